This is an optimization exercise on Yosys and OpenROAD, whose aim is small area, a short achievable clock period and few clock cycles, not a production implementation. RTL that was checked went through simulation tests only; none was proved equivalent to the original. Runs are listed by start time; runs that overlapped did not see each other's results, and the first one shown may already differ from the original design. Some runs may be left out. An edit can pass the tests and still lose a function that they never use. For run 13, only the layout was checked, not whether the RTL still works.

==> flow/design.v <==
typedef enum logic[1:0]{
    ACCU_FSM_IDLE = 2'b00,
    ACCU_FSM_CAL,
    ACCU_FSM_VLD
}cmac_accu_fsm_e;
module ytydla_cmac_mul(
    clk,
    rst_n,
    data,
    weight,
    result);
    input               clk;
    input               rst_n;
    input   signed           [32 - 1:0]   data;
    input   signed           [32 - 1:0]   weight;
    output  signed           [32 - 1:0]   result;
    logic   signed           [2 * 32 - 1:0] temp;
    logic   [32 - 1:0] pre_output;
    assign  temp = (data * weight) >> 12;
    assign  result = pre_output;
    always_ff @(posedge clk or negedge rst_n)begin
        if (~rst_n) begin
            pre_output <= 32'b0;
        end
        else begin
            pre_output <= temp;
        end
    end
endmodule
module ytydla_cmac_accu(ytydla_core_clk,
                             ytydla_core_rst_n,
                             cmac2accu_valid,
                             cmac2accu_adder_0,
                             cmac2accu_adder_1,
                             cmac2accu_adder_2,
                             cmac2accu_adder_3,
                             cmac2accu_adder_4,
                             cmac2accu_adder_5,
                             cmac2accu_adder_6,
                             cmac2accu_adder_7,
                             accu2cmac_aggregation,
                             accu2cmac_valid);
    input                               ytydla_core_clk;
    input                               ytydla_core_rst_n;
    input                               cmac2accu_valid;
    input    [32 - 1:0] cmac2accu_adder_0;
    input    [32 - 1:0] cmac2accu_adder_1;
    input    [32 - 1:0] cmac2accu_adder_2;
    input    [32 - 1:0] cmac2accu_adder_3;
    input    [32 - 1:0] cmac2accu_adder_4;
    input    [32 - 1:0] cmac2accu_adder_5;
    input    [32 - 1:0] cmac2accu_adder_6;
    input    [32 - 1:0] cmac2accu_adder_7;
    output   logic  [32 - 1:0] accu2cmac_aggregation;
    output   logic                       accu2cmac_valid;
    cmac_accu_fsm_e                     cmac_accu_fsm;
    logic      [2:0]                    cal_time;
    logic   [32 - 1:0] accu_level1_0;
    logic   [32 - 1:0] accu_level1_1;
    logic   [32 - 1:0] accu_level2_0;
    assign accu2cmac_valid = (cmac_accu_fsm == ACCU_FSM_VLD);
    always_ff @(posedge ytydla_core_clk or negedge ytydla_core_rst_n) begin
        if (~ytydla_core_rst_n) begin
            cmac_accu_fsm <= ACCU_FSM_IDLE;
        end else begin
            case (cmac_accu_fsm)
                ACCU_FSM_IDLE: 
                cmac_accu_fsm <= cmac2accu_valid ? ACCU_FSM_CAL : ACCU_FSM_IDLE;
                ACCU_FSM_CAL :
                if (cal_time >= 2) begin
                    cmac_accu_fsm <= ACCU_FSM_VLD;
                end
                else begin
                    cmac_accu_fsm <= ACCU_FSM_CAL;
                end
                ACCU_FSM_VLD:
                cmac_accu_fsm <= ACCU_FSM_IDLE;
            endcase
        end
    end
    always_ff @(posedge ytydla_core_clk or negedge ytydla_core_rst_n) begin
        if (~ytydla_core_rst_n) begin
            cal_time <= 'b0;
        end
        else begin
            if (cmac_accu_fsm == ACCU_FSM_CAL)
                cal_time <= cal_time + 1;
            else
                cal_time <= 'b0; 
        end
    end
    always_ff   @(posedge ytydla_core_clk) begin
        accu_level1_0 <= cmac2accu_adder_3 + cmac2accu_adder_2 + cmac2accu_adder_1 + cmac2accu_adder_0;
    end
    always_ff   @(posedge ytydla_core_clk) begin
        accu_level1_1 <= cmac2accu_adder_7 + cmac2accu_adder_6 + cmac2accu_adder_5 + cmac2accu_adder_4;
    end
    always_ff   @(posedge ytydla_core_clk) begin
        accu_level2_0 <= accu_level1_1 + accu_level1_0;
    end
    always_ff   @(posedge ytydla_core_clk) begin
        accu2cmac_aggregation <= accu_level2_0;
    end
endmodule
module ytydla_cmac(ytydla_core_clk,
                        ytydla_core_rst_n,
                        mem2cmac_valid,
                        mem2cmac_dat_0,
                        mem2cmac_dat_1,
                        mem2cmac_dat_2,
                        mem2cmac_dat_3,
                        mem2cmac_dat_4,
                        mem2cmac_dat_5,
                        mem2cmac_dat_6,
                        mem2cmac_dat_7,
                        mem2cmac_dat_size,
                        mem2cmac_wt_0,
                        mem2cmac_wt_1,
                        mem2cmac_wt_2,
                        mem2cmac_wt_3,
                        mem2cmac_wt_4,
                        mem2cmac_wt_5,
                        mem2cmac_wt_6,
                        mem2cmac_wt_7,
                        cmac2mem_result,
                        cmac2mem_valid);
    input                                    ytydla_core_clk;
    input                                    ytydla_core_rst_n;
    input                                    mem2cmac_valid;
    input       [32 - 1:0]  mem2cmac_dat_0;
    input       [32 - 1:0]  mem2cmac_dat_1;
    input       [32 - 1:0]  mem2cmac_dat_2;
    input       [32 - 1:0]  mem2cmac_dat_3;
    input       [32 - 1:0]  mem2cmac_dat_4;
    input       [32 - 1:0]  mem2cmac_dat_5;
    input       [32 - 1:0]  mem2cmac_dat_6;
    input       [32 - 1:0]  mem2cmac_dat_7;
    input       [31:0]                       mem2cmac_dat_size;
    input       [32 - 1:0]  mem2cmac_wt_0;
    input       [32 - 1:0]  mem2cmac_wt_1;
    input       [32 - 1:0]  mem2cmac_wt_2;
    input       [32 - 1:0]  mem2cmac_wt_3;
    input       [32 - 1:0]  mem2cmac_wt_4;
    input       [32 - 1:0]  mem2cmac_wt_5;
    input       [32 - 1:0]  mem2cmac_wt_6;
    input       [32 - 1:0]  mem2cmac_wt_7;
    output  logic  [32 - 1:0]  cmac2mem_result;
    output  logic                               cmac2mem_valid;
    logic         [32 - 1:0]  cmac_dat_0;
    logic         [32 - 1:0]  cmac_dat_1;
    logic         [32 - 1:0]  cmac_dat_2;
    logic         [32 - 1:0]  cmac_dat_3;
    logic         [32 - 1:0]  cmac_dat_4;
    logic         [32 - 1:0]  cmac_dat_5;
    logic         [32 - 1:0]  cmac_dat_6;
    logic         [32 - 1:0]  cmac_dat_7;
    logic         [32 - 1:0]  cmac_wt_0;
    logic         [32 - 1:0]  cmac_wt_1;
    logic         [32 - 1:0]  cmac_wt_2;
    logic         [32 - 1:0]  cmac_wt_3;
    logic         [32 - 1:0]  cmac_wt_4;
    logic         [32 - 1:0]  cmac_wt_5;
    logic         [32 - 1:0]  cmac_wt_6;
    logic         [32 - 1:0]  cmac_wt_7;
    logic         [32 - 1:0]  mul_result_0;
    logic         [32 - 1:0]  mul_result_1;
    logic         [32 - 1:0]  mul_result_2;
    logic         [32 - 1:0]  mul_result_3;
    logic         [32 - 1:0]  mul_result_4;
    logic         [32 - 1:0]  mul_result_5;
    logic         [32 - 1:0]  mul_result_6;
    logic         [32 - 1:0]  mul_result_7;
    logic                                      input_valid_d1;       
    logic                                      cmac2accu_valid;
    logic                                      accu2cmac_valid;
    assign cmac2mem_valid = accu2cmac_valid;
    always_ff @(posedge ytydla_core_clk or negedge ytydla_core_rst_n) begin
        if (~ytydla_core_rst_n) begin
            input_valid_d1 <= 0;
        end
        else begin
            input_valid_d1 <= mem2cmac_valid;
        end
    end
    always_ff @(posedge ytydla_core_clk or negedge ytydla_core_rst_n) begin
        if (~ytydla_core_rst_n) begin
            cmac2accu_valid <= 0;
        end
        else begin
            cmac2accu_valid <= input_valid_d1;
        end
    end
    always_ff @(posedge ytydla_core_clk or negedge ytydla_core_rst_n) begin
        if (~ytydla_core_rst_n)begin
            cmac_dat_0 <= 0;
        end
        else begin
            if(mem2cmac_dat_size > 0) begin
                cmac_dat_0 <= mem2cmac_dat_0;
            end
            else begin
                cmac_dat_0 <= 0;
            end
        end
    end
    always_ff @(posedge ytydla_core_clk or negedge ytydla_core_rst_n) begin
        if (~ytydla_core_rst_n)begin
            cmac_dat_1 <= 0;
        end
        else begin
            if(mem2cmac_dat_size > 1) begin
                cmac_dat_1 <= mem2cmac_dat_1;
            end
            else begin
                cmac_dat_1 <= 0;
            end
        end
    end
    always_ff @(posedge ytydla_core_clk or negedge ytydla_core_rst_n) begin
        if (~ytydla_core_rst_n)begin
            cmac_dat_2 <= 0;
        end
        else begin
            if(mem2cmac_dat_size > 2) begin
                cmac_dat_2 <= mem2cmac_dat_2;
            end
            else begin
                cmac_dat_2 <= 0;
            end
        end
    end
    always_ff @(posedge ytydla_core_clk or negedge ytydla_core_rst_n) begin
        if (~ytydla_core_rst_n)begin
            cmac_dat_3 <= 0;
        end
        else begin
            if(mem2cmac_dat_size > 3) begin
                cmac_dat_3 <= mem2cmac_dat_3;
            end
            else begin
                cmac_dat_3 <= 0;
            end
        end
    end
    always_ff @(posedge ytydla_core_clk or negedge ytydla_core_rst_n) begin
        if (~ytydla_core_rst_n)begin
            cmac_dat_4 <= 0;
        end
        else begin
            if(mem2cmac_dat_size > 4) begin
                cmac_dat_4 <= mem2cmac_dat_4;
            end
            else begin
                cmac_dat_4 <= 0;
            end
        end
    end
    always_ff @(posedge ytydla_core_clk or negedge ytydla_core_rst_n) begin
        if (~ytydla_core_rst_n)begin
            cmac_dat_5 <= 0;
        end
        else begin
            if(mem2cmac_dat_size > 5) begin
                cmac_dat_5 <= mem2cmac_dat_5;
            end
            else begin
                cmac_dat_5 <= 0;
            end
        end
    end
    always_ff @(posedge ytydla_core_clk or negedge ytydla_core_rst_n) begin
        if (~ytydla_core_rst_n)begin
            cmac_dat_6 <= 0;
        end
        else begin
            if(mem2cmac_dat_size > 6) begin
                cmac_dat_6 <= mem2cmac_dat_6;
            end
            else begin
                cmac_dat_6 <= 0;
            end
        end
    end
    always_ff @(posedge ytydla_core_clk or negedge ytydla_core_rst_n) begin
        if (~ytydla_core_rst_n)begin
            cmac_dat_7 <= 0;
        end
        else begin
            if(mem2cmac_dat_size > 7) begin
                cmac_dat_7 <= mem2cmac_dat_7;
            end
            else begin
                cmac_dat_7 <= 0;
            end
        end
    end
    always_ff @(posedge ytydla_core_clk or negedge ytydla_core_rst_n) begin
        if (~ytydla_core_rst_n)begin
            cmac_wt_0 <= 0;
        end
        else begin
            if(mem2cmac_dat_size > 0) begin
                cmac_wt_0 <= mem2cmac_wt_0;
            end
            else begin
                cmac_wt_0 <= 0;
            end
        end
    end
    always_ff @(posedge ytydla_core_clk or negedge ytydla_core_rst_n) begin
        if (~ytydla_core_rst_n)begin
            cmac_wt_1 <= 0;
        end
        else begin
            if(mem2cmac_dat_size > 1) begin
                cmac_wt_1 <= mem2cmac_wt_1;
            end
            else begin
                cmac_wt_1 <= 0;
            end
        end
    end
    always_ff @(posedge ytydla_core_clk or negedge ytydla_core_rst_n) begin
        if (~ytydla_core_rst_n)begin
            cmac_wt_2 <= 0;
        end
        else begin
            if(mem2cmac_dat_size > 2) begin
                cmac_wt_2 <= mem2cmac_wt_2;
            end
            else begin
                cmac_wt_2 <= 0;
            end
        end
    end
    always_ff @(posedge ytydla_core_clk or negedge ytydla_core_rst_n) begin
        if (~ytydla_core_rst_n)begin
            cmac_wt_3 <= 0;
        end
        else begin
            if(mem2cmac_dat_size > 3) begin
                cmac_wt_3 <= mem2cmac_wt_3;
            end
            else begin
                cmac_wt_3 <= 0;
            end
        end
    end
    always_ff @(posedge ytydla_core_clk or negedge ytydla_core_rst_n) begin
        if (~ytydla_core_rst_n)begin
            cmac_wt_4 <= 0;
        end
        else begin
            if(mem2cmac_dat_size > 4) begin
                cmac_wt_4 <= mem2cmac_wt_4;
            end
            else begin
                cmac_wt_4 <= 0;
            end
        end
    end
    always_ff @(posedge ytydla_core_clk or negedge ytydla_core_rst_n) begin
        if (~ytydla_core_rst_n)begin
            cmac_wt_5 <= 0;
        end
        else begin
            if(mem2cmac_dat_size > 5) begin
                cmac_wt_5 <= mem2cmac_wt_5;
            end
            else begin
                cmac_wt_5 <= 0;
            end
        end
    end
    always_ff @(posedge ytydla_core_clk or negedge ytydla_core_rst_n) begin
        if (~ytydla_core_rst_n)begin
            cmac_wt_6 <= 0;
        end
        else begin
            if(mem2cmac_dat_size > 6) begin
                cmac_wt_6 <= mem2cmac_wt_6;
            end
            else begin
                cmac_wt_6 <= 0;
            end
        end
    end
    always_ff @(posedge ytydla_core_clk or negedge ytydla_core_rst_n) begin
        if (~ytydla_core_rst_n)begin
            cmac_wt_7 <= 0;
        end
        else begin
            if(mem2cmac_dat_size > 7) begin
                cmac_wt_7 <= mem2cmac_wt_7;
            end
            else begin
                cmac_wt_7 <= 0;
            end
        end
    end
    ytydla_cmac_mul mul_0(.clk      (ytydla_core_clk),
                          .rst_n    (ytydla_core_rst_n),
                          .data     (cmac_dat_0),
                          .weight   (cmac_wt_0),
                          .result   (mul_result_0));
    ytydla_cmac_mul mul_1(.clk      (ytydla_core_clk),
                          .rst_n    (ytydla_core_rst_n),
                          .data     (cmac_dat_1),
                          .weight   (cmac_wt_1),
                          .result   (mul_result_1));
    ytydla_cmac_mul mul_2(.clk      (ytydla_core_clk),
                          .rst_n    (ytydla_core_rst_n),
                          .data     (cmac_dat_2),
                          .weight   (cmac_wt_2),
                          .result   (mul_result_2));
    ytydla_cmac_mul mul_3(.clk      (ytydla_core_clk),
                          .rst_n    (ytydla_core_rst_n),
                          .data     (cmac_dat_3),
                          .weight   (cmac_wt_3),
                          .result   (mul_result_3));
    ytydla_cmac_mul mul_4(.clk      (ytydla_core_clk),
                          .rst_n    (ytydla_core_rst_n),
                          .data     (cmac_dat_4),
                          .weight   (cmac_wt_4),
                          .result   (mul_result_4));
    ytydla_cmac_mul mul_5(.clk      (ytydla_core_clk),
                          .rst_n    (ytydla_core_rst_n),
                          .data     (cmac_dat_5),
                          .weight   (cmac_wt_5),
                          .result   (mul_result_5));
    ytydla_cmac_mul mul_6(.clk      (ytydla_core_clk),
                          .rst_n    (ytydla_core_rst_n),
                          .data     (cmac_dat_6),
                          .weight   (cmac_wt_6),
                          .result   (mul_result_6));
    ytydla_cmac_mul mul_7(.clk      (ytydla_core_clk),
                          .rst_n    (ytydla_core_rst_n),
                          .data     (cmac_dat_7),
                          .weight   (cmac_wt_7),
                          .result   (mul_result_7));
    ytydla_cmac_accu   cmac_accu(
                                .ytydla_core_clk    (ytydla_core_clk),
                                .ytydla_core_rst_n  (ytydla_core_rst_n),
                                .cmac2accu_valid    (cmac2accu_valid),
                                .cmac2accu_adder_0  (mul_result_0),
                                .cmac2accu_adder_1  (mul_result_1),
                                .cmac2accu_adder_2  (mul_result_2),
                                .cmac2accu_adder_3  (mul_result_3),
                                .cmac2accu_adder_4  (mul_result_4),
                                .cmac2accu_adder_5  (mul_result_5),
                                .cmac2accu_adder_6  (mul_result_6),
                                .cmac2accu_adder_7  (mul_result_7),
                                .accu2cmac_aggregation (cmac2mem_result),
                                .accu2cmac_valid     (accu2cmac_valid));
endmodule
==> flow/run.sh <==
#!/bin/bash
# synth_recipe.tcl (not shown) runs the flow's synth.tcl, then flattens the netlist and writes it again
# the make line also repeats each setting of config.mk as NAME=value (left out here)
make -C /OpenROAD-flow-scripts/flow DESIGN_CONFIG=/design/flow/config.mk WORK_HOME=/design/flow/orfs CLKGATE_MAP_FILE= SYNTH_SCRIPT=/design/flow/synth_recipe.tcl finish
==> flow/config.mk <==
export PLATFORM = sky130hd
export DESIGN_NAME = ytydla_cmac
export DESIGN_NICKNAME = ytydla_cmac
export VERILOG_FILES = /design/flow/design.v
export SDC_FILE = /design/flow/constraint.sdc
export NUM_CORES = 4
export LEC_CHECK = 0
export CAP_MARGIN = 20
export CORE_MARGIN = 2
export CORE_UTILIZATION = 45
export PLACE_DENSITY = 0.6
export SLEW_MARGIN = 20
==> flow/constraint.sdc <==
create_clock -name core_clock -period 9.0 [get_ports {ytydla_core_clk}]
set_input_delay 1.8000 -clock core_clock [delete_from_list [all_inputs] [get_ports {ytydla_core_clk}]]
set_output_delay 1.8000 -clock core_clock [all_outputs]
set_load 0.01 [all_outputs]
==> results of run 1 <==
-- critical path: stages (launching register included) --
cell      delay (ps)
dfrtp_1          950
and2_1           260
fa_1             430
fa_1             490
inv_1             50
fa_1             460
fa_1             560
inv_1             60
fa_1             510
inv_1             60
fa_1             530
inv_1             50
fa_1             490
fa_1             410
ha_1             340
a21o_1           170
a21o_1           170
a21oi_1          150
o21ai_0          200
a22oi_1          380
a311oi_2         250
a41o_2           360
a31o_4           280
a2111o_1         420
o211ai_2          80
xnor2_1          130
-- cell usage after synthesis (109+ instances only) --
cell,n
clkbuf_1,1250
a21o_1,109
nor2b_1,558
inv_1,5954
nand2_1,3145
dfrtp_1,775
a21oi_1,188
dfxtp_1,128
xnor2_1,531
xor2_1,157
nor2_1,202
ha_1,1369
fa_1,6085
and2_1,3572
-- per-layer routing --
| metal | track usage | wire (um) | vias to the layer above |
|---|---|---|---|
| li1 | - | - | 69913 |
| met3 | 0.0380 | 39100 | 996 |
| met1 | 0.344 | 275000 | 85244 |
| met2 | 0.439 | 328000 | 4330 |
| met5 | 0 | 96 | - |
| met4 | 0.115 | 36300 | 16 |
-- kinds of logic after synthesis --
family	Yosys count	share of synthesized area
xor gates and xnor gates	688	0.0252
muxes	2	0.0000838
DFF	903	0.0919
adders and majority gates	7454	0.581
buffers and inverters	7217	0.113
and+or+nand+nor	7789	0.169
AOI/OAI and AO/OA	666	0.0193
-- through the flow --
stage          hold WS [ps]  utilization
4_1_cts                 325        0.487
2_1_floorplan           310            -
5_1_grt                 329        0.488
6_report                324        0.488
3_3_place_gp            312        0.478
3_5_place_dp            313        0.478
-- final timing paths --
path | start | to | cells after the start
setup / recovery | cmac_wt_0[4] | mul_0.pre_output[26] | 25
hold / removal | cmac_accu.accu_level2_0[31] | cmac_accu.accu2cmac_aggregation[31] | 0
setup reg to reg | cmac_wt_0[4] | mul_0.pre_output[26] | 25
hold reg to reg | cmac_accu.accu_level2_0[31] | cmac_accu.accu2cmac_aggregation[31] | 0
max in group asynchronous | ytydla_core_rst_n | cmac_wt_1[12] | 3
min in group asynchronous | ytydla_core_rst_n | cmac_dat_7[8] | 1
-- area by class of cell --
class                           instances  share of cell area
Inverter                             5954              0.0866
Multi-Input combinational cell      16599               0.736
Tap cell                             6994              0.0339
Timing Repair Buffer                 1108              0.0385
Sequential cell                       903              0.0852
Clock buffer                          177              0.0152
Antenna cell                           91            0.000883
Clock inverter                         69             0.00328
==> impl_metrics.ini, run 1 <==
[run_status]
status = complete, no violations

[clocking]
root_buffer = clkbuf_16
cts_num_sinks = 903
path_clk_slew_ps = 50
cts_hold_buf = 0
clock_path_buffers = 4
worstSkewPairLatency_ps = 930
htree_levels = 4
cts_buffers = 137
post_cts_buffers = 0
post_cts_resized = 0
cts_tree = built

[die]
start_util = 0.452
num_rows = 267
design.core.area_mm2 = 0.529
die_y_um = 733
die_area_mm2 = 0.537
ios = 580
die_w_um = 733

[final_layout]
layoutNonFillerInstCount = 31895
final_cell_mix = fa_1, inv_1, and2_1
final_common_cell = fa_1
multi_input_area_mm2 = 0.190
regArea_mm2 = 0.0220
num-fill-cells = 49396
drive_gt1_frac = 0.0340
final_area_mm2 = 0.258
area_delta_synth_final_pct = 7.96
final_nets = 32704

[yosys]
synth_cells = 24719
netlist_area_mm2 = 0.239
seq_area_frac_synth = 0.0919
syn-num-nets = 32720
synth.top_cell.area_share = 0.510
synthDistinctLibCells = 94
post_synth.cell_area_avg_um2 = 9.67
async_flop_share = 0.858
synth_area_leaders = fa_1, inv_1, and2_1
synth_seq_cells = 903
synth_edf_count = 0
synth_ff_type = dfrtp_1
yosys.area.top_type = fa_1
yosys_warnings = 3

[timing]
finalSetupTns_ps = 0
rsz0062_at_grt = false
final-max-slew-violation-count = 0
fin_crit_ps = 8360
fin_worst_skew_ps = 77.0
worst_slew_pin_slew_ps = 1150
finalSetupViolations = 0
max_freq_mhz = 120
fin_crit_sh = 0.929
maxSlewHeadroom = 0.233
hold_viol = 0
timing.final.ws_setup_ps = 638

[global_route]
grt_pass1_vias = 180720
grtUsageTotal = 0.263
grt_pass1_wl_mm = 1080
grt_max_degree = 136
antenna_found_initial = 71
grt-ovfl-total = 0

[critical_path]
cp.required_ps = 9770
path_max_fanout = 24
startpoint_type = flip-flop
ff2ff_setup_slack_ps = 640
cp-end-kind = flip-flop
worstSetupPathType = reg2reg
critical_path_arrival_ps = 9130

[detailed_routing]
avgViaCountPerCell = 5.03
vias = 160499
firstDrtPassIters = 6
dr.first_iter.drc_count = 8920
wirelength_mm = 679
drc = 0
antenna_left = 0
wl_per_cell_um = 21.3

[hold_path]
hp-class = reg2reg

[placed_design]
dpl.cell_count = 31558
hpwl_mm = 576
dpl_cell_area_mm2 = 0.253
place_congestion = 0.898
place_ws_ps = 655
numPortBuffers = 579

[run]
maxCapViolations = 0
Testbench counts, summed over its fixed seeds: cycles 16,800.
Power of run 1 is not shown: default switching activity piles up to over one toggle a cycle in this logic, so the estimate is an artifact.
==> run 2: too many edits to list; what changed since run 1 <==
flow/design.v: 455 -> 2364 lines; modules unchanged: 0
  ytydla_cmac: edited, 351 -> 2364 lines, shown in part
  removed: ytydla_cmac_mul, ytydla_cmac_accu
  code outside the modules changed too, not shown
==> module ytydla_cmac, changes in run 2, first 46 of 2654 lines <==
@@ -1,23 +1,23 @@
 module ytydla_cmac(ytydla_core_clk,
-                        ytydla_core_rst_n,
-                        mem2cmac_valid,
-                        mem2cmac_dat_0,
-                        mem2cmac_dat_1,
-                        mem2cmac_dat_2,
-                        mem2cmac_dat_3,
-                        mem2cmac_dat_4,
-                        mem2cmac_dat_5,
-                        mem2cmac_dat_6,
-                        mem2cmac_dat_7,
-                        mem2cmac_dat_size,
-                        mem2cmac_wt_0,
-                        mem2cmac_wt_1,
-                        mem2cmac_wt_2,
-                        mem2cmac_wt_3,
-                        mem2cmac_wt_4,
-                        mem2cmac_wt_5,
-                        mem2cmac_wt_6,
-                        mem2cmac_wt_7,
-                        cmac2mem_result,
-                        cmac2mem_valid);
+                   ytydla_core_rst_n,
+                   mem2cmac_valid,
+                   mem2cmac_dat_0,
+                   mem2cmac_dat_1,
+                   mem2cmac_dat_2,
+                   mem2cmac_dat_3,
+                   mem2cmac_dat_4,
+                   mem2cmac_dat_5,
+                   mem2cmac_dat_6,
+                   mem2cmac_dat_7,
+                   mem2cmac_dat_size,
+                   mem2cmac_wt_0,
+                   mem2cmac_wt_1,
+                   mem2cmac_wt_2,
+                   mem2cmac_wt_3,
+                   mem2cmac_wt_4,
+                   mem2cmac_wt_5,
+                   mem2cmac_wt_6,
+                   mem2cmac_wt_7,
+                   cmac2mem_result,
+                   cmac2mem_valid);
     input                                    ytydla_core_clk;
@@ -44,308 +44,2321 @@
--- a/flow/config.mk
+++ b/flow/config.mk
@@ -11,2 +11,3 @@
 export PLACE_DENSITY = 0.6
+export SETUP_SLACK_MARGIN = 4.0
 export SLEW_MARGIN = 20
==> impl_metrics.ini, run 2 <==
[run_status]
status = complete, no violations

[placed_design]
hpwl_mm = 112
place_congestion = 1.18
numPortBuffers = 579

[die]
die_w_um = 249
design.core.area_mm2 = 0.0591
ios = 580
num_rows = 89
start_util = 0.456
die_area_mm2 = 0.0619
die_y_um = 249

[yosys]
post_synth.cell_area_avg_um2 = 9.00
netlist_area_mm2 = 0.0270
seq_area_frac_synth = 0.133
async_flop_share = 0.0112
yosys_warnings = 3
yosys.area.top_type = fa_1
synthDistinctLibCells = 74
syn-num-nets = 3932
synth_common_cells = inv_1, fa_1, xnor2_1
synth.top_cell.area_share = 0.209
synth_cells = 2998
synth_ff_type = dfxtp_1
synth_area_leaders = fa_1, dfxtp_1, xnor2_1
synth.most_common_cell = inv_1
synth_seq_cells = 179
synth_edf_count = 0

[clocking]
cts_buffers = 17
htree_levels = 4
clock_path_buffers = 2
worstSkewPairLatency_ps = 470
root_buffer = clkbuf_16
path_clk_slew_ps = 70
cts_num_sinks = 179
cts_hold_buf = 0
cts_tree = built

[timing]
fin_worst_skew_ps = 14.9
finalSetupViolations = 0
fin_crit_ps = 5100
fin_crit_sh = 0.566
maxSlewHeadroom = 0.157
hold_viol = 0
rsz0062_at_grt = true
worst_slew_pin_slew_ps = 1260
max_freq_mhz = 196
finalSetupTns_ps = 0
final-max-slew-violation-count = 0

[final_layout]
final_cell_mix = clkdlybuf4s50_1, inv_1, fa_1
num-fill-cells = 5150
regArea_mm2 = 0.00368
area_delta_synth_final_pct = 28.7
largestRegisters = accC: 44 flops, accS: 44 flops
drive_gt1_frac = 0.109
final_nets = 4382
multi_input_area_mm2 = 0.0215
final_common_cell = clkdlybuf4s50_1

[detailed_routing]
firstDrtPassIters = 28
wirelength_mm = 139
wl_per_cell_um = 32.6
antenna_left = 0
vias = 28681
dr.first_iter.drc_count = 4802
drc = 0
avgViaCountPerCell = 6.73

[critical_path]
worstSetupPathType = reg2out
cp-end-kind = output port
startpoint_type = flip-flop
cp.required_ps = 7200
critical_path_arrival_ps = 3300
path_max_fanout = 5

[global_route]
grt_max_degree = 75
grt_pass1_wl_mm = 199
grt_pass1_vias = 28089
grtUsageTotal = 0.439
antenna_found_initial = 32
grt-ovfl-total = 0

[run]
maxCapViolations = 0

[hold_path]
hp-class = reg2reg
## run 2: cell types whose count changed in the layout (fill, tap and decap cells not counted), sizes merged, moves of 532 or more
| cell | previous run | this run |
|---|---|---|
| fa | 6085 | 281 |
| inv | 5977 | 377 |
| and2 | 3572 | 10 |
| nand2 | 3145 | 202 |
| ha | 1369 | 106 |
| dfrtp | 775 | 2 |
| nor2b | 558 | 26 |
## run 2: cell type report
class	instances	share of cell area
timing repair buffer	662	0.184
antenna	27	0.00195
sequential	179	0.106
clock buffer	21	0.0139
inverter	385	0.0427
tap	773	0.0279
multi-input combinational	2203	0.621
clock inverter	10	0.00281
## run 2: stage by stage
| stage | setup slack (ps) | instance area, um2 | hold WS, ps | cells | utilization |
|---|---|---|---|---|---|
| after global placement | 3260 | 33200 | 609 | 4163 | 0.562 |
| after global routing | 3810 | 34700 | 670 | 4253 | 0.587 |
| after floorplan | 4180 | 27000 | 510 | 2998 | - |
| after CTS | 3790 | 34300 | 639 | 4213 | 0.580 |
| final | 3900 | 34700 | 635 | 4260 | 0.587 |
| after detailed placement | 3320 | 33200 | 623 | 4163 | 0.562 |
## run 2: logic make-up after synthesis
kind of cell | after synthesis | share of synthesized area
AOI/OAI and AO/OA | 679 | 0.187
adders and majority gates | 394 | 0.260
and+or+nand+nor | 636 | 0.122
DFF | 179 | 0.133
buffers and inverters | 617 | 0.0872
xor gates and xnor gates | 301 | 0.0977
muxes | 192 | 0.112
## run 2: worst max-delay path, stage by stage (launching register included)
cell and delay (ps):
dfxtp_2 440, ha_2 340, a21o_1 160, a21o_1 170
a21o_1 210, a21o_1 180, a21oi_1 200, nor3b_4 310
a211oi_4 120, or4_1 500, nand3_2 90, buf_6 110
## run 2: routing by layer
| layer | vias up | global-route usage | wire length [um] |
|---|---|---|---|
| li1 | 11698 | - | - |
| met1 | 13971 | 0.553 | 50800 |
| met2 | 2502 | 0.671 | 60200 |
| met3 | 498 | 0.164 | 19700 |
| met4 | 12 | 0.192 | 8270 |
| met5 | - | 0 | 93 |
## run 2: worst paths after layout
| kind | from | endpoint | slack, ps | cells past startpoint |
|---|---|---|---|---|
| worst min register to register | cls_r[1] | dr1[17] | 630 | 2 |
| max in group asynchronous | ytydla_core_rst_n | phase[1] | 7020 | 1 |
| min in group asynchronous | ytydla_core_rst_n | phase[0] | 1660 | 1 |
| worst max-delay path | accS[29] | cmac2mem_result[28] | 3900 | 11 |
| worst min-delay path | cls_r[1] | dr1[17] | 630 | 2 |
| worst max register to register | dr0[15] | accC[19] | 4090 | 13 |
## run 2: repair_timing
action	CTS	global route
gates resized for setup	134	83
pin swaps	21	21
setup endpoints to repair	66	66
setup buffers	18	18
gates cloned	1	0
Testbench counts for the RTL of run 2, summed over its fixed seeds: cycles 18,946.
Power of run 2 is left out for the same reason.
## Run 3: large edit since run 2, in outline
flow/design.v: 2364 -> 2738 lines; modules unchanged: 0
  ytydla_cmac: edited, 2364 -> 2738 lines, shown in part
==> module ytydla_cmac as of run 3, first 43 of 2738 lines <==
module ytydla_cmac(ytydla_core_clk,
                   ytydla_core_rst_n,
                   mem2cmac_valid,
                   mem2cmac_dat_0,
                   mem2cmac_dat_1,
                   mem2cmac_dat_2,
                   mem2cmac_dat_3,
                   mem2cmac_dat_4,
                   mem2cmac_dat_5,
                   mem2cmac_dat_6,
                   mem2cmac_dat_7,
                   mem2cmac_dat_size,
                   mem2cmac_wt_0,
                   mem2cmac_wt_1,
                   mem2cmac_wt_2,
                   mem2cmac_wt_3,
                   mem2cmac_wt_4,
                   mem2cmac_wt_5,
                   mem2cmac_wt_6,
                   mem2cmac_wt_7,
                   cmac2mem_result,
                   cmac2mem_valid);
    input                                    ytydla_core_clk;
    input                                    ytydla_core_rst_n;
    input                                    mem2cmac_valid;
    input       [32 - 1:0]  mem2cmac_dat_0;
    input       [32 - 1:0]  mem2cmac_dat_1;
    input       [32 - 1:0]  mem2cmac_dat_2;
    input       [32 - 1:0]  mem2cmac_dat_3;
    input       [32 - 1:0]  mem2cmac_dat_4;
    input       [32 - 1:0]  mem2cmac_dat_5;
    input       [32 - 1:0]  mem2cmac_dat_6;
    input       [32 - 1:0]  mem2cmac_dat_7;
    input       [31:0]                       mem2cmac_dat_size;
    input       [32 - 1:0]  mem2cmac_wt_0;
    input       [32 - 1:0]  mem2cmac_wt_1;
    input       [32 - 1:0]  mem2cmac_wt_2;
    input       [32 - 1:0]  mem2cmac_wt_3;
    input       [32 - 1:0]  mem2cmac_wt_4;
    input       [32 - 1:0]  mem2cmac_wt_5;
    input       [32 - 1:0]  mem2cmac_wt_6;
    input       [32 - 1:0]  mem2cmac_wt_7;
    output  logic  [32 - 1:0]  cmac2mem_result;
removed: flow/run.sh
==> flow/flow/run.sh (new file) <==
#!/bin/bash
# The standard layout (standard.sh, all ORFS steps unchanged), except that the port
# buffers that global placement inserts use the plain sky130 buffer cell named below instead
# of the cell buffer_ports picks by default (a clock delay buffer).
set -euo pipefail
export BUFFER_PORTS_ARGS="-buffer_cell sky130_fd_sc_hd__buf_1"
bash standard.sh > standard_flow.log 2>&1
==> flow/standard.sh (new file) <==
#!/bin/bash
# synth_recipe.tcl (not shown) runs the flow's synth.tcl, then flattens the netlist and writes it again
# the make line also repeats each setting of config.mk as NAME=value (left out here)
make -C /OpenROAD-flow-scripts/flow DESIGN_CONFIG=/design/flow/config.mk WORK_HOME=/design/flow/orfs CLKGATE_MAP_FILE= SYNTH_SCRIPT=/design/flow/synth_recipe.tcl "${@:-finish}"
--- a/flow/config.mk
+++ b/flow/config.mk
@@ -11,3 +11,3 @@
 export PLACE_DENSITY = 0.6
-export SETUP_SLACK_MARGIN = 4.0
+export SETUP_SLACK_MARGIN = 4.5
 export SLEW_MARGIN = 20
==> impl_metrics.ini, run 3 <==
[detailed_routing]
avgViaCountPerCell = 6.47
drc = 0
vias = 29325
wirelength_mm = 149
firstDrtPassIters = 7
dr.first_iter.drc_count = 4121
wl_per_cell_um = 33.0
antenna_left = 0

[critical_path]
cp-end-kind = output port
crit_top_cell = a21oi_2
slowest_delay_ps = 380
critPathTopFamily = compound AO/OA/AOI/OAI gates
slowest_stage = dfxtp_4
worstSetupPathType = reg2out
worst-path-buf-inv = 1
critical_path_arrival_ps = 3150
cp.required_ps = 7200
startpoint_type = flip-flop
path_max_fanout = 4
path_cells = ha_4 -> a21o_1 -> a21oi_2 -> o21bai_2 -> o211ai_1 -> a21oi_2 -> o41ai_4 -> o22ai_2 -> or3_1 -> o211a_1 -> buf_2

[die]
design.core.area_mm2 = 0.0645
num_rows = 93
die_area_mm2 = 0.0672
ios = 580
die_y_um = 259
start_util = 0.455
die_w_um = 259

[global_route]
grt_max_degree = 99
grtUsageTotal = 0.433
grt_pass1_vias = 27627
antenna_found_initial = 38
grt_pass1_wl_mm = 205
grt-ovfl-total = 0

[yosys]
synth_seq_cells = 196
synth.top_cell.area_share = 0.247
post_synth.cell_area_avg_um2 = 9.64
synth_edf_count = 0
netlist_area_mm2 = 0.0293
synth.most_common_cell = inv_1
yosys_warnings = 3
yosys.area.top_type = fa_1
seq_area_frac_synth = 0.134
async_flop_share = 0.0102
synthDistinctLibCells = 71
synth_ff_type = dfxtp_1
synth_common_cells = inv_1, a22oi_1, fa_1
synth_cells = 3040
syn-num-nets = 4049
synth_area_leaders = fa_1, dfxtp_1, a22oi_1

[run]
maxCapViolations = 0

[placed_design]
place_congestion = 1.15
numPortBuffers = 579
hpwl_mm = 117

[final_layout]
final_common_cell = buf_1
final_cell_mix = buf_1, inv_1, a22oi_1
drive_gt1_frac = 0.207
final_nets = 4642
num-fill-cells = 5941
largestRegisters = accC: 44 flops, accS: 44 flops
area_delta_synth_final_pct = 22.3

[timing]
fin_crit_sh = 0.550
rsz0062_at_grt = true
maxSlewHeadroom = 0.376
max_freq_mhz = 202
finalSetupViolations = 0
worst_slew_pin_slew_ps = 936
fin_worst_skew_ps = 17.5
hold_viol = 0
final-max-slew-violation-count = 0
fin_crit_ps = 4950
finalSetupTns_ps = 0

[clocking]
cts_tree = built
path_clk_slew_ps = 80
cts_num_sinks = 196
root_buffer = clkbuf_16
htree_levels = 4
cts_buffers = 17
worstSkewPairLatency_ps = 510
clock_path_buffers = 2

[hold_path]
hp-class = reg2reg

[run_status]
status = complete, no violations
==> run 3: cell types whose count changed after synthesis, sizes merged, moves of 38 or more <==
cell | previous run | this run
a22oi | 246 | 393
xnor2 | 249 | 327
a221oi | 64 | 26
nand2 | 202 | 92
a222oi | 64 | 0
fa | 281 | 361
==> run 3: final cells by class <==
class / count / area, um2 / area share
antenna: 29 / 72.6 / 0.00203
inverter: 409 / 1620 / 0.0452
timing repair buffer: 842 / 4560 / 0.127
clock inverter: 13 / 133 / 0.00370
clock buffer: 19 / 453 / 0.0126
multi-input combinational: 2167 / 23600 / 0.660
tap: 855 / 1070 / 0.0299
sequential: 196 / 4280 / 0.119
==> run 3: repair_timing <==
action,4_1_cts,5_1_grt
hold buffers,0,0
setup endpoints to repair,72,59
hold endpoints to repair,0,0
resized for setup,281,181
buffers inserted,102,133
pin swaps,40,92
==> run 3: kinds of logic (layout without fill, tap and decap cells) <==
kind of cell / after synthesis / after routing / synth area share
buffers and inverters: 677 / 1283 / 0.0895
adders and majority gates: 466 / 466 / 0.291
xor gates and xnor gates: 391 / 391 / 0.117
and+or+nand+nor: 453 / 453 / 0.0843
AOI/OAI and AO/OA: 662 / 662 / 0.164
DFF: 196 / 196 / 0.134
muxes: 195 / 195 / 0.120
other: 0 / 29 / 0
==> run 3: per-layer routing <==
metal / share of wire / vias up / global-route usage
li1: - / 11911 / -
met1: 0.36 / 14493 / 0.536
met2: 0.41 / 2354 / 0.613
met3: 0.15 / 547 / 0.212
met4: 0.072 / 20 / 0.243
met5: 0.00086 / - / 0
==> run 3: per-stage QoR <==
| step | setup slack [ps] | utilization | hold slack (ps) | instances | cell area (um2) |
|---|---|---|---|---|---|
| 3_5_place_dp | 3590 | 0.492 | 526 | 4234 | 31700 |
| 6_report | 4050 | 0.556 | 551 | 4530 | 35800 |
| 4_1_cts | 3990 | 0.526 | 542 | 4368 | 33900 |
| 2_1_floorplan | 4480 | - | 466 | 3040 | 29300 |
| 5_1_grt | 3930 | 0.555 | 596 | 4511 | 35800 |
| 3_3_place_gp | 3620 | 0.492 | 532 | 4233 | 31700 |
==> run 3: worst paths after layout <==
check                                       start                   to  slack [ps]  cells past startpoint
min in group asynchronous       ytydla_core_rst_n             phase[0]        1070                      1
worst min register to register             k_r[2]                s2_fl         550                      1
max in group asynchronous       ytydla_core_rst_n             phase[1]        7800                      1
worst max register to register             dr1[6]             accC[12]        4530                     15
worst max-delay path                     accS[13]  cmac2mem_result[31]        4050                     11
worst min-delay path                       k_r[2]                s2_fl         550                      1
==> run 3: worst register-to-register path, cell delays in order, from the launching register on <==
cell and delay (ps):
dfxtp_4 390, buf_4 150, a22oi_2 180, xor2_1 210, fa_1 500, fa_1 470, inv_1 100, ha_2 230
ha_2 260, ha_4 230, nor2b_1 130, maj3_1 350, nand2_1 90, o31ai_2 80, fa_1 570, fa_1 420
Testbench counts for the RTL of run 3, summed over its fixed seeds: cycles 16,597.
Power of run 3 is left out for the same reason.
==> run 4: changes to the inputs <==
--- a/flow/design.v
+++ b/flow/design.v
@@ -2736,3 +2736,331 @@
     end
-    assign cmac2mem_result = accS[43:12] + accC[43:12];
+    wire [31:0] op = accS[43:12] ^ accC[43:12];
+    wire [31:0] og0 = accS[43:12] & accC[43:12];
+    wire [31:0] opp0 = op;
+    wire [31:0] og1, opp1;
+    assign og1[0] = og0[0];
+    assign opp1[0] = opp0[0];
+    assign og1[1] = og0[1] | (opp0[1] & og0[0]);
+    assign opp1[1] = opp0[1] & opp0[0];
+    assign og1[2] = og0[2] | (opp0[2] & og0[1]);
+    assign opp1[2] = opp0[2] & opp0[1];
+    assign og1[3] = og0[3] | (opp0[3] & og0[2]);
+    assign opp1[3] = opp0[3] & opp0[2];
+    assign og1[4] = og0[4] | (opp0[4] & og0[3]);
+    assign opp1[4] = opp0[4] & opp0[3];
+    assign og1[5] = og0[5] | (opp0[5] & og0[4]);
+    assign opp1[5] = opp0[5] & opp0[4];
+    assign og1[6] = og0[6] | (opp0[6] & og0[5]);
+    assign opp1[6] = opp0[6] & opp0[5];
+    assign og1[7] = og0[7] | (opp0[7] & og0[6]);
+    assign opp1[7] = opp0[7] & opp0[6];
+    assign og1[8] = og0[8] | (opp0[8] & og0[7]);
+    assign opp1[8] = opp0[8] & opp0[7];
+    assign og1[9] = og0[9] | (opp0[9] & og0[8]);
+    assign opp1[9] = opp0[9] & opp0[8];
+    assign og1[10] = og0[10] | (opp0[10] & og0[9]);
+    assign opp1[10] = opp0[10] & opp0[9];
+    assign og1[11] = og0[11] | (opp0[11] & og0[10]);
+    assign opp1[11] = opp0[11] & opp0[10];
+    assign og1[12] = og0[12] | (opp0[12] & og0[11]);
+    assign opp1[12] = opp0[12] & opp0[11];
+    assign og1[13] = og0[13] | (opp0[13] & og0[12]);
+    assign opp1[13] = opp0[13] & opp0[12];
+    assign og1[14] = og0[14] | (opp0[14] & og0[13]);
+    assign opp1[14] = opp0[14] & opp0[13];
+    assign og1[15] = og0[15] | (opp0[15] & og0[14]);
+    assign opp1[15] = opp0[15] & opp0[14];
+    assign og1[16] = og0[16] | (opp0[16] & og0[15]);
+    assign opp1[16] = opp0[16] & opp0[15];
+    assign og1[17] = og0[17] | (opp0[17] & og0[16]);
+    assign opp1[17] = opp0[17] & opp0[16];
+    assign og1[18] = og0[18] | (opp0[18] & og0[17]);
+    assign opp1[18] = opp0[18] & opp0[17];
+    assign og1[19] = og0[19] | (opp0[19] & og0[18]);
+    assign opp1[19] = opp0[19] & opp0[18];
+    assign og1[20] = og0[20] | (opp0[20] & og0[19]);
+    assign opp1[20] = opp0[20] & opp0[19];
+    assign og1[21] = og0[21] | (opp0[21] & og0[20]);
+    assign opp1[21] = opp0[21] & opp0[20];
+    assign og1[22] = og0[22] | (opp0[22] & og0[21]);
+    assign opp1[22] = opp0[22] & opp0[21];
+    assign og1[23] = og0[23] | (opp0[23] & og0[22]);
+    assign opp1[23] = opp0[23] & opp0[22];
+    assign og1[24] = og0[24] | (opp0[24] & og0[23]);
+    assign opp1[24] = opp0[24] & opp0[23];
+    assign og1[25] = og0[25] | (opp0[25] & og0[24]);
+    assign opp1[25] = opp0[25] & opp0[24];
+    assign og1[26] = og0[26] | (opp0[26] & og0[25]);
+    assign opp1[26] = opp0[26] & opp0[25];
+    assign og1[27] = og0[27] | (opp0[27] & og0[26]);
+    assign opp1[27] = opp0[27] & opp0[26];
+    assign og1[28] = og0[28] | (opp0[28] & og0[27]);
+    assign opp1[28] = opp0[28] & opp0[27];
+    assign og1[29] = og0[29] | (opp0[29] & og0[28]);
+    assign opp1[29] = opp0[29] & opp0[28];
+    assign og1[30] = og0[30] | (opp0[30] & og0[29]);
+    assign opp1[30] = opp0[30] & opp0[29];
+    assign og1[31] = og0[31] | (opp0[31] & og0[30]);
+    assign opp1[31] = opp0[31] & opp0[30];
+    wire [31:0] og2, opp2;
+    assign og2[0] = og1[0];
+    assign opp2[0] = opp1[0];
+    assign og2[1] = og1[1];
+    assign opp2[1] = opp1[1];
+    assign og2[2] = og1[2] | (opp1[2] & og1[0]);
+    assign opp2[2] = opp1[2] & opp1[0];
+    assign og2[3] = og1[3] | (opp1[3] & og1[1]);
+    assign opp2[3] = opp1[3] & opp1[1];
+    assign og2[4] = og1[4] | (opp1[4] & og1[2]);
+    assign opp2[4] = opp1[4] & opp1[2];
+    assign og2[5] = og1[5] | (opp1[5] & og1[3]);
+    assign opp2[5] = opp1[5] & opp1[3];
+    assign og2[6] = og1[6] | (opp1[6] & og1[4]);
+    assign opp2[6] = opp1[6] & opp1[4];
+    assign og2[7] = og1[7] | (opp1[7] & og1[5]);
+    assign opp2[7] = opp1[7] & opp1[5];
+    assign og2[8] = og1[8] | (opp1[8] & og1[6]);
+    assign opp2[8] = opp1[8] & opp1[6];
+    assign og2[9] = og1[9] | (opp1[9] & og1[7]);
+    assign opp2[9] = opp1[9] & opp1[7];
+    assign og2[10] = og1[10] | (opp1[10] & og1[8]);
+    assign opp2[10] = opp1[10] & opp1[8];
+    assign og2[11] = og1[11] | (opp1[11] & og1[9]);
+    assign opp2[11] = opp1[11] & opp1[9];
+    assign og2[12] = og1[12] | (opp1[12] & og1[10]);
+    assign opp2[12] = opp1[12] & opp1[10];
+    assign og2[13] = og1[13] | (opp1[13] & og1[11]);
+    assign opp2[13] = opp1[13] & opp1[11];
+    assign og2[14] = og1[14] | (opp1[14] & og1[12]);
+    assign opp2[14] = opp1[14] & opp1[12];
+    assign og2[15] = og1[15] | (opp1[15] & og1[13]);
+    assign opp2[15] = opp1[15] & opp1[13];
+    assign og2[16] = og1[16] | (opp1[16] & og1[14]);
+    assign opp2[16] = opp1[16] & opp1[14];
+    assign og2[17] = og1[17] | (opp1[17] & og1[15]);
+    assign opp2[17] = opp1[17] & opp1[15];
+    assign og2[18] = og1[18] | (opp1[18] & og1[16]);
+    assign opp2[18] = opp1[18] & opp1[16];
+    assign og2[19] = og1[19] | (opp1[19] & og1[17]);
+    assign opp2[19] = opp1[19] & opp1[17];
+    assign og2[20] = og1[20] | (opp1[20] & og1[18]);
+    assign opp2[20] = opp1[20] & opp1[18];
+    assign og2[21] = og1[21] | (opp1[21] & og1[19]);
+    assign opp2[21] = opp1[21] & opp1[19];
+    assign og2[22] = og1[22] | (opp1[22] & og1[20]);
+    assign opp2[22] = opp1[22] & opp1[20];
+    assign og2[23] = og1[23] | (opp1[23] & og1[21]);
+    assign opp2[23] = opp1[23] & opp1[21];
+    assign og2[24] = og1[24] | (opp1[24] & og1[22]);
+    assign opp2[24] = opp1[24] & opp1[22];
+    assign og2[25] = og1[25] | (opp1[25] & og1[23]);
+    assign opp2[25] = opp1[25] & opp1[23];
+    assign og2[26] = og1[26] | (opp1[26] & og1[24]);
+    assign opp2[26] = opp1[26] & opp1[24];
+    assign og2[27] = og1[27] | (opp1[27] & og1[25]);
+    assign opp2[27] = opp1[27] & opp1[25];
+    assign og2[28] = og1[28] | (opp1[28] & og1[26]);
+    assign opp2[28] = opp1[28] & opp1[26];
+    assign og2[29] = og1[29] | (opp1[29] & og1[27]);
+    assign opp2[29] = opp1[29] & opp1[27];
+    assign og2[30] = og1[30] | (opp1[30] & og1[28]);
+    assign opp2[30] = opp1[30] & opp1[28];
+    assign og2[31] = og1[31] | (opp1[31] & og1[29]);
+    assign opp2[31] = opp1[31] & opp1[29];
+    wire [31:0] og3, opp3;
+    assign og3[0] = og2[0];
+    assign opp3[0] = opp2[0];
+    assign og3[1] = og2[1];
+    assign opp3[1] = opp2[1];
+    assign og3[2] = og2[2];
+    assign opp3[2] = opp2[2];
+    assign og3[3] = og2[3];
+    assign opp3[3] = opp2[3];
+    assign og3[4] = og2[4] | (opp2[4] & og2[0]);
+    assign opp3[4] = opp2[4] & opp2[0];
+    assign og3[5] = og2[5] | (opp2[5] & og2[1]);
+    assign opp3[5] = opp2[5] & opp2[1];
+    assign og3[6] = og2[6] | (opp2[6] & og2[2]);
+    assign opp3[6] = opp2[6] & opp2[2];
+    assign og3[7] = og2[7] | (opp2[7] & og2[3]);
+    assign opp3[7] = opp2[7] & opp2[3];
+    assign og3[8] = og2[8] | (opp2[8] & og2[4]);
+    assign opp3[8] = opp2[8] & opp2[4];
+    assign og3[9] = og2[9] | (opp2[9] & og2[5]);
+    assign opp3[9] = opp2[9] & opp2[5];
+    assign og3[10] = og2[10] | (opp2[10] & og2[6]);
+    assign opp3[10] = opp2[10] & opp2[6];
+    assign og3[11] = og2[11] | (opp2[11] & og2[7]);
+    assign opp3[11] = opp2[11] & opp2[7];
+    assign og3[12] = og2[12] | (opp2[12] & og2[8]);
+    assign opp3[12] = opp2[12] & opp2[8];
+    assign og3[13] = og2[13] | (opp2[13] & og2[9]);
+    assign opp3[13] = opp2[13] & opp2[9];
+    assign og3[14] = og2[14] | (opp2[14] & og2[10]);
+    assign opp3[14] = opp2[14] & opp2[10];
+    assign og3[15] = og2[15] | (opp2[15] & og2[11]);
+    assign opp3[15] = opp2[15] & opp2[11];
+    assign og3[16] = og2[16] | (opp2[16] & og2[12]);
+    assign opp3[16] = opp2[16] & opp2[12];
+    assign og3[17] = og2[17] | (opp2[17] & og2[13]);
+    assign opp3[17] = opp2[17] & opp2[13];
+    assign og3[18] = og2[18] | (opp2[18] & og2[14]);
+    assign opp3[18] = opp2[18] & opp2[14];
+    assign og3[19] = og2[19] | (opp2[19] & og2[15]);
+    assign opp3[19] = opp2[19] & opp2[15];
+    assign og3[20] = og2[20] | (opp2[20] & og2[16]);
+    assign opp3[20] = opp2[20] & opp2[16];
+    assign og3[21] = og2[21] | (opp2[21] & og2[17]);
+    assign opp3[21] = opp2[21] & opp2[17];
+    assign og3[22] = og2[22] | (opp2[22] & og2[18]);
+    assign opp3[22] = opp2[22] & opp2[18];
+    assign og3[23] = og2[23] | (opp2[23] & og2[19]);
+    assign opp3[23] = opp2[23] & opp2[19];
+    assign og3[24] = og2[24] | (opp2[24] & og2[20]);
+    assign opp3[24] = opp2[24] & opp2[20];
+    assign og3[25] = og2[25] | (opp2[25] & og2[21]);
+    assign opp3[25] = opp2[25] & opp2[21];
+    assign og3[26] = og2[26] | (opp2[26] & og2[22]);
+    assign opp3[26] = opp2[26] & opp2[22];
+    assign og3[27] = og2[27] | (opp2[27] & og2[23]);
+    assign opp3[27] = opp2[27] & opp2[23];
+    assign og3[28] = og2[28] | (opp2[28] & og2[24]);
+    assign opp3[28] = opp2[28] & opp2[24];
+    assign og3[29] = og2[29] | (opp2[29] & og2[25]);
+    assign opp3[29] = opp2[29] & opp2[25];
+    assign og3[30] = og2[30] | (opp2[30] & og2[26]);
+    assign opp3[30] = opp2[30] & opp2[26];
+    assign og3[31] = og2[31] | (opp2[31] & og2[27]);
+    assign opp3[31] = opp2[31] & opp2[27];
+    wire [31:0] og4, opp4;
+    assign og4[0] = og3[0];
+    assign opp4[0] = opp3[0];
+    assign og4[1] = og3[1];
+    assign opp4[1] = opp3[1];
+    assign og4[2] = og3[2];
+    assign opp4[2] = opp3[2];
+    assign og4[3] = og3[3];
+    assign opp4[3] = opp3[3];
+    assign og4[4] = og3[4];
+    assign opp4[4] = opp3[4];
+    assign og4[5] = og3[5];
+    assign opp4[5] = opp3[5];
+    assign og4[6] = og3[6];
+    assign opp4[6] = opp3[6];
+    assign og4[7] = og3[7];
+    assign opp4[7] = opp3[7];
+    assign og4[8] = og3[8] | (opp3[8] & og3[0]);
+    assign opp4[8] = opp3[8] & opp3[0];
+    assign og4[9] = og3[9] | (opp3[9] & og3[1]);
+    assign opp4[9] = opp3[9] & opp3[1];
+    assign og4[10] = og3[10] | (opp3[10] & og3[2]);
+    assign opp4[10] = opp3[10] & opp3[2];
+    assign og4[11] = og3[11] | (opp3[11] & og3[3]);
+    assign opp4[11] = opp3[11] & opp3[3];
+    assign og4[12] = og3[12] | (opp3[12] & og3[4]);
+    assign opp4[12] = opp3[12] & opp3[4];
+    assign og4[13] = og3[13] | (opp3[13] & og3[5]);
+    assign opp4[13] = opp3[13] & opp3[5];
+    assign og4[14] = og3[14] | (opp3[14] & og3[6]);
+    assign opp4[14] = opp3[14] & opp3[6];
+    assign og4[15] = og3[15] | (opp3[15] & og3[7]);
+    assign opp4[15] = opp3[15] & opp3[7];
+    assign og4[16] = og3[16] | (opp3[16] & og3[8]);
+    assign opp4[16] = opp3[16] & opp3[8];
+    assign og4[17] = og3[17] | (opp3[17] & og3[9]);
+    assign opp4[17] = opp3[17] & opp3[9];
+    assign og4[18] = og3[18] | (opp3[18] & og3[10]);
+    assign opp4[18] = opp3[18] & opp3[10];
+    assign og4[19] = og3[19] | (opp3[19] & og3[11]);
+    assign opp4[19] = opp3[19] & opp3[11];
+    assign og4[20] = og3[20] | (opp3[20] & og3[12]);
+    assign opp4[20] = opp3[20] & opp3[12];
+    assign og4[21] = og3[21] | (opp3[21] & og3[13]);
+    assign opp4[21] = opp3[21] & opp3[13];
+    assign og4[22] = og3[22] | (opp3[22] & og3[14]);
+    assign opp4[22] = opp3[22] & opp3[14];
+    assign og4[23] = og3[23] | (opp3[23] & og3[15]);
+    assign opp4[23] = opp3[23] & opp3[15];
+    assign og4[24] = og3[24] | (opp3[24] & og3[16]);
+    assign opp4[24] = opp3[24] & opp3[16];
+    assign og4[25] = og3[25] | (opp3[25] & og3[17]);
+    assign opp4[25] = opp3[25] & opp3[17];
+    assign og4[26] = og3[26] | (opp3[26] & og3[18]);
+    assign opp4[26] = opp3[26] & opp3[18];
+    assign og4[27] = og3[27] | (opp3[27] & og3[19]);
+    assign opp4[27] = opp3[27] & opp3[19];
+    assign og4[28] = og3[28] | (opp3[28] & og3[20]);
+    assign opp4[28] = opp3[28] & opp3[20];
+    assign og4[29] = og3[29] | (opp3[29] & og3[21]);
+    assign opp4[29] = opp3[29] & opp3[21];
+    assign og4[30] = og3[30] | (opp3[30] & og3[22]);
+    assign opp4[30] = opp3[30] & opp3[22];
+    assign og4[31] = og3[31] | (opp3[31] & og3[23]);
+    assign opp4[31] = opp3[31] & opp3[23];
+    wire [31:0] og5, opp5;
+    assign og5[0] = og4[0];
+    assign opp5[0] = opp4[0];
+    assign og5[1] = og4[1];
+    assign opp5[1] = opp4[1];
+    assign og5[2] = og4[2];
+    assign opp5[2] = opp4[2];
+    assign og5[3] = og4[3];
+    assign opp5[3] = opp4[3];
+    assign og5[4] = og4[4];
+    assign opp5[4] = opp4[4];
+    assign og5[5] = og4[5];
+    assign opp5[5] = opp4[5];
+    assign og5[6] = og4[6];
+    assign opp5[6] = opp4[6];
+    assign og5[7] = og4[7];
+    assign opp5[7] = opp4[7];
+    assign og5[8] = og4[8];
+    assign opp5[8] = opp4[8];
+    assign og5[9] = og4[9];
+    assign opp5[9] = opp4[9];
+    assign og5[10] = og4[10];
+    assign opp5[10] = opp4[10];
+    assign og5[11] = og4[11];
+    assign opp5[11] = opp4[11];
+    assign og5[12] = og4[12];
+    assign opp5[12] = opp4[12];
+    assign og5[13] = og4[13];
+    assign opp5[13] = opp4[13];
+    assign og5[14] = og4[14];
+    assign opp5[14] = opp4[14];
+    assign og5[15] = og4[15];
+    assign opp5[15] = opp4[15];
+    assign og5[16] = og4[16] | (opp4[16] & og4[0]);
+    assign opp5[16] = opp4[16] & opp4[0];
+    assign og5[17] = og4[17] | (opp4[17] & og4[1]);
+    assign opp5[17] = opp4[17] & opp4[1];
+    assign og5[18] = og4[18] | (opp4[18] & og4[2]);
+    assign opp5[18] = opp4[18] & opp4[2];
+    assign og5[19] = og4[19] | (opp4[19] & og4[3]);
+    assign opp5[19] = opp4[19] & opp4[3];
+    assign og5[20] = og4[20] | (opp4[20] & og4[4]);
+    assign opp5[20] = opp4[20] & opp4[4];
+    assign og5[21] = og4[21] | (opp4[21] & og4[5]);
+    assign opp5[21] = opp4[21] & opp4[5];
+    assign og5[22] = og4[22] | (opp4[22] & og4[6]);
+    assign opp5[22] = opp4[22] & opp4[6];
+    assign og5[23] = og4[23] | (opp4[23] & og4[7]);
+    assign opp5[23] = opp4[23] & opp4[7];
+    assign og5[24] = og4[24] | (opp4[24] & og4[8]);
+    assign opp5[24] = opp4[24] & opp4[8];
+    assign og5[25] = og4[25] | (opp4[25] & og4[9]);
+    assign opp5[25] = opp4[25] & opp4[9];
+    assign og5[26] = og4[26] | (opp4[26] & og4[10]);
+    assign opp5[26] = opp4[26] & opp4[10];
+    assign og5[27] = og4[27] | (opp4[27] & og4[11]);
+    assign opp5[27] = opp4[27] & opp4[11];
+    assign og5[28] = og4[28] | (opp4[28] & og4[12]);
+    assign opp5[28] = opp4[28] & opp4[12];
+    assign og5[29] = og4[29] | (opp4[29] & og4[13]);
+    assign opp5[29] = opp4[29] & opp4[13];
+    assign og5[30] = og4[30] | (opp4[30] & og4[14]);
+    assign opp5[30] = opp4[30] & opp4[14];
+    assign og5[31] = og4[31] | (opp4[31] & og4[15]);
+    assign opp5[31] = opp4[31] & opp4[15];
+    assign cmac2mem_result = op ^ {og5[30:0], 1'b0};
 endmodule
--- a/flow/config.mk
+++ b/flow/config.mk
@@ -11,3 +11,3 @@
 export PLACE_DENSITY = 0.6
-export SETUP_SLACK_MARGIN = 4.5
+export SETUP_SLACK_MARGIN = 5.0
 export SLEW_MARGIN = 20
==> impl_metrics.ini, run 4 <==
[run]
maxCapViolations = 0

[yosys]
post_synth.cell_area_avg_um2 = 9.22
yosys_warnings = 3
netlist_area_mm2 = 0.0295
syn-num-nets = 4210
synth.top_cell.area_share = 0.245
synth_ff_type = dfxtp_1
async_flop_share = 0.0102
synth_cells = 3202
synth_common_cells = inv_1, fa_1, a22oi_1
synth_seq_cells = 196
synthDistinctLibCells = 75
seq_area_frac_synth = 0.133
yosys.area.top_type = fa_1
synth.most_common_cell = inv_1
synth_edf_count = 0
synth_area_leaders = fa_1, dfxtp_1, xnor2_1

[detailed_routing]
wirelength_mm = 152
wl_per_cell_um = 31.9
avgViaCountPerCell = 6.45
drc = 0
vias = 30805
dr.first_iter.drc_count = 4598
firstDrtPassIters = 9
antenna_left = 0

[final_layout]
final_cell_mix = buf_1, inv_1, buf_4
final_nets = 4886
area_delta_synth_final_pct = 31.0
final_common_cell = buf_1
drive_gt1_frac = 0.309
final_area_mm2 = 0.0387
largestRegisters = accC: 44 flops, accS: 44 flops
layoutNonFillerInstCount = 4774

[placed_design]
hpwl_mm = 116
dpl_cell_area_mm2 = 0.0323
numPortBuffers = 579
place_congestion = 1.29
dpl.cell_count = 4376

[critical_path]
critPathTopFamily = compound AO/OA/AOI/OAI gates
worstSetupPathType = reg2out
cp.required_ps = 7200
startpoint_type = flip-flop
cp-end-kind = output port
worst-path-buf-inv = 1
path_cells = ha_4 -> or3_4 -> a311oi_4 -> o311ai_4 -> a2111oi_4 -> o21ai_2 -> a41oi_2 -> o21ai_2 -> xor2_1 -> buf_2
path_max_fanout = 3
crit_top_cell = o21ai_2
slowest_delay_ps = 420
slowest_stage = a2111oi_4
critical_path_arrival_ps = 3120

[global_route]
grtUsageTotal = 0.441
antenna_found_initial = 37
grt_pass1_vias = 29839
grt-ovfl-total = 0
grt_max_degree = 80
grt_pass1_wl_mm = 212

[die]
die_w_um = 260
design.core.area_mm2 = 0.0647
die_area_mm2 = 0.0676
num_rows = 93
start_util = 0.456
die_y_um = 260
ios = 580

[clocking]
worstSkewPairLatency_ps = 520
htree_levels = 4
cts_hold_buf = 0
clock_path_buffers = 2
cts_tree = built
path_clk_slew_ps = 90
cts_buffers = 17
root_buffer = clkbuf_16
cts_num_sinks = 196

[timing]
fin_worst_skew_ps = 22.1
finalSetupViolations = 0
whs_ps = 512
finalSetupTns_ps = 0
worst_slew_pin_slew_ps = 1110
fin_crit_sh = 0.547
rsz0062_at_grt = true
hold_viol = 0
final-max-slew-violation-count = 0
fin_crit_ps = 4920
max_freq_mhz = 203
maxSlewHeadroom = 0.258

[run_status]
status = complete, no violations

[hold_path]
hp-class = reg2reg
## run 4: cell types whose count changed in the layout (fill, tap and decap cells not counted), moves of 56 or more
cell / delta
a22oi_1: -136
a22oi_2: +100
buf_1: -63
fa_1: -89
fa_2: +89
inv_1: -59
inv_2: +61
mux4_2: -56
## run 4: path summary, 6_finish.rpt
check	startpoint	to	slack, ps	cells past startpoint
max	accS[16]	cmac2mem_result[29]	4080	10
min	rw_N	bn1[8]	510	2
max reg2reg	b20[0]	accC[19]	4460	13
min reg2reg	rw_N	bn1[8]	510	2
max in group asynchronous	ytydla_core_rst_n	phase[0]	7820	1
min in group asynchronous	ytydla_core_rst_n	phase[1]	1060	1
## run 4: kinds of logic (layout without fill, tap and decap cells)
group | Yosys count | count (layout) | synth area share
and+or+nand+nor | 519 | 520 | 0.0931
AOI/OAI and AO/OA | 777 | 777 | 0.197
adders and majority gates | 470 | 470 | 0.290
other | 0 | 28 | 0
buffers and inverters | 706 | 1394 | 0.0926
muxes | 144 | 144 | 0.0779
DFF | 196 | 196 | 0.133
xor gates and xnor gates | 390 | 390 | 0.116
## run 4: cell type report
type | count | area [um2]
flip-flops and latches | 196 | 4280
diodes | 28 | 70.1
clock buffers | 17 | 425
multi-input cells | 2301 | 25200
repair buffers | 950 | 5800
fillers | 5652 | 26000
clock inverters | 15 | 210
inverters | 412 | 1660
well taps | 855 | 1070
## run 4: per-stage QoR
| stage | worst slack, ps | utilization |
|---|---|---|
| after floorplan | 4640 | - |
| after global placement | 3800 | 0.499 |
| after detailed placement | 3780 | 0.499 |
| after CTS | 3980 | 0.574 |
| after global routing | 3970 | 0.597 |
| final | 4080 | 0.598 |
## run 4: timing repair
action                     in CTS  in global routing
gates cloned                    2                  0
gates resized for setup       610                243
setup endpoints to repair     149                103
pin swaps                     193                154
setup buffers                 267                 69
## run 4: worst min-delay path, cell delays in order, from the launching register on
cell     delay [ps]
dfxtp_1         340
nand2_1          60
a21oi_1          60
## run 4: routing by layer
layer  vias to the layer above  part of all wire  global-route usage
met1                     15212              0.38               0.562
li1                      12705                 -                   -
met3                       531              0.13               0.171
met5                         -           0.00037                   0
met2                      2347              0.42               0.644
met4                        10             0.069               0.233
Testbench counts for the RTL of run 4, summed over its fixed seeds: cycles 16,597.
Power of run 4 is left out for the same reason.
==> run 5: changes to the inputs <==
--- a/flow/config.mk
+++ b/flow/config.mk
@@ -11,3 +11,3 @@
 export PLACE_DENSITY = 0.6
-export SETUP_SLACK_MARGIN = 5.0
+export SETUP_SLACK_MARGIN = 4.0
 export SLEW_MARGIN = 20
==> impl_metrics.ini, run 5 <==
[critical_path]
critical_path_arrival_ps = 3170
r2r-end = accC[12]
cp-end-kind = output port
path_cells = ha_4 -> inv_2 -> fa_2 -> nor2b_4 -> o31ai_2 -> a211o_1 -> a21o_1 -> a31oi_4 -> a211oi_2 -> o31ai_1 -> a21oi_1 -> xnor2_1 -> buf_2
cp.required_ps = 7200
r2r-start = dr0[6]
slowest_stage = fa_2
startpoint_type = flip-flop
worstSetupPathType = reg2out
critPathTopFamily = compound AO/OA/AOI/OAI gates
slowest_delay_ps = 410
path_max_fanout = 3
r2r_cells = 13
worst-path-buf-inv = 2
ff2ff_setup_slack_ps = 4080

[global_route]
grt_max_degree = 80
grt_pass1_wl_mm = 205
antenna_found_initial = 31
grtUsageTotal = 0.428
grt-ovfl-total = 0
grt_pass1_vias = 27727

[yosys]
synth.most_common_cell = inv_1
synth_ff_type = dfxtp_1
synth_area_leaders = fa_1, dfxtp_1, xnor2_1
syn-num-nets = 4210
synth_common_cells = inv_1, fa_1, a22oi_1
synthDistinctLibCells = 75
seq_area_frac_synth = 0.133
yosys_warnings = 3
synth_seq_cells = 196
async_flop_share = 0.0102
netlist_area_mm2 = 0.0295
yosys.area.top_type = fa_1
synth.top_cell.area_share = 0.245
post_synth.cell_area_avg_um2 = 9.22
synth_cells = 3202
synth_edf_count = 0

[detailed_routing]
avgViaCountPerCell = 6.49
dr.first_iter.drc_count = 4392
antenna_left = 0
drc = 0
wl_met3_mm = 19.1
firstDrtPassIters = 7
vias = 29147
wl_met2_mm = 61.7
wirelength_mm = 146
met1_length_mm = 58.5
wl_per_cell_um = 32.6
routed.top_layer = met5

[hold_path]
hp-class = reg2reg
min_from = phase[1]
min_path_cells = 1
hold_end = phase[1]

[timing]
fin_worst_skew_ps = 14.5
fin_crit_ps = 4970
finalSetupViolations = 0
timing.final.ws_setup_ps = 4030
rsz0062_at_grt = true
hold_viol = 0
final-max-slew-violation-count = 0
worst_slew_pin_slew_ps = 1070
maxSlewHeadroom = 0.284
finalSetupTns_ps = 0
fin_crit_sh = 0.552
max_freq_mhz = 201
whs_ps = 554

[die]
start_util = 0.456
num_rows = 93
ios = 580
design.core.area_mm2 = 0.0647
die_w_um = 260
die_y_um = 260
die_area_mm2 = 0.0676

[placed_design]
place_congestion = 1.10
numPortBuffers = 579
place_ws_ps = 3520
hpwl_mm = 118

[final_layout]
drive_gt1_frac = 0.0909
final_cell_mix = buf_1, inv_1, fa_1
final_common_cell = buf_1
area_delta_synth_final_pct = 12.9
fin_util = 0.515
largestRegisters = accC: 44 flops, accS: 44 flops
final_nets = 4605

[clocking]
root_buffer = clkbuf_16
path_clk_slew_ps = 80
clock_path_buffers = 2
worstSkewPairLatency_ps = 520
cts_buffers = 17
cts_num_sinks = 196
cts_hold_buf = 0
cts_tree = built
htree_levels = 4

[run]
maxCapViolations = 0

[run_status]
status = complete, no violations
run 5: cell counts after synthesis:
Identical to the previous run, type by type.
run 5: cell families after synthesis:
family                     Yosys count  synth area share
buffers and inverters              706            0.0926
adders and majority gates          470             0.290
muxes                              144            0.0779
AOI/OAI and AO/OA                  777             0.197
and+or+nand+nor                    519            0.0931
DFF                                196             0.133
xor gates and xnor gates           390             0.116
run 5: repair_timing:
item	4_1_cts	5_1_grt
pin swaps	11	15
gates resized for setup	60	65
buffers inserted	18	19
endpoints found under the setup margin	42	26
run 5: metal layers:
layer,vias to the layer above,GRT usage
li1,12119,-
met1,14386,0.591
met2,2307,0.615
met3,331,0.130
met4,4,0.187
met5,-,0
run 5: worst max-delay path by stage:
stage / cells past startpoint / from / to
after floorplan: 14 / bn0[1] / accC[12]
after global placement: 11 / accS[13] / cmac2mem_result[29]
after detailed placement: 11 / accS[13] / cmac2mem_result[29]
after CTS: 13 / accS[12] / cmac2mem_result[30]
after global routing: 13 / accS[12] / cmac2mem_result[30]
final: 13 / accS[12] / cmac2mem_result[30]
run 5: metrics by stage:
stage	std cells	cell area, um2
floorplan	3202	29500
global placement	4396	32000
detailed placement	4396	32000
CTS	4446	32900
global route	4482	33300
finish	4489	33300
run 5: worst register-to-register path: stages, from the launching register on:
cell and delay (ps):
dfxtp_2 680, a22oi_1 200, xor2_1 220, fa_1 470
fa_1 520, inv_1 40, ha_1 260, ha_1 220
ha_1 320, maj3_1 380, maj3_1 370, and3_1 210
fa_1 530, fa_1 400
run 5: cell type report:
type | count | area [um2]
antenna | 24 | 60.1
clock buffer | 17 | 425
clock inverter | 15 | 180
fill | 6332 | 31400
inverter | 412 | 1580
multi-input combinational | 2300 | 23100
sequential | 196 | 4030
tap | 855 | 1070
timing repair buffer | 670 | 2870
Power of run 5 is left out for the same reason.
==> run 6: changes to the inputs <==
--- a/flow/config.mk
+++ b/flow/config.mk
@@ -11,3 +11,3 @@
 export PLACE_DENSITY = 0.6
-export SETUP_SLACK_MARGIN = 4.0
+export SETUP_SLACK_MARGIN = 3.5
 export SLEW_MARGIN = 20
==> impl_metrics.ini, run 6 <==
[detailed_routing]
firstDrtPassIters = 8
antenna_left = 0
wirelength_mm = 145
wl_per_cell_um = 32.6
vias = 28893
dr.first_iter.drc_count = 4386
drc = 0
avgViaCountPerCell = 6.49

[global_route]
grt-ovfl-total = 0
grt_pass1_vias = 27582
grt_max_degree = 80
grtUsageTotal = 0.425
antenna_found_initial = 31
grt_pass1_wl_mm = 204

[clocking]
cts_buffers = 17
clock_path_buffers = 2
path_clk_slew_ps = 80
worstSkewPairLatency_ps = 520
htree_levels = 4
root_buffer = clkbuf_16
cts_tree = built
cts_hold_buf = 0
cts_num_sinks = 196

[critical_path]
worst-path-buf-inv = 2
cp.required_ps = 7200
cp-end-kind = output port
critical_path_arrival_ps = 3570
slowest_stage = fa_1
path_cells = ha_1 -> inv_1 -> fa_1 -> nor2b_1 -> o31ai_1 -> a211o_1 -> a21o_1 -> a31oi_2 -> a211oi_1 -> o31ai_1 -> a21oi_1 -> xnor2_1 -> buf_1
slowest_delay_ps = 440
crit_top_cell = o31ai_1
critPathTopFamily = compound AO/OA/AOI/OAI gates
startpoint_type = flip-flop
path_max_fanout = 3
worstSetupPathType = reg2out

[yosys]
yosys_warnings = 3
synthDistinctLibCells = 75
synth_compound_area_frac = 0.197
yosys.area.top_type = fa_1
synth_common_cells = inv_1, fa_1, a22oi_1
synth.top_cell.area_share = 0.245
synth_fa_ha_area_frac = 0.290
synth.most_common_cell = inv_1
syn-num-nets = 4210
synthXorXnorAreaFrac = 0.116
synth_seq_cells = 196
synth_area_leaders = fa_1, dfxtp_1, xnor2_1
synth_top_family_by_area = adder cells
async_flop_share = 0.0102
synthSimpleGateAreaFrac = 0.0931
synth_edf_count = 0
post_synth.cell_area_avg_um2 = 9.22
seq_area_frac_synth = 0.133
muxShareOfSynthArea = 0.0779
synth_cells = 3202
netlist_area_mm2 = 0.0295
synth_ff_type = dfxtp_1

[final_layout]
num-fill-cells = 6382
layoutNonFillerInstCount = 4453
fin_util = 0.506
final_nets = 4569
final_area_mm2 = 0.0327
final_common_cell = buf_1
drive_gt1_frac = 0.0562
area_delta_synth_final_pct = 10.9
largestRegisters = accC: 44 flops, accS: 44 flops
final_cell_mix = buf_1, inv_1, fa_1

[placed_design]
numPortBuffers = 579
hpwl_mm = 118
dpl_cell_area_mm2 = 0.0320
place_congestion = 1.10
dpl.cell_count = 4396

[timing]
fin_crit_ps = 5370
finalSetupViolations = 0
hold_viol = 0
finalSetupTns_ps = 0
worst_slew_pin_slew_ps = 1190
maxSlewHeadroom = 0.208
fin_crit_sh = 0.597
rsz0062_at_grt = true
max_freq_mhz = 186
final-max-slew-violation-count = 0
fin_worst_skew_ps = 15.2

[hold_path]
hp-class = reg2reg

[run]
maxCapViolations = 0

[die]
start_util = 0.456
num_rows = 93
die_w_um = 260
die_area_mm2 = 0.0676
die_y_um = 260
ios = 580
design.core.area_mm2 = 0.0647

[run_status]
status = complete, no violations
-- run 6: cell type report --
| class | count | area [um2] | area share |
|---|---|---|---|
| diodes | 24 | 60.1 | 0.00183 |
| clock buffers | 17 | 425 | 0.0130 |
| clock inverters | 15 | 180 | 0.00550 |
| inverters | 412 | 1550 | 0.0475 |
| multi-input cells | 2300 | 22900 | 0.700 |
| flip-flops and latches | 196 | 3950 | 0.121 |
| well taps | 855 | 1070 | 0.0327 |
| repair buffers | 634 | 2590 | 0.0790 |
-- run 6: repair_timing --
action	4_1_cts	5_1_grt
endpoints found under the setup margin	6	8
cloned	0	0
pin swaps	1	1
endpoints found under the hold margin	0	0
buffers inserted	1	0
resized for setup	4	5
-- run 6: final timing paths --
path                       cells past startpoint  slack [ps]              start                   to
max reg2reg                                   12        3650             bn1[7]             accC[19]
min reg2reg                                    1         560           phase[1]             phase[1]
min                                            1         560           phase[1]             phase[1]
max in group asynchronous                      1        7530  ytydla_core_rst_n             phase[1]
max                                           13        3630           accS[12]  cmac2mem_result[30]
min in group asynchronous                      1        1180  ytydla_core_rst_n             phase[0]
-- run 6: logic make-up after synthesis --
family,after synthesis
adders and majority gates,470
AOI/OAI and AO/OA,777
muxes,144
and+or+nand+nor,519
DFF,196
buffers and inverters,706
xor gates and xnor gates,390
-- run 6: worst reg2reg max path, delay by kind of cell, from the launching register on --
family | cells | cell delay, ps
XOR/XNOR | 1 | 480
adder cells (fa/ha/maj) | 7 | 3010
buffers and inverters | 4 | 1010
flip-flops | 1 | 710
-- run 6: metrics by stage --
step	worst slack, ps	hold WS (ps)
after floorplan	4200	458
after global placement	3600	536
after detailed placement	3520	534
after CTS	3560	553
after global routing	3420	599
final	3630	555
-- run 6: metal layers --
metal  track usage  routed length (um)  share of wire  vias to the layer above
li1              -                   -              -                    12050
met1         0.584               58300           0.40                    14310
met4         0.175                6550          0.045                        4
met3         0.133               18800           0.13                      321
met5             0                  26        0.00018                        -
met2         0.618               61600           0.42                     2208
Power of run 6 is left out for the same reason.
==> run 7: changes to the inputs <==
--- a/flow/config.mk
+++ b/flow/config.mk
@@ -7,3 +7,3 @@
 export LEC_CHECK = 0
-export CAP_MARGIN = 20
+export CAP_MARGIN = 5
 export CORE_MARGIN = 2
@@ -11,3 +11,3 @@
 export PLACE_DENSITY = 0.6
-export SETUP_SLACK_MARGIN = 3.5
-export SLEW_MARGIN = 20
+export SETUP_SLACK_MARGIN = 4.0
+export SLEW_MARGIN = 5
==> impl_metrics.ini, run 7 <==
[yosys]
synth_edf_count = 0
synth_area_leaders = fa_1, dfxtp_1, xnor2_1
synth.most_common_cell = inv_1
syn-num-nets = 4210
synthDistinctLibCells = 75
netlist_area_mm2 = 0.0295
yosys.area.top_type = fa_1
synth_ff_type = dfxtp_1
synth.top_cell.area_share = 0.245
seq_area_frac_synth = 0.133
synth_common_cells = inv_1, fa_1, a22oi_1
synth_cells = 3202
synth_seq_cells = 196
async_flop_share = 0.0102
yosys_warnings = 3
post_synth.cell_area_avg_um2 = 9.22

[clocking]
root_buffer = clkbuf_16
clock_path_buffers = 2
cts_tree = built
cts_num_sinks = 196
worstSkewPairLatency_ps = 520
cts_hold_buf = 0
htree_levels = 4
cts_buffers = 17
path_clk_slew_ps = 80

[detailed_routing]
dr.first_iter.drc_count = 4571
avgViaCountPerCell = 6.52
wirelength_mm = 146
vias = 29258
antenna_left = 0
wl_per_cell_um = 32.6
drc = 0
firstDrtPassIters = 7

[critical_path]
cp-end-kind = output port
cp-startpoint = accS[12]
critical_path_arrival_ps = 3180
r2r_cells = 13
startpoint_type = flip-flop
cp.required_ps = 7200
path_max_fanout = 3
worstSetupPathType = reg2out
r2r-start = dr0[6]

[final_layout]
final_area_mm2 = 0.0333
regArea_mm2 = 0.00403
largestRegisters = accC: 44 flops, accS: 44 flops
fin_util = 0.515
num-fill-cells = 6330
final_cell_mix = buf_1, inv_1, fa_1
drive_gt1_frac = 0.0909
final_nets = 4605
area_delta_synth_final_pct = 12.8
multi_input_area_mm2 = 0.0231
final_common_cell = buf_1

[global_route]
grt-ovfl-total = 0
grt_max_degree = 80
grtUsageTotal = 0.428
antenna_found_initial = 31
grt_pass1_vias = 27727
grt_pass1_wl_mm = 205

[timing]
finalSetupViolations = 0
hold_viol = 0
final-max-slew-violation-count = 0
finalSetupTns_ps = 0
max_freq_mhz = 201
fin_worst_skew_ps = 13.5
worst_slew_pin_slew_ps = 1230
timing.final.ws_setup_ps = 4020
maxSlewHeadroom = 0.178
fin_crit_ps = 4980
fin_crit_sh = 0.553
rsz0062_at_grt = true

[die]
design.core.area_mm2 = 0.0647
ios = 580
die_w_um = 260
num_rows = 93
die_area_mm2 = 0.0676
die_y_um = 260
start_util = 0.456

[placed_design]
place_congestion = 1.10
numPortBuffers = 579
hpwl_mm = 118
place_ws_ps = 3520
dpl_cell_area_mm2 = 0.0320

[hold_path]
hp-class = reg2reg
min_from = phase[1]
min_path_cells = 1

[run]
maxCapViolations = 0

[run_status]
status = complete, no violations
[run 7: changes by cell type in the layout (fill, tap and decap cells not counted), moves of 3 or more]
| cell | before | now |
|---|---|---|
| dfxtp_1 | 187 | 132 |
| dfxtp_2 | 5 | 55 |
| buf_4 | 55 | 90 |
| ha_1 | 100 | 92 |
| ha_4 | 0 | 7 |
| inv_1 | 402 | 395 |
| buf_1 | 579 | 574 |
| clkinv_1 | 5 | 0 |
| dfxtp_4 | 2 | 7 |
| inv_4 | 1 | 6 |
| buf_2 | 0 | 4 |
| clkinvlp_4 | 3 | 7 |
| o21ai_0 | 47 | 44 |
[run 7: kinds of logic after synthesis]
group / count (synthesis) / synth area share
xor gates and xnor gates: 390 / 0.116
adders and majority gates: 470 / 0.290
and+or+nand+nor: 519 / 0.0931
AOI/OAI and AO/OA: 777 / 0.197
DFF: 196 / 0.133
buffers and inverters: 706 / 0.0926
muxes: 144 / 0.0779
[run 7: timing repair]
action                     in CTS  in global routing
setup buffers                  18                 19
resized for setup              60                 65
pin swaps                      11                 15
setup endpoints to repair      42                 26
[run 7: path summary, 6_finish.rpt]
kind	end	slack, ps
max	cmac2mem_result[30]	4020
min	phase[1]	550
max reg2reg	accC[12]	4060
min reg2reg	phase[1]	550
max in group asynchronous	phase[1]	7510
min in group asynchronous	phase[0]	1190
[run 7: critical path: stages, from the launching register on]
cell and delay, ps:
dfxtp_4 370, ha_4 150, inv_2 40, fa_2 410
nor2b_4 140, o31ai_2 70, a211o_1 300, a21o_1 240
a31oi_4 170, a211oi_2 110, o31ai_1 270, a21oi_1 120
xnor2_1 130, buf_2 140
[run 7: per-stage QoR]
step / std cells / hold slack [ps]
6_report: 4488 / 554
4_1_cts: 4446 / 553
3_5_place_dp: 4396 / 534
2_1_floorplan: 3202 / 458
5_1_grt: 4482 / 600
3_3_place_gp: 4396 / 536
[run 7: routing by layer]
| metal | global-route usage | up-vias | wire length, um |
|---|---|---|---|
| li1 | - | 12120 | - |
| met1 | 0.591 | 14440 | 58100 |
| met2 | 0.615 | 2343 | 61500 |
| met3 | 0.130 | 349 | 19600 |
| met4 | 0.187 | 6 | 7120 |
| met5 | 0 | - | 36 |
[run 7: cell type report]
type / count / area share
multi-input combinational: 2300 / 0.693
timing repair buffer: 670 / 0.0861
inverter: 412 / 0.0476
sequential: 196 / 0.121
antenna: 23 / 0.00173
clock inverter: 15 / 0.00541
tap: 855 / 0.0321
clock buffer: 17 / 0.0128
Power of run 7 is left out for the same reason.
==> run 8: changes to the inputs <==
--- a/flow/config.mk
+++ b/flow/config.mk
@@ -7,7 +7,7 @@
 export LEC_CHECK = 0
-export CAP_MARGIN = 5
+export CAP_MARGIN = 20
 export CORE_MARGIN = 2
-export CORE_UTILIZATION = 45
-export PLACE_DENSITY = 0.6
+export CORE_UTILIZATION = 55
+export PLACE_DENSITY = 0.7
 export SETUP_SLACK_MARGIN = 4.0
-export SLEW_MARGIN = 5
+export SLEW_MARGIN = 20
==> impl_metrics.ini, run 8 <==
[yosys]
synth_area_leaders = fa_1, dfxtp_1, xnor2_1
synthSimpleGateAreaFrac = 0.0931
yosys_warnings = 3
netlist_area_mm2 = 0.0295
synth_common_cells = inv_1, fa_1, a22oi_1
post_synth.cell_area_avg_um2 = 9.22
muxShareOfSynthArea = 0.0779
syn-num-nets = 4210
synthDistinctLibCells = 75
synth_ff_type = dfxtp_1
seq_area_frac_synth = 0.133
yosys.area.top_type = fa_1
synth.most_common_cell = inv_1
synth_cells = 3202
synth_compound_area_frac = 0.197
synthXorXnorAreaFrac = 0.116
synth.top_cell.area_share = 0.245
async_flop_share = 0.0102
synth_seq_cells = 196
synth_edf_count = 0
synth_fa_ha_area_frac = 0.290
synth_top_family_by_area = adder cells

[timing]
maxSlewHeadroom = 0.273
hold_viol = 0
worst_slew_pin_slew_ps = 1090
fin_crit_sh = 0.566
fin_crit_ps = 5100
finalSetupViolations = 0
final-max-slew-violation-count = 0
fin_worst_skew_ps = 21.7
finalSetupTns_ps = 0
max_freq_mhz = 196
rsz0062_at_grt = true

[final_layout]
largestRegisters = accC: 44 flops, accS: 44 flops
final_cell_mix = buf_1, inv_1, fa_1
area_delta_synth_final_pct = 11.8
drive_gt1_frac = 0.0892
final_nets = 4593
final_common_cell = buf_1

[detailed_routing]
wl_per_cell_um = 34.6
firstDrtPassIters = 13
vias = 31408
wl_met2_mm = 59.7
wl_met3_mm = 25.8
drc = 0
wirelength_mm = 149
antenna_left = 0
met1_length_mm = 50.9
dr.first_iter.drc_count = 6110
avgViaCountPerCell = 7.30
routed.top_layer = met5

[global_route]
grt_pass1_vias = 30625
grt_max_degree = 80
grt_pass1_wl_mm = 209
grtUsageTotal = 0.520
grt-ovfl-total = 0
antenna_found_initial = 30

[clocking]
clock_path_buffers = 2
htree_levels = 4
path_clk_slew_ps = 80
cts_num_sinks = 196
cts_hold_buf = 0
root_buffer = clkbuf_16
worstSkewPairLatency_ps = 500
cts_tree = built
cts_buffers = 17

[die]
ios = 580
die_area_mm2 = 0.0555
start_util = 0.559
die_y_um = 236
die_w_um = 236
design.core.area_mm2 = 0.0528
num_rows = 84

[critical_path]
cp-end-kind = output port
r2r-start = bn1[5]
startpoint_type = flip-flop
path_max_fanout = 3
cp-startpoint = accS[12]
worstSetupPathType = reg2out
critical_path_arrival_ps = 3300
cp.required_ps = 7200

[run]
maxCapViolations = 0

[run_status]
status = complete, no violations

[placed_design]
hpwl_mm = 117
numPortBuffers = 579
place_congestion = 1.19

[hold_path]
min_from = accC[43]
hp-class = reg2reg
==> run 8: cell counts after synthesis <==
No cell type changed its count.
==> run 8: worst paths after layout <==
path / end / slack, ps / depth (start not counted)
worst max-delay path: cmac2mem_result[30] / 3900 / 13
worst min register to register: accC[43] / 600 / 2
min in group asynchronous: phase[0] / 1230 / 1
max in group asynchronous: phase[1] / 7440 / 1
worst min-delay path: accC[43] / 600 / 2
worst max register to register: accC[16] / 4000 / 13
==> run 8: cell families (layout without fill, tap and decap cells) <==
| group | after synthesis | in the layout |
|---|---|---|
| AND/OR/NAND/NOR | 519 | 519 |
| flip-flops | 196 | 196 |
| XOR/XNOR | 390 | 390 |
| AO/OA/AOI/OAI | 777 | 777 |
| adder cells (fa/ha/maj) | 470 | 470 |
| other | 0 | 19 |
| buffers and inverters | 706 | 1101 |
| multiplexers | 144 | 144 |
==> run 8: layout make-up <==
cell class	count	area, um2
sequential	196	4040
multi-input combinational	2300	23100
tap	688	861
inverter	412	1590
antenna	19	47.5
timing repair buffer	658	2780
clock buffer	20	437
fill	4284	19800
clock inverter	11	153
==> run 8: through the flow <==
step | hold slack (ps) | cells | cell area, um2 | setup slack [ps] | utilization
finish | 605 | 4304 | 33000 | 3900 | 0.625
global route | 616 | 4296 | 33000 | 3830 | 0.625
CTS | 583 | 4262 | 32600 | 3920 | 0.619
detailed placement | 567 | 4222 | 31800 | 3610 | 0.602
global placement | 530 | 4222 | 31800 | 3630 | 0.602
floorplan | 458 | 3202 | 29500 | 4200 | -
==> run 8: repair_timing <==
action	in CTS	in global routing
gates resized for setup	80	56
endpoints found under the setup margin	46	29
buffers inserted	9	22
pin swaps	13	12
==> run 8: metal layers <==
layer | GRT usage | vias up
met2 | 0.738 | 3431
li1 | - | 12101
met3 | 0.242 | 857
met1 | 0.642 | 15001
met4 | 0.310 | 18
met5 | 0.0260 | -
==> run 8: critical path, stage by stage, from the launching register on <==
cell and delay, ps:
dfxtp_4 390, ha_4 160, inv_4 40, fa_2 370, nor2b_4 190, o31ai_4 90, a211o_1 310, a21o_1 240
a31oi_4 210, a211oi_2 110, o31ai_1 250, a21oi_1 120, xnor2_1 150, buf_2 150
Power of run 8 is left out for the same reason.
==> run 9: changes to the inputs <==
--- a/flow/config.mk
+++ b/flow/config.mk
@@ -9,4 +9,6 @@
 export CORE_MARGIN = 2
-export CORE_UTILIZATION = 55
-export PLACE_DENSITY = 0.7
+export CORE_UTILIZATION = 45
+export CTS_CLUSTER_DIAMETER = 150
+export CTS_CLUSTER_SIZE = 40
+export PLACE_DENSITY = 0.6
 export SETUP_SLACK_MARGIN = 4.0
==> impl_metrics.ini, run 9 <==
[yosys]
synth_common_cells = inv_1, fa_1, a22oi_1
synth.top_cell.area_share = 0.245
yosys.area.top_type = fa_1
synth_edf_count = 0
post_synth.cell_area_avg_um2 = 9.22
syn-num-nets = 4210
synth_area_leaders = fa_1, dfxtp_1, xnor2_1
synth_cells = 3202
yosys_warnings = 3
synthDistinctLibCells = 75
synth_seq_cells = 196
seq_area_frac_synth = 0.133
synth_ff_type = dfxtp_1
async_flop_share = 0.0102
synth.most_common_cell = inv_1
netlist_area_mm2 = 0.0295

[run]
maxCapViolations = 0

[final_layout]
drive_gt1_frac = 0.0909
final_nets = 4605
final_cell_mix = buf_1, inv_1, fa_1
largestRegisters = accC: 44 flops, accS: 44 flops
area_delta_synth_final_pct = 12.9
final_common_cell = buf_1

[detailed_routing]
wl_per_cell_um = 32.6
avgViaCountPerCell = 6.49
antenna_left = 0
wirelength_mm = 146
drc = 0
vias = 29147
firstDrtPassIters = 7
dr.first_iter.drc_count = 4392

[timing]
fin_crit_ps = 4970
fin_worst_skew_ps = 14.5
timing.final.ws_setup_ps = 4030
fin_crit_sh = 0.552
rsz0062_at_grt = true
finalSetupTns_ps = 0
finalSetupViolations = 0
final-max-slew-violation-count = 0
hold_viol = 0
max_freq_mhz = 201
worst_slew_pin_slew_ps = 1070
maxSlewHeadroom = 0.284

[critical_path]
worstSetupPathType = reg2out
cp-end-kind = output port
startpoint_type = flip-flop
critical_path_arrival_ps = 3170
path_max_fanout = 3
cp.required_ps = 7200

[placed_design]
numPortBuffers = 579
place_ws_ps = 3520
place_congestion = 1.10
hpwl_mm = 118

[clocking]
htree_levels = 4
cts_tree = built
cts_num_sinks = 196
root_buffer = clkbuf_16
clock_path_buffers = 2
worstSkewPairLatency_ps = 520
path_clk_slew_ps = 80
cts_buffers = 17

[die]
num_rows = 93
ios = 580
die_y_um = 260
start_util = 0.456
design.core.area_mm2 = 0.0647
die_w_um = 260
die_area_mm2 = 0.0676

[global_route]
antenna_found_initial = 31
grt_pass1_wl_mm = 205
grt_pass1_vias = 27727
grtUsageTotal = 0.428
grt-ovfl-total = 0
grt_max_degree = 80

[hold_path]
hp-class = reg2reg

[run_status]
status = complete, no violations
==> run 9: cell counts after synthesis <==
No cell type changed its count.
==> run 9: final cells by class <==
class                   count  area [um2]
fillers                  6332       31400
multi-input cells        2300       23100
flip-flops and latches    196        4030
repair buffers            670        2870
inverters                 412        1580
well taps                 855        1070
clock buffers              17         425
clock inverters            15         180
diodes                     24        60.1
==> run 9: critical path, stage by stage, from the launching register on <==
cell      delay [ps]
dfxtp_4          370
ha_4             150
inv_2             40
fa_2             410
nor2b_4          140
o31ai_2           70
a211o_1          300
a21o_1           240
a31oi_4          170
a211oi_2         110
o31ai_1          270
a21oi_1          120
xnor2_1          130
buf_2            140
==> run 9: metrics by stage <==
step / cells / util / instance area [um2] / hold WS, ps
detailed placement: 4396 / 0.495 / 32000 / 534
CTS: 4446 / 0.509 / 32900 / 553
global route: 4482 / 0.515 / 33300 / 600
global placement: 4396 / 0.495 / 32000 / 536
floorplan: 3202 / - / 29500 / 458
finish: 4489 / 0.515 / 33300 / 554
==> run 9: path summary, 6_finish.rpt <==
| kind | start | slack, ps | depth (start not counted) | endpoint |
|---|---|---|---|---|
| worst max-delay path | accS[12] | 4030 | 13 | cmac2mem_result[30] |
| max in group asynchronous | ytydla_core_rst_n | 7530 | 1 | phase[1] |
| worst max register to register | dr0[6] | 4080 | 13 | accC[12] |
| min in group asynchronous | ytydla_core_rst_n | 1190 | 1 | phase[0] |
| worst min-delay path | phase[1] | 550 | 1 | phase[1] |
| worst min register to register | phase[1] | 550 | 1 | phase[1] |
==> run 9: kinds of logic after synthesis <==
kind of cell               after synthesis  synth area share
AOI/OAI and AO/OA                      777             0.197
buffers and inverters                  706            0.0926
and+or+nand+nor                        519            0.0931
adders and majority gates              470             0.290
xor gates and xnor gates               390             0.116
DFF                                    196             0.133
muxes                                  144            0.0779
==> run 9: timing repair <==
item,CTS,global route
hold buffers,0,0
setup endpoints to repair,42,26
buffers inserted,18,19
pin swaps,11,15
gates resized for setup,60,65
hold endpoints to repair,0,0
==> run 9: per-layer routing <==
metal | up-vias | GRT usage | wire length (um)
li1 | 12119 | - | -
met1 | 14386 | 0.591 | 58500
met2 | 2307 | 0.615 | 61700
met3 | 331 | 0.130 | 19100
met4 | 4 | 0.187 | 7000
met5 | - | 0 | 23
Power of run 9 is left out for the same reason.
==> run 10: changes to the inputs <==
==> flow/flow/run.sh (replaced) <==
#!/bin/bash
# The standard layout (standard.sh, all ORFS steps), with two changes:
#  - the port buffers that global placement inserts use the plain sky130 buffer cell named
#    below instead of the cell buffer_ports picks by default (a clock delay buffer);
#  - after the standard synthesis, fixinv.py removes the inverters that Yosys's full-adder
#    extraction leaves between full-adder cells (a full adder is self-dual, so a cell may
#    take inverted inputs and give inverted outputs).  Registers are not touched.
set -euo pipefail
export BUFFER_PORTS_ARGS="-buffer_cell sky130_fd_sc_hd__buf_1"
R=orfs/results/sky130hd/ytydla_cmac/base
bash standard.sh synth > standard_synth.log 2>&1
cp $R/1_2_yosys.v $R/1_2_yosys.standard.v
python3 flow/fixinv.py $R/1_2_yosys.v > fixinv.log 2>&1
rm -f $R/1_synth.odb $R/1_synth.sdc
bash standard.sh > standard_flow.log 2>&1
==> flow/flow/fixinv.py (new file) <==
#!/usr/bin/env python3
"""Remove the inverters that Yosys's extract_fa leaves around full-adder cells.

A full adder is self-dual: FA(~a, ~b, ~c) = (~sum, ~cout).  Every full-adder cell may so
be flipped (fed inverted inputs, giving inverted outputs) without changing the logic.
This script reads the synthesized netlist, looks through all inverters, picks a flip for
each full adder that needs few inverters, and writes the netlist back with only the
inverters that are still needed (one per net and polarity).  Registers and all other
cells are left as they are.
usage: fixinv.py NETLIST.v   (rewritten in place)"""
import re, sys

path = sys.argv[1]
src = open(path).read()
inst_re = re.compile(r'\n(\s*)(sky130_fd_sc_hd__\w+)\s+(\S+)\s*\((.*?)\);', re.S)
pin_re = re.compile(r'\.(\w+)\(\s*(.*?)\s*\)\s*(?:,|$)', re.S)
OUTPINS = {'X', 'Y', 'Q', 'Q_N', 'SUM', 'COUT', 'HI', 'LO'}

matches = list(inst_re.finditer(src))
head = src[:matches[0].start()]
tail = src[matches[-1].end():]
for a, b in zip(matches, matches[1:]):
    assert src[a.end():b.start()].strip() == '', 'unexpected text between cells'
assert tail.strip() == 'endmodule', 'unexpected text after cells'

insts = []
for m in matches:
    pins = {}
    for pm in pin_re.finditer(m.group(4)):
        pins[pm.group(1)] = pm.group(2).strip()
    insts.append({'type': m.group(2), 'name': m.group(3), 'pins': pins, 'indent': m.group(1)})

outports = set()
for m in re.finditer(r'^\s*output\s+(\[(\d+):(\d+)\]\s*)?(\S+?)\s*;', head, re.M):
    if m.group(1):
        hi, lo = int(m.group(2)), int(m.group(3))
        for i in range(min(hi, lo), max(hi, lo) + 1):
            outports.add(f'{m.group(4)}[{i}]')
    else:
        outports.add(m.group(4))

def is_inv(t):
    return re.match(r'sky130_fd_sc_hd__(clk)?inv_\d+$', t) is not None
def is_fa(t):
    return re.match(r'sky130_fd_sc_hd__fa_\d+$', t) is not None

driver = {}
for k, c in enumerate(insts):
    for p, n in c['pins'].items():
        if p in OUTPINS:
            driver[n] = (k, p)

removable = set(k for k, c in enumerate(insts) if is_inv(c['type']) and c['pins']['Y'] not in outports)

def resolve(net):
    par = 0
    seen = 0
    while net in driver and driver[net][0] in removable:
        net = insts[driver[net][0]]['pins']['A']
        par ^= 1
        seen += 1
        assert seen < 100
    return net, par

# loads: list of (inst, pin, base, parity)
loads = []
for k, c in enumerate(insts):
    if k in removable:
        continue
    for p, n in c['pins'].items():
        if p in OUTPINS:
            continue
        b, i = resolve(n)
        loads.append((k, p, b, i))
# output ports fed by removable inverters cannot exist (excluded above)

fas = [k for k, c in enumerate(insts) if is_fa(c['type'])]
flip = {k: 0 for k in fas}
fixed = set(k for k in fas if insts[k]['pins'].get('SUM') in outports or insts[k]['pins'].get('COUT') in outports)

loads_of = {}
for li, (k, p, b, i) in enumerate(loads):
    loads_of.setdefault(b, []).append(li)

def pol(b):
    d = driver.get(b)
    if d and d[0] in flip:
        return flip[d[0]]
    return 0

def need(li):
    k, p, b, i = loads[li]
    return i ^ flip.get(k, 0) ^ pol(b)

def netcost(b):
    return 1 if any(need(li) for li in loads_of.get(b, [])) else 0

def touched(k):
    c = insts[k]
    nets = set()
    for p in ('A', 'B', 'CIN'):
        nets.add(resolve(c['pins'][p])[0])
    for p in ('SUM', 'COUT'):
        if p in c['pins']:
            nets.add(c['pins'][p])
    return nets

before = sum(netcost(b) for b in loads_of)

def local_search(order):
    for it in range(50):
        changed = 0
        for k in order:
            if k in fixed:
                continue
            nets = touched(k)
            c0 = sum(netcost(b) for b in nets)
            flip[k] ^= 1
            c1 = sum(netcost(b) for b in nets)
            if c1 < c0 or (c1 == c0 and rnd.random() < 0.3):
                changed += c1 < c0
            else:
                flip[k] ^= 1
        if not changed:
            break

import random
rnd = random.Random(1)
best = None
for trial in range(12):
    for k in fas:
        flip[k] = 0 if trial == 0 else (rnd.random() < 0.5 and k not in fixed)
    order = list(fas)
    rnd.shuffle(order)
    local_search(order)
    cost = sum(netcost(b) for b in loads_of)
    if best is None or cost < best[0]:
        best = (cost, dict(flip))
flip.update(best[1])
after = sum(netcost(b) for b in loads_of)

# rewrite
invnet = {}
newcells = []
def inverted(b):
    if b not in invnet:
        n = f'fixinv_n{len(invnet)}'
        invnet[b] = n
        newcells.append((b, n))
    return invnet[b]

def fmt(n):
    return n + ' ' if n.startswith('\\') else n

for li, (k, p, b, i) in enumerate(loads):
    insts[k]['pins'][p] = inverted(b) if need(li) else b

out = [head.rstrip('\n')]
decl = [f'  wire {n};' for b, n in newcells]
out += decl
for k, c in enumerate(insts):
    if k in removable:
        continue
    pins = ',\n'.join(f'    .{p}({fmt(n)})' for p, n in c['pins'].items())
    out.append(f"{c['indent'].lstrip(chr(10))}{c['type']} {c['name']} (\n{pins}\n  );")
for j, (b, n) in enumerate(newcells):
    out.append(f'  sky130_fd_sc_hd__inv_1 fixinv_{j} (\n    .A({fmt(b)}),\n    .Y({n})\n  );')
out.append('endmodule')
open(path, 'w').write('\n'.join(out) + '\n')
print(f'full adders {len(fas)}, flipped {sum(flip.values())}; inverters: {len(removable)} removed, '
      f'{len(newcells)} written (cost estimate before {before}, after {after})')
if len(sys.argv) > 2:
    from collections import Counter
    cnt = Counter()
    for li, (k, p, b, i) in enumerate(loads):
        if need(li):
            d = driver.get(b)
            dt = insts[d[0]]['type'].replace('sky130_fd_sc_hd__', '') + '.' + d[1] if d else 'port'
            cnt[(dt, insts[k]['type'].replace('sky130_fd_sc_hd__', '') + '.' + p)] += 1
    for x, v in cnt.most_common(25):
        print(v, x)
--- a/flow/config.mk
+++ b/flow/config.mk
@@ -10,4 +10,2 @@
 export CORE_UTILIZATION = 45
-export CTS_CLUSTER_DIAMETER = 150
-export CTS_CLUSTER_SIZE = 40
 export PLACE_DENSITY = 0.6
==> impl_metrics.ini, run 10 <==
[run_status]
status = complete, no violations

[detailed_routing]
avgViaCountPerCell = 6.81
wirelength_mm = 150
wl_per_cell_um = 34.7
antenna_left = 0
drc = 0
firstDrtPassIters = 10
dr.first_iter.drc_count = 4925
vias = 29445

[yosys]
yosys_warnings = 3
syn-num-nets = 4047
post_synth.cell_area_avg_um2 = 9.51
netlist_area_mm2 = 0.0289
synth_cells = 3039

[placed_design]
numPortBuffers = 579
place_congestion = 1.12
hpwl_mm = 119

[final_layout]
num-fill-cells = 5916
area_delta_synth_final_pct = 13.8
largestRegisters = accC: 44 flops, accS: 44 flops
drive_gt1_frac = 0.106
regArea_mm2 = 0.00406
multi_input_area_mm2 = 0.0231
final_common_cell = buf_1
final_cell_mix = buf_1, fa_1, a22oi_1
final_nets = 4460

[critical_path]
path_max_fanout = 4
r2r-start = dr1[0]
ff2ff_setup_slack_ps = 4040
cp.required_ps = 7200
startpoint_type = flip-flop
worstSetupPathType = reg2out
r2r-end = accC[19]
r2r_cells = 10
cp-end-kind = output port
critical_path_arrival_ps = 3230

[global_route]
grt_pass1_vias = 29487
grt_max_degree = 80
antenna_found_initial = 22
grt_pass1_wl_mm = 212
grtUsageTotal = 0.444
grt-ovfl-total = 0

[die]
design.core.area_mm2 = 0.0633
die_area_mm2 = 0.0663
ios = 580
num_rows = 92
start_util = 0.456
die_y_um = 257
die_w_um = 257

[timing]
max_freq_mhz = 199
worst_slew_pin_slew_ps = 1150
fin_worst_skew_ps = 15.7
finalSetupViolations = 0
maxSlewHeadroom = 0.235
final-max-slew-violation-count = 0
rsz0062_at_grt = true
fin_crit_sh = 0.559
finalSetupTns_ps = 0
fin_crit_ps = 5030
hold_viol = 0

[clocking]
cts_num_sinks = 196
worstSkewPairLatency_ps = 520
cts_buffers = 17
path_clk_slew_ps = 80
root_buffer = clkbuf_16
cts_tree = built
clock_path_buffers = 2
htree_levels = 4

[hold_path]
min_from = phase[1]
min_path_cells = 1
hold_end = phase[1]
hp-class = reg2reg

[run]
maxCapViolations = 0
-- run 10: how the worst max path moves through the flow --
stage                        start                   to  slack (ps)
after floorplan             bn0[4]             accC[12]        4200
after global placement      bn0[4]             accC[12]        3700
after detailed placement    bn0[4]             accC[12]        3640
after CTS                 accS[13]  cmac2mem_result[25]        3980
after global routing      accS[17]  cmac2mem_result[25]        3910
final                     accC[17]  cmac2mem_result[25]        3970
-- run 10: area by class of cell --
cell class	instances	area share
Tap cell	846	0.0322
Multi-Input combinational cell	2300	0.704
Inverter	249	0.0298
Clock inverter	15	0.00551
Clock buffer	17	0.0129
Antenna cell	11	0.000837
Timing Repair Buffer	688	0.0920
Sequential cell	196	0.123
-- run 10: stage by stage --
step / setup WS [ps] / cell area (um2) / hold WS [ps] / util / cells
after global routing: 3910 / 32900 / 585 / 0.519 / 4316
after CTS: 3980 / 32400 / 559 / 0.512 / 4280
final: 3970 / 32900 / 556 / 0.520 / 4322
after floorplan: 4200 / 28900 / 458 / - / 3039
after global placement: 3700 / 31300 / 522 / 0.494 / 4206
after detailed placement: 3640 / 31300 / 540 / 0.494 / 4207
-- run 10: what timing repair did --
| item | in CTS | in global routing |
|---|---|---|
| gates cloned | 0 | 0 |
| endpoints found under the setup margin | 29 | 30 |
| pin swaps | 17 | 22 |
| gates resized for setup | 76 | 69 |
| hold buffers | 0 | 0 |
| buffers inserted | 41 | 30 |
-- run 10: critical path: stages, from the launching register on --
cell       delay (ps)
dfxtp_1           340
ha_2              210
or3_1             410
a311oi_4          350
o311ai_4          150
a2111oi_2         360
buf_4             220
o21ai_4            60
a21o_1            180
a21oi_2           160
xnor2_1           130
buf_2             150
-- run 10: layer usage --
| layer | GRT usage | routed length, um | up-vias |
|---|---|---|---|
| met5 | 0 | 40 | - |
| met4 | 0.202 | 8820 | 6 |
| met3 | 0.157 | 21100 | 465 |
| met2 | 0.663 | 63900 | 2574 |
| met1 | 0.578 | 56000 | 14576 |
| li1 | - | - | 11824 |
Power of run 10 is left out for the same reason.
==> run 11: changes to the inputs <==
==> flow/flow/run.sh (replaced) <==
#!/bin/bash
# The standard layout (standard.sh, all ORFS steps unchanged), except that the port
# buffers that global placement inserts use the plain sky130 buffer cell named below instead
# of the cell buffer_ports picks by default (a clock delay buffer).
set -euo pipefail
export BUFFER_PORTS_ARGS="-buffer_cell sky130_fd_sc_hd__buf_1"
bash standard.sh > standard_flow.log 2>&1
--- a/flow/config.mk
+++ b/flow/config.mk
@@ -10,3 +10,3 @@
 export CORE_UTILIZATION = 45
-export PLACE_DENSITY = 0.6
+export PLACE_DENSITY = 0.5
 export SETUP_SLACK_MARGIN = 4.0
removed: flow/flow/fixinv.py
==> impl_metrics.ini, run 11 <==
[die]
die_w_um = 260
start_util = 0.456
design.core.area_mm2 = 0.0647
die_y_um = 260
num_rows = 93
ios = 580
die_area_mm2 = 0.0676

[final_layout]
final_nets = 4584
fin_util = 0.512
final_common_cell = buf_1
regArea_mm2 = 0.00408
final_cell_mix = buf_1, inv_1, fa_1
final_area_mm2 = 0.0331
multi_input_area_mm2 = 0.0231
drive_gt1_frac = 0.0914
area_delta_synth_final_pct = 12.3
num-fill-cells = 6287
largestRegisters = accC: 44 flops, accS: 44 flops

[critical_path]
path_max_fanout = 4
cp-end-kind = output port
startpoint_type = flip-flop
r2r_cells = 12
worstSetupPathType = reg2out
critical_path_arrival_ps = 3220
cp.required_ps = 7200

[yosys]
yosys_warnings = 3
netlist_area_mm2 = 0.0295
synth_ff_type = dfxtp_1
async_flop_share = 0.0102
synth.top_cell.area_share = 0.245
synthDistinctLibCells = 75
seq_area_frac_synth = 0.133
synth_common_cells = inv_1, fa_1, a22oi_1
synth_area_leaders = fa_1, dfxtp_1, xnor2_1
synth_cells = 3202
syn-num-nets = 4210
yosys.area.top_type = fa_1
synth_edf_count = 0
synth_seq_cells = 196
post_synth.cell_area_avg_um2 = 9.22
synth.most_common_cell = inv_1

[run_status]
status = complete, no violations

[timing]
max_freq_mhz = 199
hold_viol = 0
rsz0062_at_grt = true
finalSetupTns_ps = 0
fin_worst_skew_ps = 26.5
fin_crit_ps = 5020
final-max-slew-violation-count = 0
worst_slew_pin_slew_ps = 1110
finalSetupViolations = 0
fin_crit_sh = 0.557
maxSlewHeadroom = 0.261

[clocking]
cts_tree = built
path_clk_slew_ps = 100
root_buffer = clkbuf_16
htree_levels = 4
clock_path_buffers = 2
cts_num_sinks = 196
cts_buffers = 17
worstSkewPairLatency_ps = 530

[placed_design]
place_congestion = 1.02
dpl_cell_area_mm2 = 0.0319
numPortBuffers = 579
hpwl_mm = 112

[detailed_routing]
dr.first_iter.drc_count = 3988
drc = 0
antenna_left = 0
firstDrtPassIters = 9
avgViaCountPerCell = 6.47
wl_per_cell_um = 30.7
wirelength_mm = 137
vias = 28829

[global_route]
met1_usage = 0.537
grt_pass1_vias = 28374
gr-usage-met2 = 0.626
gr-usage-met3 = 0.0958
antenna_found_initial = 15
grt_max_degree = 93
grtUsageTotal = 0.399
grt-busiest-layer = met2
grt-ovfl-total = 0
grt_pass1_wl_mm = 196

[run]
maxCapViolations = 0

[hold_path]
min_path_cells = 2
hp-class = reg2reg
[run 11: cells by family after synthesis]
| kind of cell | synth area share |
|---|---|
| mux | 0.0779 |
| xor+xnor | 0.116 |
| flops | 0.133 |
| compound gates | 0.197 |
| buf+inv | 0.0926 |
| fa+ha+maj | 0.290 |
| simple gates | 0.0931 |
[run 11: final timing paths]
path | from | end | slack (ps)
setup / recovery | accC[16] | cmac2mem_result[29] | 3980
hold / removal | rw_N | bn0[8] | 550
setup reg to reg | dr0[15] | accC[19] | 4080
hold reg to reg | rw_N | bn0[8] | 550
max in group asynchronous | ytydla_core_rst_n | phase[1] | 7780
min in group asynchronous | ytydla_core_rst_n | phase[0] | 1070
[run 11: worst max-delay path, cell delays in order (launching register included)]
cell and delay [ps]:
dfxtp_4 380, ha_4 170, or3_4 380, a311oi_2 200, buf_4 180, o311ai_4 130, a2111oi_4 470, o21ai_2 140
a41oi_1 220, o21ai_0 120, xor2_1 150, buf_2 140
[run 11: area by class of cell]
class / instances / area share
Multi-Input combinational cell: 2300 / 0.697
Sequential cell: 196 / 0.123
Timing Repair Buffer: 649 / 0.0816
Inverter: 412 / 0.0479
Tap cell: 855 / 0.0323
Clock buffer: 17 / 0.0128
Clock inverter: 15 / 0.00487
Antenna cell: 12 / 0.000906
[run 11: metrics by stage]
| stage | setup WS [ps] | hold slack, ps | instances |
|---|---|---|---|
| after floorplan | 4200 | 458 | 3202 |
| after global placement | 3540 | 528 | 4379 |
| after detailed placement | 3510 | 547 | 4379 |
| after CTS | 3940 | 550 | 4440 |
| after global routing | 3830 | 566 | 4453 |
| final | 3980 | 553 | 4456 |
[run 11: repair_timing]
action | CTS | global route
hold buffers | 0 | 0
gates resized for setup | 88 | 66
pin swaps | 12 | 7
setup endpoints to repair | 41 | 31
buffers inserted | 29 | 4
hold endpoints to repair | 0 | 0
[run 11: per-layer routing]
| metal | vias up | wire (um) | part of all wire |
|---|---|---|---|
| li1 | 12058 | - | - |
| met1 | 14385 | 54400 | 0.40 |
| met2 | 2065 | 61600 | 0.45 |
| met3 | 315 | 15200 | 0.11 |
| met4 | 6 | 5700 | 0.042 |
| met5 | - | 38 | 0.00028 |
Power of run 11 is left out for the same reason.
==> run 12: changes to the inputs <==
--- a/flow/config.mk
+++ b/flow/config.mk
@@ -10,4 +10,4 @@
 export CORE_UTILIZATION = 45
-export PLACE_DENSITY = 0.5
-export SETUP_SLACK_MARGIN = 4.0
+export PLACE_DENSITY = 0.6
+export SETUP_SLACK_MARGIN = 4.25
 export SLEW_MARGIN = 20
==> impl_metrics.ini, run 12 <==
[run_status]
status = complete, no violations

[yosys]
synth_seq_cells = 196
synth_ff_type = dfxtp_1
netlist_area_mm2 = 0.0295
seq_area_frac_synth = 0.133
synth_cells = 3202
post_synth.cell_area_avg_um2 = 9.22
yosys.area.top_type = fa_1
yosys_warnings = 3
synth.top_cell.area_share = 0.245
syn-num-nets = 4210
synth_area_leaders = fa_1, dfxtp_1, xnor2_1
synth_common_cells = inv_1, fa_1, a22oi_1
synthDistinctLibCells = 75
synth_edf_count = 0
synth.most_common_cell = inv_1
async_flop_share = 0.0102

[detailed_routing]
wirelength_mm = 142
wl_per_cell_um = 31.6
avgViaCountPerCell = 6.44
vias = 28997
drc = 0
firstDrtPassIters = 7
dr.first_iter.drc_count = 4105
antenna_left = 0

[timing]
worst_slew_pin_slew_ps = 1120
rsz0062_at_grt = true
whs_ps = 573
hold_viol = 0
final-max-slew-violation-count = 0
fin_crit_ps = 4900
maxSlewHeadroom = 0.253
max_freq_mhz = 204
finalSetupTns_ps = 0
finalSetupViolations = 0
timing.final.ws_setup_ps = 4100
fin_worst_skew_ps = 26.9
fin_crit_sh = 0.545

[die]
die_area_mm2 = 0.0676
die_y_um = 260
start_util = 0.456
die_w_um = 260
ios = 580
design.core.area_mm2 = 0.0647
num_rows = 93

[critical_path]
r2r_cells = 13
ff2ff_setup_slack_ps = 4340
worstSetupPathType = reg2out
startpoint_type = flip-flop
path_max_fanout = 3
cp.required_ps = 7200
r2r-end = accC[21]
cp-end-kind = output port
critical_path_arrival_ps = 3100
r2r-start = b20[8]

[placed_design]
place_congestion = 1.20
place_ws_ps = 3440
dpl.cell_count = 4391
numPortBuffers = 579
hpwl_mm = 114

[global_route]
antenna_found_initial = 25
grt_pass1_wl_mm = 201
grt_pass1_vias = 28187
grt_max_degree = 80
grtUsageTotal = 0.416
grt-ovfl-total = 0

[run]
maxCapViolations = 0

[final_layout]
layoutNonFillerInstCount = 4502
final_nets = 4627
largestRegisters = accC: 44 flops, accS: 44 flops
final_cell_mix = buf_1, inv_1, fa_1
drive_gt1_frac = 0.117
final_common_cell = buf_1
area_delta_synth_final_pct = 15.1

[clocking]
htree_levels = 4
cts_buffers = 17
path_clk_slew_ps = 90
clock_path_buffers = 2
cts_hold_buf = 0
cts_num_sinks = 196
cts_tree = built
worstSkewPairLatency_ps = 530
root_buffer = clkbuf_16

[hold_path]
hp-class = reg2reg
min_path_cells = 1
hold_end = phase[1]
min_from = phase[1]
==> run 12: cell counts after synthesis <==
No cell type changed its count.
==> run 12: per-stage QoR <==
step	util	area (um2)
6_report	0.525	34000
5_1_grt	0.525	34000
4_1_cts	0.515	33300
3_5_place_dp	0.494	32000
3_3_place_gp	0.494	32000
2_1_floorplan	-	29500
==> run 12: critical path, cell delays in order, from the launching register on <==
cell and delay (ps):
dfxtp_4 400, ha_4 160, inv_2 40, fa_2 360
nor2b_4 160, o31ai_4 70, a211o_1 310, a21o_1 210
and3_1 160, o21bai_1 160, a21o_1 200, nand4b_1 110
o311ai_1 80, buf_2 170
==> run 12: how the worst max path moves through the flow <==
stage,start,endpoint,slack (ps),cells past startpoint
after global routing,accS[12],cmac2mem_result[30],3930,13
after detailed placement,accS[13],cmac2mem_result[29],3440,11
after floorplan,bn0[4],accC[12],4250,14
after global placement,accS[13],cmac2mem_result[29],3390,11
final,accS[12],cmac2mem_result[24],4100,13
after CTS,accS[12],cmac2mem_result[30],4000,13
==> run 12: kinds of logic (layout without fill, tap and decap cells) <==
group	after synthesis	after routing	share of synthesized area
AO/OA/AOI/OAI	777	777	0.197
adder cells (fa/ha/maj)	470	470	0.290
multiplexers	144	144	0.0779
other	0	15	0
AND/OR/NAND/NOR	519	520	0.0931
XOR/XNOR	390	390	0.116
flip-flops	196	196	0.133
buffers and inverters	706	1135	0.0926
==> run 12: timing repair <==
item	in CTS	in global routing
pin swaps	31	22
cloned	0	1
setup buffers	39	24
gates resized for setup	169	111
setup endpoints to repair	61	37
==> run 12: layout make-up <==
type	instances	area (um2)
sequential	196	4190
timing repair buffer	691	3120
fill	6149	30700
clock buffer	17	425
antenna	15	37.5
tap	855	1070
multi-input combinational	2301	23300
clock inverter	15	190
inverter	412	1600
==> run 12: metal layers <==
metal / GRT usage / wire, um / up-vias
met5: 0 / 85 / -
met4: 0.168 / 6730 / 12
met3: 0.163 / 19800 / 340
met2: 0.606 / 60100 / 2134
met1: 0.552 / 55400 / 14336
li1: - / - / 12175
Power of run 12 is left out for the same reason.
==> run 13: changes to the inputs <==
--- a/flow/design.v
+++ b/flow/design.v
@@ -1 +1,332 @@
+module ytydla_cmac_add(input [31:0] a, input [31:0] b, output [31:0] s);
+    wire [31:0] op = a ^ b;
+    wire [31:0] og0 = a & b;
+    wire [31:0] opp0 = op;
+    wire [31:0] og1, opp1;
+    assign og1[0] = og0[0];
+    assign opp1[0] = opp0[0];
+    assign og1[1] = og0[1] | (opp0[1] & og0[0]);
+    assign opp1[1] = opp0[1] & opp0[0];
+    assign og1[2] = og0[2] | (opp0[2] & og0[1]);
+    assign opp1[2] = opp0[2] & opp0[1];
+    assign og1[3] = og0[3] | (opp0[3] & og0[2]);
+    assign opp1[3] = opp0[3] & opp0[2];
+    assign og1[4] = og0[4] | (opp0[4] & og0[3]);
+    assign opp1[4] = opp0[4] & opp0[3];
+    assign og1[5] = og0[5] | (opp0[5] & og0[4]);
+    assign opp1[5] = opp0[5] & opp0[4];
+    assign og1[6] = og0[6] | (opp0[6] & og0[5]);
+    assign opp1[6] = opp0[6] & opp0[5];
+    assign og1[7] = og0[7] | (opp0[7] & og0[6]);
+    assign opp1[7] = opp0[7] & opp0[6];
+    assign og1[8] = og0[8] | (opp0[8] & og0[7]);
+    assign opp1[8] = opp0[8] & opp0[7];
+    assign og1[9] = og0[9] | (opp0[9] & og0[8]);
+    assign opp1[9] = opp0[9] & opp0[8];
+    assign og1[10] = og0[10] | (opp0[10] & og0[9]);
+    assign opp1[10] = opp0[10] & opp0[9];
+    assign og1[11] = og0[11] | (opp0[11] & og0[10]);
+    assign opp1[11] = opp0[11] & opp0[10];
+    assign og1[12] = og0[12] | (opp0[12] & og0[11]);
+    assign opp1[12] = opp0[12] & opp0[11];
+    assign og1[13] = og0[13] | (opp0[13] & og0[12]);
+    assign opp1[13] = opp0[13] & opp0[12];
+    assign og1[14] = og0[14] | (opp0[14] & og0[13]);
+    assign opp1[14] = opp0[14] & opp0[13];
+    assign og1[15] = og0[15] | (opp0[15] & og0[14]);
+    assign opp1[15] = opp0[15] & opp0[14];
+    assign og1[16] = og0[16] | (opp0[16] & og0[15]);
+    assign opp1[16] = opp0[16] & opp0[15];
+    assign og1[17] = og0[17] | (opp0[17] & og0[16]);
+    assign opp1[17] = opp0[17] & opp0[16];
+    assign og1[18] = og0[18] | (opp0[18] & og0[17]);
+    assign opp1[18] = opp0[18] & opp0[17];
+    assign og1[19] = og0[19] | (opp0[19] & og0[18]);
+    assign opp1[19] = opp0[19] & opp0[18];
+    assign og1[20] = og0[20] | (opp0[20] & og0[19]);
+    assign opp1[20] = opp0[20] & opp0[19];
+    assign og1[21] = og0[21] | (opp0[21] & og0[20]);
+    assign opp1[21] = opp0[21] & opp0[20];
+    assign og1[22] = og0[22] | (opp0[22] & og0[21]);
+    assign opp1[22] = opp0[22] & opp0[21];
+    assign og1[23] = og0[23] | (opp0[23] & og0[22]);
+    assign opp1[23] = opp0[23] & opp0[22];
+    assign og1[24] = og0[24] | (opp0[24] & og0[23]);
+    assign opp1[24] = opp0[24] & opp0[23];
+    assign og1[25] = og0[25] | (opp0[25] & og0[24]);
+    assign opp1[25] = opp0[25] & opp0[24];
+    assign og1[26] = og0[26] | (opp0[26] & og0[25]);
+    assign opp1[26] = opp0[26] & opp0[25];
+    assign og1[27] = og0[27] | (opp0[27] & og0[26]);
+    assign opp1[27] = opp0[27] & opp0[26];
+    assign og1[28] = og0[28] | (opp0[28] & og0[27]);
+    assign opp1[28] = opp0[28] & opp0[27];
+    assign og1[29] = og0[29] | (opp0[29] & og0[28]);
+    assign opp1[29] = opp0[29] & opp0[28];
+    assign og1[30] = og0[30] | (opp0[30] & og0[29]);
+    assign opp1[30] = opp0[30] & opp0[29];
+    assign og1[31] = og0[31] | (opp0[31] & og0[30]);
+    assign opp1[31] = opp0[31] & opp0[30];
+    wire [31:0] og2, opp2;
+    assign og2[0] = og1[0];
+    assign opp2[0] = opp1[0];
+    assign og2[1] = og1[1];
+    assign opp2[1] = opp1[1];
+    assign og2[2] = og1[2] | (opp1[2] & og1[0]);
+    assign opp2[2] = opp1[2] & opp1[0];
+    assign og2[3] = og1[3] | (opp1[3] & og1[1]);
+    assign opp2[3] = opp1[3] & opp1[1];
+    assign og2[4] = og1[4] | (opp1[4] & og1[2]);
+    assign opp2[4] = opp1[4] & opp1[2];
+    assign og2[5] = og1[5] | (opp1[5] & og1[3]);
+    assign opp2[5] = opp1[5] & opp1[3];
+    assign og2[6] = og1[6] | (opp1[6] & og1[4]);
+    assign opp2[6] = opp1[6] & opp1[4];
+    assign og2[7] = og1[7] | (opp1[7] & og1[5]);
+    assign opp2[7] = opp1[7] & opp1[5];
+    assign og2[8] = og1[8] | (opp1[8] & og1[6]);
+    assign opp2[8] = opp1[8] & opp1[6];
+    assign og2[9] = og1[9] | (opp1[9] & og1[7]);
+    assign opp2[9] = opp1[9] & opp1[7];
+    assign og2[10] = og1[10] | (opp1[10] & og1[8]);
+    assign opp2[10] = opp1[10] & opp1[8];
+    assign og2[11] = og1[11] | (opp1[11] & og1[9]);
+    assign opp2[11] = opp1[11] & opp1[9];
+    assign og2[12] = og1[12] | (opp1[12] & og1[10]);
+    assign opp2[12] = opp1[12] & opp1[10];
+    assign og2[13] = og1[13] | (opp1[13] & og1[11]);
+    assign opp2[13] = opp1[13] & opp1[11];
+    assign og2[14] = og1[14] | (opp1[14] & og1[12]);
+    assign opp2[14] = opp1[14] & opp1[12];
+    assign og2[15] = og1[15] | (opp1[15] & og1[13]);
+    assign opp2[15] = opp1[15] & opp1[13];
+    assign og2[16] = og1[16] | (opp1[16] & og1[14]);
+    assign opp2[16] = opp1[16] & opp1[14];
+    assign og2[17] = og1[17] | (opp1[17] & og1[15]);
+    assign opp2[17] = opp1[17] & opp1[15];
+    assign og2[18] = og1[18] | (opp1[18] & og1[16]);
+    assign opp2[18] = opp1[18] & opp1[16];
+    assign og2[19] = og1[19] | (opp1[19] & og1[17]);
+    assign opp2[19] = opp1[19] & opp1[17];
+    assign og2[20] = og1[20] | (opp1[20] & og1[18]);
+    assign opp2[20] = opp1[20] & opp1[18];
+    assign og2[21] = og1[21] | (opp1[21] & og1[19]);
+    assign opp2[21] = opp1[21] & opp1[19];
+    assign og2[22] = og1[22] | (opp1[22] & og1[20]);
+    assign opp2[22] = opp1[22] & opp1[20];
+    assign og2[23] = og1[23] | (opp1[23] & og1[21]);
+    assign opp2[23] = opp1[23] & opp1[21];
+    assign og2[24] = og1[24] | (opp1[24] & og1[22]);
+    assign opp2[24] = opp1[24] & opp1[22];
+    assign og2[25] = og1[25] | (opp1[25] & og1[23]);
+    assign opp2[25] = opp1[25] & opp1[23];
+    assign og2[26] = og1[26] | (opp1[26] & og1[24]);
+    assign opp2[26] = opp1[26] & opp1[24];
+    assign og2[27] = og1[27] | (opp1[27] & og1[25]);
+    assign opp2[27] = opp1[27] & opp1[25];
+    assign og2[28] = og1[28] | (opp1[28] & og1[26]);
+    assign opp2[28] = opp1[28] & opp1[26];
+    assign og2[29] = og1[29] | (opp1[29] & og1[27]);
+    assign opp2[29] = opp1[29] & opp1[27];
+    assign og2[30] = og1[30] | (opp1[30] & og1[28]);
+    assign opp2[30] = opp1[30] & opp1[28];
+    assign og2[31] = og1[31] | (opp1[31] & og1[29]);
+    assign opp2[31] = opp1[31] & opp1[29];
+    wire [31:0] og3, opp3;
+    assign og3[0] = og2[0];
+    assign opp3[0] = opp2[0];
+    assign og3[1] = og2[1];
+    assign opp3[1] = opp2[1];
+    assign og3[2] = og2[2];
+    assign opp3[2] = opp2[2];
+    assign og3[3] = og2[3];
+    assign opp3[3] = opp2[3];
+    assign og3[4] = og2[4] | (opp2[4] & og2[0]);
+    assign opp3[4] = opp2[4] & opp2[0];
+    assign og3[5] = og2[5] | (opp2[5] & og2[1]);
+    assign opp3[5] = opp2[5] & opp2[1];
+    assign og3[6] = og2[6] | (opp2[6] & og2[2]);
+    assign opp3[6] = opp2[6] & opp2[2];
+    assign og3[7] = og2[7] | (opp2[7] & og2[3]);
+    assign opp3[7] = opp2[7] & opp2[3];
+    assign og3[8] = og2[8] | (opp2[8] & og2[4]);
+    assign opp3[8] = opp2[8] & opp2[4];
+    assign og3[9] = og2[9] | (opp2[9] & og2[5]);
+    assign opp3[9] = opp2[9] & opp2[5];
+    assign og3[10] = og2[10] | (opp2[10] & og2[6]);
+    assign opp3[10] = opp2[10] & opp2[6];
+    assign og3[11] = og2[11] | (opp2[11] & og2[7]);
+    assign opp3[11] = opp2[11] & opp2[7];
+    assign og3[12] = og2[12] | (opp2[12] & og2[8]);
+    assign opp3[12] = opp2[12] & opp2[8];
+    assign og3[13] = og2[13] | (opp2[13] & og2[9]);
+    assign opp3[13] = opp2[13] & opp2[9];
+    assign og3[14] = og2[14] | (opp2[14] & og2[10]);
+    assign opp3[14] = opp2[14] & opp2[10];
+    assign og3[15] = og2[15] | (opp2[15] & og2[11]);
+    assign opp3[15] = opp2[15] & opp2[11];
+    assign og3[16] = og2[16] | (opp2[16] & og2[12]);
+    assign opp3[16] = opp2[16] & opp2[12];
+    assign og3[17] = og2[17] | (opp2[17] & og2[13]);
+    assign opp3[17] = opp2[17] & opp2[13];
+    assign og3[18] = og2[18] | (opp2[18] & og2[14]);
+    assign opp3[18] = opp2[18] & opp2[14];
+    assign og3[19] = og2[19] | (opp2[19] & og2[15]);
+    assign opp3[19] = opp2[19] & opp2[15];
+    assign og3[20] = og2[20] | (opp2[20] & og2[16]);
+    assign opp3[20] = opp2[20] & opp2[16];
+    assign og3[21] = og2[21] | (opp2[21] & og2[17]);
+    assign opp3[21] = opp2[21] & opp2[17];
+    assign og3[22] = og2[22] | (opp2[22] & og2[18]);
+    assign opp3[22] = opp2[22] & opp2[18];
+    assign og3[23] = og2[23] | (opp2[23] & og2[19]);
+    assign opp3[23] = opp2[23] & opp2[19];
+    assign og3[24] = og2[24] | (opp2[24] & og2[20]);
+    assign opp3[24] = opp2[24] & opp2[20];
+    assign og3[25] = og2[25] | (opp2[25] & og2[21]);
+    assign opp3[25] = opp2[25] & opp2[21];
+    assign og3[26] = og2[26] | (opp2[26] & og2[22]);
+    assign opp3[26] = opp2[26] & opp2[22];
+    assign og3[27] = og2[27] | (opp2[27] & og2[23]);
+    assign opp3[27] = opp2[27] & opp2[23];
+    assign og3[28] = og2[28] | (opp2[28] & og2[24]);
+    assign opp3[28] = opp2[28] & opp2[24];
+    assign og3[29] = og2[29] | (opp2[29] & og2[25]);
+    assign opp3[29] = opp2[29] & opp2[25];
+    assign og3[30] = og2[30] | (opp2[30] & og2[26]);
+    assign opp3[30] = opp2[30] & opp2[26];
+    assign og3[31] = og2[31] | (opp2[31] & og2[27]);
+    assign opp3[31] = opp2[31] & opp2[27];
+    wire [31:0] og4, opp4;
+    assign og4[0] = og3[0];
+    assign opp4[0] = opp3[0];
+    assign og4[1] = og3[1];
+    assign opp4[1] = opp3[1];
+    assign og4[2] = og3[2];
+    assign opp4[2] = opp3[2];
+    assign og4[3] = og3[3];
+    assign opp4[3] = opp3[3];
+    assign og4[4] = og3[4];
+    assign opp4[4] = opp3[4];
+    assign og4[5] = og3[5];
+    assign opp4[5] = opp3[5];
+    assign og4[6] = og3[6];
+    assign opp4[6] = opp3[6];
+    assign og4[7] = og3[7];
+    assign opp4[7] = opp3[7];
+    assign og4[8] = og3[8] | (opp3[8] & og3[0]);
+    assign opp4[8] = opp3[8] & opp3[0];
+    assign og4[9] = og3[9] | (opp3[9] & og3[1]);
+    assign opp4[9] = opp3[9] & opp3[1];
+    assign og4[10] = og3[10] | (opp3[10] & og3[2]);
+    assign opp4[10] = opp3[10] & opp3[2];
+    assign og4[11] = og3[11] | (opp3[11] & og3[3]);
+    assign opp4[11] = opp3[11] & opp3[3];
+    assign og4[12] = og3[12] | (opp3[12] & og3[4]);
+    assign opp4[12] = opp3[12] & opp3[4];
+    assign og4[13] = og3[13] | (opp3[13] & og3[5]);
+    assign opp4[13] = opp3[13] & opp3[5];
+    assign og4[14] = og3[14] | (opp3[14] & og3[6]);
+    assign opp4[14] = opp3[14] & opp3[6];
+    assign og4[15] = og3[15] | (opp3[15] & og3[7]);
+    assign opp4[15] = opp3[15] & opp3[7];
+    assign og4[16] = og3[16] | (opp3[16] & og3[8]);
+    assign opp4[16] = opp3[16] & opp3[8];
+    assign og4[17] = og3[17] | (opp3[17] & og3[9]);
+    assign opp4[17] = opp3[17] & opp3[9];
+    assign og4[18] = og3[18] | (opp3[18] & og3[10]);
+    assign opp4[18] = opp3[18] & opp3[10];
+    assign og4[19] = og3[19] | (opp3[19] & og3[11]);
+    assign opp4[19] = opp3[19] & opp3[11];
+    assign og4[20] = og3[20] | (opp3[20] & og3[12]);
+    assign opp4[20] = opp3[20] & opp3[12];
+    assign og4[21] = og3[21] | (opp3[21] & og3[13]);
+    assign opp4[21] = opp3[21] & opp3[13];
+    assign og4[22] = og3[22] | (opp3[22] & og3[14]);
+    assign opp4[22] = opp3[22] & opp3[14];
+    assign og4[23] = og3[23] | (opp3[23] & og3[15]);
+    assign opp4[23] = opp3[23] & opp3[15];
+    assign og4[24] = og3[24] | (opp3[24] & og3[16]);
+    assign opp4[24] = opp3[24] & opp3[16];
+    assign og4[25] = og3[25] | (opp3[25] & og3[17]);
+    assign opp4[25] = opp3[25] & opp3[17];
+    assign og4[26] = og3[26] | (opp3[26] & og3[18]);
+    assign opp4[26] = opp3[26] & opp3[18];
+    assign og4[27] = og3[27] | (opp3[27] & og3[19]);
+    assign opp4[27] = opp3[27] & opp3[19];
+    assign og4[28] = og3[28] | (opp3[28] & og3[20]);
+    assign opp4[28] = opp3[28] & opp3[20];
+    assign og4[29] = og3[29] | (opp3[29] & og3[21]);
+    assign opp4[29] = opp3[29] & opp3[21];
+    assign og4[30] = og3[30] | (opp3[30] & og3[22]);
+    assign opp4[30] = opp3[30] & opp3[22];
+    assign og4[31] = og3[31] | (opp3[31] & og3[23]);
+    assign opp4[31] = opp3[31] & opp3[23];
+    wire [31:0] og5, opp5;
+    assign og5[0] = og4[0];
+    assign opp5[0] = opp4[0];
+    assign og5[1] = og4[1];
+    assign opp5[1] = opp4[1];
+    assign og5[2] = og4[2];
+    assign opp5[2] = opp4[2];
+    assign og5[3] = og4[3];
+    assign opp5[3] = opp4[3];
+    assign og5[4] = og4[4];
+    assign opp5[4] = opp4[4];
+    assign og5[5] = og4[5];
+    assign opp5[5] = opp4[5];
+    assign og5[6] = og4[6];
+    assign opp5[6] = opp4[6];
+    assign og5[7] = og4[7];
+    assign opp5[7] = opp4[7];
+    assign og5[8] = og4[8];
+    assign opp5[8] = opp4[8];
+    assign og5[9] = og4[9];
+    assign opp5[9] = opp4[9];
+    assign og5[10] = og4[10];
+    assign opp5[10] = opp4[10];
+    assign og5[11] = og4[11];
+    assign opp5[11] = opp4[11];
+    assign og5[12] = og4[12];
+    assign opp5[12] = opp4[12];
+    assign og5[13] = og4[13];
+    assign opp5[13] = opp4[13];
+    assign og5[14] = og4[14];
+    assign opp5[14] = opp4[14];
+    assign og5[15] = og4[15];
+    assign opp5[15] = opp4[15];
+    assign og5[16] = og4[16] | (opp4[16] & og4[0]);
+    assign opp5[16] = opp4[16] & opp4[0];
+    assign og5[17] = og4[17] | (opp4[17] & og4[1]);
+    assign opp5[17] = opp4[17] & opp4[1];
+    assign og5[18] = og4[18] | (opp4[18] & og4[2]);
+    assign opp5[18] = opp4[18] & opp4[2];
+    assign og5[19] = og4[19] | (opp4[19] & og4[3]);
+    assign opp5[19] = opp4[19] & opp4[3];
+    assign og5[20] = og4[20] | (opp4[20] & og4[4]);
+    assign opp5[20] = opp4[20] & opp4[4];
+    assign og5[21] = og4[21] | (opp4[21] & og4[5]);
+    assign opp5[21] = opp4[21] & opp4[5];
+    assign og5[22] = og4[22] | (opp4[22] & og4[6]);
+    assign opp5[22] = opp4[22] & opp4[6];
+    assign og5[23] = og4[23] | (opp4[23] & og4[7]);
+    assign opp5[23] = opp4[23] & opp4[7];
+    assign og5[24] = og4[24] | (opp4[24] & og4[8]);
+    assign opp5[24] = opp4[24] & opp4[8];
+    assign og5[25] = og4[25] | (opp4[25] & og4[9]);
+    assign opp5[25] = opp4[25] & opp4[9];
+    assign og5[26] = og4[26] | (opp4[26] & og4[10]);
+    assign opp5[26] = opp4[26] & opp4[10];
+    assign og5[27] = og4[27] | (opp4[27] & og4[11]);
+    assign opp5[27] = opp4[27] & opp4[11];
+    assign og5[28] = og4[28] | (opp4[28] & og4[12]);
+    assign opp5[28] = opp4[28] & opp4[12];
+    assign og5[29] = og4[29] | (opp4[29] & og4[13]);
+    assign opp5[29] = opp4[29] & opp4[13];
+    assign og5[30] = og4[30] | (opp4[30] & og4[14]);
+    assign opp5[30] = opp4[30] & opp4[14];
+    assign og5[31] = og4[31] | (opp4[31] & og4[15]);
+    assign opp5[31] = opp4[31] & opp4[15];
+    assign s = op ^ {og5[30:0], 1'b0};
+endmodule
 module ytydla_cmac(ytydla_core_clk,
@@ -2736,331 +3067,3 @@
     end
-    wire [31:0] op = accS[43:12] ^ accC[43:12];
-    wire [31:0] og0 = accS[43:12] & accC[43:12];
-    wire [31:0] opp0 = op;
-    wire [31:0] og1, opp1;
-    assign og1[0] = og0[0];
-    assign opp1[0] = opp0[0];
-    assign og1[1] = og0[1] | (opp0[1] & og0[0]);
-    assign opp1[1] = opp0[1] & opp0[0];
-    assign og1[2] = og0[2] | (opp0[2] & og0[1]);
-    assign opp1[2] = opp0[2] & opp0[1];
-    assign og1[3] = og0[3] | (opp0[3] & og0[2]);
-    assign opp1[3] = opp0[3] & opp0[2];
-    assign og1[4] = og0[4] | (opp0[4] & og0[3]);
-    assign opp1[4] = opp0[4] & opp0[3];
-    assign og1[5] = og0[5] | (opp0[5] & og0[4]);
-    assign opp1[5] = opp0[5] & opp0[4];
-    assign og1[6] = og0[6] | (opp0[6] & og0[5]);
-    assign opp1[6] = opp0[6] & opp0[5];
-    assign og1[7] = og0[7] | (opp0[7] & og0[6]);
-    assign opp1[7] = opp0[7] & opp0[6];
-    assign og1[8] = og0[8] | (opp0[8] & og0[7]);
-    assign opp1[8] = opp0[8] & opp0[7];
-    assign og1[9] = og0[9] | (opp0[9] & og0[8]);
-    assign opp1[9] = opp0[9] & opp0[8];
-    assign og1[10] = og0[10] | (opp0[10] & og0[9]);
-    assign opp1[10] = opp0[10] & opp0[9];
-    assign og1[11] = og0[11] | (opp0[11] & og0[10]);
-    assign opp1[11] = opp0[11] & opp0[10];
-    assign og1[12] = og0[12] | (opp0[12] & og0[11]);
-    assign opp1[12] = opp0[12] & opp0[11];
-    assign og1[13] = og0[13] | (opp0[13] & og0[12]);
-    assign opp1[13] = opp0[13] & opp0[12];
-    assign og1[14] = og0[14] | (opp0[14] & og0[13]);
-    assign opp1[14] = opp0[14] & opp0[13];
-    assign og1[15] = og0[15] | (opp0[15] & og0[14]);
-    assign opp1[15] = opp0[15] & opp0[14];
-    assign og1[16] = og0[16] | (opp0[16] & og0[15]);
-    assign opp1[16] = opp0[16] & opp0[15];
-    assign og1[17] = og0[17] | (opp0[17] & og0[16]);
-    assign opp1[17] = opp0[17] & opp0[16];
-    assign og1[18] = og0[18] | (opp0[18] & og0[17]);
-    assign opp1[18] = opp0[18] & opp0[17];
-    assign og1[19] = og0[19] | (opp0[19] & og0[18]);
-    assign opp1[19] = opp0[19] & opp0[18];
-    assign og1[20] = og0[20] | (opp0[20] & og0[19]);
-    assign opp1[20] = opp0[20] & opp0[19];
-    assign og1[21] = og0[21] | (opp0[21] & og0[20]);
-    assign opp1[21] = opp0[21] & opp0[20];
-    assign og1[22] = og0[22] | (opp0[22] & og0[21]);
-    assign opp1[22] = opp0[22] & opp0[21];
-    assign og1[23] = og0[23] | (opp0[23] & og0[22]);
-    assign opp1[23] = opp0[23] & opp0[22];
-    assign og1[24] = og0[24] | (opp0[24] & og0[23]);
-    assign opp1[24] = opp0[24] & opp0[23];
-    assign og1[25] = og0[25] | (opp0[25] & og0[24]);
-    assign opp1[25] = opp0[25] & opp0[24];
-    assign og1[26] = og0[26] | (opp0[26] & og0[25]);
-    assign opp1[26] = opp0[26] & opp0[25];
-    assign og1[27] = og0[27] | (opp0[27] & og0[26]);
-    assign opp1[27] = opp0[27] & opp0[26];
-    assign og1[28] = og0[28] | (opp0[28] & og0[27]);
-    assign opp1[28] = opp0[28] & opp0[27];
-    assign og1[29] = og0[29] | (opp0[29] & og0[28]);
-    assign opp1[29] = opp0[29] & opp0[28];
-    assign og1[30] = og0[30] | (opp0[30] & og0[29]);
-    assign opp1[30] = opp0[30] & opp0[29];
-    assign og1[31] = og0[31] | (opp0[31] & og0[30]);
-    assign opp1[31] = opp0[31] & opp0[30];
-    wire [31:0] og2, opp2;
-    assign og2[0] = og1[0];
-    assign opp2[0] = opp1[0];
-    assign og2[1] = og1[1];
-    assign opp2[1] = opp1[1];
-    assign og2[2] = og1[2] | (opp1[2] & og1[0]);
-    assign opp2[2] = opp1[2] & opp1[0];
-    assign og2[3] = og1[3] | (opp1[3] & og1[1]);
-    assign opp2[3] = opp1[3] & opp1[1];
-    assign og2[4] = og1[4] | (opp1[4] & og1[2]);
-    assign opp2[4] = opp1[4] & opp1[2];
-    assign og2[5] = og1[5] | (opp1[5] & og1[3]);
-    assign opp2[5] = opp1[5] & opp1[3];
-    assign og2[6] = og1[6] | (opp1[6] & og1[4]);
-    assign opp2[6] = opp1[6] & opp1[4];
-    assign og2[7] = og1[7] | (opp1[7] & og1[5]);
-    assign opp2[7] = opp1[7] & opp1[5];
-    assign og2[8] = og1[8] | (opp1[8] & og1[6]);
-    assign opp2[8] = opp1[8] & opp1[6];
-    assign og2[9] = og1[9] | (opp1[9] & og1[7]);
-    assign opp2[9] = opp1[9] & opp1[7];
-    assign og2[10] = og1[10] | (opp1[10] & og1[8]);
-    assign opp2[10] = opp1[10] & opp1[8];
-    assign og2[11] = og1[11] | (opp1[11] & og1[9]);
-    assign opp2[11] = opp1[11] & opp1[9];
-    assign og2[12] = og1[12] | (opp1[12] & og1[10]);
-    assign opp2[12] = opp1[12] & opp1[10];
-    assign og2[13] = og1[13] | (opp1[13] & og1[11]);
-    assign opp2[13] = opp1[13] & opp1[11];
-    assign og2[14] = og1[14] | (opp1[14] & og1[12]);
-    assign opp2[14] = opp1[14] & opp1[12];
-    assign og2[15] = og1[15] | (opp1[15] & og1[13]);
-    assign opp2[15] = opp1[15] & opp1[13];
-    assign og2[16] = og1[16] | (opp1[16] & og1[14]);
-    assign opp2[16] = opp1[16] & opp1[14];
-    assign og2[17] = og1[17] | (opp1[17] & og1[15]);
-    assign opp2[17] = opp1[17] & opp1[15];
-    assign og2[18] = og1[18] | (opp1[18] & og1[16]);
-    assign opp2[18] = opp1[18] & opp1[16];
-    assign og2[19] = og1[19] | (opp1[19] & og1[17]);
-    assign opp2[19] = opp1[19] & opp1[17];
-    assign og2[20] = og1[20] | (opp1[20] & og1[18]);
-    assign opp2[20] = opp1[20] & opp1[18];
-    assign og2[21] = og1[21] | (opp1[21] & og1[19]);
-    assign opp2[21] = opp1[21] & opp1[19];
-    assign og2[22] = og1[22] | (opp1[22] & og1[20]);
-    assign opp2[22] = opp1[22] & opp1[20];
-    assign og2[23] = og1[23] | (opp1[23] & og1[21]);
-    assign opp2[23] = opp1[23] & opp1[21];
-    assign og2[24] = og1[24] | (opp1[24] & og1[22]);
-    assign opp2[24] = opp1[24] & opp1[22];
-    assign og2[25] = og1[25] | (opp1[25] & og1[23]);
-    assign opp2[25] = opp1[25] & opp1[23];
-    assign og2[26] = og1[26] | (opp1[26] & og1[24]);
-    assign opp2[26] = opp1[26] & opp1[24];
-    assign og2[27] = og1[27] | (opp1[27] & og1[25]);
-    assign opp2[27] = opp1[27] & opp1[25];
-    assign og2[28] = og1[28] | (opp1[28] & og1[26]);
-    assign opp2[28] = opp1[28] & opp1[26];
-    assign og2[29] = og1[29] | (opp1[29] & og1[27]);
-    assign opp2[29] = opp1[29] & opp1[27];
-    assign og2[30] = og1[30] | (opp1[30] & og1[28]);
-    assign opp2[30] = opp1[30] & opp1[28];
-    assign og2[31] = og1[31] | (opp1[31] & og1[29]);
-    assign opp2[31] = opp1[31] & opp1[29];
-    wire [31:0] og3, opp3;
-    assign og3[0] = og2[0];
-    assign opp3[0] = opp2[0];
-    assign og3[1] = og2[1];
-    assign opp3[1] = opp2[1];
-    assign og3[2] = og2[2];
-    assign opp3[2] = opp2[2];
-    assign og3[3] = og2[3];
-    assign opp3[3] = opp2[3];
-    assign og3[4] = og2[4] | (opp2[4] & og2[0]);
-    assign opp3[4] = opp2[4] & opp2[0];
-    assign og3[5] = og2[5] | (opp2[5] & og2[1]);
-    assign opp3[5] = opp2[5] & opp2[1];
-    assign og3[6] = og2[6] | (opp2[6] & og2[2]);
-    assign opp3[6] = opp2[6] & opp2[2];
-    assign og3[7] = og2[7] | (opp2[7] & og2[3]);
-    assign opp3[7] = opp2[7] & opp2[3];
-    assign og3[8] = og2[8] | (opp2[8] & og2[4]);
-    assign opp3[8] = opp2[8] & opp2[4];
-    assign og3[9] = og2[9] | (opp2[9] & og2[5]);
-    assign opp3[9] = opp2[9] & opp2[5];
-    assign og3[10] = og2[10] | (opp2[10] & og2[6]);
-    assign opp3[10] = opp2[10] & opp2[6];
-    assign og3[11] = og2[11] | (opp2[11] & og2[7]);
-    assign opp3[11] = opp2[11] & opp2[7];
-    assign og3[12] = og2[12] | (opp2[12] & og2[8]);
-    assign opp3[12] = opp2[12] & opp2[8];
-    assign og3[13] = og2[13] | (opp2[13] & og2[9]);
-    assign opp3[13] = opp2[13] & opp2[9];
-    assign og3[14] = og2[14] | (opp2[14] & og2[10]);
-    assign opp3[14] = opp2[14] & opp2[10];
-    assign og3[15] = og2[15] | (opp2[15] & og2[11]);
-    assign opp3[15] = opp2[15] & opp2[11];
-    assign og3[16] = og2[16] | (opp2[16] & og2[12]);
-    assign opp3[16] = opp2[16] & opp2[12];
-    assign og3[17] = og2[17] | (opp2[17] & og2[13]);
-    assign opp3[17] = opp2[17] & opp2[13];
-    assign og3[18] = og2[18] | (opp2[18] & og2[14]);
-    assign opp3[18] = opp2[18] & opp2[14];
-    assign og3[19] = og2[19] | (opp2[19] & og2[15]);
-    assign opp3[19] = opp2[19] & opp2[15];
-    assign og3[20] = og2[20] | (opp2[20] & og2[16]);
-    assign opp3[20] = opp2[20] & opp2[16];
-    assign og3[21] = og2[21] | (opp2[21] & og2[17]);
-    assign opp3[21] = opp2[21] & opp2[17];
-    assign og3[22] = og2[22] | (opp2[22] & og2[18]);
-    assign opp3[22] = opp2[22] & opp2[18];
-    assign og3[23] = og2[23] | (opp2[23] & og2[19]);
-    assign opp3[23] = opp2[23] & opp2[19];
-    assign og3[24] = og2[24] | (opp2[24] & og2[20]);
-    assign opp3[24] = opp2[24] & opp2[20];
-    assign og3[25] = og2[25] | (opp2[25] & og2[21]);
-    assign opp3[25] = opp2[25] & opp2[21];
-    assign og3[26] = og2[26] | (opp2[26] & og2[22]);
-    assign opp3[26] = opp2[26] & opp2[22];
-    assign og3[27] = og2[27] | (opp2[27] & og2[23]);
-    assign opp3[27] = opp2[27] & opp2[23];
-    assign og3[28] = og2[28] | (opp2[28] & og2[24]);
-    assign opp3[28] = opp2[28] & opp2[24];
-    assign og3[29] = og2[29] | (opp2[29] & og2[25]);
-    assign opp3[29] = opp2[29] & opp2[25];
-    assign og3[30] = og2[30] | (opp2[30] & og2[26]);
-    assign opp3[30] = opp2[30] & opp2[26];
-    assign og3[31] = og2[31] | (opp2[31] & og2[27]);
-    assign opp3[31] = opp2[31] & opp2[27];
-    wire [31:0] og4, opp4;
-    assign og4[0] = og3[0];
-    assign opp4[0] = opp3[0];
-    assign og4[1] = og3[1];
-    assign opp4[1] = opp3[1];
-    assign og4[2] = og3[2];
-    assign opp4[2] = opp3[2];
-    assign og4[3] = og3[3];
-    assign opp4[3] = opp3[3];
-    assign og4[4] = og3[4];
-    assign opp4[4] = opp3[4];
-    assign og4[5] = og3[5];
-    assign opp4[5] = opp3[5];
-    assign og4[6] = og3[6];
-    assign opp4[6] = opp3[6];
-    assign og4[7] = og3[7];
-    assign opp4[7] = opp3[7];
-    assign og4[8] = og3[8] | (opp3[8] & og3[0]);
-    assign opp4[8] = opp3[8] & opp3[0];
-    assign og4[9] = og3[9] | (opp3[9] & og3[1]);
-    assign opp4[9] = opp3[9] & opp3[1];
-    assign og4[10] = og3[10] | (opp3[10] & og3[2]);
-    assign opp4[10] = opp3[10] & opp3[2];
-    assign og4[11] = og3[11] | (opp3[11] & og3[3]);
-    assign opp4[11] = opp3[11] & opp3[3];
-    assign og4[12] = og3[12] | (opp3[12] & og3[4]);
-    assign opp4[12] = opp3[12] & opp3[4];
-    assign og4[13] = og3[13] | (opp3[13] & og3[5]);
-    assign opp4[13] = opp3[13] & opp3[5];
-    assign og4[14] = og3[14] | (opp3[14] & og3[6]);
-    assign opp4[14] = opp3[14] & opp3[6];
-    assign og4[15] = og3[15] | (opp3[15] & og3[7]);
-    assign opp4[15] = opp3[15] & opp3[7];
-    assign og4[16] = og3[16] | (opp3[16] & og3[8]);
-    assign opp4[16] = opp3[16] & opp3[8];
-    assign og4[17] = og3[17] | (opp3[17] & og3[9]);
-    assign opp4[17] = opp3[17] & opp3[9];
-    assign og4[18] = og3[18] | (opp3[18] & og3[10]);
-    assign opp4[18] = opp3[18] & opp3[10];
-    assign og4[19] = og3[19] | (opp3[19] & og3[11]);
-    assign opp4[19] = opp3[19] & opp3[11];
-    assign og4[20] = og3[20] | (opp3[20] & og3[12]);
-    assign opp4[20] = opp3[20] & opp3[12];
-    assign og4[21] = og3[21] | (opp3[21] & og3[13]);
-    assign opp4[21] = opp3[21] & opp3[13];
-    assign og4[22] = og3[22] | (opp3[22] & og3[14]);
-    assign opp4[22] = opp3[22] & opp3[14];
-    assign og4[23] = og3[23] | (opp3[23] & og3[15]);
-    assign opp4[23] = opp3[23] & opp3[15];
-    assign og4[24] = og3[24] | (opp3[24] & og3[16]);
-    assign opp4[24] = opp3[24] & opp3[16];
-    assign og4[25] = og3[25] | (opp3[25] & og3[17]);
-    assign opp4[25] = opp3[25] & opp3[17];
-    assign og4[26] = og3[26] | (opp3[26] & og3[18]);
-    assign opp4[26] = opp3[26] & opp3[18];
-    assign og4[27] = og3[27] | (opp3[27] & og3[19]);
-    assign opp4[27] = opp3[27] & opp3[19];
-    assign og4[28] = og3[28] | (opp3[28] & og3[20]);
-    assign opp4[28] = opp3[28] & opp3[20];
-    assign og4[29] = og3[29] | (opp3[29] & og3[21]);
-    assign opp4[29] = opp3[29] & opp3[21];
-    assign og4[30] = og3[30] | (opp3[30] & og3[22]);
-    assign opp4[30] = opp3[30] & opp3[22];
-    assign og4[31] = og3[31] | (opp3[31] & og3[23]);
-    assign opp4[31] = opp3[31] & opp3[23];
-    wire [31:0] og5, opp5;
-    assign og5[0] = og4[0];
-    assign opp5[0] = opp4[0];
-    assign og5[1] = og4[1];
-    assign opp5[1] = opp4[1];
-    assign og5[2] = og4[2];
-    assign opp5[2] = opp4[2];
-    assign og5[3] = og4[3];
-    assign opp5[3] = opp4[3];
-    assign og5[4] = og4[4];
-    assign opp5[4] = opp4[4];
-    assign og5[5] = og4[5];
-    assign opp5[5] = opp4[5];
-    assign og5[6] = og4[6];
-    assign opp5[6] = opp4[6];
-    assign og5[7] = og4[7];
-    assign opp5[7] = opp4[7];
-    assign og5[8] = og4[8];
-    assign opp5[8] = opp4[8];
-    assign og5[9] = og4[9];
-    assign opp5[9] = opp4[9];
-    assign og5[10] = og4[10];
-    assign opp5[10] = opp4[10];
-    assign og5[11] = og4[11];
-    assign opp5[11] = opp4[11];
-    assign og5[12] = og4[12];
-    assign opp5[12] = opp4[12];
-    assign og5[13] = og4[13];
-    assign opp5[13] = opp4[13];
-    assign og5[14] = og4[14];
-    assign opp5[14] = opp4[14];
-    assign og5[15] = og4[15];
-    assign opp5[15] = opp4[15];
-    assign og5[16] = og4[16] | (opp4[16] & og4[0]);
-    assign opp5[16] = opp4[16] & opp4[0];
-    assign og5[17] = og4[17] | (opp4[17] & og4[1]);
-    assign opp5[17] = opp4[17] & opp4[1];
-    assign og5[18] = og4[18] | (opp4[18] & og4[2]);
-    assign opp5[18] = opp4[18] & opp4[2];
-    assign og5[19] = og4[19] | (opp4[19] & og4[3]);
-    assign opp5[19] = opp4[19] & opp4[3];
-    assign og5[20] = og4[20] | (opp4[20] & og4[4]);
-    assign opp5[20] = opp4[20] & opp4[4];
-    assign og5[21] = og4[21] | (opp4[21] & og4[5]);
-    assign opp5[21] = opp4[21] & opp4[5];
-    assign og5[22] = og4[22] | (opp4[22] & og4[6]);
-    assign opp5[22] = opp4[22] & opp4[6];
-    assign og5[23] = og4[23] | (opp4[23] & og4[7]);
-    assign opp5[23] = opp4[23] & opp4[7];
-    assign og5[24] = og4[24] | (opp4[24] & og4[8]);
-    assign opp5[24] = opp4[24] & opp4[8];
-    assign og5[25] = og4[25] | (opp4[25] & og4[9]);
-    assign opp5[25] = opp4[25] & opp4[9];
-    assign og5[26] = og4[26] | (opp4[26] & og4[10]);
-    assign opp5[26] = opp4[26] & opp4[10];
-    assign og5[27] = og4[27] | (opp4[27] & og4[11]);
-    assign opp5[27] = opp4[27] & opp4[11];
-    assign og5[28] = og4[28] | (opp4[28] & og4[12]);
-    assign opp5[28] = opp4[28] & opp4[12];
-    assign og5[29] = og4[29] | (opp4[29] & og4[13]);
-    assign opp5[29] = opp4[29] & opp4[13];
-    assign og5[30] = og4[30] | (opp4[30] & og4[14]);
-    assign opp5[30] = opp4[30] & opp4[14];
-    assign og5[31] = og4[31] | (opp4[31] & og4[15]);
-    assign opp5[31] = opp4[31] & opp4[15];
-    assign cmac2mem_result = op ^ {og5[30:0], 1'b0};
+    ytydla_cmac_add result_add (.a(accS[43:12]), .b(accC[43:12]), .s(cmac2mem_result));
 endmodule
--- a/flow/config.mk
+++ b/flow/config.mk
@@ -11,3 +11,5 @@
 export PLACE_DENSITY = 0.6
-export SETUP_SLACK_MARGIN = 4.25
+export SETUP_SLACK_MARGIN = 4.0
 export SLEW_MARGIN = 20
+export SYNTH_HIERARCHICAL = 1
+export SYNTH_MINIMUM_KEEP_SIZE = 0
==> impl_metrics.ini, run 13 <==
[timing]
finalSetupViolations = 0
worst_slew_pin_slew_ps = 1200
maxSlewHeadroom = 0.189
rsz0062_at_grt = true
hold_viol = 0
max_freq_mhz = 194
fin_crit_ps = 5150
final-max-slew-violation-count = 0
fin_worst_skew_ps = 17.0
finalSetupTns_ps = 0
fin_crit_sh = 0.572

[critical_path]
r2r_cells = 12
startpoint_type = flip-flop
worst-path-buf-inv = 1
slowest_delay_ps = 390
cp.required_ps = 7200
critical_path_arrival_ps = 3350
path_max_fanout = 3
cp-end-kind = output port
path_cells = ha_4 -> fa_2 -> a21o_1 -> a221oi_4 -> or3_4 -> nand3_4 -> a221oi_4 -> o21ai_2 -> or4_1 -> and3_1 -> buf_1
r2r-end = accC[21]
r2r-start = dr1[15]
slowest_stage = or4_1
worstSetupPathType = reg2out
ff2ff_setup_slack_ps = 4040
critPathTopFamily = compound AO/OA/AOI/OAI gates
crit_top_cell = a221oi_4

[yosys]
synth.most_common_cell = inv_1
synth.top_cell.area_share = 0.242
seq_area_frac_synth = 0.132
synth_edf_count = 0
yosys.area.top_type = fa_1
synth_area_leaders = fa_1, dfxtp_1, xnor2_1
syn-num-nets = 4225
async_flop_share = 0.0102
post_synth.cell_area_avg_um2 = 9.27
synthDistinctLibCells = 89
synth_ff_type = dfxtp_1
synth_seq_cells = 196
synth_cells = 3217
yosys_warnings = 9
synth_common_cells = inv_1, fa_1, a22oi_1
netlist_area_mm2 = 0.0298

[detailed_routing]
antenna_left = 0
drc = 0
wirelength_mm = 136
vias = 28557
avgViaCountPerCell = 6.35
firstDrtPassIters = 7
wl_per_cell_um = 30.2
dr.first_iter.drc_count = 3500

[final_layout]
largestRegisters = accC: 44 flops, accS: 44 flops
final_cell_mix = buf_1, inv_1, fa_1
area_delta_synth_final_pct = 12.3
layoutNonFillerInstCount = 4494
drive_gt1_frac = 0.0936
final_common_cell = buf_1
final_nets = 4607

[hold_path]
hp-class = reg2reg
min_path_cells = 1
hold_end = s2_fl
min_from = k_r[2]

[global_route]
antenna_found_initial = 21
grtUsageTotal = 0.396
grt_pass1_wl_mm = 194
grt_pass1_vias = 28024
grt_max_degree = 74
grt-ovfl-total = 0

[run]
maxCapViolations = 0

[run_status]
status = complete, no violations

[die]
ios = 580
num_rows = 94
die_area_mm2 = 0.0683
design.core.area_mm2 = 0.0656
start_util = 0.454
die_y_um = 261
die_w_um = 261

[clocking]
cts_num_sinks = 196
path_clk_slew_ps = 90
htree_levels = 4
root_buffer = clkbuf_16
cts_buffers = 17
clock_path_buffers = 2
cts_tree = built
worstSkewPairLatency_ps = 520
cts_hold_buf = 0

[placed_design]
hpwl_mm = 110
numPortBuffers = 579
place_congestion = 1.17
dpl.cell_count = 4409
==> run 13: cells by family (layout without fill, tap and decap cells) <==
group	count (synthesis)	count (layout)	share of synthesized area
adder cells (fa/ha/maj)	470	470	0.287
multiplexers	144	144	0.0772
other	0	18	0
AND/OR/NAND/NOR	509	509	0.0948
buffers and inverters	702	1097	0.0911
flip-flops	196	196	0.132
XOR/XNOR	388	388	0.114
AO/OA/AOI/OAI	808	808	0.203
==> run 13: routing by layer <==
metal | up-vias | wire, um | global-route usage
met4 | 6 | 7940 | 0.208
met3 | 329 | 15700 | 0.110
li1 | 12208 | - | -
met2 | 1848 | 58600 | 0.598
met1 | 14166 | 53300 | 0.519
met5 | - | 41 | 0
==> run 13: worst max path at each step <==
stage                       startpoint                   to  slack, ps  cells after the start
floorplan                       bn1[2]             accC[12]       4180                     18
global placement    mem2cmac_dat_7[17]             phase[1]       3040                     10
detailed placement  mem2cmac_dat_7[17]             phase[1]       3610                     10
CTS                           accC[12]  cmac2mem_result[28]       3780                     11
global route                  accC[12]  cmac2mem_result[28]       3760                     11
finish                        accC[12]  cmac2mem_result[28]       3850                     11
==> run 13: timing repair <==
action | CTS | global route
setup buffers | 18 | 17
setup endpoints to repair | 33 | 31
hold endpoints to repair | 0 | 0
pin swaps | 12 | 11
gates resized for setup | 42 | 68
==> run 13: per-stage QoR <==
| stage | utilization | hold WS, ps | cell area, um2 | setup slack (ps) |
|---|---|---|---|---|
| 2_1_floorplan | - | 436 | 29800 | 4180 |
| 3_3_place_gp | 0.491 | 472 | 32200 | 3040 |
| 3_5_place_dp | 0.492 | 473 | 32300 | 3610 |
| 6_report | 0.510 | 490 | 33500 | 3850 |
| 5_1_grt | 0.510 | 502 | 33400 | 3760 |
| 4_1_cts | 0.505 | 487 | 33100 | 3780 |
==> run 13: cell type report <==
type	instances	area (um2)
Fill cell	6401	32200
Multi-Input combinational cell	2319	23300
Sequential cell	196	4020
Timing Repair Buffer	660	2820
Inverter	405	1550
Tap cell	864	1080
Clock buffer	17	425
Clock inverter	15	198
Antenna cell	18	45.0
==> run 13: modules after synthesis (local to each module, per instance) <==
module / flip-flops and latches / times used / area (um2)
ytydla_cmac: 196 / 1 / 28100
ytydla_cmac_add: 0 / 1 / 1690
Power of run 13 is left out for the same reason.

==> re-timing with driven ports <==
No port has a modelled driver above. Below, the same layouts with a new extraction and two added sets of constraints.
Step 1, drivers: a clkbuf_16 drives ytydla_core_clk and a buf_2 each remaining input, both assumed.
Step 2 adds t to the input delays and takes it off the output delays; t is the mean of the earliest and latest rising clock arrival at the registers after step 1. Input paths then give back, and output paths get back, about the clock's delay inside the block.
Three values: no drivers, after step 1, after step 2; two values: the first two.
run | t, ns | setup slack, ns | hold WS [ns] | worst slew at a driven data input, ns | cell pins on the clock port's net
run 1 | 1.019 | 0.638 / 0.638 / 0.638 | 0.324 / 0.324 / 0.324 | 0.27 | 1
run 2 | 0.530 | 3.905 / 3.836 / 3.388 | 0.635 / 0.635 / 0.635 | 0.19 | 1
run 3 | 0.561 | 4.054 / 3.997 / 3.827 | 0.551 / 0.551 / 0.551 | 0.29 | 1
run 4 | 0.569 | 4.076 / 4.013 / 4.271 | 0.512 / 0.512 / 0.512 | 0.23 | 1
run 5 | 0.569 | 4.028 / 3.972 / 3.587 | 0.554 / 0.554 / 0.554 | 0.18 | 1
run 6 | 0.570 | 3.631 / 3.573 / 3.565 | 0.555 / 0.555 / 0.555 | 0.18 | 1
run 7 | 0.571 | 4.022 / 3.966 / 3.594 | 0.554 / 0.554 / 0.554 | 0.19 | 1
run 8 | 0.546 | 3.905 / 3.851 / 3.530 | 0.605 / 0.605 / 0.605 | 0.21 | 1
run 9 | 0.569 | 4.028 / 3.972 / 3.587 | 0.554 / 0.554 / 0.554 | 0.18 | 1
run 10 | 0.561 | 3.971 / 3.918 / 3.618 | 0.556 / 0.556 / 0.556 | 0.22 | 1
run 11 | 0.564 | 3.984 / 3.932 / 3.627 | 0.553 / 0.553 / 0.553 | 0.21 | 1
run 12 | 0.567 | 4.095 / 4.042 / 3.907 | 0.573 / 0.573 / 0.573 | 0.15 | 1
run 13 | 0.570 | 3.851 / 3.789 / 3.659 | 0.490 / 0.490 / 0.490 | 0.16 | 1
After both steps every run listed still meets setup and hold. The setup slack of run 2, which loses most, moves by -0.069 ns with the drivers and by -0.517 ns with both steps.
